Background: an optimization exercise with open tools, aiming at small area. Do not read the settings as production practice.
In this exercise RTL edits were held to simulation tests only and were not proved equivalent to the original.
Runs are listed by start time; runs that overlapped did not see each other's results, and the first one shown may already differ from the original design.
The series may have gaps, and a smaller design here may also do less where the tests do not look.

File: design/flow/config.mk
export PLATFORM = sky130hd
export DESIGN_NAME = fdiv
export DESIGN_NICKNAME = fdiv
export VERILOG_FILES = /design/flow/design.v
export SDC_FILE = /design/flow/constraint.sdc
export NUM_CORES = 4
export LEC_CHECK = 0
export CAP_MARGIN = 20
export CORE_MARGIN = 2
export CORE_UTILIZATION = 40
export SLEW_MARGIN = 20
File: design/flow/constraint.sdc
create_clock -name core_clock -period 11.0 [get_ports {clk}]
set_input_delay 2.2000 -clock core_clock [delete_from_list [all_inputs] [get_ports {clk}]]
set_output_delay 2.2000 -clock core_clock [all_outputs]
set_load 0.01 [all_outputs]
File: design/flow/design.v
module flopren(input  logic       clk,
               input  logic       reset,
               input  logic       en, 
               input  logic [29:0] d, 
               output logic [29:0] q);
  always_ff @(posedge clk, posedge reset)
    if      (reset) q <= 4'b0;
    else if (en)    q <= d;
endmodule
module mux4(input  logic [29:0] d0, d1, d2, d3,
            input  logic [1:0] s,
            output logic [29:0] y);
   assign y = s[1] ? (s[0] ? d3 : d2) 
                   : (s[0] ? d1 : d0); 
endmodule
module mux2a(input  logic [7:0] d0, d1, 
            input  logic       s,
            output logic [7:0] y);
   assign y = s ? d1 : d0; 
endmodule
module fdiv (input  logic [31:0] N, D,
			input  logic [1:0] c1,
			input  logic [5:0] op,
			input  logic rm,
			input  logic reset,
			input  logic clk ,
            output logic [31:0] Q);
logic [29:0] ia;
logic [29:0] ina ;
logic [29:0] inb ;
logic [29:0] regc;
logic [29:0] rega;
logic [29:0] regb;
logic [29:0] regd;
logic [59:0] mult_output;
logic [59:0] comp_output;
logic [29:0] Nf;
logic [29:0] Df;
logic [29:0] rem;
logic [29:0] prem;
logic [29:0] rn;
logic [29:0] rz;
logic [29:0] mat;
logic [29:0] trunc;
logic [29:0] inc;
logic [29:0] dec;
logic [29:0] rne;
logic [1:0] rzd;
logic [7:0] ne;
logic sl1;
logic [7:0] nd;
logic [7:0] ned;
logic [7:0] ndd;
assign Nf = 30'b100000000000000000000000000000 | {N[22:0], 6'b0};
assign Df = 30'b100000000000000000000000000000 | {D[22:0], 6'b0};
assign ia = 30'b011000000000000000000000000000;
assign ne = N[30:23] - D[30:23] ;
assign nd = D[30:23] - N[30:23];
assign sl1 = D[30:23] > N[30:23];
assign ned = ne + 8'b01111111;
assign ndd = 8'b01111111 - nd;
mux2a mux2a ((ned), (ndd), sl1, Q [30:23]);
mux4 muxA (ia, regc, rega, prem, op[1:0], ina);
mux4 muxB (Nf, Df, rega, regb, c1, inb);
mux4 muxRN (trunc, dec, inc, rne, rzd, rn);
flopren RA (clk, reset, op [4], mult_output [58:29], rega);
flopren RC (clk, reset, op [2], comp_output [58:29], regc);
flopren RB (clk, reset, op [3], mult_output [58:29], regb);
flopren RD (clk, reset, op [5], mult_output [59:30], regd);
assign mult_output = ina * inb;
assign comp_output  = ~mult_output;
assign rem = regd - Nf;
assign prem = 30'b0;
assign rne = 30'b0;
assign trunc = rega + 30'b000000000000000000000000010000;
assign inc = rega + 30'b000000000000000000000001010000;
assign dec = rega + 30'b111111111111111111111111001111;
assign Q [31] = N[31] ^ D[31];
assign Q [22:0] = rn [28:5];
always @(*)
  begin
    case ({rega[6], rem[29:28], rm})
      4'b0000  : rzd <= 0;	
      4'b0001  : rzd <= 0;
      4'b0010  : rzd <= 0;
      4'b0011  : rzd <= 0;
	  4'b0100  : rzd <= 0;
	  4'b0101  : rzd <= 0;
      4'b0110  : rzd <= 0;
      4'b0111  : rzd <= 1;
	  4'b1000  : rzd <= 3;	
      4'b1001  : rzd <= 0;
      4'b1010  : rzd <= 2;
      4'b1011  : rzd <= 0;
	  4'b1100  : rzd <= 0;
	  4'b1101  : rzd <= 0;
      4'b1110  : rzd <= 0;
      4'b1111  : rzd <= 0;
      default : rzd <= 0; 
    endcase
  end
endmodule
File: design/flow/run.sh
#!/bin/bash
# synth_recipe.tcl (not shown) runs the flow's synth.tcl, then flattens the netlist and writes it again
# the make line also repeats each setting of config.mk as NAME=value (left out here)
make -C /OpenROAD-flow-scripts/flow DESIGN_CONFIG=/design/flow/config.mk WORK_HOME=/design/flow/orfs CLKGATE_MAP_FILE= SYNTH_SCRIPT=/design/flow/synth_recipe.tcl finish
==> run summary, run 1 <==
* Status: no timing/DRC/antenna violations
* Met1 Use GR at 0.366
* Worst EP required at 11.31 ns
* Final hold violation count at 0
* Die area at 93,000 um^2
* Slew Viols, Final at 0
* Met2 Use GR at 0.481
* Ports at 107
* Total wire length at 130 mm
* Layout net count at 5,456
* Clock sinks at 114
* Mapped Area at 36,200 um^2
* Std cell rows at 110
* CTS Buf Count at 17
* RSZ-0062 raised after global routing: false
* Placement Setup Slack at -0.296 ns
* Post-layout util at 0.456
* Vias per Instance at 5.46
* Crit path max-delay cell type: o21ai_2
* Setup crit end kind: flop
* Number of synthesized flops with an enable pin at 0
* Most frequent cells in the layout: inv_1, fa_1, nor2_1, nand2_1, ha_1
* WL/cell at 23.6 um
* Final min period at 10.76 ns
* DR vias at 30.1k
* Clk slew on worst S/H paths at 0.06 ns
* Share of post-route cells with drive strength above 1 at 0.0933
* Detail Route Antenna Nets at 0
* Crit path max fanout at 10
* Synth Area in Compound Gates at 0.0824
* Vias in the first global route at 31.9k
* Tot GR Track Use at 0.287
* Max cap viols at 0
* CP top delay family: adder cells
* GR peak layer: met2
* Met3 Usage GRT at 0.0469
* Tcrit/Tclk final at 0.978
* # H-tree levels at 4
* Largest family of logic cells by synthesized area: adder cells
* GP Congestion at 0.988
* Die X at 305 um
* Remaining global-route overflow at 0
* Initial drt markers at 2,524
* Post-synthesis xor/xnor area fraction at 0.0102
* Slowest stage delay, CP at 0.74 ns
* Chip height at 305 um
* Clock skew at 0.0120 ns
* Synthesis-to-layout area growth at 13.1%
* CP Class: input pin to flop
* Initial core utilization at 0.403
* Most used cell, CP: fa_1
* Clock latency (worst-skew pair) at 0.43 ns
* Detailed placement HPWL at 107 mm
* Post-route DRC at 0
* Mean Syn Cell Area at 8.63 um^2
* Final setup fails at 0
* Syn Inst Count at 4,197
* Clock Path Buffers at 2
* Register area share after synthesis at 0.0788
* Buffers & Inverters on Critical Path at 8
* DR pass1 iterations at 6
* First-pass GRT wire length at 199 mm
* Yosys warns at 2
* Hold crit path type: flop to flop
* Post-synthesis mux area share at 0.0346
* Commonest non-fill, non-tap cell in the layout: inv_1
* CP Launch Type: input pin
* Synth Flop Type: dfrtp_1
* Synth Area in Adders at 0.529
* Worst setup margin at 0.237 ns
* CTS tree: built
* Relative slew slack at 0.291
* Clk root buf: clkbuf_16
* WP data arrival at 11.07 ns
* Max frequency at 0.0929 GHz
* Initial antenna violation count at 2
* Worst Tran Pin Value at 1.06 ns
* Flops & latches, synth at 114
* Netlist cell types at 72
* Core Box Area at 89,900 um^2
* Port bufs at 106
* Largest net degree at the start of global routing at 67
* Ys async rst share at 1.00
* Post-CTS Repair Setup Buffers at 0
* Post-synthesis simple-gate area fraction at 0.151
-- logic make-up (layout without fill, tap and decap cells) --
logic type | count (synthesis) | in the layout
AND/OR/NAND/NOR | 1325 | 1325
buffers and inverters | 1090 | 1224
adder cells (fa/ha/maj) | 1063 | 1063
AO/OA/AOI/OAI | 453 | 453
flip-flops | 114 | 114
multiplexers | 110 | 110
XOR/XNOR | 42 | 42
other | 0 | 1
-- Yosys cell counts (5+ instances only) --
master / count / area [um^2]
a211o_1: 8 / 70.1
a211oi_1: 9 / 67.6
a21o_1: 32 / 240
a21oi_1: 129 / 646
a221oi_1: 5 / 43.8
a22o_1: 27 / 236
a22oi_1: 35 / 263
a31o_2: 5 / 43.8
a31oi_1: 18 / 113
and2_1: 20 / 125
and3_1: 17 / 106
and4_1: 5 / 43.8
buf_1: 7 / 26.3
clkbuf_1: 228 / 856
dfrtp_1: 114 / 2850
fa_1: 781 / 15600
ha_1: 282 / 3530
inv_1: 847 / 3180
mux2_2: 82 / 923
mux2i_1: 24 / 240
nand2_1: 495 / 1860
nand2b_1: 20 / 125
nand3_1: 42 / 210
nand4_1: 28 / 175
nor2_1: 616 / 2310
nor2b_1: 8 / 50.1
nor3_1: 24 / 120
nor4_1: 13 / 81.3
o211ai_1: 9 / 67.6
o21a_1: 24 / 180
o21ai_0: 77 / 385
o21ai_1: 8 / 40.0
o21bai_1: 15 / 113
o31ai_1: 7 / 52.6
o32a_1: 5 / 50.1
or3_1: 13 / 81.3
or4_1: 8 / 60.1
xnor2_1: 29 / 254
xor2_1: 13 / 114
-- per-layer routing --
| metal | share of wire | vias to the layer above |
|---|---|---|
| met5 | 0 | - |
| met3 | 0.077 | 308 |
| li1 | - | 13100 |
| met4 | 0.053 | 0 |
| met2 | 0.48 | 1279 |
| met1 | 0.39 | 15400 |
-- sequential cells by signal, summed over array words and instances, names as in the netlist --
name	count
RA.q	30
RD.q	24
RB.q	30
RC.q	30
-- worst reg2reg max path: cells and delay by family (launching register included) --
kind / cells / cell delay, ns
AOI/OAI and AO/OA: 9 / 2.52
xor gates and xnor gates: 1 / 0.15
adders and majority gates: 9 / 4.26
buffers and inverters: 7 / 0.95
DFF: 1 / 0.75
muxes: 1 / 0.30
and+or+nand+nor: 1 / 0.16
-- through the flow --
| step | setup TNS, ns | std cells | area [um^2] | hold WS [ns] |
|---|---|---|---|---|
| floorplan | 0 | 4197 | 36200 | 0.471 |
| detailed placement | -3.30 | 5475 | 40300 | 0.491 |
| global placement | -0.715 | 5475 | 40300 | 0.484 |
| finish | 0 | 5508 | 40900 | 0.502 |
| global route | 0 | 5507 | 40900 | 0.519 |
| CTS | 0 | 5507 | 40900 | 0.502 |
-- final timing paths --
kind	startpoint	to	slack (ns)	depth (start not counted)
min in group asynchronous	reset	RB.q[21]$_DFFE_PP0P_	2.22	2
worst min register to register	RB.q[3]$_DFFE_PP0P_	RB.q[3]$_DFFE_PP0P_	0.50	1
max in group asynchronous	reset	RA.q[7]$_DFFE_PP0P_	7.44	3
worst min-delay path	RB.q[3]$_DFFE_PP0P_	RB.q[3]$_DFFE_PP0P_	0.50	1
worst max register to register	RA.q[10]$_DFFE_PP0P_	RA.q[27]$_DFFE_PP0P_	1.81	28
worst max-delay path	N[4]	RA.q[27]$_DFFE_PP0P_	0.24	29
-- area by class of cell --
| class | count | area [um^2] |
|---|---|---|
| Inverter | 848 | 3190 |
| Multi-Input combinational cell | 2993 | 29400 |
| Tap cell | 1176 | 1470 |
| Fill cell | 8808 | 48900 |
| Antenna cell | 1 | 2.50 |
| Timing Repair Buffer | 344 | 3470 |
| Clock buffer | 20 | 457 |
| Clock inverter | 12 | 156 |
| Sequential cell | 114 | 2850 |
-- what timing repair did --
item | in CTS | in global routing
hold buffers | 0 | 0
endpoints found under the setup margin | 0 | 15
resized for setup | 0 | 8
Power of run 1 is left out: the tool's default activity adds up to more than one toggle a clock period on the data nets, which glitch-free logic cannot reach.
==> run 2: changes to the inputs <==
==> design/flow/design.v (replaced) <==
module flopren(input  logic       clk,
               input  logic       reset,
               input  logic       en, 
               input  logic [29:0] d, 
               output logic [29:0] q);
  always_ff @(posedge clk, posedge reset)
    if      (reset) q <= 4'b0;
    else if (en)    q <= d;
endmodule
module mux4(input  logic [29:0] d0, d1, d2, d3,
            input  logic [1:0] s,
            output logic [29:0] y);
   assign y = s[1] ? (s[0] ? d3 : d2) 
                   : (s[0] ? d1 : d0); 
endmodule
module mux2a(input  logic [7:0] d0, d1, 
            input  logic       s,
            output logic [7:0] y);
   assign y = s ? d1 : d0; 
endmodule
module fdiv (input  logic [31:0] N, D,
             input  logic [1:0] c1,
             input  logic [5:0] op,
             input  logic rm,
             input  logic reset,
             input  logic clk,
             output logic [31:0] Q);
  logic [29:0] rega, regb, regc;
  logic [29:6] regd;           
  logic [29:0] ina, inb;
  logic [30:0] prod;           
  assign ina = (op[1:0] == 2'd1) ? regc :
               (op[1:0] == 2'd2) ? rega :
               (op[1:0] == 2'd0) ? 30'h18000000 : 30'd0;
  assign inb = (c1 == 2'd0) ? {1'b1, N[22:0], 6'b0} :
               (c1 == 2'd1) ? {1'b1, D[22:0], 6'b0} :
               (c1 == 2'd2) ? rega : regb;
  logic b_one0, b_two0, b_neg0;
  logic [29:0] bz0;
  logic [30:0] bp0;
  assign b_one0 = ina[0] ^ 1'b0;
  assign b_two0 = (ina[1] & ~ina[0] & ~1'b0) | (~ina[1] & ina[0] & 1'b0);
  assign b_neg0 = ina[1] & ~(ina[0] & 1'b0);
  assign bz0 = inb ^ {30{b_neg0}};
  assign bp0 = ({31{b_one0}} & {b_neg0, bz0}) | ({31{b_two0}} & {bz0, b_neg0});
  logic b_one1, b_two1, b_neg1;
  logic [29:0] bz1;
  logic [30:0] bp1;
  assign b_one1 = ina[2] ^ ina[1];
  assign b_two1 = (ina[3] & ~ina[2] & ~ina[1]) | (~ina[3] & ina[2] & ina[1]);
  assign b_neg1 = ina[3] & ~(ina[2] & ina[1]);
  assign bz1 = inb ^ {30{b_neg1}};
  assign bp1 = ({31{b_one1}} & {b_neg1, bz1}) | ({31{b_two1}} & {bz1, b_neg1});
  logic b_one2, b_two2, b_neg2;
  logic [29:0] bz2;
  logic [30:0] bp2;
  assign b_one2 = ina[4] ^ ina[3];
  assign b_two2 = (ina[5] & ~ina[4] & ~ina[3]) | (~ina[5] & ina[4] & ina[3]);
  assign b_neg2 = ina[5] & ~(ina[4] & ina[3]);
  assign bz2 = inb ^ {30{b_neg2}};
  assign bp2 = ({31{b_one2}} & {b_neg2, bz2}) | ({31{b_two2}} & {bz2, b_neg2});
  logic b_one3, b_two3, b_neg3;
  logic [29:0] bz3;
  logic [30:0] bp3;
  assign b_one3 = ina[6] ^ ina[5];
  assign b_two3 = (ina[7] & ~ina[6] & ~ina[5]) | (~ina[7] & ina[6] & ina[5]);
  assign b_neg3 = ina[7] & ~(ina[6] & ina[5]);
  assign bz3 = inb ^ {30{b_neg3}};
  assign bp3 = ({31{b_one3}} & {b_neg3, bz3}) | ({31{b_two3}} & {bz3, b_neg3});
  logic b_one4, b_two4, b_neg4;
  logic [29:0] bz4;
  logic [30:0] bp4;
  assign b_one4 = ina[8] ^ ina[7];
  assign b_two4 = (ina[9] & ~ina[8] & ~ina[7]) | (~ina[9] & ina[8] & ina[7]);
  assign b_neg4 = ina[9] & ~(ina[8] & ina[7]);
  assign bz4 = inb ^ {30{b_neg4}};
  assign bp4 = ({31{b_one4}} & {b_neg4, bz4}) | ({31{b_two4}} & {bz4, b_neg4});
  logic b_one5, b_two5, b_neg5;
  logic [29:0] bz5;
  logic [30:0] bp5;
  assign b_one5 = ina[10] ^ ina[9];
  assign b_two5 = (ina[11] & ~ina[10] & ~ina[9]) | (~ina[11] & ina[10] & ina[9]);
  assign b_neg5 = ina[11] & ~(ina[10] & ina[9]);
  assign bz5 = inb ^ {30{b_neg5}};
  assign bp5 = ({31{b_one5}} & {b_neg5, bz5}) | ({31{b_two5}} & {bz5, b_neg5});
  logic b_one6, b_two6, b_neg6;
  logic [29:0] bz6;
  logic [30:0] bp6;
  assign b_one6 = ina[12] ^ ina[11];
  assign b_two6 = (ina[13] & ~ina[12] & ~ina[11]) | (~ina[13] & ina[12] & ina[11]);
  assign b_neg6 = ina[13] & ~(ina[12] & ina[11]);
  assign bz6 = inb ^ {30{b_neg6}};
  assign bp6 = ({31{b_one6}} & {b_neg6, bz6}) | ({31{b_two6}} & {bz6, b_neg6});
  logic b_one7, b_two7, b_neg7;
  logic [29:0] bz7;
  logic [30:0] bp7;
  assign b_one7 = ina[14] ^ ina[13];
  assign b_two7 = (ina[15] & ~ina[14] & ~ina[13]) | (~ina[15] & ina[14] & ina[13]);
  assign b_neg7 = ina[15] & ~(ina[14] & ina[13]);
  assign bz7 = inb ^ {30{b_neg7}};
  assign bp7 = ({31{b_one7}} & {b_neg7, bz7}) | ({31{b_two7}} & {bz7, b_neg7});
  logic b_one8, b_two8, b_neg8;
  logic [29:0] bz8;
  logic [30:0] bp8;
  assign b_one8 = ina[16] ^ ina[15];
  assign b_two8 = (ina[17] & ~ina[16] & ~ina[15]) | (~ina[17] & ina[16] & ina[15]);
  assign b_neg8 = ina[17] & ~(ina[16] & ina[15]);
  assign bz8 = inb ^ {30{b_neg8}};
  assign bp8 = ({31{b_one8}} & {b_neg8, bz8}) | ({31{b_two8}} & {bz8, b_neg8});
  logic b_one9, b_two9, b_neg9;
  logic [29:0] bz9;
  logic [30:0] bp9;
  assign b_one9 = ina[18] ^ ina[17];
  assign b_two9 = (ina[19] & ~ina[18] & ~ina[17]) | (~ina[19] & ina[18] & ina[17]);
  assign b_neg9 = ina[19] & ~(ina[18] & ina[17]);
  assign bz9 = inb ^ {30{b_neg9}};
  assign bp9 = ({31{b_one9}} & {b_neg9, bz9}) | ({31{b_two9}} & {bz9, b_neg9});
  logic b_one10, b_two10, b_neg10;
  logic [29:0] bz10;
  logic [30:0] bp10;
  assign b_one10 = ina[20] ^ ina[19];
  assign b_two10 = (ina[21] & ~ina[20] & ~ina[19]) | (~ina[21] & ina[20] & ina[19]);
  assign b_neg10 = ina[21] & ~(ina[20] & ina[19]);
  assign bz10 = inb ^ {30{b_neg10}};
  assign bp10 = ({31{b_one10}} & {b_neg10, bz10}) | ({31{b_two10}} & {bz10, b_neg10});
  logic b_one11, b_two11, b_neg11;
  logic [29:0] bz11;
  logic [30:0] bp11;
  assign b_one11 = ina[22] ^ ina[21];
  assign b_two11 = (ina[23] & ~ina[22] & ~ina[21]) | (~ina[23] & ina[22] & ina[21]);
  assign b_neg11 = ina[23] & ~(ina[22] & ina[21]);
  assign bz11 = inb ^ {30{b_neg11}};
  assign bp11 = ({31{b_one11}} & {b_neg11, bz11}) | ({31{b_two11}} & {bz11, b_neg11});
  logic b_one12, b_two12, b_neg12;
  logic [29:0] bz12;
  logic [30:0] bp12;
  assign b_one12 = ina[24] ^ ina[23];
  assign b_two12 = (ina[25] & ~ina[24] & ~ina[23]) | (~ina[25] & ina[24] & ina[23]);
  assign b_neg12 = ina[25] & ~(ina[24] & ina[23]);
  assign bz12 = inb ^ {30{b_neg12}};
  assign bp12 = ({31{b_one12}} & {b_neg12, bz12}) | ({31{b_two12}} & {bz12, b_neg12});
  logic b_one13, b_two13, b_neg13;
  logic [29:0] bz13;
  logic [30:0] bp13;
  assign b_one13 = ina[26] ^ ina[25];
  assign b_two13 = (ina[27] & ~ina[26] & ~ina[25]) | (~ina[27] & ina[26] & ina[25]);
  assign b_neg13 = ina[27] & ~(ina[26] & ina[25]);
  assign bz13 = inb ^ {30{b_neg13}};
  assign bp13 = ({31{b_one13}} & {b_neg13, bz13}) | ({31{b_two13}} & {bz13, b_neg13});
  logic b_one14, b_two14, b_neg14;
  logic [29:0] bz14;
  logic [30:0] bp14;
  assign b_one14 = ina[28] ^ ina[27];
  assign b_two14 = (ina[29] & ~ina[28] & ~ina[27]) | (~ina[29] & ina[28] & ina[27]);
  assign b_neg14 = ina[29] & ~(ina[28] & ina[27]);
  assign bz14 = inb ^ {30{b_neg14}};
  assign bp14 = ({31{b_one14}} & {b_neg14, bz14}) | ({31{b_two14}} & {bz14, b_neg14});
  logic s1;
  logic c2;
  fdiv_ha ha1 (.a(b_neg12), .b(bp0[24]), .s(s1), .co(c2));
  logic s3;
  logic c4;
  fdiv_ha ha2 (.a(bp0[25]), .b(bp1[23]), .s(s3), .co(c4));
  logic s5;
  logic c6;
  fdiv_fa fa1 (.a(b_neg13), .b(bp0[26]), .ci(bp1[24]), .s(s5), .co(c6));
  logic s7;
  logic c8;
  fdiv_ha ha3 (.a(bp2[22]), .b(bp3[20]), .s(s7), .co(c8));
  logic s9;
  logic c10;
  fdiv_fa fa2 (.a(bp0[27]), .b(bp1[25]), .ci(bp2[23]), .s(s9), .co(c10));
  logic s11;
  logic c12;
  fdiv_ha ha4 (.a(bp3[21]), .b(bp4[19]), .s(s11), .co(c12));
  logic s13;
  logic c14;
  fdiv_fa fa3 (.a(b_neg14), .b(bp0[28]), .ci(bp1[26]), .s(s13), .co(c14));
  logic s15;
  logic c16;
  fdiv_fa fa4 (.a(bp2[24]), .b(bp3[22]), .ci(bp4[20]), .s(s15), .co(c16));
  logic s17;
  logic c18;
  fdiv_ha ha5 (.a(bp5[18]), .b(bp6[16]), .s(s17), .co(c18));
  logic s19;
  logic c20;
  fdiv_fa fa5 (.a(bp0[29]), .b(bp1[27]), .ci(bp2[25]), .s(s19), .co(c20));
  logic s21;
  logic c22;
  fdiv_fa fa6 (.a(bp3[23]), .b(bp4[21]), .ci(bp5[19]), .s(s21), .co(c22));
  logic s23;
  logic c24;
  fdiv_ha ha6 (.a(bp6[17]), .b(bp7[15]), .s(s23), .co(c24));
  logic s25;
  logic c26;
  fdiv_fa fa7 (.a((ina[29] & inb[0])), .b(bp0[30]), .ci(bp1[28]), .s(s25), .co(c26));
  logic s27;
  logic c28;
  fdiv_fa fa8 (.a(bp2[26]), .b(bp3[24]), .ci(bp4[22]), .s(s27), .co(c28));
  logic s29;
  logic c30;
  fdiv_fa fa9 (.a(bp5[20]), .b(bp6[18]), .ci(bp7[16]), .s(s29), .co(c30));
  logic s31;
  logic c32;
  fdiv_fa fa10 (.a(1'b1), .b((ina[29] & inb[1])), .ci(~b_neg0), .s(s31), .co(c32));
  logic s33;
  logic c34;
  fdiv_fa fa11 (.a(bp1[29]), .b(bp2[27]), .ci(bp3[25]), .s(s33), .co(c34));
  logic s35;
  logic c36;
  fdiv_fa fa12 (.a(bp4[23]), .b(bp5[21]), .ci(bp6[19]), .s(s35), .co(c36));
  logic s37;
  logic c38;
  fdiv_ha ha7 (.a(bp7[17]), .b(bp8[15]), .s(s37), .co(c38));
  logic s39;
  logic c40;
  fdiv_fa fa13 (.a(1'b1), .b((ina[29] & inb[2])), .ci(bp1[30]), .s(s39), .co(c40));
  logic s41;
  logic c42;
  fdiv_fa fa14 (.a(bp2[28]), .b(bp3[26]), .ci(bp4[24]), .s(s41), .co(c42));
  logic s43;
  logic c44;
  fdiv_fa fa15 (.a(bp5[22]), .b(bp6[20]), .ci(bp7[18]), .s(s43), .co(c44));
  logic s45;
  logic c46;
  fdiv_ha ha8 (.a(bp8[16]), .b(bp9[14]), .s(s45), .co(c46));
  logic s47;
  logic c48;
  fdiv_fa fa16 (.a((ina[29] & inb[3])), .b(~b_neg1), .ci(bp2[29]), .s(s47), .co(c48));
  logic s49;
  logic c50;
  fdiv_fa fa17 (.a(bp3[27]), .b(bp4[25]), .ci(bp5[23]), .s(s49), .co(c50));
  logic s51;
  logic c52;
  fdiv_fa fa18 (.a(bp6[21]), .b(bp7[19]), .ci(bp8[17]), .s(s51), .co(c52));
  logic s53;
  logic c54;
  fdiv_fa fa19 (.a(1'b1), .b((ina[29] & inb[4])), .ci(bp2[30]), .s(s53), .co(c54));
  logic s55;
  logic c56;
  fdiv_fa fa20 (.a(bp3[28]), .b(bp4[26]), .ci(bp5[24]), .s(s55), .co(c56));
  logic s57;
  logic c58;
  fdiv_ha ha9 (.a(bp6[22]), .b(bp7[20]), .s(s57), .co(c58));
  logic s59;
  logic c60;
  fdiv_fa fa21 (.a((ina[29] & inb[5])), .b(~b_neg2), .ci(bp3[29]), .s(s59), .co(c60));
  logic s61;
  logic c62;
  fdiv_fa fa22 (.a(bp4[27]), .b(bp5[25]), .ci(bp6[23]), .s(s61), .co(c62));
  logic s63;
  logic c64;
  fdiv_fa fa23 (.a(1'b1), .b((ina[29] & inb[6])), .ci(bp3[30]), .s(s63), .co(c64));
  logic s65;
  logic c66;
  fdiv_ha ha10 (.a(bp4[28]), .b(bp5[26]), .s(s65), .co(c66));
  logic s67;
  logic c68;
  fdiv_fa fa24 (.a((ina[29] & inb[7])), .b(~b_neg3), .ci(bp4[29]), .s(s67), .co(c68));
  logic s69;
  logic c70;
  fdiv_ha ha11 (.a(1'b1), .b((ina[29] & inb[8])), .s(s69), .co(c70));
  logic s71;
  logic c72;
  fdiv_ha ha12 (.a(b_neg8), .b(bp0[16]), .s(s71), .co(c72));
  logic s73;
  logic c74;
  fdiv_ha ha13 (.a(bp0[17]), .b(bp1[15]), .s(s73), .co(c74));
  logic s75;
  logic c76;
  fdiv_fa fa25 (.a(b_neg9), .b(bp0[18]), .ci(bp1[16]), .s(s75), .co(c76));
  logic s77;
  logic c78;
  fdiv_ha ha14 (.a(bp2[14]), .b(bp3[12]), .s(s77), .co(c78));
  logic s79;
  logic c80;
  fdiv_fa fa26 (.a(bp0[19]), .b(bp1[17]), .ci(bp2[15]), .s(s79), .co(c80));
  logic s81;
  logic c82;
  fdiv_ha ha15 (.a(bp3[13]), .b(bp4[11]), .s(s81), .co(c82));
  logic s83;
  logic c84;
  fdiv_fa fa27 (.a(b_neg10), .b(bp0[20]), .ci(bp1[18]), .s(s83), .co(c84));
  logic s85;
  logic c86;
  fdiv_fa fa28 (.a(bp2[16]), .b(bp3[14]), .ci(bp4[12]), .s(s85), .co(c86));
  logic s87;
  logic c88;
  fdiv_ha ha16 (.a(bp5[10]), .b(bp6[8]), .s(s87), .co(c88));
  logic s89;
  logic c90;
  fdiv_fa fa29 (.a(bp0[21]), .b(bp1[19]), .ci(bp2[17]), .s(s89), .co(c90));
  logic s91;
  logic c92;
  fdiv_fa fa30 (.a(bp3[15]), .b(bp4[13]), .ci(bp5[11]), .s(s91), .co(c92));
  logic s93;
  logic c94;
  fdiv_ha ha17 (.a(bp6[9]), .b(bp7[7]), .s(s93), .co(c94));
  logic s95;
  logic c96;
  fdiv_fa fa31 (.a(b_neg11), .b(bp0[22]), .ci(bp1[20]), .s(s95), .co(c96));
  logic s97;
  logic c98;
  fdiv_fa fa32 (.a(bp2[18]), .b(bp3[16]), .ci(bp4[14]), .s(s97), .co(c98));
  logic s99;
  logic c100;
  fdiv_fa fa33 (.a(bp5[12]), .b(bp6[10]), .ci(bp7[8]), .s(s99), .co(c100));
  logic s101;
  logic c102;
  fdiv_ha ha18 (.a(bp8[6]), .b(bp9[4]), .s(s101), .co(c102));
  logic s103;
  logic c104;
  fdiv_fa fa34 (.a(bp0[23]), .b(bp1[21]), .ci(bp2[19]), .s(s103), .co(c104));
  logic s105;
  logic c106;
  fdiv_fa fa35 (.a(bp3[17]), .b(bp4[15]), .ci(bp5[13]), .s(s105), .co(c106));
  logic s107;
  logic c108;
  fdiv_fa fa36 (.a(bp6[11]), .b(bp7[9]), .ci(bp8[7]), .s(s107), .co(c108));
  logic s109;
  logic c110;
  fdiv_ha ha19 (.a(bp9[5]), .b(bp10[3]), .s(s109), .co(c110));
  logic s111;
  logic c112;
  fdiv_fa fa37 (.a(bp1[22]), .b(bp2[20]), .ci(bp3[18]), .s(s111), .co(c112));
  logic s113;
  logic c114;
  fdiv_fa fa38 (.a(bp4[16]), .b(bp5[14]), .ci(bp6[12]), .s(s113), .co(c114));
  logic s115;
  logic c116;
  fdiv_fa fa39 (.a(bp7[10]), .b(bp8[8]), .ci(bp9[6]), .s(s115), .co(c116));
  logic s117;
  logic c118;
  fdiv_fa fa40 (.a(bp10[4]), .b(bp11[2]), .ci(bp12[0]), .s(s117), .co(c118));
  logic s119;
  logic c120;
  fdiv_fa fa41 (.a(bp2[21]), .b(bp3[19]), .ci(bp4[17]), .s(s119), .co(c120));
  logic s121;
  logic c122;
  fdiv_fa fa42 (.a(bp5[15]), .b(bp6[13]), .ci(bp7[11]), .s(s121), .co(c122));
  logic s123;
  logic c124;
  fdiv_fa fa43 (.a(bp8[9]), .b(bp9[7]), .ci(bp10[5]), .s(s123), .co(c124));
  logic s125;
  logic c126;
  fdiv_fa fa44 (.a(bp11[3]), .b(bp12[1]), .ci(c2), .s(s125), .co(c126));
  logic s127;
  logic c128;
  fdiv_fa fa45 (.a(bp4[18]), .b(bp5[16]), .ci(bp6[14]), .s(s127), .co(c128));
  logic s129;
  logic c130;
  fdiv_fa fa46 (.a(bp7[12]), .b(bp8[10]), .ci(bp9[8]), .s(s129), .co(c130));
  logic s131;
  logic c132;
  fdiv_fa fa47 (.a(bp10[6]), .b(bp11[4]), .ci(bp12[2]), .s(s131), .co(c132));
  logic s133;
  logic c134;
  fdiv_fa fa48 (.a(bp13[0]), .b(c4), .ci(s7), .s(s133), .co(c134));
  logic s135;
  logic c136;
  fdiv_fa fa49 (.a(bp5[17]), .b(bp6[15]), .ci(bp7[13]), .s(s135), .co(c136));
  logic s137;
  logic c138;
  fdiv_fa fa50 (.a(bp8[11]), .b(bp9[9]), .ci(bp10[7]), .s(s137), .co(c138));
  logic s139;
  logic c140;
  fdiv_fa fa51 (.a(bp11[5]), .b(bp12[3]), .ci(bp13[1]), .s(s139), .co(c140));
  logic s141;
  logic c142;
  fdiv_fa fa52 (.a(c8), .b(s11), .ci(c6), .s(s141), .co(c142));
  logic s143;
  logic c144;
  fdiv_fa fa53 (.a(bp7[14]), .b(bp8[12]), .ci(bp9[10]), .s(s143), .co(c144));
  logic s145;
  logic c146;
  fdiv_fa fa54 (.a(bp10[8]), .b(bp11[6]), .ci(bp12[4]), .s(s145), .co(c146));
  logic s147;
  logic c148;
  fdiv_fa fa55 (.a(bp13[2]), .b(bp14[0]), .ci(c12), .s(s147), .co(c148));
  logic s149;
  logic c150;
  fdiv_fa fa56 (.a(s17), .b(c10), .ci(s13), .s(s149), .co(c150));
  logic s151;
  logic c152;
  fdiv_fa fa57 (.a(bp8[13]), .b(bp9[11]), .ci(bp10[9]), .s(s151), .co(c152));
  logic s153;
  logic c154;
  fdiv_fa fa58 (.a(bp11[7]), .b(bp12[5]), .ci(bp13[3]), .s(s153), .co(c154));
  logic s155;
  logic c156;
  fdiv_fa fa59 (.a(bp14[1]), .b(c18), .ci(s23), .s(s155), .co(c156));
  logic s157;
  logic c158;
  fdiv_fa fa60 (.a(c14), .b(c16), .ci(s19), .s(s157), .co(c158));
  logic s159;
  logic c160;
  fdiv_fa fa61 (.a(bp8[14]), .b(bp9[12]), .ci(bp10[10]), .s(s159), .co(c160));
  logic s161;
  logic c162;
  fdiv_fa fa62 (.a(bp11[8]), .b(bp12[6]), .ci(bp13[4]), .s(s161), .co(c162));
  logic s163;
  logic c164;
  fdiv_fa fa63 (.a(bp14[2]), .b(c24), .ci(c20), .s(s163), .co(c164));
  logic s165;
  logic c166;
  fdiv_fa fa64 (.a(c22), .b(s25), .ci(s27), .s(s165), .co(c166));
  logic s167;
  logic c168;
  fdiv_fa fa65 (.a(bp9[13]), .b(bp10[11]), .ci(bp11[9]), .s(s167), .co(c168));
  logic s169;
  logic c170;
  fdiv_fa fa66 (.a(bp12[7]), .b(bp13[5]), .ci(bp14[3]), .s(s169), .co(c170));
  logic s171;
  logic c172;
  fdiv_fa fa67 (.a(s31), .b(s37), .ci(c26), .s(s171), .co(c172));
  logic s173;
  logic c174;
  fdiv_fa fa68 (.a(c28), .b(c30), .ci(s33), .s(s173), .co(c174));
  logic s175;
  logic c176;
  fdiv_fa fa69 (.a(bp10[12]), .b(bp11[10]), .ci(bp12[8]), .s(s175), .co(c176));
  logic s177;
  logic c178;
  fdiv_fa fa70 (.a(bp13[6]), .b(bp14[4]), .ci(c32), .s(s177), .co(c178));
  logic s179;
  logic c180;
  fdiv_fa fa71 (.a(c38), .b(s45), .ci(c34), .s(s179), .co(c180));
  logic s181;
  logic c182;
  fdiv_fa fa72 (.a(c36), .b(s39), .ci(s41), .s(s181), .co(c182));
  logic s183;
  logic c184;
  fdiv_fa fa73 (.a(bp9[15]), .b(bp10[13]), .ci(bp11[11]), .s(s183), .co(c184));
  logic s185;
  logic c186;
  fdiv_fa fa74 (.a(bp12[9]), .b(bp13[7]), .ci(bp14[5]), .s(s185), .co(c186));
  logic s187;
  logic c188;
  fdiv_fa fa75 (.a(c46), .b(c40), .ci(c42), .s(s187), .co(c188));
  logic s189;
  logic c190;
  fdiv_fa fa76 (.a(c44), .b(s47), .ci(s49), .s(s189), .co(c190));
  logic s191;
  logic c192;
  fdiv_fa fa77 (.a(bp8[18]), .b(bp9[16]), .ci(bp10[14]), .s(s191), .co(c192));
  logic s193;
  logic c194;
  fdiv_fa fa78 (.a(bp11[12]), .b(bp12[10]), .ci(bp13[8]), .s(s193), .co(c194));
  logic s195;
  logic c196;
  fdiv_fa fa79 (.a(bp14[6]), .b(s57), .ci(c48), .s(s195), .co(c196));
  logic s197;
  logic c198;
  fdiv_fa fa80 (.a(c50), .b(c52), .ci(s53), .s(s197), .co(c198));
  logic s199;
  logic c200;
  fdiv_fa fa81 (.a(bp7[21]), .b(bp8[19]), .ci(bp9[17]), .s(s199), .co(c200));
  logic s201;
  logic c202;
  fdiv_fa fa82 (.a(bp10[15]), .b(bp11[13]), .ci(bp12[11]), .s(s201), .co(c202));
  logic s203;
  logic c204;
  fdiv_fa fa83 (.a(bp13[9]), .b(bp14[7]), .ci(c58), .s(s203), .co(c204));
  logic s205;
  logic c206;
  fdiv_fa fa84 (.a(c54), .b(c56), .ci(s59), .s(s205), .co(c206));
  logic s207;
  logic c208;
  fdiv_fa fa85 (.a(bp6[24]), .b(bp7[22]), .ci(bp8[20]), .s(s207), .co(c208));
  logic s209;
  logic c210;
  fdiv_fa fa86 (.a(bp9[18]), .b(bp10[16]), .ci(bp11[14]), .s(s209), .co(c210));
  logic s211;
  logic c212;
  fdiv_fa fa87 (.a(bp12[12]), .b(bp13[10]), .ci(bp14[8]), .s(s211), .co(c212));
  logic s213;
  logic c214;
  fdiv_fa fa88 (.a(s65), .b(c60), .ci(c62), .s(s213), .co(c214));
  logic s215;
  logic c216;
  fdiv_fa fa89 (.a(bp5[27]), .b(bp6[25]), .ci(bp7[23]), .s(s215), .co(c216));
  logic s217;
  logic c218;
  fdiv_fa fa90 (.a(bp8[21]), .b(bp9[19]), .ci(bp10[17]), .s(s217), .co(c218));
  logic s219;
  logic c220;
  fdiv_fa fa91 (.a(bp11[15]), .b(bp12[13]), .ci(bp13[11]), .s(s219), .co(c220));
  logic s221;
  logic c222;
  fdiv_fa fa92 (.a(bp14[9]), .b(c66), .ci(c64), .s(s221), .co(c222));
  logic s223;
  logic c224;
  fdiv_fa fa93 (.a(s69), .b(bp4[30]), .ci(bp5[28]), .s(s223), .co(c224));
  logic s225;
  logic c226;
  fdiv_fa fa94 (.a(bp6[26]), .b(bp7[24]), .ci(bp8[22]), .s(s225), .co(c226));
  logic s227;
  logic c228;
  fdiv_fa fa95 (.a(bp9[20]), .b(bp10[18]), .ci(bp11[16]), .s(s227), .co(c228));
  logic s229;
  logic c230;
  fdiv_fa fa96 (.a(bp12[14]), .b(bp13[12]), .ci(bp14[10]), .s(s229), .co(c230));
  logic s231;
  logic c232;
  fdiv_fa fa97 (.a((ina[29] & inb[9])), .b(~b_neg4), .ci(c70), .s(s231), .co(c232));
  logic s233;
  logic c234;
  fdiv_fa fa98 (.a(bp5[29]), .b(bp6[27]), .ci(bp7[25]), .s(s233), .co(c234));
  logic s235;
  logic c236;
  fdiv_fa fa99 (.a(bp8[23]), .b(bp9[21]), .ci(bp10[19]), .s(s235), .co(c236));
  logic s237;
  logic c238;
  fdiv_fa fa100 (.a(bp11[17]), .b(bp12[15]), .ci(bp13[13]), .s(s237), .co(c238));
  logic s239;
  logic c240;
  fdiv_fa fa101 (.a(1'b1), .b((ina[29] & inb[10])), .ci(bp5[30]), .s(s239), .co(c240));
  logic s241;
  logic c242;
  fdiv_fa fa102 (.a(bp6[28]), .b(bp7[26]), .ci(bp8[24]), .s(s241), .co(c242));
  logic s243;
  logic c244;
  fdiv_fa fa103 (.a(bp9[22]), .b(bp10[20]), .ci(bp11[18]), .s(s243), .co(c244));
  logic s245;
  logic c246;
  fdiv_ha ha20 (.a(bp12[16]), .b(bp13[14]), .s(s245), .co(c246));
  logic s247;
  logic c248;
  fdiv_fa fa104 (.a((ina[29] & inb[11])), .b(~b_neg5), .ci(bp6[29]), .s(s247), .co(c248));
  logic s249;
  logic c250;
  fdiv_fa fa105 (.a(bp7[27]), .b(bp8[25]), .ci(bp9[23]), .s(s249), .co(c250));
  logic s251;
  logic c252;
  fdiv_fa fa106 (.a(bp10[21]), .b(bp11[19]), .ci(bp12[17]), .s(s251), .co(c252));
  logic s253;
  logic c254;
  fdiv_fa fa107 (.a(1'b1), .b((ina[29] & inb[12])), .ci(bp6[30]), .s(s253), .co(c254));
  logic s255;
  logic c256;
  fdiv_fa fa108 (.a(bp7[28]), .b(bp8[26]), .ci(bp9[24]), .s(s255), .co(c256));
  logic s257;
  logic c258;
  fdiv_ha ha21 (.a(bp10[22]), .b(bp11[20]), .s(s257), .co(c258));
  logic s259;
  logic c260;
  fdiv_fa fa109 (.a((ina[29] & inb[13])), .b(~b_neg6), .ci(bp7[29]), .s(s259), .co(c260));
  logic s261;
  logic c262;
  fdiv_fa fa110 (.a(bp8[27]), .b(bp9[25]), .ci(bp10[23]), .s(s261), .co(c262));
  logic s263;
  logic c264;
  fdiv_fa fa111 (.a(1'b1), .b((ina[29] & inb[14])), .ci(bp7[30]), .s(s263), .co(c264));
  logic s265;
  logic c266;
  fdiv_ha ha22 (.a(bp8[28]), .b(bp9[26]), .s(s265), .co(c266));
  logic s267;
  logic c268;
  fdiv_fa fa112 (.a((ina[29] & inb[15])), .b(~b_neg7), .ci(bp8[29]), .s(s267), .co(c268));
  logic s269;
  logic c270;
  fdiv_ha ha23 (.a(1'b1), .b((ina[29] & inb[16])), .s(s269), .co(c270));
  logic s271;
  logic c272;
  fdiv_ha ha24 (.a(b_neg5), .b(bp0[10]), .s(s271), .co(c272));
  logic s273;
  logic c274;
  fdiv_ha ha25 (.a(bp0[11]), .b(bp1[9]), .s(s273), .co(c274));
  logic s275;
  logic c276;
  fdiv_fa fa113 (.a(b_neg6), .b(bp0[12]), .ci(bp1[10]), .s(s275), .co(c276));
  logic s277;
  logic c278;
  fdiv_ha ha26 (.a(bp2[8]), .b(bp3[6]), .s(s277), .co(c278));
  logic s279;
  logic c280;
  fdiv_fa fa114 (.a(bp0[13]), .b(bp1[11]), .ci(bp2[9]), .s(s279), .co(c280));
  logic s281;
  logic c282;
  fdiv_ha ha27 (.a(bp3[7]), .b(bp4[5]), .s(s281), .co(c282));
  logic s283;
  logic c284;
  fdiv_fa fa115 (.a(b_neg7), .b(bp0[14]), .ci(bp1[12]), .s(s283), .co(c284));
  logic s285;
  logic c286;
  fdiv_fa fa116 (.a(bp2[10]), .b(bp3[8]), .ci(bp4[6]), .s(s285), .co(c286));
  logic s287;
  logic c288;
  fdiv_ha ha28 (.a(bp5[4]), .b(bp6[2]), .s(s287), .co(c288));
  logic s289;
  logic c290;
  fdiv_fa fa117 (.a(bp0[15]), .b(bp1[13]), .ci(bp2[11]), .s(s289), .co(c290));
  logic s291;
  logic c292;
  fdiv_fa fa118 (.a(bp3[9]), .b(bp4[7]), .ci(bp5[5]), .s(s291), .co(c292));
  logic s293;
  logic c294;
  fdiv_ha ha29 (.a(bp6[3]), .b(bp7[1]), .s(s293), .co(c294));
  logic s295;
  logic c296;
  fdiv_fa fa119 (.a(bp1[14]), .b(bp2[12]), .ci(bp3[10]), .s(s295), .co(c296));
  logic s297;
  logic c298;
  fdiv_fa fa120 (.a(bp4[8]), .b(bp5[6]), .ci(bp6[4]), .s(s297), .co(c298));
  logic s299;
  logic c300;
  fdiv_fa fa121 (.a(bp7[2]), .b(bp8[0]), .ci(s71), .s(s299), .co(c300));
  logic s301;
  logic c302;
  fdiv_fa fa122 (.a(bp2[13]), .b(bp3[11]), .ci(bp4[9]), .s(s301), .co(c302));
  logic s303;
  logic c304;
  fdiv_fa fa123 (.a(bp5[7]), .b(bp6[5]), .ci(bp7[3]), .s(s303), .co(c304));
  logic s305;
  logic c306;
  fdiv_fa fa124 (.a(bp8[1]), .b(c72), .ci(s73), .s(s305), .co(c306));
  logic s307;
  logic c308;
  fdiv_fa fa125 (.a(bp4[10]), .b(bp5[8]), .ci(bp6[6]), .s(s307), .co(c308));
  logic s309;
  logic c310;
  fdiv_fa fa126 (.a(bp7[4]), .b(bp8[2]), .ci(bp9[0]), .s(s309), .co(c310));
  logic s311;
  logic c312;
  fdiv_fa fa127 (.a(c74), .b(s77), .ci(s75), .s(s311), .co(c312));
  logic s313;
  logic c314;
  fdiv_fa fa128 (.a(bp5[9]), .b(bp6[7]), .ci(bp7[5]), .s(s313), .co(c314));
  logic s315;
  logic c316;
  fdiv_fa fa129 (.a(bp8[3]), .b(bp9[1]), .ci(c78), .s(s315), .co(c316));
  logic s317;
  logic c318;
  fdiv_fa fa130 (.a(s81), .b(c76), .ci(s79), .s(s317), .co(c318));
  logic s319;
  logic c320;
  fdiv_fa fa131 (.a(bp7[6]), .b(bp8[4]), .ci(bp9[2]), .s(s319), .co(c320));
  logic s321;
  logic c322;
  fdiv_fa fa132 (.a(bp10[0]), .b(c82), .ci(s87), .s(s321), .co(c322));
  logic s323;
  logic c324;
  fdiv_fa fa133 (.a(c80), .b(s83), .ci(s85), .s(s323), .co(c324));
  logic s325;
  logic c326;
  fdiv_fa fa134 (.a(bp8[5]), .b(bp9[3]), .ci(bp10[1]), .s(s325), .co(c326));
  logic s327;
  logic c328;
  fdiv_fa fa135 (.a(c88), .b(s93), .ci(c84), .s(s327), .co(c328));
  logic s329;
  logic c330;
  fdiv_fa fa136 (.a(c86), .b(s89), .ci(s91), .s(s329), .co(c330));
  logic s331;
  logic c332;
  fdiv_fa fa137 (.a(bp10[2]), .b(bp11[0]), .ci(c94), .s(s331), .co(c332));
  logic s333;
  logic c334;
  fdiv_fa fa138 (.a(s101), .b(c90), .ci(c92), .s(s333), .co(c334));
  logic s335;
  logic c336;
  fdiv_fa fa139 (.a(s95), .b(s97), .ci(s99), .s(s335), .co(c336));
  logic s337;
  logic c338;
  fdiv_fa fa140 (.a(bp11[1]), .b(c102), .ci(s109), .s(s337), .co(c338));
  logic s339;
  logic c340;
  fdiv_fa fa141 (.a(c96), .b(c98), .ci(c100), .s(s339), .co(c340));
  logic s341;
  logic c342;
  fdiv_fa fa142 (.a(s103), .b(s105), .ci(s107), .s(s341), .co(c342));
  logic s343;
  logic c344;
  fdiv_fa fa143 (.a(c110), .b(s1), .ci(c104), .s(s343), .co(c344));
  logic s345;
  logic c346;
  fdiv_fa fa144 (.a(c106), .b(c108), .ci(s111), .s(s345), .co(c346));
  logic s347;
  logic c348;
  fdiv_fa fa145 (.a(s113), .b(s115), .ci(s117), .s(s347), .co(c348));
  logic s349;
  logic c350;
  fdiv_fa fa146 (.a(s3), .b(c112), .ci(c114), .s(s349), .co(c350));
  logic s351;
  logic c352;
  fdiv_fa fa147 (.a(c116), .b(c118), .ci(s119), .s(s351), .co(c352));
  logic s353;
  logic c354;
  fdiv_fa fa148 (.a(s121), .b(s123), .ci(s125), .s(s353), .co(c354));
  logic s355;
  logic c356;
  fdiv_fa fa149 (.a(c120), .b(c122), .ci(c124), .s(s355), .co(c356));
  logic s357;
  logic c358;
  fdiv_fa fa150 (.a(s127), .b(s129), .ci(s131), .s(s357), .co(c358));
  logic s359;
  logic c360;
  fdiv_fa fa151 (.a(s5), .b(c126), .ci(s133), .s(s359), .co(c360));
  logic s361;
  logic c362;
  fdiv_fa fa152 (.a(c128), .b(c130), .ci(c132), .s(s361), .co(c362));
  logic s363;
  logic c364;
  fdiv_fa fa153 (.a(s135), .b(s137), .ci(s139), .s(s363), .co(c364));
  logic s365;
  logic c366;
  fdiv_fa fa154 (.a(s9), .b(c134), .ci(s141), .s(s365), .co(c366));
  logic s367;
  logic c368;
  fdiv_fa fa155 (.a(c136), .b(c138), .ci(c140), .s(s367), .co(c368));
  logic s369;
  logic c370;
  fdiv_fa fa156 (.a(s143), .b(s145), .ci(s15), .s(s369), .co(c370));
  logic s371;
  logic c372;
  fdiv_fa fa157 (.a(s147), .b(c142), .ci(s149), .s(s371), .co(c372));
  logic s373;
  logic c374;
  fdiv_fa fa158 (.a(c144), .b(c146), .ci(s151), .s(s373), .co(c374));
  logic s375;
  logic c376;
  fdiv_fa fa159 (.a(s153), .b(s21), .ci(c148), .s(s375), .co(c376));
  logic s377;
  logic c378;
  fdiv_fa fa160 (.a(s155), .b(c150), .ci(s157), .s(s377), .co(c378));
  logic s379;
  logic c380;
  fdiv_fa fa161 (.a(c152), .b(c154), .ci(s159), .s(s379), .co(c380));
  logic s381;
  logic c382;
  fdiv_fa fa162 (.a(s161), .b(s29), .ci(c156), .s(s381), .co(c382));
  logic s383;
  logic c384;
  fdiv_fa fa163 (.a(s163), .b(c158), .ci(s165), .s(s383), .co(c384));
  logic s385;
  logic c386;
  fdiv_fa fa164 (.a(c160), .b(c162), .ci(s167), .s(s385), .co(c386));
  logic s387;
  logic c388;
  fdiv_fa fa165 (.a(s169), .b(s35), .ci(c164), .s(s387), .co(c388));
  logic s389;
  logic c390;
  fdiv_fa fa166 (.a(s171), .b(c166), .ci(s173), .s(s389), .co(c390));
  logic s391;
  logic c392;
  fdiv_fa fa167 (.a(c168), .b(c170), .ci(s175), .s(s391), .co(c392));
  logic s393;
  logic c394;
  fdiv_fa fa168 (.a(s43), .b(s177), .ci(c172), .s(s393), .co(c394));
  logic s395;
  logic c396;
  fdiv_fa fa169 (.a(s179), .b(c174), .ci(s181), .s(s395), .co(c396));
  logic s397;
  logic c398;
  fdiv_fa fa170 (.a(c176), .b(s183), .ci(s185), .s(s397), .co(c398));
  logic s399;
  logic c400;
  fdiv_fa fa171 (.a(s51), .b(c178), .ci(c180), .s(s399), .co(c400));
  logic s401;
  logic c402;
  fdiv_fa fa172 (.a(c182), .b(s187), .ci(s189), .s(s401), .co(c402));
  logic s403;
  logic c404;
  fdiv_fa fa173 (.a(c184), .b(c186), .ci(s191), .s(s403), .co(c404));
  logic s405;
  logic c406;
  fdiv_fa fa174 (.a(s193), .b(s55), .ci(c188), .s(s405), .co(c406));
  logic s407;
  logic c408;
  fdiv_fa fa175 (.a(s195), .b(c190), .ci(s197), .s(s407), .co(c408));
  logic s409;
  logic c410;
  fdiv_fa fa176 (.a(c192), .b(c194), .ci(s199), .s(s409), .co(c410));
  logic s411;
  logic c412;
  fdiv_fa fa177 (.a(s201), .b(s61), .ci(s203), .s(s411), .co(c412));
  logic s413;
  logic c414;
  fdiv_fa fa178 (.a(c196), .b(c198), .ci(s205), .s(s413), .co(c414));
  logic s415;
  logic c416;
  fdiv_fa fa179 (.a(c200), .b(c202), .ci(s63), .s(s415), .co(c416));
  logic s417;
  logic c418;
  fdiv_fa fa180 (.a(s207), .b(s209), .ci(s211), .s(s417), .co(c418));
  logic s419;
  logic c420;
  fdiv_fa fa181 (.a(c204), .b(c206), .ci(s213), .s(s419), .co(c420));
  logic s421;
  logic c422;
  fdiv_fa fa182 (.a(c208), .b(c210), .ci(c212), .s(s421), .co(c422));
  logic s423;
  logic c424;
  fdiv_fa fa183 (.a(s67), .b(s215), .ci(s217), .s(s423), .co(c424));
  logic s425;
  logic c426;
  fdiv_fa fa184 (.a(s219), .b(c214), .ci(s221), .s(s425), .co(c426));
  logic s427;
  logic c428;
  fdiv_fa fa185 (.a(c216), .b(c218), .ci(c220), .s(s427), .co(c428));
  logic s429;
  logic c430;
  fdiv_fa fa186 (.a(c68), .b(s223), .ci(s225), .s(s429), .co(c430));
  logic s431;
  logic c432;
  fdiv_fa fa187 (.a(s227), .b(s229), .ci(c222), .s(s431), .co(c432));
  logic s433;
  logic c434;
  fdiv_fa fa188 (.a(bp14[11]), .b(s231), .ci(c224), .s(s433), .co(c434));
  logic s435;
  logic c436;
  fdiv_fa fa189 (.a(c226), .b(c228), .ci(c230), .s(s435), .co(c436));
  logic s437;
  logic c438;
  fdiv_fa fa190 (.a(s233), .b(s235), .ci(s237), .s(s437), .co(c438));
  logic s439;
  logic c440;
  fdiv_fa fa191 (.a(bp14[12]), .b(c232), .ci(s245), .s(s439), .co(c440));
  logic s441;
  logic c442;
  fdiv_fa fa192 (.a(c234), .b(c236), .ci(c238), .s(s441), .co(c442));
  logic s443;
  logic c444;
  fdiv_fa fa193 (.a(s239), .b(s241), .ci(s243), .s(s443), .co(c444));
  logic s445;
  logic c446;
  fdiv_fa fa194 (.a(bp13[15]), .b(bp14[13]), .ci(c246), .s(s445), .co(c446));
  logic s447;
  logic c448;
  fdiv_fa fa195 (.a(c240), .b(c242), .ci(c244), .s(s447), .co(c448));
  logic s449;
  logic c450;
  fdiv_fa fa196 (.a(s247), .b(s249), .ci(s251), .s(s449), .co(c450));
  logic s451;
  logic c452;
  fdiv_fa fa197 (.a(bp12[18]), .b(bp13[16]), .ci(bp14[14]), .s(s451), .co(c452));
  logic s453;
  logic c454;
  fdiv_fa fa198 (.a(s257), .b(c248), .ci(c250), .s(s453), .co(c454));
  logic s455;
  logic c456;
  fdiv_fa fa199 (.a(c252), .b(s253), .ci(s255), .s(s455), .co(c456));
  logic s457;
  logic c458;
  fdiv_fa fa200 (.a(bp11[21]), .b(bp12[19]), .ci(bp13[17]), .s(s457), .co(c458));
  logic s459;
  logic c460;
  fdiv_fa fa201 (.a(bp14[15]), .b(c258), .ci(c254), .s(s459), .co(c460));
  logic s461;
  logic c462;
  fdiv_fa fa202 (.a(c256), .b(s259), .ci(s261), .s(s461), .co(c462));
  logic s463;
  logic c464;
  fdiv_fa fa203 (.a(bp10[24]), .b(bp11[22]), .ci(bp12[20]), .s(s463), .co(c464));
  logic s465;
  logic c466;
  fdiv_fa fa204 (.a(bp13[18]), .b(bp14[16]), .ci(s265), .s(s465), .co(c466));
  logic s467;
  logic c468;
  fdiv_fa fa205 (.a(c260), .b(c262), .ci(s263), .s(s467), .co(c468));
  logic s469;
  logic c470;
  fdiv_fa fa206 (.a(bp9[27]), .b(bp10[25]), .ci(bp11[23]), .s(s469), .co(c470));
  logic s471;
  logic c472;
  fdiv_fa fa207 (.a(bp12[21]), .b(bp13[19]), .ci(bp14[17]), .s(s471), .co(c472));
  logic s473;
  logic c474;
  fdiv_fa fa208 (.a(c266), .b(c264), .ci(s267), .s(s473), .co(c474));
  logic s475;
  logic c476;
  fdiv_fa fa209 (.a(s269), .b(bp8[30]), .ci(bp9[28]), .s(s475), .co(c476));
  logic s477;
  logic c478;
  fdiv_fa fa210 (.a(bp10[26]), .b(bp11[24]), .ci(bp12[22]), .s(s477), .co(c478));
  logic s479;
  logic c480;
  fdiv_fa fa211 (.a(bp13[20]), .b(bp14[18]), .ci(c268), .s(s479), .co(c480));
  logic s481;
  logic c482;
  fdiv_fa fa212 (.a((ina[29] & inb[17])), .b(~b_neg8), .ci(c270), .s(s481), .co(c482));
  logic s483;
  logic c484;
  fdiv_fa fa213 (.a(bp9[29]), .b(bp10[27]), .ci(bp11[25]), .s(s483), .co(c484));
  logic s485;
  logic c486;
  fdiv_fa fa214 (.a(bp12[23]), .b(bp13[21]), .ci(bp14[19]), .s(s485), .co(c486));
  logic s487;
  logic c488;
  fdiv_fa fa215 (.a(1'b1), .b((ina[29] & inb[18])), .ci(bp9[30]), .s(s487), .co(c488));
  logic s489;
  logic c490;
  fdiv_fa fa216 (.a(bp10[28]), .b(bp11[26]), .ci(bp12[24]), .s(s489), .co(c490));
  logic s491;
  logic c492;
  fdiv_ha ha30 (.a(bp13[22]), .b(bp14[20]), .s(s491), .co(c492));
  logic s493;
  logic c494;
  fdiv_fa fa217 (.a((ina[29] & inb[19])), .b(~b_neg9), .ci(bp10[29]), .s(s493), .co(c494));
  logic s495;
  logic c496;
  fdiv_fa fa218 (.a(bp11[27]), .b(bp12[25]), .ci(bp13[23]), .s(s495), .co(c496));
  logic s497;
  logic c498;
  fdiv_fa fa219 (.a(1'b1), .b((ina[29] & inb[20])), .ci(bp10[30]), .s(s497), .co(c498));
  logic s499;
  logic c500;
  fdiv_ha ha31 (.a(bp11[28]), .b(bp12[26]), .s(s499), .co(c500));
  logic s501;
  logic c502;
  fdiv_fa fa220 (.a((ina[29] & inb[21])), .b(~b_neg10), .ci(bp11[29]), .s(s501), .co(c502));
  logic s503;
  logic c504;
  fdiv_ha ha32 (.a(1'b1), .b((ina[29] & inb[22])), .s(s503), .co(c504));
  logic s505;
  logic c506;
  fdiv_ha ha33 (.a(b_neg3), .b(bp0[6]), .s(s505), .co(c506));
  logic s507;
  logic c508;
  fdiv_ha ha34 (.a(bp0[7]), .b(bp1[5]), .s(s507), .co(c508));
  logic s509;
  logic c510;
  fdiv_fa fa221 (.a(b_neg4), .b(bp0[8]), .ci(bp1[6]), .s(s509), .co(c510));
  logic s511;
  logic c512;
  fdiv_ha ha35 (.a(bp2[4]), .b(bp3[2]), .s(s511), .co(c512));
  logic s513;
  logic c514;
  fdiv_fa fa222 (.a(bp0[9]), .b(bp1[7]), .ci(bp2[5]), .s(s513), .co(c514));
  logic s515;
  logic c516;
  fdiv_ha ha36 (.a(bp3[3]), .b(bp4[1]), .s(s515), .co(c516));
  logic s517;
  logic c518;
  fdiv_fa fa223 (.a(bp1[8]), .b(bp2[6]), .ci(bp3[4]), .s(s517), .co(c518));
  logic s519;
  logic c520;
  fdiv_fa fa224 (.a(bp4[2]), .b(bp5[0]), .ci(s271), .s(s519), .co(c520));
  logic s521;
  logic c522;
  fdiv_fa fa225 (.a(bp2[7]), .b(bp3[5]), .ci(bp4[3]), .s(s521), .co(c522));
  logic s523;
  logic c524;
  fdiv_fa fa226 (.a(bp5[1]), .b(c272), .ci(s273), .s(s523), .co(c524));
  logic s525;
  logic c526;
  fdiv_fa fa227 (.a(bp4[4]), .b(bp5[2]), .ci(bp6[0]), .s(s525), .co(c526));
  logic s527;
  logic c528;
  fdiv_fa fa228 (.a(c274), .b(s277), .ci(s275), .s(s527), .co(c528));
  logic s529;
  logic c530;
  fdiv_fa fa229 (.a(bp5[3]), .b(bp6[1]), .ci(c278), .s(s529), .co(c530));
  logic s531;
  logic c532;
  fdiv_fa fa230 (.a(s281), .b(c276), .ci(s279), .s(s531), .co(c532));
  logic s533;
  logic c534;
  fdiv_fa fa231 (.a(bp7[0]), .b(c282), .ci(s287), .s(s533), .co(c534));
  logic s535;
  logic c536;
  fdiv_fa fa232 (.a(c280), .b(s283), .ci(s285), .s(s535), .co(c536));
  logic s537;
  logic c538;
  fdiv_fa fa233 (.a(c288), .b(s293), .ci(c284), .s(s537), .co(c538));
  logic s539;
  logic c540;
  fdiv_fa fa234 (.a(c286), .b(s289), .ci(s291), .s(s539), .co(c540));
  logic s541;
  logic c542;
  fdiv_fa fa235 (.a(c294), .b(c290), .ci(c292), .s(s541), .co(c542));
  logic s543;
  logic c544;
  fdiv_fa fa236 (.a(s295), .b(s297), .ci(s299), .s(s543), .co(c544));
  logic s545;
  logic c546;
  fdiv_fa fa237 (.a(c296), .b(c298), .ci(s301), .s(s545), .co(c546));
  logic s547;
  logic c548;
  fdiv_fa fa238 (.a(s303), .b(c300), .ci(s305), .s(s547), .co(c548));
  logic s549;
  logic c550;
  fdiv_fa fa239 (.a(c302), .b(c304), .ci(s307), .s(s549), .co(c550));
  logic s551;
  logic c552;
  fdiv_fa fa240 (.a(s309), .b(c306), .ci(s311), .s(s551), .co(c552));
  logic s553;
  logic c554;
  fdiv_fa fa241 (.a(c308), .b(c310), .ci(s313), .s(s553), .co(c554));
  logic s555;
  logic c556;
  fdiv_fa fa242 (.a(s315), .b(c312), .ci(s317), .s(s555), .co(c556));
  logic s557;
  logic c558;
  fdiv_fa fa243 (.a(c314), .b(s319), .ci(c316), .s(s557), .co(c558));
  logic s559;
  logic c560;
  fdiv_fa fa244 (.a(s321), .b(c318), .ci(s323), .s(s559), .co(c560));
  logic s561;
  logic c562;
  fdiv_fa fa245 (.a(c320), .b(s325), .ci(c322), .s(s561), .co(c562));
  logic s563;
  logic c564;
  fdiv_fa fa246 (.a(s327), .b(c324), .ci(s329), .s(s563), .co(c564));
  logic s565;
  logic c566;
  fdiv_fa fa247 (.a(c326), .b(s331), .ci(c328), .s(s565), .co(c566));
  logic s567;
  logic c568;
  fdiv_fa fa248 (.a(c330), .b(s333), .ci(s335), .s(s567), .co(c568));
  logic s569;
  logic c570;
  fdiv_fa fa249 (.a(c332), .b(s337), .ci(c334), .s(s569), .co(c570));
  logic s571;
  logic c572;
  fdiv_fa fa250 (.a(c336), .b(s339), .ci(s341), .s(s571), .co(c572));
  logic s573;
  logic c574;
  fdiv_fa fa251 (.a(c338), .b(c340), .ci(s343), .s(s573), .co(c574));
  logic s575;
  logic c576;
  fdiv_fa fa252 (.a(c342), .b(s345), .ci(s347), .s(s575), .co(c576));
  logic s577;
  logic c578;
  fdiv_fa fa253 (.a(c344), .b(c346), .ci(c348), .s(s577), .co(c578));
  logic s579;
  logic c580;
  fdiv_fa fa254 (.a(s349), .b(s351), .ci(s353), .s(s579), .co(c580));
  logic s581;
  logic c582;
  fdiv_fa fa255 (.a(c350), .b(c352), .ci(s355), .s(s581), .co(c582));
  logic s583;
  logic c584;
  fdiv_fa fa256 (.a(s357), .b(c354), .ci(s359), .s(s583), .co(c584));
  logic s585;
  logic c586;
  fdiv_fa fa257 (.a(c356), .b(c358), .ci(s361), .s(s585), .co(c586));
  logic s587;
  logic c588;
  fdiv_fa fa258 (.a(s363), .b(c360), .ci(s365), .s(s587), .co(c588));
  logic s589;
  logic c590;
  fdiv_fa fa259 (.a(c362), .b(c364), .ci(s367), .s(s589), .co(c590));
  logic s591;
  logic c592;
  fdiv_fa fa260 (.a(s369), .b(c366), .ci(s371), .s(s591), .co(c592));
  logic s593;
  logic c594;
  fdiv_fa fa261 (.a(c368), .b(c370), .ci(s373), .s(s593), .co(c594));
  logic s595;
  logic c596;
  fdiv_fa fa262 (.a(s375), .b(c372), .ci(s377), .s(s595), .co(c596));
  logic s597;
  logic c598;
  fdiv_fa fa263 (.a(c374), .b(s379), .ci(c376), .s(s597), .co(c598));
  logic s599;
  logic c600;
  fdiv_fa fa264 (.a(s381), .b(c378), .ci(s383), .s(s599), .co(c600));
  logic s601;
  logic c602;
  fdiv_fa fa265 (.a(c380), .b(s385), .ci(c382), .s(s601), .co(c602));
  logic s603;
  logic c604;
  fdiv_fa fa266 (.a(s387), .b(c384), .ci(s389), .s(s603), .co(c604));
  logic s605;
  logic c606;
  fdiv_fa fa267 (.a(c386), .b(s391), .ci(c388), .s(s605), .co(c606));
  logic s607;
  logic c608;
  fdiv_fa fa268 (.a(s393), .b(c390), .ci(s395), .s(s607), .co(c608));
  logic s609;
  logic c610;
  fdiv_fa fa269 (.a(c392), .b(s397), .ci(c394), .s(s609), .co(c610));
  logic s611;
  logic c612;
  fdiv_fa fa270 (.a(s399), .b(c396), .ci(s401), .s(s611), .co(c612));
  logic s613;
  logic c614;
  fdiv_fa fa271 (.a(c398), .b(s403), .ci(c400), .s(s613), .co(c614));
  logic s615;
  logic c616;
  fdiv_fa fa272 (.a(s405), .b(c402), .ci(s407), .s(s615), .co(c616));
  logic s617;
  logic c618;
  fdiv_fa fa273 (.a(c404), .b(s409), .ci(s411), .s(s617), .co(c618));
  logic s619;
  logic c620;
  fdiv_fa fa274 (.a(c406), .b(c408), .ci(s413), .s(s619), .co(c620));
  logic s621;
  logic c622;
  fdiv_fa fa275 (.a(c410), .b(s415), .ci(s417), .s(s621), .co(c622));
  logic s623;
  logic c624;
  fdiv_fa fa276 (.a(c412), .b(c414), .ci(s419), .s(s623), .co(c624));
  logic s625;
  logic c626;
  fdiv_fa fa277 (.a(c416), .b(c418), .ci(s421), .s(s625), .co(c626));
  logic s627;
  logic c628;
  fdiv_fa fa278 (.a(s423), .b(c420), .ci(s425), .s(s627), .co(c628));
  logic s629;
  logic c630;
  fdiv_fa fa279 (.a(c422), .b(c424), .ci(s427), .s(s629), .co(c630));
  logic s631;
  logic c632;
  fdiv_fa fa280 (.a(s429), .b(c426), .ci(s431), .s(s631), .co(c632));
  logic s633;
  logic c634;
  fdiv_fa fa281 (.a(c428), .b(s433), .ci(c430), .s(s633), .co(c634));
  logic s635;
  logic c636;
  fdiv_fa fa282 (.a(s435), .b(s437), .ci(c432), .s(s635), .co(c636));
  logic s637;
  logic c638;
  fdiv_fa fa283 (.a(s439), .b(c434), .ci(c436), .s(s637), .co(c638));
  logic s639;
  logic c640;
  fdiv_fa fa284 (.a(c438), .b(s441), .ci(s443), .s(s639), .co(c640));
  logic s641;
  logic c642;
  fdiv_fa fa285 (.a(s445), .b(c440), .ci(c442), .s(s641), .co(c642));
  logic s643;
  logic c644;
  fdiv_fa fa286 (.a(c444), .b(s447), .ci(s449), .s(s643), .co(c644));
  logic s645;
  logic c646;
  fdiv_fa fa287 (.a(s451), .b(c446), .ci(c448), .s(s645), .co(c646));
  logic s647;
  logic c648;
  fdiv_fa fa288 (.a(c450), .b(s453), .ci(s455), .s(s647), .co(c648));
  logic s649;
  logic c650;
  fdiv_fa fa289 (.a(c452), .b(s457), .ci(c454), .s(s649), .co(c650));
  logic s651;
  logic c652;
  fdiv_fa fa290 (.a(s459), .b(c456), .ci(s461), .s(s651), .co(c652));
  logic s653;
  logic c654;
  fdiv_fa fa291 (.a(c458), .b(s463), .ci(s465), .s(s653), .co(c654));
  logic s655;
  logic c656;
  fdiv_fa fa292 (.a(c460), .b(c462), .ci(s467), .s(s655), .co(c656));
  logic s657;
  logic c658;
  fdiv_fa fa293 (.a(c464), .b(s469), .ci(s471), .s(s657), .co(c658));
  logic s659;
  logic c660;
  fdiv_fa fa294 (.a(c466), .b(c468), .ci(s473), .s(s659), .co(c660));
  logic s661;
  logic c662;
  fdiv_fa fa295 (.a(c470), .b(c472), .ci(s475), .s(s661), .co(c662));
  logic s663;
  logic c664;
  fdiv_fa fa296 (.a(s477), .b(c474), .ci(s479), .s(s663), .co(c664));
  logic s665;
  logic c666;
  fdiv_fa fa297 (.a(s481), .b(c476), .ci(c478), .s(s665), .co(c666));
  logic s667;
  logic c668;
  fdiv_fa fa298 (.a(s483), .b(s485), .ci(c480), .s(s667), .co(c668));
  logic s669;
  logic c670;
  fdiv_fa fa299 (.a(c482), .b(s491), .ci(c484), .s(s669), .co(c670));
  logic s671;
  logic c672;
  fdiv_fa fa300 (.a(c486), .b(s487), .ci(s489), .s(s671), .co(c672));
  logic s673;
  logic c674;
  fdiv_fa fa301 (.a(bp14[21]), .b(c492), .ci(c488), .s(s673), .co(c674));
  logic s675;
  logic c676;
  fdiv_fa fa302 (.a(c490), .b(s493), .ci(s495), .s(s675), .co(c676));
  logic s677;
  logic c678;
  fdiv_fa fa303 (.a(bp13[24]), .b(bp14[22]), .ci(s499), .s(s677), .co(c678));
  logic s679;
  logic c680;
  fdiv_fa fa304 (.a(c494), .b(c496), .ci(s497), .s(s679), .co(c680));
  logic s681;
  logic c682;
  fdiv_fa fa305 (.a(bp12[27]), .b(bp13[25]), .ci(bp14[23]), .s(s681), .co(c682));
  logic s683;
  logic c684;
  fdiv_fa fa306 (.a(c500), .b(c498), .ci(s501), .s(s683), .co(c684));
  logic s685;
  logic c686;
  fdiv_fa fa307 (.a(s503), .b(bp11[30]), .ci(bp12[28]), .s(s685), .co(c686));
  logic s687;
  logic c688;
  fdiv_fa fa308 (.a(bp13[26]), .b(bp14[24]), .ci(c502), .s(s687), .co(c688));
  logic s689;
  logic c690;
  fdiv_fa fa309 (.a((ina[29] & inb[23])), .b(~b_neg11), .ci(c504), .s(s689), .co(c690));
  logic s691;
  logic c692;
  fdiv_fa fa310 (.a(bp12[29]), .b(bp13[27]), .ci(bp14[25]), .s(s691), .co(c692));
  logic s693;
  logic c694;
  fdiv_fa fa311 (.a(1'b1), .b((ina[29] & inb[24])), .ci(bp12[30]), .s(s693), .co(c694));
  logic s695;
  logic c696;
  fdiv_ha ha37 (.a(bp13[28]), .b(bp14[26]), .s(s695), .co(c696));
  logic s697;
  logic c698;
  fdiv_fa fa312 (.a((ina[29] & inb[25])), .b(~b_neg12), .ci(bp13[29]), .s(s697), .co(c698));
  logic s699;
  logic c700;
  fdiv_ha ha38 (.a(1'b1), .b((ina[29] & inb[26])), .s(s699), .co(c700));
  logic s701;
  logic c702;
  fdiv_ha ha39 (.a(b_neg2), .b(bp0[4]), .s(s701), .co(c702));
  logic s703;
  logic c704;
  fdiv_ha ha40 (.a(bp0[5]), .b(bp1[3]), .s(s703), .co(c704));
  logic s705;
  logic c706;
  fdiv_fa fa313 (.a(bp1[4]), .b(bp2[2]), .ci(bp3[0]), .s(s705), .co(c706));
  logic s707;
  logic c708;
  fdiv_fa fa314 (.a(bp2[3]), .b(bp3[1]), .ci(c506), .s(s707), .co(c708));
  logic s709;
  logic c710;
  fdiv_fa fa315 (.a(bp4[0]), .b(c508), .ci(s511), .s(s709), .co(c710));
  logic s711;
  logic c712;
  fdiv_fa fa316 (.a(c512), .b(s515), .ci(c510), .s(s711), .co(c712));
  logic s713;
  logic c714;
  fdiv_fa fa317 (.a(c516), .b(c514), .ci(s517), .s(s713), .co(c714));
  logic s715;
  logic c716;
  fdiv_fa fa318 (.a(c518), .b(s521), .ci(c520), .s(s715), .co(c716));
  logic s717;
  logic c718;
  fdiv_fa fa319 (.a(c522), .b(s525), .ci(c524), .s(s717), .co(c718));
  logic s719;
  logic c720;
  fdiv_fa fa320 (.a(c526), .b(s529), .ci(c528), .s(s719), .co(c720));
  logic s721;
  logic c722;
  fdiv_fa fa321 (.a(c530), .b(s533), .ci(c532), .s(s721), .co(c722));
  logic s723;
  logic c724;
  fdiv_fa fa322 (.a(c534), .b(s537), .ci(c536), .s(s723), .co(c724));
  logic s725;
  logic c726;
  fdiv_fa fa323 (.a(c538), .b(c540), .ci(s541), .s(s725), .co(c726));
  logic s727;
  logic c728;
  fdiv_fa fa324 (.a(c542), .b(s545), .ci(c544), .s(s727), .co(c728));
  logic s729;
  logic c730;
  fdiv_fa fa325 (.a(c546), .b(s549), .ci(c548), .s(s729), .co(c730));
  logic s731;
  logic c732;
  fdiv_fa fa326 (.a(c550), .b(s553), .ci(c552), .s(s731), .co(c732));
  logic s733;
  logic c734;
  fdiv_fa fa327 (.a(c554), .b(s557), .ci(c556), .s(s733), .co(c734));
  logic s735;
  logic c736;
  fdiv_fa fa328 (.a(c558), .b(s561), .ci(c560), .s(s735), .co(c736));
  logic s737;
  logic c738;
  fdiv_fa fa329 (.a(c562), .b(s565), .ci(c564), .s(s737), .co(c738));
  logic s739;
  logic c740;
  fdiv_fa fa330 (.a(c566), .b(s569), .ci(c568), .s(s739), .co(c740));
  logic s741;
  logic c742;
  fdiv_fa fa331 (.a(c570), .b(s573), .ci(c572), .s(s741), .co(c742));
  logic s743;
  logic c744;
  fdiv_fa fa332 (.a(c574), .b(c576), .ci(s577), .s(s743), .co(c744));
  logic s745;
  logic c746;
  fdiv_fa fa333 (.a(c578), .b(s581), .ci(c580), .s(s745), .co(c746));
  logic s747;
  logic c748;
  fdiv_fa fa334 (.a(c582), .b(s585), .ci(c584), .s(s747), .co(c748));
  logic s749;
  logic c750;
  fdiv_fa fa335 (.a(c586), .b(s589), .ci(c588), .s(s749), .co(c750));
  logic s751;
  logic c752;
  fdiv_fa fa336 (.a(c590), .b(s593), .ci(c592), .s(s751), .co(c752));
  logic s753;
  logic c754;
  fdiv_fa fa337 (.a(c594), .b(s597), .ci(c596), .s(s753), .co(c754));
  logic s755;
  logic c756;
  fdiv_fa fa338 (.a(c598), .b(s601), .ci(c600), .s(s755), .co(c756));
  logic s757;
  logic c758;
  fdiv_fa fa339 (.a(c602), .b(s605), .ci(c604), .s(s757), .co(c758));
  logic s759;
  logic c760;
  fdiv_fa fa340 (.a(c606), .b(s609), .ci(c608), .s(s759), .co(c760));
  logic s761;
  logic c762;
  fdiv_fa fa341 (.a(c610), .b(s613), .ci(c612), .s(s761), .co(c762));
  logic s763;
  logic c764;
  fdiv_fa fa342 (.a(s617), .b(c614), .ci(c616), .s(s763), .co(c764));
  logic s765;
  logic c766;
  fdiv_fa fa343 (.a(s621), .b(c618), .ci(c620), .s(s765), .co(c766));
  logic s767;
  logic c768;
  fdiv_fa fa344 (.a(c622), .b(s625), .ci(c624), .s(s767), .co(c768));
  logic s769;
  logic c770;
  fdiv_fa fa345 (.a(c626), .b(s629), .ci(c628), .s(s769), .co(c770));
  logic s771;
  logic c772;
  fdiv_fa fa346 (.a(c630), .b(s633), .ci(c632), .s(s771), .co(c772));
  logic s773;
  logic c774;
  fdiv_fa fa347 (.a(c634), .b(s637), .ci(s639), .s(s773), .co(c774));
  logic s775;
  logic c776;
  fdiv_fa fa348 (.a(c638), .b(s641), .ci(c640), .s(s775), .co(c776));
  logic s777;
  logic c778;
  fdiv_fa fa349 (.a(c642), .b(s645), .ci(c644), .s(s777), .co(c778));
  logic s779;
  logic c780;
  fdiv_fa fa350 (.a(c646), .b(s649), .ci(c648), .s(s779), .co(c780));
  logic s781;
  logic c782;
  fdiv_fa fa351 (.a(s653), .b(c650), .ci(c652), .s(s781), .co(c782));
  logic s783;
  logic c784;
  fdiv_fa fa352 (.a(s657), .b(c654), .ci(c656), .s(s783), .co(c784));
  logic s785;
  logic c786;
  fdiv_fa fa353 (.a(c658), .b(s661), .ci(c660), .s(s785), .co(c786));
  logic s787;
  logic c788;
  fdiv_fa fa354 (.a(c662), .b(s665), .ci(c664), .s(s787), .co(c788));
  logic s789;
  logic c790;
  fdiv_fa fa355 (.a(c666), .b(s669), .ci(s671), .s(s789), .co(c790));
  logic s791;
  logic c792;
  fdiv_fa fa356 (.a(c670), .b(s673), .ci(c672), .s(s791), .co(c792));
  logic s793;
  logic c794;
  fdiv_fa fa357 (.a(s677), .b(c674), .ci(c676), .s(s793), .co(c794));
  logic s795;
  logic c796;
  fdiv_fa fa358 (.a(s681), .b(c678), .ci(c680), .s(s795), .co(c796));
  logic s797;
  logic c798;
  fdiv_fa fa359 (.a(c682), .b(s685), .ci(c684), .s(s797), .co(c798));
  logic s799;
  logic c800;
  fdiv_fa fa360 (.a(s689), .b(c686), .ci(s691), .s(s799), .co(c800));
  logic s801;
  logic c802;
  fdiv_fa fa361 (.a(c690), .b(s695), .ci(c692), .s(s801), .co(c802));
  logic s803;
  logic c804;
  fdiv_fa fa362 (.a(bp14[27]), .b(c696), .ci(c694), .s(s803), .co(c804));
  logic s805;
  logic c806;
  fdiv_fa fa363 (.a(s699), .b(bp13[30]), .ci(bp14[28]), .s(s805), .co(c806));
  logic s807;
  logic c808;
  fdiv_fa fa364 (.a((ina[29] & inb[27])), .b(~b_neg13), .ci(c700), .s(s807), .co(c808));
  logic s809;
  logic c810;
  fdiv_ha ha41 (.a(1'b1), .b((ina[29] & inb[28])), .s(s809), .co(c810));
  logic s811;
  logic c812;
  fdiv_ha ha42 (.a(b_neg1), .b(bp0[2]), .s(s811), .co(c812));
  logic s813;
  logic c814;
  fdiv_ha ha43 (.a(bp0[3]), .b(bp1[1]), .s(s813), .co(c814));
  logic s815;
  logic c816;
  fdiv_fa fa365 (.a(bp1[2]), .b(bp2[0]), .ci(s701), .s(s815), .co(c816));
  logic s817;
  logic c818;
  fdiv_fa fa366 (.a(bp2[1]), .b(c702), .ci(s703), .s(s817), .co(c818));
  logic s819;
  logic c820;
  fdiv_fa fa367 (.a(c704), .b(s505), .ci(s705), .s(s819), .co(c820));
  logic s821;
  logic c822;
  fdiv_fa fa368 (.a(s507), .b(c706), .ci(s707), .s(s821), .co(c822));
  logic s823;
  logic c824;
  fdiv_fa fa369 (.a(s509), .b(c708), .ci(s709), .s(s823), .co(c824));
  logic s825;
  logic c826;
  fdiv_fa fa370 (.a(s513), .b(c710), .ci(s711), .s(s825), .co(c826));
  logic s827;
  logic c828;
  fdiv_fa fa371 (.a(s519), .b(c712), .ci(s713), .s(s827), .co(c828));
  logic s829;
  logic c830;
  fdiv_fa fa372 (.a(s523), .b(c714), .ci(s715), .s(s829), .co(c830));
  logic s831;
  logic c832;
  fdiv_fa fa373 (.a(s527), .b(c716), .ci(s717), .s(s831), .co(c832));
  logic s833;
  logic c834;
  fdiv_fa fa374 (.a(s531), .b(c718), .ci(s719), .s(s833), .co(c834));
  logic s835;
  logic c836;
  fdiv_fa fa375 (.a(s535), .b(c720), .ci(s721), .s(s835), .co(c836));
  logic s837;
  logic c838;
  fdiv_fa fa376 (.a(s539), .b(c722), .ci(s723), .s(s837), .co(c838));
  logic s839;
  logic c840;
  fdiv_fa fa377 (.a(s543), .b(c724), .ci(s725), .s(s839), .co(c840));
  logic s841;
  logic c842;
  fdiv_fa fa378 (.a(s547), .b(c726), .ci(s727), .s(s841), .co(c842));
  logic s843;
  logic c844;
  fdiv_fa fa379 (.a(s551), .b(c728), .ci(s729), .s(s843), .co(c844));
  logic s845;
  logic c846;
  fdiv_fa fa380 (.a(s555), .b(c730), .ci(s731), .s(s845), .co(c846));
  logic s847;
  logic c848;
  fdiv_fa fa381 (.a(s559), .b(c732), .ci(s733), .s(s847), .co(c848));
  logic s849;
  logic c850;
  fdiv_fa fa382 (.a(s563), .b(c734), .ci(s735), .s(s849), .co(c850));
  logic s851;
  logic c852;
  fdiv_fa fa383 (.a(s567), .b(c736), .ci(s737), .s(s851), .co(c852));
  logic s853;
  logic c854;
  fdiv_fa fa384 (.a(s571), .b(c738), .ci(s739), .s(s853), .co(c854));
  logic s855;
  logic c856;
  fdiv_fa fa385 (.a(s575), .b(c740), .ci(s741), .s(s855), .co(c856));
  logic s857;
  logic c858;
  fdiv_fa fa386 (.a(s579), .b(c742), .ci(s743), .s(s857), .co(c858));
  logic s859;
  logic c860;
  fdiv_fa fa387 (.a(s583), .b(c744), .ci(s745), .s(s859), .co(c860));
  logic s861;
  logic c862;
  fdiv_fa fa388 (.a(s587), .b(c746), .ci(s747), .s(s861), .co(c862));
  logic s863;
  logic c864;
  fdiv_fa fa389 (.a(s591), .b(c748), .ci(s749), .s(s863), .co(c864));
  logic s865;
  logic c866;
  fdiv_fa fa390 (.a(s595), .b(c750), .ci(s751), .s(s865), .co(c866));
  logic s867;
  logic c868;
  fdiv_fa fa391 (.a(s599), .b(c752), .ci(s753), .s(s867), .co(c868));
  logic s869;
  logic c870;
  fdiv_fa fa392 (.a(s603), .b(c754), .ci(s755), .s(s869), .co(c870));
  logic s871;
  logic c872;
  fdiv_fa fa393 (.a(s607), .b(c756), .ci(s757), .s(s871), .co(c872));
  logic s873;
  logic c874;
  fdiv_fa fa394 (.a(s611), .b(c758), .ci(s759), .s(s873), .co(c874));
  logic s875;
  logic c876;
  fdiv_fa fa395 (.a(s615), .b(c760), .ci(s761), .s(s875), .co(c876));
  logic s877;
  logic c878;
  fdiv_fa fa396 (.a(s619), .b(c762), .ci(s763), .s(s877), .co(c878));
  logic s879;
  logic c880;
  fdiv_fa fa397 (.a(s623), .b(s765), .ci(c764), .s(s879), .co(c880));
  logic s881;
  logic c882;
  fdiv_fa fa398 (.a(s627), .b(c766), .ci(s767), .s(s881), .co(c882));
  logic s883;
  logic c884;
  fdiv_fa fa399 (.a(s631), .b(c768), .ci(s769), .s(s883), .co(c884));
  logic s885;
  logic c886;
  fdiv_fa fa400 (.a(s635), .b(s771), .ci(c770), .s(s885), .co(c886));
  logic s887;
  logic c888;
  fdiv_fa fa401 (.a(c636), .b(s773), .ci(c772), .s(s887), .co(c888));
  logic s889;
  logic c890;
  fdiv_fa fa402 (.a(s643), .b(c774), .ci(s775), .s(s889), .co(c890));
  logic s891;
  logic c892;
  fdiv_fa fa403 (.a(s647), .b(c776), .ci(s777), .s(s891), .co(c892));
  logic s893;
  logic c894;
  fdiv_fa fa404 (.a(s651), .b(s779), .ci(c778), .s(s893), .co(c894));
  logic s895;
  logic c896;
  fdiv_fa fa405 (.a(s655), .b(c780), .ci(s781), .s(s895), .co(c896));
  logic s897;
  logic c898;
  fdiv_fa fa406 (.a(s659), .b(c782), .ci(s783), .s(s897), .co(c898));
  logic s899;
  logic c900;
  fdiv_fa fa407 (.a(s663), .b(c784), .ci(s785), .s(s899), .co(c900));
  logic s901;
  logic c902;
  fdiv_fa fa408 (.a(s667), .b(s787), .ci(c786), .s(s901), .co(c902));
  logic s903;
  logic c904;
  fdiv_fa fa409 (.a(c668), .b(s789), .ci(c788), .s(s903), .co(c904));
  logic s905;
  logic c906;
  fdiv_fa fa410 (.a(s675), .b(c790), .ci(s791), .s(s905), .co(c906));
  logic s907;
  logic c908;
  fdiv_fa fa411 (.a(s679), .b(c792), .ci(s793), .s(s907), .co(c908));
  logic s909;
  logic c910;
  fdiv_fa fa412 (.a(s683), .b(s795), .ci(c794), .s(s909), .co(c910));
  logic s911;
  logic c912;
  fdiv_fa fa413 (.a(s687), .b(c796), .ci(s797), .s(s911), .co(c912));
  logic s913;
  logic c914;
  fdiv_fa fa414 (.a(c688), .b(s799), .ci(c798), .s(s913), .co(c914));
  logic s915;
  logic c916;
  fdiv_fa fa415 (.a(s693), .b(s801), .ci(c800), .s(s915), .co(c916));
  logic s917;
  logic c918;
  fdiv_fa fa416 (.a(s697), .b(c802), .ci(s803), .s(s917), .co(c918));
  logic s919;
  logic c920;
  fdiv_fa fa417 (.a(c698), .b(s805), .ci(c804), .s(s919), .co(c920));
  logic s921;
  logic c922;
  fdiv_fa fa418 (.a(bp14[29]), .b(s807), .ci(c806), .s(s921), .co(c922));
  logic s923;
  logic c924;
  fdiv_fa fa419 (.a(s809), .b(bp14[30]), .ci(c808), .s(s923), .co(c924));
  logic s925;
  logic c926;
  fdiv_fa fa420 (.a((ina[29] & inb[29])), .b(~b_neg14), .ci(c810), .s(s925), .co(c926));
  logic [59:0] fa_a, fa_b;
  assign fa_a[0] = b_neg0;  assign fa_b[0] = bp0[0];
  assign fa_a[1] = bp0[1];  assign fa_b[1] = 1'b0;
  assign fa_a[2] = s811;  assign fa_b[2] = bp1[0];
  assign fa_a[3] = c812;  assign fa_b[3] = s813;
  assign fa_a[4] = c814;  assign fa_b[4] = s815;
  assign fa_a[5] = c816;  assign fa_b[5] = s817;
  assign fa_a[6] = c818;  assign fa_b[6] = s819;
  assign fa_a[7] = c820;  assign fa_b[7] = s821;
  assign fa_a[8] = c822;  assign fa_b[8] = s823;
  assign fa_a[9] = c824;  assign fa_b[9] = s825;
  assign fa_a[10] = c826;  assign fa_b[10] = s827;
  assign fa_a[11] = c828;  assign fa_b[11] = s829;
  assign fa_a[12] = c830;  assign fa_b[12] = s831;
  assign fa_a[13] = c832;  assign fa_b[13] = s833;
  assign fa_a[14] = c834;  assign fa_b[14] = s835;
  assign fa_a[15] = c836;  assign fa_b[15] = s837;
  assign fa_a[16] = c838;  assign fa_b[16] = s839;
  assign fa_a[17] = c840;  assign fa_b[17] = s841;
  assign fa_a[18] = c842;  assign fa_b[18] = s843;
  assign fa_a[19] = c844;  assign fa_b[19] = s845;
  assign fa_a[20] = c846;  assign fa_b[20] = s847;
  assign fa_a[21] = c848;  assign fa_b[21] = s849;
  assign fa_a[22] = c850;  assign fa_b[22] = s851;
  assign fa_a[23] = c852;  assign fa_b[23] = s853;
  assign fa_a[24] = c854;  assign fa_b[24] = s855;
  assign fa_a[25] = c856;  assign fa_b[25] = s857;
  assign fa_a[26] = c858;  assign fa_b[26] = s859;
  assign fa_a[27] = c860;  assign fa_b[27] = s861;
  assign fa_a[28] = c862;  assign fa_b[28] = s863;
  assign fa_a[29] = c864;  assign fa_b[29] = s865;
  assign fa_a[30] = c866;  assign fa_b[30] = s867;
  assign fa_a[31] = c868;  assign fa_b[31] = s869;
  assign fa_a[32] = c870;  assign fa_b[32] = s871;
  assign fa_a[33] = c872;  assign fa_b[33] = s873;
  assign fa_a[34] = c874;  assign fa_b[34] = s875;
  assign fa_a[35] = c876;  assign fa_b[35] = s877;
  assign fa_a[36] = c878;  assign fa_b[36] = s879;
  assign fa_a[37] = c880;  assign fa_b[37] = s881;
  assign fa_a[38] = c882;  assign fa_b[38] = s883;
  assign fa_a[39] = c884;  assign fa_b[39] = s885;
  assign fa_a[40] = c886;  assign fa_b[40] = s887;
  assign fa_a[41] = c888;  assign fa_b[41] = s889;
  assign fa_a[42] = c890;  assign fa_b[42] = s891;
  assign fa_a[43] = c892;  assign fa_b[43] = s893;
  assign fa_a[44] = c894;  assign fa_b[44] = s895;
  assign fa_a[45] = c896;  assign fa_b[45] = s897;
  assign fa_a[46] = c898;  assign fa_b[46] = s899;
  assign fa_a[47] = c900;  assign fa_b[47] = s901;
  assign fa_a[48] = c902;  assign fa_b[48] = s903;
  assign fa_a[49] = c904;  assign fa_b[49] = s905;
  assign fa_a[50] = c906;  assign fa_b[50] = s907;
  assign fa_a[51] = c908;  assign fa_b[51] = s909;
  assign fa_a[52] = c910;  assign fa_b[52] = s911;
  assign fa_a[53] = c912;  assign fa_b[53] = s913;
  assign fa_a[54] = c914;  assign fa_b[54] = s915;
  assign fa_a[55] = c916;  assign fa_b[55] = s917;
  assign fa_a[56] = c918;  assign fa_b[56] = s919;
  assign fa_a[57] = c920;  assign fa_b[57] = s921;
  assign fa_a[58] = c922;  assign fa_b[58] = s923;
  assign fa_a[59] = c924;  assign fa_b[59] = s925;
  logic [59:0] fg, fp, fx;
  assign fg = fa_a & fa_b;
  assign fp = fa_a | fa_b;
  assign fx = fa_a ^ fa_b;
  logic gg1, pp1;
  assign gg1 = fg[1] | (fp[1] & fg[0]);
  logic gg2, pp2;
  assign gg2 = fg[2] | (fp[2] & gg1);
  logic gg3, pp3;
  assign gg3 = fg[3] | (fp[3] & gg2);
  logic gg4, pp4;
  assign gg4 = fg[5] | (fp[5] & fg[4]);
  assign pp4 = fp[5] & fp[4];
  logic gg5, pp5;
  assign gg5 = gg4 | (pp4 & gg3);
  logic gg6, pp6;
  assign gg6 = fg[7] | (fp[7] & fg[6]);
  assign pp6 = fp[7] & fp[6];
  logic gg7, pp7;
  assign gg7 = fg[9] | (fp[9] & fg[8]);
  assign pp7 = fp[9] & fp[8];
  logic gg8, pp8;
  assign gg8 = gg6 | (pp6 & gg5);
  logic gg9, pp9;
  assign gg9 = fg[10] | (fp[10] & gg7);
  assign pp9 = fp[10] & pp7;
  logic gg10, pp10;
  assign gg10 = fg[12] | (fp[12] & fg[11]);
  assign pp10 = fp[12] & fp[11];
  logic gg11, pp11;
  assign gg11 = gg9 | (pp9 & gg8);
  logic gg12, pp12;
  assign gg12 = fg[14] | (fp[14] & fg[13]);
  assign pp12 = fp[14] & fp[13];
  logic gg13, pp13;
  assign gg13 = fg[16] | (fp[16] & fg[15]);
  assign pp13 = fp[16] & fp[15];
  logic gg14, pp14;
  assign gg14 = gg10 | (pp10 & gg11);
  logic gg15, pp15;
  assign gg15 = gg13 | (pp13 & gg12);
  assign pp15 = pp13 & pp12;
  logic gg16, pp16;
  assign gg16 = fg[18] | (fp[18] & fg[17]);
  assign pp16 = fp[18] & fp[17];
  logic gg17, pp17;
  assign gg17 = fg[20] | (fp[20] & fg[19]);
  assign pp17 = fp[20] & fp[19];
  logic gg18, pp18;
  assign gg18 = fg[22] | (fp[22] & fg[21]);
  assign pp18 = fp[22] & fp[21];
  logic gg19, pp19;
  assign gg19 = fg[24] | (fp[24] & fg[23]);
  assign pp19 = fp[24] & fp[23];
  logic gg20, pp20;
  assign gg20 = gg15 | (pp15 & gg14);
  logic gg21, pp21;
  assign gg21 = fg[26] | (fp[26] & fg[25]);
  assign pp21 = fp[26] & fp[25];
  logic gg22, pp22;
  assign gg22 = gg17 | (pp17 & gg16);
  assign pp22 = pp17 & pp16;
  logic gg23, pp23;
  assign gg23 = gg19 | (pp19 & gg18);
  assign pp23 = pp19 & pp18;
  logic gg24, pp24;
  assign gg24 = fg[28] | (fp[28] & fg[27]);
  assign pp24 = fp[28] & fp[27];
  logic gg25, pp25;
  assign gg25 = gg22 | (pp22 & gg20);
  logic gg26, pp26;
  assign gg26 = gg21 | (pp21 & gg23);
  assign pp26 = pp21 & pp23;
  logic gg27, pp27;
  assign gg27 = gg26 | (pp26 & gg25);
  logic gg28, pp28;
  assign gg28 = gg24 | (pp24 & gg27);
  logic gg29, pp29;
  assign gg29 = fg[30] | (fx[30] & fg[29]);
  assign pp29 = fx[30] & fx[29];
  logic gg30, pp30;
  assign gg30 = fg[32] | (fx[32] & fg[31]);
  assign pp30 = fx[32] & fx[31];
  logic gg31, pp31;
  assign gg31 = fg[34] | (fx[34] & fg[33]);
  assign pp31 = fx[34] & fx[33];
  logic gg32, pp32;
  assign gg32 = fg[36] | (fx[36] & fg[35]);
  assign pp32 = fx[36] & fx[35];
  logic gg33, pp33;
  assign gg33 = fg[38] | (fx[38] & fg[37]);
  assign pp33 = fx[38] & fx[37];
  logic gg34, pp34;
  assign gg34 = fg[40] | (fx[40] & fg[39]);
  assign pp34 = fx[40] & fx[39];
  logic gg35, pp35;
  assign gg35 = fg[42] | (fx[42] & fg[41]);
  assign pp35 = fx[42] & fx[41];
  logic gg36, pp36;
  assign gg36 = fg[44] | (fx[44] & fg[43]);
  assign pp36 = fx[44] & fx[43];
  logic gg37, pp37;
  assign gg37 = fg[46] | (fx[46] & fg[45]);
  assign pp37 = fx[46] & fx[45];
  logic gg38, pp38;
  assign gg38 = fg[48] | (fx[48] & fg[47]);
  assign pp38 = fx[48] & fx[47];
  logic gg39, pp39;
  assign gg39 = fg[50] | (fx[50] & fg[49]);
  assign pp39 = fx[50] & fx[49];
  logic gg40, pp40;
  assign gg40 = fg[52] | (fx[52] & fg[51]);
  assign pp40 = fx[52] & fx[51];
  logic gg41, pp41;
  assign gg41 = fg[54] | (fx[54] & fg[53]);
  assign pp41 = fx[54] & fx[53];
  logic gg42, pp42;
  assign gg42 = fg[56] | (fx[56] & fg[55]);
  assign pp42 = fx[56] & fx[55];
  logic gg43, pp43;
  assign gg43 = fg[58] | (fx[58] & fg[57]);
  assign pp43 = fx[58] & fx[57];
  logic gg44, pp44;
  assign gg44 = gg30 | (pp30 & gg29);
  assign pp44 = pp30 & pp29;
  logic gg45, pp45;
  assign gg45 = gg32 | (pp32 & gg31);
  assign pp45 = pp32 & pp31;
  logic gg46, pp46;
  assign gg46 = gg34 | (pp34 & gg33);
  assign pp46 = pp34 & pp33;
  logic gg47, pp47;
  assign gg47 = gg36 | (pp36 & gg35);
  assign pp47 = pp36 & pp35;
  logic gg48, pp48;
  assign gg48 = gg38 | (pp38 & gg37);
  assign pp48 = pp38 & pp37;
  logic gg49, pp49;
  assign gg49 = gg40 | (pp40 & gg39);
  assign pp49 = pp40 & pp39;
  logic gg50, pp50;
  assign gg50 = gg42 | (pp42 & gg41);
  assign pp50 = pp42 & pp41;
  logic gg51, pp51;
  assign gg51 = gg45 | (pp45 & gg44);
  assign pp51 = pp45 & pp44;
  logic gg52, pp52;
  assign gg52 = gg47 | (pp47 & gg46);
  assign pp52 = pp47 & pp46;
  logic gg53, pp53;
  assign gg53 = gg49 | (pp49 & gg48);
  assign pp53 = pp49 & pp48;
  logic gg54, pp54;
  assign gg54 = gg52 | (pp52 & gg51);
  assign pp54 = pp52 & pp51;
  logic gg55, pp55;
  assign gg55 = gg53 | (pp53 & gg54);
  assign pp55 = pp53 & pp54;
  logic gg56, pp56;
  assign gg56 = gg46 | (pp46 & gg51);
  assign pp56 = pp46 & pp51;
  logic gg57, pp57;
  assign gg57 = gg48 | (pp48 & gg54);
  assign pp57 = pp48 & pp54;
  logic gg58, pp58;
  assign gg58 = gg50 | (pp50 & gg55);
  assign pp58 = pp50 & pp55;
  logic gg59, pp59;
  assign gg59 = gg31 | (pp31 & gg44);
  assign pp59 = pp31 & pp44;
  logic gg60, pp60;
  assign gg60 = gg33 | (pp33 & gg51);
  assign pp60 = pp33 & pp51;
  logic gg61, pp61;
  assign gg61 = gg35 | (pp35 & gg56);
  assign pp61 = pp35 & pp56;
  logic gg62, pp62;
  assign gg62 = gg37 | (pp37 & gg54);
  assign pp62 = pp37 & pp54;
  logic gg63, pp63;
  assign gg63 = gg39 | (pp39 & gg57);
  assign pp63 = pp39 & pp57;
  logic gg64, pp64;
  assign gg64 = gg41 | (pp41 & gg55);
  assign pp64 = pp41 & pp55;
  logic gg65, pp65;
  assign gg65 = gg43 | (pp43 & gg58);
  assign pp65 = pp43 & pp58;
  logic gg66, pp66;
  assign gg66 = fg[31] | (fx[31] & gg29);
  assign pp66 = fx[31] & pp29;
  logic gg67, pp67;
  assign gg67 = fg[33] | (fx[33] & gg44);
  assign pp67 = fx[33] & pp44;
  logic gg68, pp68;
  assign gg68 = fg[35] | (fx[35] & gg59);
  assign pp68 = fx[35] & pp59;
  logic gg69, pp69;
  assign gg69 = fg[37] | (fx[37] & gg51);
  assign pp69 = fx[37] & pp51;
  logic gg70, pp70;
  assign gg70 = fg[39] | (fx[39] & gg60);
  assign pp70 = fx[39] & pp60;
  logic gg71, pp71;
  assign gg71 = fg[41] | (fx[41] & gg56);
  assign pp71 = fx[41] & pp56;
  logic gg72, pp72;
  assign gg72 = fg[43] | (fx[43] & gg61);
  assign pp72 = fx[43] & pp61;
  logic gg73, pp73;
  assign gg73 = fg[45] | (fx[45] & gg54);
  assign pp73 = fx[45] & pp54;
  logic gg74, pp74;
  assign gg74 = fg[47] | (fx[47] & gg62);
  assign pp74 = fx[47] & pp62;
  logic gg75, pp75;
  assign gg75 = fg[49] | (fx[49] & gg57);
  assign pp75 = fx[49] & pp57;
  logic gg76, pp76;
  assign gg76 = fg[51] | (fx[51] & gg63);
  assign pp76 = fx[51] & pp63;
  logic gg77, pp77;
  assign gg77 = fg[53] | (fx[53] & gg55);
  assign pp77 = fx[53] & pp55;
  logic gg78, pp78;
  assign gg78 = fg[55] | (fx[55] & gg64);
  assign pp78 = fx[55] & pp64;
  logic gg79, pp79;
  assign gg79 = fg[57] | (fx[57] & gg58);
  assign pp79 = fx[57] & pp58;
  logic gg80, pp80;
  assign gg80 = fg[59] | (fx[59] & gg65);
  assign pp80 = fx[59] & pp65;
  logic [30:0] fc;
  assign fc[0] = gg28;
  assign fc[1] = fg[29] | (fx[29] & gg28);
  assign fc[2] = gg29 | (pp29 & gg28);
  assign fc[3] = gg66 | (pp66 & gg28);
  assign fc[4] = gg44 | (pp44 & gg28);
  assign fc[5] = gg67 | (pp67 & gg28);
  assign fc[6] = gg59 | (pp59 & gg28);
  assign fc[7] = gg68 | (pp68 & gg28);
  assign fc[8] = gg51 | (pp51 & gg28);
  assign fc[9] = gg69 | (pp69 & gg28);
  assign fc[10] = gg60 | (pp60 & gg28);
  assign fc[11] = gg70 | (pp70 & gg28);
  assign fc[12] = gg56 | (pp56 & gg28);
  assign fc[13] = gg71 | (pp71 & gg28);
  assign fc[14] = gg61 | (pp61 & gg28);
  assign fc[15] = gg72 | (pp72 & gg28);
  assign fc[16] = gg54 | (pp54 & gg28);
  assign fc[17] = gg73 | (pp73 & gg28);
  assign fc[18] = gg62 | (pp62 & gg28);
  assign fc[19] = gg74 | (pp74 & gg28);
  assign fc[20] = gg57 | (pp57 & gg28);
  assign fc[21] = gg75 | (pp75 & gg28);
  assign fc[22] = gg63 | (pp63 & gg28);
  assign fc[23] = gg76 | (pp76 & gg28);
  assign fc[24] = gg55 | (pp55 & gg28);
  assign fc[25] = gg77 | (pp77 & gg28);
  assign fc[26] = gg64 | (pp64 & gg28);
  assign fc[27] = gg78 | (pp78 & gg28);
  assign fc[28] = gg58 | (pp58 & gg28);
  assign fc[29] = gg79 | (pp79 & gg28);
  assign fc[30] = gg65 | (pp65 & gg28);
  assign prod = fx[59:29] ^ fc;
  always_ff @(posedge clk, posedge reset)
    if (reset) begin
      rega <= 30'd0; regb <= 30'd0; regc <= 30'd0; regd <= 24'd0;
    end else begin
      if (op[4]) rega <= prod[29:0];
      if (op[3]) regb <= prod[29:0];
      if (op[2]) regc <= ~prod[29:0];
      if (op[5]) regd <= prod[30:7];
    end
  logic [23:0] rem;            
  logic [2:0] delta;
  logic zero;
  assign rem = regd - {1'b1, N[22:0]};
  assign zero = rega[6] & ~rem[23] & ~rm & ~rem[22];
  always_comb
    case ({rega[6], rem[23:22], rm})
      4'b0111: delta = rega[4] & (rega[3:0] != 4'd0) ? 3'b111 : 3'b110;    
      4'b1010: delta = rega[4] ? 3'd3 : 3'd2;                               
      default: delta = {2'b00, rega[4]};                                    
    endcase
  assign Q[31] = N[31] ^ D[31];
  assign Q[30:23] = N[30:23] - D[30:23] + 8'd127;
  assign Q[22:0] = zero ? 23'd0 : rega[27:5] + {{20{delta[2]}}, delta};
endmodule
module fdiv_fa (input logic a, b, ci, output logic s, co);
  assign s = a ^ b ^ ci;
  assign co = (a & b) | (ci & (a ^ b));
endmodule
module fdiv_ha (input logic a, b, output logic s, co);
  assign s = a ^ b;
  assign co = a & b;
endmodule
--- a/design/flow/config.mk
+++ b/design/flow/config.mk
@@ -9,3 +9,5 @@
 export CORE_MARGIN = 2
 export CORE_UTILIZATION = 40
 export SLEW_MARGIN = 20
+export SYNTH_HIERARCHICAL = 1
+export SYNTH_MINIMUM_KEEP_SIZE = 0
==> run summary, run 2 <==
* Status: no timing/DRC/antenna violations
* # H-tree levels at 4 (unchanged)
* Top cell type's share of synthesized area at 0.305 (-0.126)
* Final min period at 10.66 ns (-0.104 ns)
* Final setup fails at 0 (unchanged)
* DR pass1 iterations at 8 (+2)
* CP Class: input pin to flop
* Max frequency at 0.0938 GHz (+0.98%)
* Most frequent cells in the layout: xnor2_1, fa_1, o22ai_1, buf_4, nand2_1
* Std cell rows at 96 (-13%)
* Die X at 267 um (-12%)
* Hold Buf Count CTS at 0 (unchanged)
* Setup crit end kind: flop
* Clock skew at 0.0145 ns (+0.00244 ns)
* RSZ-0062 raised after global routing: false
* Flops & latches, synth at 114 (unchanged)
* Mapped Area at 27,700 um^2 (-23%)
* Slew Viols, Final at 0 (unchanged)
* Initial core utilization at 0.404 (+0.00122)
* Initial drt markers at 2,720 (+7.8%)
* Top cells by area, synth: fa_1, xnor2_1, dfrtp_1
* Synthesis-to-layout area growth at 12.6%
* Largest registers: rega x30, regb x30, regc x30
* Vias per Instance at 6.26 (+15%)
* Share of post-route cells with drive strength above 1 at 0.126 (+0.0327)
* Synth top cells by count: xnor2_1, fa_1, o22ai_1, clkbuf_1, nand2_1
* Commonest non-fill, non-tap cell in the layout: xnor2_1
* Yosys warns at 7 (+5)
* Initial antenna violation count at 4 (+2)
* Final hold violation count at 0 (unchanged)
* Largest net degree at the start of global routing at 74 (+10%)
* CTS Buf Count at 17 (unchanged)
* Core Box Area at 68,600 um^2 (-24%)
* Register area share after synthesis at 0.103 (+0.0241)
* Total wire length at 105 mm (-19%)
* Port bufs at 106 (unchanged)
* CTS tree: built
* Clk slew on worst S/H paths at 0.06 ns (about the same)
* WL/cell at 26.9 um (+14%)
* Detailed placement HPWL at 84.9 mm (-21%)
* Remaining global-route overflow at 0 (unchanged)
* Cell area after layout at 31,200 um^2 (-24%)
* Synth area leader: fa_1
* Clock sinks at 114 (unchanged)
* Clock Path Buffers at 2 (unchanged)
* Post-CTS Repair Setup Buffers at 0 (unchanged)
* CP Launch Type: input pin
* Flop2flop setup slack at 2.73 ns (+0.92 ns)
* Clk root buf: clkbuf_16
* Worst Tran Pin Value at 1.14 ns (+0.0720 ns)
* Worst EP required at 11.30 ns (about the same)
* Mean Syn Cell Area at 9.56 um^2 (+11%)
* Max cap viols at 0 (unchanged)
* Number of synthesized flops with an enable pin at 0 (unchanged)
* Die area at 71,400 um^2 (-23%)
* Detail Route Antenna Nets at 0 (unchanged)
* Syn Inst Count at 2,899 (-31%)
* Hold crit path type: flop to flop
* Post-DP Area at 30,600 um^2 (-24%)
* Tcrit/Tclk final at 0.969 (-0.00948)
* Tot GR Track Use at 0.297 (+0.00982)
* Vias in the first global route at 25.5k (-20%)
* DR vias at 24.6k (-18%)
* Crit path max fanout at 26 (+16)
* Layout net count at 3,620 (-34%)
* Netlist cell types at 80 (+11%)
* Synth Flop Type: dfrtp_1
* Relative slew slack at 0.243 (-0.0480)
* Top-count cell post-synth: xnor2_1
* GP Congestion at 1.03 (+4.1%)
* Post-route DRC at 0 (unchanged)
* Ys async rst share at 1.00 (unchanged)
* Ports at 107 (unchanged)
* First-pass GRT wire length at 159 mm (-20%)
* WP data arrival at 10.95 ns (-0.12 ns)
* Clock latency (worst-skew pair) at 0.42 ns (about the same)
* Chip height at 267 um (-12%)
## run 2: cell types whose count changed after synthesis, moves of 19 or more
cell and change:
nor2_1 -499, ha_1 -140, nor2b_1 +37, fa_1 -358, a22o_1 +40, buf_1 +38
inv_1 -769, o22ai_1 +300, nand2_1 -324, clkbuf_1 -45, xnor2_1 +419, mux4_2 +19
o221ai_1 +53
## run 2: final cells by class
type,instances,area [um^2]
Clock inverter,15,185
Tap cell,931,1160
Clock buffer,17,425
Inverter,91,345
Fill cell,6533,37400
Multi-Input combinational cell,2457,23700
Sequential cell,114,2850
Timing Repair Buffer,299,2540
Antenna cell,2,5.00
## run 2: per-stage QoR
| stage | instances | TNS, ns | worst slack, ns | hold slack [ns] | utilization |
|---|---|---|---|---|---|
| after floorplan | 2913 | 0 | 0.131 | 0.453 | - |
| after global placement | 3892 | -0.0606 | -0.0606 | 0.480 | 0.446 |
| after detailed placement | 3892 | -0.171 | -0.120 | 0.479 | 0.446 |
| after CTS | 3924 | 0 | 0.0323 | 0.503 | 0.454 |
| after global routing | 3925 | 0 | 0.000571 | 0.515 | 0.455 |
| final | 3926 | 0 | 0.341 | 0.503 | 0.455 |
## run 2: timing repair
item,4_1_cts,5_1_grt
endpoints found under the setup margin,1,2
gates resized for setup,1,6
pin swaps,0,2
## run 2: path summary, 6_finish.rpt
check / from / endpoint / depth (start not counted)
min in group asynchronous: reset / rega[22]$_DFFE_PP0P_ / 2
min reg2reg: regb[23]$_DFFE_PP0P_ / regb[23]$_DFFE_PP0P_ / 1
max in group asynchronous: reset / rega[5]$_DFFE_PP0P_ / 3
max: op[0] / rega[0]$_DFFE_PP0P_ / 26
min: regb[23]$_DFFE_PP0P_ / regb[23]$_DFFE_PP0P_ / 1
max reg2reg: rega[7]$_DFFE_PP0P_ / rega[0]$_DFFE_PP0P_ / 23
## run 2: cells by family (layout without fill, tap and decap cells)
logic type | after synthesis | in the layout | share of synthesized area
AO/OA/AOI/OAI | 788 | 788 | 0.190
multiplexers | 98 | 98 | 0.0488
adder cells (fa/ha/maj) | 565 | 565 | 0.370
other | 1 | 17 | 0.000135
AND/OR/NAND/NOR | 518 | 518 | 0.0912
flip-flops | 114 | 114 | 0.103
buffers and inverters | 342 | 422 | 0.0475
XOR/XNOR | 473 | 473 | 0.150
## run 2: modules after synthesis (local to each module, per instance)
module | area [um^2] | cells inside | times used
fdiv | 18800 | 2436 | 1
fdiv_fa | 20.0 | 1 | 420
fdiv_ha | 12.5 | 1 | 43
## run 2: routing by layer
| layer | track usage | vias up | wire length, um |
|---|---|---|---|
| li1 | - | 10500 | - |
| met1 | 0.372 | 12400 | 39900 |
| met2 | 0.483 | 1431 | 49000 |
| met3 | 0.0542 | 302 | 9590 |
| met4 | 0.167 | 2 | 6930 |
| met5 | 0 | - | 12 |
## run 2: worst max-delay path: stages
cell	delay, ns
clkdlybuf4s50_1	0.62
nor2b_2	0.28
buf_12	0.18
a22oi_1	0.28
inv_1	0.16
ha_1	0.23
or2_2	0.36
inv_2	0.31
buf_4	0.40
xnor2_1	0.20
o22ai_1	0.17
fa_1	0.42
fa_1	0.47
fa_1	0.45
fa_1	0.47
fa_1	0.56
o22ai_1	0.12
nor4_1	0.51
o21ai_0	0.36
a311oi_1	0.43
nor3_1	0.15
a21oi_2	0.42
buf_4	0.24
and2_1	0.15
fa_1	0.48
mux2_2	0.30
Power of run 2 is left out for the same reason.
==> run 3: too many edits to list; what changed since run 2 <==
design/flow/design.v: 1905 -> 2570 lines; modules unchanged: 5
  fdiv: edited, 1877 -> 2529 lines, shown in part
  fdiv_hai: new, 4 lines
  fdiv_xnor2: new, 3 lines
  fdiv_or2: new, 3 lines
  fdiv_aoi222: new, 3 lines
==> module fdiv as of run 3, first 45 of 2529 lines <==
module fdiv (input  logic [31:0] N, D,
             input  logic [1:0] c1,
             input  logic [5:0] op,
             input  logic rm,
             input  logic reset,
             input  logic clk,
             output logic [31:0] Q);
  logic [29:0] rega, regb, regc;
  logic [29:6] regd;           
  logic [29:0] ina, inb;
  logic [30:0] prod;           
  assign ina = (op[1:0] == 2'd1) ? regc :
               (op[1:0] == 2'd2) ? rega :
               (op[1:0] == 2'd0) ? 30'h18000000 : 30'd0;
  assign inb = (c1 == 2'd0) ? {1'b1, N[22:0], 6'b0} :
               (c1 == 2'd1) ? {1'b1, D[22:0], 6'b0} :
               (c1 == 2'd2) ? rega : regb;
  logic [31:0] ty;
  assign ty = {2'b00, ina};
  logic [31:0] t3c;
  logic gg1;
  assign gg1 = (regc[1] & regc[0]) | ((regc[1] ^ regc[0]) & 1'b0);
  logic gg2;
  assign gg2 = (regc[3] & regc[2]) | ((regc[3] ^ regc[2]) & (regc[2] & regc[1]));
  logic pp2;
  assign pp2 = (regc[3] ^ regc[2]) & (regc[2] ^ regc[1]);
  logic gg3;
  assign gg3 = (regc[5] & regc[4]) | ((regc[5] ^ regc[4]) & (regc[4] & regc[3]));
  logic pp3;
  assign pp3 = (regc[5] ^ regc[4]) & (regc[4] ^ regc[3]);
  logic gg4;
  assign gg4 = (regc[7] & regc[6]) | ((regc[7] ^ regc[6]) & (regc[6] & regc[5]));
  logic pp4;
  assign pp4 = (regc[7] ^ regc[6]) & (regc[6] ^ regc[5]);
  logic gg5;
  assign gg5 = (regc[9] & regc[8]) | ((regc[9] ^ regc[8]) & (regc[8] & regc[7]));
  logic pp5;
  assign pp5 = (regc[9] ^ regc[8]) & (regc[8] ^ regc[7]);
  logic gg6;
  assign gg6 = (regc[11] & regc[10]) | ((regc[11] ^ regc[10]) & (regc[10] & regc[9]));
  logic pp6;
  assign pp6 = (regc[11] ^ regc[10]) & (regc[10] ^ regc[9]);
  logic gg7;
  assign gg7 = (regc[13] & regc[12]) | ((regc[13] ^ regc[12]) & (regc[12] & regc[11]));
  logic pp7;
==> module fdiv_hai as of run 3 <==
module fdiv_hai (input logic a, b, output logic s, co);
  fdiv_xnor2 x (.a(a), .b(b), .y(s));
  fdiv_or2 o (.a(a), .b(b), .y(co));
endmodule
==> module fdiv_xnor2 as of run 3 <==
module fdiv_xnor2 (input logic a, b, output logic y);
  assign y = ~(a ^ b);
endmodule
==> module fdiv_or2 as of run 3 <==
module fdiv_or2 (input logic a, b, output logic y);
  assign y = a | b;
endmodule
==> module fdiv_aoi222 as of run 3 <==
module fdiv_aoi222 (input logic a1, a2, b1, b2, c1, c2, output logic y);
  assign y = ~((a1 & a2) | (b1 & b2) | (c1 & c2));
endmodule
==> run summary, run 3 <==
* Hold Buf Count CTS at 0 (unchanged)
* Synth area leader: fa_1
* Status: no timing/DRC/antenna violations
* Total wire length at 114 mm (+8.0%)
* CTS Buf Count at 17 (unchanged)
* Crit path max-delay cell type: clkdlybuf4s50_1
* Tot GR Track Use at 0.356 (+0.0589)
* Number of synthesized flops with an enable pin at 0 (unchanged)
* # H-tree levels at 4 (unchanged)
* Most frequent cells in the layout: a222oi_1, fa_1, buf_4, ha_1, inv_1
* CTS tree: built
* Synthesis-to-layout area growth at 18.2%
* Multi-input gate area at 21,300 um^2 (-10%)
* Largest net degree at the start of global routing at 67 (-9.5%)
* Initial core utilization at 0.402 (-0.00180)
* Top cell type's share of synthesized area at 0.319 (+0.0139)
* Register area share after synthesis at 0.116 (+0.0126)
* Detail Route Antenna Nets at 0 (unchanged)
* Critical path, cell by cell: clkdlybuf4s50_1 -> inv_1 -> ha_1 -> a21o_1 -> a21o_1 -> a21oi_1 -> and3_1 -> o21ai_0 -> a21o_1 -> xnor2_1 -> nor2_1 -> a31oi_1 -> ha_1 -> fa_1 -> a21o_1 -> a21oi_1 -> o21bai_1 -> a21oi_1 -> o211ai_1 -> o211ai_1 -> a21oi_1 -> a211o_1 -> mux2i_1 -> clkdlybuf4s50_1
* Clock sinks at 114 (unchanged)
* Commonest non-fill, non-tap cell in the layout: a222oi_1
* Detailed placement HPWL at 83.9 mm (-1.2%)
* Post_cts resized at 0 (-1)
* Clk root buf: clkbuf_16
* Initial antenna violation count at 1 (-3)
* Layout net count at 3,194 (-12%)
* Chip height at 252 um (-5.5%)
* Hold crit path type: flop to flop
* Ys async rst share at 1.00 (unchanged)
* RSZ-0062 raised after global routing: false
* Vias per Instance at 7.57 (+21%)
* Slowest stage delay, CP at 0.55 ns (-0.07 ns)
* Remaining global-route overflow at 0 (unchanged)
* Flops & latches, synth at 114 (unchanged)
* CP top delay family: compound AO/OA/AOI/OAI gates
* Initial drt markers at 7,078 (+160%)
* Mean Syn Cell Area at 10.8 um^2 (+13%)
* Core Box Area at 61,400 um^2 (-11%)
* Synth top cells by count: a222oi_1, fa_1, ha_1, inv_1, nand2_1
* Final hold violation count at 0 (unchanged)
* Die X at 252 um (-5.5%)
* Final min period at 10.55 ns (-0.108 ns)
* Die area at 63,700 um^2 (-11%)
* DR pass1 iterations at 17 (+9)
* Post-route DRC at 0 (unchanged)
* Relative slew slack at 0.165 (-0.0787)
* Setup TNS at 0 ns (unchanged)
* Syn Inst Count at 2,283 (-21%)
* Ports at 107 (unchanged)
* Crit path max fanout at 7 (-73%)
* Worst EP required at 8.80 ns (-2.50 ns)
* WL/cell at 33.7 um (+25%)
* Post-CTS Repair Setup Buffers at 0 (unchanged)
* Clock Path Buffers at 2 (unchanged)
* Tcrit/Tclk final at 0.959 (-0.00979)
* CP Class: input pin to output port
* Vias in the first global route at 26.2k (+2.9%)
* Std cell rows at 91 (-5.2%)
* GP Congestion at 1.07 (+4.2%)
* Largest registers: rega x30, regb x30, regc x30
* First-pass GRT wire length at 168 mm (+6.2%)
* Netlist cell types at 76 (-5.0%)
* Clock skew at 0.0132 ns (-0.00128 ns)
* Top-count cell post-synth: a222oi_1
* Top cells by area, synth: fa_1, a222oi_1, dfrtp_1
* Yosys warns at 7 (unchanged)
* Setup crit end kind: output port
* Synth Flop Type: dfrtp_1
* Buffers & Inverters on Critical Path at 3 (-3)
* FILL cells at 5,623 (-14%)
* Final setup fails at 0 (unchanged)
* Share of post-route cells with drive strength above 1 at 0.163 (+0.0374)
* Register area at 2850 um^2 (unchanged)
* Worst Tran Pin Value at 1.25 ns (+0.118 ns)
* CP Launch Type: input pin
* Clock latency (worst-skew pair) at 0.45 ns (+0.03 ns)
* Clk slew on worst S/H paths at 0.06 ns (about the same)
* DR vias at 25.6k (+4.1%)
* Mapped Area at 24,700 um^2 (-11%)
* Max cap viols at 0 (unchanged)
* WP data arrival at 8.35 ns (-2.60 ns)
* Slew Viols, Final at 0 (unchanged)
* Port bufs at 106 (unchanged)
* Max frequency at 0.0948 GHz (+1.0%)
==> run 3: cell count changes after synthesis, moves of 32 or more <==
cell	previous run	this run
nand3_1	48	16
nand2_1	171	120
buf_1	45	5
a22o_1	67	24
inv_1	78	134
o221ai_1	54	2
o22ai_1	301	19
xnor2_1	448	82
a222oi_1	0	439
o21ai_0	94	59
clkbuf_1	183	45
==> run 3: worst paths after layout <==
check                                     from                   end  slack, ns  cells after the start
max in group asynchronous                reset   rega[2]$_DFFE_PP0P_       7.46                      3
max                                      N[11]                 Q[22]       0.45                     24
max reg2reg                rega[7]$_DFFE_PP0P_  regb[28]$_DFFE_PP0P_       0.78                     31
min                        regd[6]$_DFFE_PP0P_   regd[6]$_DFFE_PP0P_       0.50                      1
min reg2reg                regd[6]$_DFFE_PP0P_   regd[6]$_DFFE_PP0P_       0.50                      1
min in group asynchronous                reset  rega[25]$_DFFE_PP0P_       2.18                      2
==> run 3: area by class of cell <==
type                            count  area share
Clock inverter                     15     0.00622
Antenna cell                        1   0.0000858
Tap cell                          790      0.0339
Timing Repair Buffer              328      0.0996
Sequential cell                   114      0.0978
Multi-Input combinational cell   1981       0.731
Inverter                          134      0.0173
Clock buffer                       17      0.0146
==> run 3: cells by family after synthesis <==
kind of cell    count (synthesis)  share of synthesized area
fa+ha+maj                     544                      0.395
flops                         114                      0.116
buf+inv                       188                     0.0293
xor+xnor                      107                     0.0380
compound gates                832                      0.286
mux                           101                     0.0561
simple gates                  397                     0.0797
==> run 3: per-stage QoR <==
step           worst slack, ns  utilization  std cells  area, um^2  hold slack (ns)
3_5_place_dp             0.506        0.466       3347       28600            0.492
4_1_cts                  0.467        0.475       3379       29200            0.504
2_1_floorplan            0.578            -       2283       24700            0.472
3_3_place_gp             0.713        0.466       3347       28600            0.483
6_report                 0.449        0.476       3380       29200            0.502
5_1_grt                 0.0744        0.475       3379       29200            0.516
==> run 3: modules after synthesis (local to each module, per instance), a selection <==
module / flip-flops and latches / area, um^2
fdiv_xnor2: 0 / 8.76
fdiv_aoi222: 0 / 10.0
fdiv: 114 / 12700
fdiv_fa: 0 / 20.0
fdiv_or2: 0 / 6.26
==> run 3: layer usage <==
metal	routed length [um]	GRT usage	share of wire	vias up
li1	-	-	-	10100
met1	39300	0.436	0.34	12500
met2	48300	0.530	0.42	2407
met3	16900	0.127	0.15	580
met4	9440	0.228	0.083	0
met5	0	0	0	-
Power of run 3 is left out for the same reason.
==> run 4: changes to the inputs <==
--- a/design/flow/design.v
+++ b/design/flow/design.v
@@ -37,370 +37,393 @@
                (c1 == 2'd2) ? rega : regb;
   logic [31:0] ty;
   assign ty = {2'b00, ina};
-  logic [31:0] t3c;
-  logic gg1;
-  assign gg1 = (regc[1] & regc[0]) | ((regc[1] ^ regc[0]) & 1'b0);
-  logic gg2;
-  assign gg2 = (regc[3] & regc[2]) | ((regc[3] ^ regc[2]) & (regc[2] & regc[1]));
-  logic pp2;
-  assign pp2 = (regc[3] ^ regc[2]) & (regc[2] ^ regc[1]);
-  logic gg3;
-  assign gg3 = (regc[5] & regc[4]) | ((regc[5] ^ regc[4]) & (regc[4] & regc[3]));
-  logic pp3;
-  assign pp3 = (regc[5] ^ regc[4]) & (regc[4] ^ regc[3]);
-  logic gg4;
-  assign gg4 = (regc[7] & regc[6]) | ((regc[7] ^ regc[6]) & (regc[6] & regc[5]));
-  logic pp4;
-  assign pp4 = (regc[7] ^ regc[6]) & (regc[6] ^ regc[5]);
-  logic gg5;
-  assign gg5 = (regc[9] & regc[8]) | ((regc[9] ^ regc[8]) & (regc[8] & regc[7]));
-  logic pp5;
-  assign pp5 = (regc[9] ^ regc[8]) & (regc[8] ^ regc[7]);
-  logic gg6;
-  assign gg6 = (regc[11] & regc[10]) | ((regc[11] ^ regc[10]) & (regc[10] & regc[9]));
-  logic pp6;
-  assign pp6 = (regc[11] ^ regc[10]) & (regc[10] ^ regc[9]);
-  logic gg7;
-  assign gg7 = (regc[13] & regc[12]) | ((regc[13] ^ regc[12]) & (regc[12] & regc[11]));
-  logic pp7;
-  assign pp7 = (regc[13] ^ regc[12]) & (regc[12] ^ regc[11]);
-  logic gg8;
-  assign gg8 = (regc[15] & regc[14]) | ((regc[15] ^ regc[14]) & (regc[14] & regc[13]));
-  logic pp8;
-  assign pp8 = (regc[15] ^ regc[14]) & (regc[14] ^ regc[13]);
-  logic gg9;
-  assign gg9 = (regc[17] & regc[16]) | ((regc[17] ^ regc[16]) & (regc[16] & regc[15]));
-  logic pp9;
-  assign pp9 = (regc[17] ^ regc[16]) & (regc[16] ^ regc[15]);
-  logic gg10;
-  assign gg10 = (regc[19] & regc[18]) | ((regc[19] ^ regc[18]) & (regc[18] & regc[17]));
-  logic pp10;
-  assign pp10 = (regc[19] ^ regc[18]) & (regc[18] ^ regc[17]);
-  logic gg11;
-  assign gg11 = (regc[21] & regc[20]) | ((regc[21] ^ regc[20]) & (regc[20] & regc[19]));
-  logic pp11;
-  assign pp11 = (regc[21] ^ regc[20]) & (regc[20] ^ regc[19]);
-  logic gg12;
-  assign gg12 = (regc[23] & regc[22]) | ((regc[23] ^ regc[22]) & (regc[22] & regc[21]));
-  logic pp12;
-  assign pp12 = (regc[23] ^ regc[22]) & (regc[22] ^ regc[21]);
-  logic gg13;
-  assign gg13 = (regc[25] & regc[24]) | ((regc[25] ^ regc[24]) & (regc[24] & regc[23]));
-  logic pp13;
-  assign pp13 = (regc[25] ^ regc[24]) & (regc[24] ^ regc[23]);
-  logic gg14;
-  assign gg14 = (regc[27] & regc[26]) | ((regc[27] ^ regc[26]) & (regc[26] & regc[25]));
-  logic pp14;
-  assign pp14 = (regc[27] ^ regc[26]) & (regc[26] ^ regc[25]);
-  logic gg15;
-  assign gg15 = (regc[29] & regc[28]) | ((regc[29] ^ regc[28]) & (regc[28] & regc[27]));
-  logic pp15;
-  assign pp15 = (regc[29] ^ regc[28]) & (regc[28] ^ regc[27]);
-  logic gg16;
-  assign gg16 = gg2 | (pp2 & gg1);
-  logic gg17;
-  assign gg17 = gg4 | (pp4 & gg3);
-  logic pp17;
-  assign pp17 = pp4 & pp3;
-  logic gg18;
-  assign gg18 = gg6 | (pp6 & gg5);
-  logic pp18;
-  assign pp18 = pp6 & pp5;
-  logic gg19;
-  assign gg19 = gg8 | (pp8 & gg7);
-  logic pp19;
-  assign pp19 = pp8 & pp7;
-  logic gg20;
-  assign gg20 = gg10 | (pp10 & gg9);
-  logic pp20;
-  assign pp20 = pp10 & pp9;
-  logic gg21;
-  assign gg21 = gg12 | (pp12 & gg11);
-  logic pp21;
-  assign pp21 = pp12 & pp11;
-  logic gg22;
-  assign gg22 = gg14 | (pp14 & gg13);
-  logic pp22;
-  assign pp22 = pp14 & pp13;
-  logic gg23;
-  assign gg23 = gg17 | (pp17 & gg16);
-  logic gg24;
-  assign gg24 = gg19 | (pp19 & gg18);
-  logic pp24;
-  assign pp24 = pp19 & pp18;
-  logic gg25;
-  assign gg25 = gg21 | (pp21 & gg20);
-  logic pp25;
-  assign pp25 = pp21 & pp20;
-  logic gg26;
-  assign gg26 = gg24 | (pp24 & gg23);
-  logic gg27;
-  assign gg27 = gg25 | (pp25 & gg26);
-  logic gg28;
-  assign gg28 = gg18 | (pp18 & gg23);
-  logic gg29;
-  assign gg29 = gg20 | (pp20 & gg26);
-  logic gg30;
-  assign gg30 = gg22 | (pp22 & gg27);
-  logic gg31;
-  assign gg31 = gg3 | (pp3 & gg16);
-  logic gg32;
-  assign gg32 = gg5 | (pp5 & gg23);
-  logic gg33;
-  assign gg33 = gg7 | (pp7 & gg28);
-  logic gg34;
-  assign gg34 = gg9 | (pp9 & gg26);
-  logic gg35;
-  assign gg35 = gg11 | (pp11 & gg29);
-  logic gg36;
-  assign gg36 = gg13 | (pp13 & gg27);
-  logic gg37;
-  assign gg37 = gg15 | (pp15 & gg30);
-  logic gg38;
-  assign gg38 = (regc[2] & regc[1]) | ((regc[2] ^ regc[1]) & gg1);
-  logic gg39;
-  assign gg39 = (regc[4] & regc[3]) | ((regc[4] ^ regc[3]) & gg16);
-  logic gg40;
-  assign gg40 = (regc[6] & regc[5]) | ((regc[6] ^ regc[5]) & gg31);
-  logic gg41;
-  assign gg41 = (regc[8] & regc[7]) | ((regc[8] ^ regc[7]) & gg23);
-  logic gg42;
-  assign gg42 = (regc[10] & regc[9]) | ((regc[10] ^ regc[9]) & gg32);
-  logic gg43;
-  assign gg43 = (regc[12] & regc[11]) | ((regc[12] ^ regc[11]) & gg28);
-  logic gg44;
-  assign gg44 = (regc[14] & regc[13]) | ((regc[14] ^ regc[13]) & gg33);
-  logic gg45;
-  assign gg45 = (regc[16] & regc[15]) | ((regc[16] ^ regc[15]) & gg26);
-  logic gg46;
-  assign gg46 = (regc[18] & regc[17]) | ((regc[18] ^ regc[17]) & gg34);
-  logic gg47;
-  assign gg47 = (regc[20] & regc[19]) | ((regc[20] ^ regc[19]) & gg29);
-  logic gg48;
-  assign gg48 = (regc[22] & regc[21]) | ((regc[22] ^ regc[21]) & gg35);
-  logic gg49;
-  assign gg49 = (regc[24] & regc[23]) | ((regc[24] ^ regc[23]) & gg27);
-  logic gg50;
-  assign gg50 = (regc[26] & regc[25]) | ((regc[26] ^ regc[25]) & gg36);
-  logic gg51;
-  assign gg51 = (regc[28] & regc[27]) | ((regc[28] ^ regc[27]) & gg30);
-  logic gg52;
-  assign gg52 = (1'b0 & regc[29]) | ((1'b0 ^ regc[29]) & gg37);
-  assign t3c[0] = regc[0];
-  assign t3c[1] = regc[1] ^ regc[0] ^ 1'b0;
-  assign t3c[2] = regc[2] ^ regc[1] ^ gg1;
-  assign t3c[3] = regc[3] ^ regc[2] ^ gg38;
-  assign t3c[4] = regc[4] ^ regc[3] ^ gg16;
-  assign t3c[5] = regc[5] ^ regc[4] ^ gg39;
-  assign t3c[6] = regc[6] ^ regc[5] ^ gg31;
-  assign t3c[7] = regc[7] ^ regc[6] ^ gg40;
-  assign t3c[8] = regc[8] ^ regc[7] ^ gg23;
-  assign t3c[9] = regc[9] ^ regc[8] ^ gg41;
-  assign t3c[10] = regc[10] ^ regc[9] ^ gg32;
-  assign t3c[11] = regc[11] ^ regc[10] ^ gg42;
-  assign t3c[12] = regc[12] ^ regc[11] ^ gg28;
-  assign t3c[13] = regc[13] ^ regc[12] ^ gg43;
-  assign t3c[14] = regc[14] ^ regc[13] ^ gg33;
-  assign t3c[15] = regc[15] ^ regc[14] ^ gg44;
-  assign t3c[16] = regc[16] ^ regc[15] ^ gg26;
-  assign t3c[17] = regc[17] ^ regc[16] ^ gg45;
-  assign t3c[18] = regc[18] ^ regc[17] ^ gg34;
-  assign t3c[19] = regc[19] ^ regc[18] ^ gg46;
-  assign t3c[20] = regc[20] ^ regc[19] ^ gg29;
-  assign t3c[21] = regc[21] ^ regc[20] ^ gg47;
-  assign t3c[22] = regc[22] ^ regc[21] ^ gg35;
-  assign t3c[23] = regc[23] ^ regc[22] ^ gg48;
-  assign t3c[24] = regc[24] ^ regc[23] ^ gg27;
-  assign t3c[25] = regc[25] ^ regc[24] ^ gg49;
-  assign t3c[26] = regc[26] ^ regc[25] ^ gg36;
-  assign t3c[27] = regc[27] ^ regc[26] ^ gg50;
-  assign t3c[28] = regc[28] ^ regc[27] ^ gg30;
-  assign t3c[29] = regc[29] ^ regc[28] ^ gg51;
-  assign t3c[30] = regc[29] ^ gg37;
-  assign t3c[31] = gg52;
-  logic [31:0] t3a;
-  logic gg53;
-  assign gg53 = (rega[1] & rega[0]) | ((rega[1] ^ rega[0]) & 1'b0);
-  logic gg54;
-  assign gg54 = (rega[3] & rega[2]) | ((rega[3] ^ rega[2]) & (rega[2] & rega[1]));
-  logic pp54;
-  assign pp54 = (rega[3] ^ rega[2]) & (rega[2] ^ rega[1]);
-  logic gg55;
-  assign gg55 = (rega[5] & rega[4]) | ((rega[5] ^ rega[4]) & (rega[4] & rega[3]));
-  logic pp55;
-  assign pp55 = (rega[5] ^ rega[4]) & (rega[4] ^ rega[3]);
-  logic gg56;
-  assign gg56 = (rega[7] & rega[6]) | ((rega[7] ^ rega[6]) & (rega[6] & rega[5]));
-  logic pp56;
-  assign pp56 = (rega[7] ^ rega[6]) & (rega[6] ^ rega[5]);
-  logic gg57;
-  assign gg57 = (rega[9] & rega[8]) | ((rega[9] ^ rega[8]) & (rega[8] & rega[7]));
-  logic pp57;
-  assign pp57 = (rega[9] ^ rega[8]) & (rega[8] ^ rega[7]);
-  logic gg58;
-  assign gg58 = (rega[11] & rega[10]) | ((rega[11] ^ rega[10]) & (rega[10] & rega[9]));
-  logic pp58;
-  assign pp58 = (rega[11] ^ rega[10]) & (rega[10] ^ rega[9]);
-  logic gg59;
-  assign gg59 = (rega[13] & rega[12]) | ((rega[13] ^ rega[12]) & (rega[12] & rega[11]));
-  logic pp59;
-  assign pp59 = (rega[13] ^ rega[12]) & (rega[12] ^ rega[11]);
-  logic gg60;
-  assign gg60 = (rega[15] & rega[14]) | ((rega[15] ^ rega[14]) & (rega[14] & rega[13]));
-  logic pp60;
-  assign pp60 = (rega[15] ^ rega[14]) & (rega[14] ^ rega[13]);
-  logic gg61;
-  assign gg61 = (rega[17] & rega[16]) | ((rega[17] ^ rega[16]) & (rega[16] & rega[15]));
-  logic pp61;
-  assign pp61 = (rega[17] ^ rega[16]) & (rega[16] ^ rega[15]);
-  logic gg62;
-  assign gg62 = (rega[19] & rega[18]) | ((rega[19] ^ rega[18]) & (rega[18] & rega[17]));
-  logic pp62;
-  assign pp62 = (rega[19] ^ rega[18]) & (rega[18] ^ rega[17]);
-  logic gg63;
-  assign gg63 = (rega[21] & rega[20]) | ((rega[21] ^ rega[20]) & (rega[20] & rega[19]));
-  logic pp63;
-  assign pp63 = (rega[21] ^ rega[20]) & (rega[20] ^ rega[19]);
-  logic gg64;
-  assign gg64 = (rega[23] & rega[22]) | ((rega[23] ^ rega[22]) & (rega[22] & rega[21]));
-  logic pp64;
-  assign pp64 = (rega[23] ^ rega[22]) & (rega[22] ^ rega[21]);
-  logic gg65;
-  assign gg65 = (rega[25] & rega[24]) | ((rega[25] ^ rega[24]) & (rega[24] & rega[23]));
-  logic pp65;
-  assign pp65 = (rega[25] ^ rega[24]) & (rega[24] ^ rega[23]);
-  logic gg66;
-  assign gg66 = (rega[27] & rega[26]) | ((rega[27] ^ rega[26]) & (rega[26] & rega[25]));
-  logic pp66;
-  assign pp66 = (rega[27] ^ rega[26]) & (rega[26] ^ rega[25]);
-  logic gg67;
-  assign gg67 = (rega[29] & rega[28]) | ((rega[29] ^ rega[28]) & (rega[28] & rega[27]));
-  logic pp67;
-  assign pp67 = (rega[29] ^ rega[28]) & (rega[28] ^ rega[27]);
-  logic gg68;
-  assign gg68 = gg54 | (pp54 & gg53);
-  logic gg69;
-  assign gg69 = gg56 | (pp56 & gg55);
-  logic pp69;
-  assign pp69 = pp56 & pp55;
-  logic gg70;
-  assign gg70 = gg58 | (pp58 & gg57);
-  logic pp70;
-  assign pp70 = pp58 & pp57;
-  logic gg71;
-  assign gg71 = gg60 | (pp60 & gg59);
-  logic pp71;
-  assign pp71 = pp60 & pp59;
-  logic gg72;
-  assign gg72 = gg62 | (pp62 & gg61);
-  logic pp72;
-  assign pp72 = pp62 & pp61;
-  logic gg73;
-  assign gg73 = gg64 | (pp64 & gg63);
-  logic pp73;
-  assign pp73 = pp64 & pp63;
-  logic gg74;
-  assign gg74 = gg66 | (pp66 & gg65);
-  logic pp74;
-  assign pp74 = pp66 & pp65;
-  logic gg75;
-  assign gg75 = gg69 | (pp69 & gg68);
-  logic gg76;
-  assign gg76 = gg71 | (pp71 & gg70);
-  logic pp76;
-  assign pp76 = pp71 & pp70;
-  logic gg77;
-  assign gg77 = gg73 | (pp73 & gg72);
-  logic pp77;
-  assign pp77 = pp73 & pp72;
-  logic gg78;
-  assign gg78 = gg76 | (pp76 & gg75);
-  logic gg79;
-  assign gg79 = gg77 | (pp77 & gg78);
-  logic gg80;
-  assign gg80 = gg70 | (pp70 & gg75);
-  logic gg81;
-  assign gg81 = gg72 | (pp72 & gg78);
-  logic gg82;
-  assign gg82 = gg74 | (pp74 & gg79);
-  logic gg83;
-  assign gg83 = gg55 | (pp55 & gg68);
-  logic gg84;
-  assign gg84 = gg57 | (pp57 & gg75);
-  logic gg85;
-  assign gg85 = gg59 | (pp59 & gg80);
-  logic gg86;
-  assign gg86 = gg61 | (pp61 & gg78);
-  logic gg87;
-  assign gg87 = gg63 | (pp63 & gg81);
-  logic gg88;
-  assign gg88 = gg65 | (pp65 & gg79);
-  logic gg89;
-  assign gg89 = gg67 | (pp67 & gg82);
-  logic gg90;
-  assign gg90 = (rega[2] & rega[1]) | ((rega[2] ^ rega[1]) & gg53);
-  logic gg91;
-  assign gg91 = (rega[4] & rega[3]) | ((rega[4] ^ rega[3]) & gg68);
-  logic gg92;
-  assign gg92 = (rega[6] & rega[5]) | ((rega[6] ^ rega[5]) & gg83);
-  logic gg93;
-  assign gg93 = (rega[8] & rega[7]) | ((rega[8] ^ rega[7]) & gg75);
-  logic gg94;
-  assign gg94 = (rega[10] & rega[9]) | ((rega[10] ^ rega[9]) & gg84);
-  logic gg95;
-  assign gg95 = (rega[12] & rega[11]) | ((rega[12] ^ rega[11]) & gg80);
-  logic gg96;
-  assign gg96 = (rega[14] & rega[13]) | ((rega[14] ^ rega[13]) & gg85);
-  logic gg97;
-  assign gg97 = (rega[16] & rega[15]) | ((rega[16] ^ rega[15]) & gg78);
-  logic gg98;
-  assign gg98 = (rega[18] & rega[17]) | ((rega[18] ^ rega[17]) & gg86);
-  logic gg99;
-  assign gg99 = (rega[20] & rega[19]) | ((rega[20] ^ rega[19]) & gg81);
-  logic gg100;
-  assign gg100 = (rega[22] & rega[21]) | ((rega[22] ^ rega[21]) & gg87);
-  logic gg101;
-  assign gg101 = (rega[24] & rega[23]) | ((rega[24] ^ rega[23]) & gg79);
-  logic gg102;
-  assign gg102 = (rega[26] & rega[25]) | ((rega[26] ^ rega[25]) & gg88);
-  logic gg103;
-  assign gg103 = (rega[28] & rega[27]) | ((rega[28] ^ rega[27]) & gg82);
-  logic gg104;
-  assign gg104 = (1'b0 & rega[29]) | ((1'b0 ^ rega[29]) & gg89);
-  assign t3a[0] = rega[0];
-  assign t3a[1] = rega[1] ^ rega[0] ^ 1'b0;
-  assign t3a[2] = rega[2] ^ rega[1] ^ gg53;
-  assign t3a[3] = rega[3] ^ rega[2] ^ gg90;
-  assign t3a[4] = rega[4] ^ rega[3] ^ gg68;
-  assign t3a[5] = rega[5] ^ rega[4] ^ gg91;
-  assign t3a[6] = rega[6] ^ rega[5] ^ gg83;
-  assign t3a[7] = rega[7] ^ rega[6] ^ gg92;
-  assign t3a[8] = rega[8] ^ rega[7] ^ gg75;
-  assign t3a[9] = rega[9] ^ rega[8] ^ gg93;
-  assign t3a[10] = rega[10] ^ rega[9] ^ gg84;
-  assign t3a[11] = rega[11] ^ rega[10] ^ gg94;
-  assign t3a[12] = rega[12] ^ rega[11] ^ gg80;
-  assign t3a[13] = rega[13] ^ rega[12] ^ gg95;
-  assign t3a[14] = rega[14] ^ rega[13] ^ gg85;
-  assign t3a[15] = rega[15] ^ rega[14] ^ gg96;
-  assign t3a[16] = rega[16] ^ rega[15] ^ gg78;
-  assign t3a[17] = rega[17] ^ rega[16] ^ gg97;
-  assign t3a[18] = rega[18] ^ rega[17] ^ gg86;
-  assign t3a[19] = rega[19] ^ rega[18] ^ gg98;
-  assign t3a[20] = rega[20] ^ rega[19] ^ gg81;
-  assign t3a[21] = rega[21] ^ rega[20] ^ gg99;
-  assign t3a[22] = rega[22] ^ rega[21] ^ gg87;
-  assign t3a[23] = rega[23] ^ rega[22] ^ gg100;
-  assign t3a[24] = rega[24] ^ rega[23] ^ gg79;
-  assign t3a[25] = rega[25] ^ rega[24] ^ gg101;
-  assign t3a[26] = rega[26] ^ rega[25] ^ gg88;
-  assign t3a[27] = rega[27] ^ rega[26] ^ gg102;
-  assign t3a[28] = rega[28] ^ rega[27] ^ gg82;
-  assign t3a[29] = rega[29] ^ rega[28] ^ gg103;
-  assign t3a[30] = rega[29] ^ gg89;
-  assign t3a[31] = gg104;
   logic [31:0] t3;
-  assign t3 = (op[1:0] == 2'd1) ? t3c : (op[1:0] == 2'd2) ? t3a : (op[1:0] == 2'd0) ? 32'h48000000 : 32'd0;
+  logic gp1;
+  fdiv_nand2 u_gp1 (.a(ina[1]), .b(ina[0]), .y(gp1));
+  logic gp2;
+  fdiv_xnor2 u_gp2 (.a(ina[1]), .b(ina[0]), .y(gp2));
+  logic gp3;
+  fdiv_nand2 u_gp3 (.a(ina[2]), .b(ina[1]), .y(gp3));
+  logic gp4;
+  fdiv_xnor2 u_gp4 (.a(ina[2]), .b(ina[1]), .y(gp4));
+  logic gp5;
+  fdiv_nand2 u_gp5 (.a(ina[3]), .b(ina[2]), .y(gp5));
+  logic gp6;
+  fdiv_xnor2 u_gp6 (.a(ina[3]), .b(ina[2]), .y(gp6));
+  logic gp7;
+  fdiv_nand2 u_gp7 (.a(ina[4]), .b(ina[3]), .y(gp7));
+  logic gp8;
+  fdiv_xnor2 u_gp8 (.a(ina[4]), .b(ina[3]), .y(gp8));
+  logic gp9;
+  fdiv_nand2 u_gp9 (.a(ina[5]), .b(ina[4]), .y(gp9));
+  logic gp10;
+  fdiv_xnor2 u_gp10 (.a(ina[5]), .b(ina[4]), .y(gp10));
+  logic gp11;
+  fdiv_nand2 u_gp11 (.a(ina[6]), .b(ina[5]), .y(gp11));
+  logic gp12;
+  fdiv_xnor2 u_gp12 (.a(ina[6]), .b(ina[5]), .y(gp12));
+  logic gp13;
+  fdiv_nand2 u_gp13 (.a(ina[7]), .b(ina[6]), .y(gp13));
+  logic gp14;
+  fdiv_xnor2 u_gp14 (.a(ina[7]), .b(ina[6]), .y(gp14));
+  logic gp15;
+  fdiv_nand2 u_gp15 (.a(ina[8]), .b(ina[7]), .y(gp15));
+  logic gp16;
+  fdiv_xnor2 u_gp16 (.a(ina[8]), .b(ina[7]), .y(gp16));
+  logic gp17;
+  fdiv_nand2 u_gp17 (.a(ina[9]), .b(ina[8]), .y(gp17));
+  logic gp18;
+  fdiv_xnor2 u_gp18 (.a(ina[9]), .b(ina[8]), .y(gp18));
+  logic gp19;
+  fdiv_nand2 u_gp19 (.a(ina[10]), .b(ina[9]), .y(gp19));
+  logic gp20;
+  fdiv_xnor2 u_gp20 (.a(ina[10]), .b(ina[9]), .y(gp20));
+  logic gp21;
+  fdiv_nand2 u_gp21 (.a(ina[11]), .b(ina[10]), .y(gp21));
+  logic gp22;
+  fdiv_xnor2 u_gp22 (.a(ina[11]), .b(ina[10]), .y(gp22));
+  logic gp23;
+  fdiv_nand2 u_gp23 (.a(ina[12]), .b(ina[11]), .y(gp23));
+  logic gp24;
+  fdiv_xnor2 u_gp24 (.a(ina[12]), .b(ina[11]), .y(gp24));
+  logic gp25;
+  fdiv_nand2 u_gp25 (.a(ina[13]), .b(ina[12]), .y(gp25));
+  logic gp26;
+  fdiv_xnor2 u_gp26 (.a(ina[13]), .b(ina[12]), .y(gp26));
+  logic gp27;
+  fdiv_nand2 u_gp27 (.a(ina[14]), .b(ina[13]), .y(gp27));
+  logic gp28;
+  fdiv_xnor2 u_gp28 (.a(ina[14]), .b(ina[13]), .y(gp28));
+  logic gp29;
+  fdiv_nand2 u_gp29 (.a(ina[15]), .b(ina[14]), .y(gp29));
+  logic gp30;
+  fdiv_xnor2 u_gp30 (.a(ina[15]), .b(ina[14]), .y(gp30));
+  logic gp31;
+  fdiv_nand2 u_gp31 (.a(ina[16]), .b(ina[15]), .y(gp31));
+  logic gp32;
+  fdiv_xnor2 u_gp32 (.a(ina[16]), .b(ina[15]), .y(gp32));
+  logic gp33;
+  fdiv_nand2 u_gp33 (.a(ina[17]), .b(ina[16]), .y(gp33));
+  logic gp34;
+  fdiv_xnor2 u_gp34 (.a(ina[17]), .b(ina[16]), .y(gp34));
+  logic gp35;
+  fdiv_nand2 u_gp35 (.a(ina[18]), .b(ina[17]), .y(gp35));
+  logic gp36;
+  fdiv_xnor2 u_gp36 (.a(ina[18]), .b(ina[17]), .y(gp36));
+  logic gp37;
+  fdiv_nand2 u_gp37 (.a(ina[19]), .b(ina[18]), .y(gp37));
+  logic gp38;
+  fdiv_xnor2 u_gp38 (.a(ina[19]), .b(ina[18]), .y(gp38));
+  logic gp39;
+  fdiv_nand2 u_gp39 (.a(ina[20]), .b(ina[19]), .y(gp39));
+  logic gp40;
+  fdiv_xnor2 u_gp40 (.a(ina[20]), .b(ina[19]), .y(gp40));
+  logic gp41;
+  fdiv_nand2 u_gp41 (.a(ina[21]), .b(ina[20]), .y(gp41));
+  logic gp42;
+  fdiv_xnor2 u_gp42 (.a(ina[21]), .b(ina[20]), .y(gp42));
+  logic gp43;
+  fdiv_nand2 u_gp43 (.a(ina[22]), .b(ina[21]), .y(gp43));
+  logic gp44;
+  fdiv_xnor2 u_gp44 (.a(ina[22]), .b(ina[21]), .y(gp44));
+  logic gp45;
+  fdiv_nand2 u_gp45 (.a(ina[23]), .b(ina[22]), .y(gp45));
+  logic gp46;
+  fdiv_xnor2 u_gp46 (.a(ina[23]), .b(ina[22]), .y(gp46));
+  logic gp47;
+  fdiv_nand2 u_gp47 (.a(ina[24]), .b(ina[23]), .y(gp47));
+  logic gp48;
+  fdiv_xnor2 u_gp48 (.a(ina[24]), .b(ina[23]), .y(gp48));
+  logic gp49;
+  fdiv_nand2 u_gp49 (.a(ina[25]), .b(ina[24]), .y(gp49));
+  logic gp50;
+  fdiv_xnor2 u_gp50 (.a(ina[25]), .b(ina[24]), .y(gp50));
+  logic gp51;
+  fdiv_nand2 u_gp51 (.a(ina[26]), .b(ina[25]), .y(gp51));
+  logic gp52;
+  fdiv_xnor2 u_gp52 (.a(ina[26]), .b(ina[25]), .y(gp52));
+  logic gp53;
+  fdiv_nand2 u_gp53 (.a(ina[27]), .b(ina[26]), .y(gp53));
+  logic gp54;
+  fdiv_xnor2 u_gp54 (.a(ina[27]), .b(ina[26]), .y(gp54));
+  logic gp55;
+  fdiv_nand2 u_gp55 (.a(ina[28]), .b(ina[27]), .y(gp55));
+  logic gp56;
+  fdiv_xnor2 u_gp56 (.a(ina[28]), .b(ina[27]), .y(gp56));
+  logic gp57;
+  fdiv_nand2 u_gp57 (.a(ina[29]), .b(ina[28]), .y(gp57));
+  logic gp58;
+  fdiv_xnor2 u_gp58 (.a(ina[29]), .b(ina[28]), .y(gp58));
+  logic gp59;
+  fdiv_oai21 u_gp59 (.a1(gp6), .a2(gp3), .b1(gp5), .y(gp59));
+  logic gp60;
+  fdiv_nor2 u_gp60 (.a(gp6), .b(gp4), .y(gp60));
+  logic gp61;
+  fdiv_oai21 u_gp61 (.a1(gp10), .a2(gp7), .b1(gp9), .y(gp61));
+  logic gp62;
+  fdiv_nor2 u_gp62 (.a(gp10), .b(gp8), .y(gp62));
+  logic gp63;
+  fdiv_oai21 u_gp63 (.a1(gp14), .a2(gp11), .b1(gp13), .y(gp63));
+  logic gp64;
+  fdiv_nor2 u_gp64 (.a(gp14), .b(gp12), .y(gp64));
+  logic gp65;
+  fdiv_oai21 u_gp65 (.a1(gp18), .a2(gp15), .b1(gp17), .y(gp65));
+  logic gp66;
+  fdiv_nor2 u_gp66 (.a(gp18), .b(gp16), .y(gp66));
+  logic gp67;
+  fdiv_oai21 u_gp67 (.a1(gp22), .a2(gp19), .b1(gp21), .y(gp67));
+  logic gp68;
+  fdiv_nor2 u_gp68 (.a(gp22), .b(gp20), .y(gp68));
+  logic gp69;
+  fdiv_oai21 u_gp69 (.a1(gp26), .a2(gp23), .b1(gp25), .y(gp69));
+  logic gp70;
+  fdiv_nor2 u_gp70 (.a(gp26), .b(gp24), .y(gp70));
+  logic gp71;
+  fdiv_oai21 u_gp71 (.a1(gp30), .a2(gp27), .b1(gp29), .y(gp71));
+  logic gp72;
+  fdiv_nor2 u_gp72 (.a(gp30), .b(gp28), .y(gp72));
+  logic gp73;
+  fdiv_oai21 u_gp73 (.a1(gp34), .a2(gp31), .b1(gp33), .y(gp73));
+  logic gp74;
+  fdiv_nor2 u_gp74 (.a(gp34), .b(gp32), .y(gp74));
+  logic gp75;
+  fdiv_oai21 u_gp75 (.a1(gp38), .a2(gp35), .b1(gp37), .y(gp75));
+  logic gp76;
+  fdiv_nor2 u_gp76 (.a(gp38), .b(gp36), .y(gp76));
+  logic gp77;
+  fdiv_oai21 u_gp77 (.a1(gp42), .a2(gp39), .b1(gp41), .y(gp77));
+  logic gp78;
+  fdiv_nor2 u_gp78 (.a(gp42), .b(gp40), .y(gp78));
+  logic gp79;
+  fdiv_oai21 u_gp79 (.a1(gp46), .a2(gp43), .b1(gp45), .y(gp79));
+  logic gp80;
+  fdiv_nor2 u_gp80 (.a(gp46), .b(gp44), .y(gp80));
+  logic gp81;
+  fdiv_oai21 u_gp81 (.a1(gp50), .a2(gp47), .b1(gp49), .y(gp81));
+  logic gp82;
+  fdiv_nor2 u_gp82 (.a(gp50), .b(gp48), .y(gp82));
+  logic gp83;
+  fdiv_oai21 u_gp83 (.a1(gp54), .a2(gp51), .b1(gp53), .y(gp83));
+  logic gp84;
+  fdiv_nor2 u_gp84 (.a(gp54), .b(gp52), .y(gp84));
+  logic gp85;
+  fdiv_oai21 u_gp85 (.a1(gp58), .a2(gp55), .b1(gp57), .y(gp85));
+  logic gp86;
+  fdiv_nor2 u_gp86 (.a(gp58), .b(gp56), .y(gp86));
+  logic gp87;
+  fdiv_oai21 u_gp87 (.a1(gp4), .a2(gp1), .b1(gp3), .y(gp87));
+  logic gp88;
+  assign gp88 = gp59 | (gp60 & ~gp1);
+  logic gp89;
+  assign gp89 = ~gp11 | (~gp12 & gp61);
+  logic gp90;
+  assign gp90 = ~gp12 & gp62;
+  logic gp91;
+  fdiv_aoi21 u_gp91 (.a1(gp64), .a2(gp61), .b1(gp63), .y(gp91));
+  logic gp92;
+  fdiv_nand2 u_gp92 (.a(gp64), .b(gp62), .y(gp92));
+  logic gp93;
+  assign gp93 = ~gp19 | (~gp20 & gp65);
+  logic gp94;
+  assign gp94 = ~gp20 & gp66;
+  logic gp95;
+  fdiv_aoi21 u_gp95 (.a1(gp68), .a2(gp65), .b1(gp67), .y(gp95));
+  logic gp96;
+  fdiv_nand2 u_gp96 (.a(gp68), .b(gp66), .y(gp96));
+  logic gp97;
+  assign gp97 = ~gp27 | (~gp28 & gp69);
+  logic gp98;
+  assign gp98 = ~gp28 & gp70;
+  logic gp99;
+  fdiv_aoi21 u_gp99 (.a1(gp72), .a2(gp69), .b1(gp71), .y(gp99));
+  logic gp100;
+  fdiv_nand2 u_gp100 (.a(gp72), .b(gp70), .y(gp100));
+  logic gp101;
+  assign gp101 = ~gp35 | (~gp36 & gp73);
+  logic gp102;
+  assign gp102 = ~gp36 & gp74;
+  logic gp103;
+  fdiv_aoi21 u_gp103 (.a1(gp76), .a2(gp73), .b1(gp75), .y(gp103));
+  logic gp104;
+  fdiv_nand2 u_gp104 (.a(gp76), .b(gp74), .y(gp104));
+  logic gp105;
+  assign gp105 = ~gp43 | (~gp44 & gp77);
+  logic gp106;
+  assign gp106 = ~gp44 & gp78;
+  logic gp107;
+  fdiv_aoi21 u_gp107 (.a1(gp80), .a2(gp77), .b1(gp79), .y(gp107));
+  logic gp108;
+  fdiv_nand2 u_gp108 (.a(gp80), .b(gp78), .y(gp108));
+  logic gp109;
+  assign gp109 = ~gp51 | (~gp52 & gp81);
+  logic gp110;
+  assign gp110 = ~gp52 & gp82;
+  logic gp111;
+  fdiv_aoi21 u_gp111 (.a1(gp84), .a2(gp81), .b1(gp83), .y(gp111));
+  logic gp112;
+  fdiv_nand2 u_gp112 (.a(gp84), .b(gp82), .y(gp112));
+  logic gp113;
+  fdiv_nand2 u_gp113 (.a(ina[29]), .b(gp85), .y(gp113));
+  logic gp114;
+  fdiv_nand2 u_gp114 (.a(ina[29]), .b(gp86), .y(gp114));
+  logic gp115;
+  assign gp115 = ~gp7 | (~gp8 & gp88);
+  logic gp116;
+  fdiv_aoi21 u_gp116 (.a1(gp62), .a2(gp88), .b1(gp61), .y(gp116));
+  logic gp117;
+  fdiv_aoi21 u_gp117 (.a1(gp90), .a2(gp88), .b1(gp89), .y(gp117));
+  logic gp118;
+  assign gp118 = ~gp91 | (~gp92 & gp88);
+  logic gp119;
+  fdiv_oai21 u_gp119 (.a1(gp24), .a2(gp95), .b1(gp23), .y(gp119));
+  logic gp120;
+  fdiv_nor2 u_gp120 (.a(gp24), .b(gp96), .y(gp120));
+  logic gp121;
+  assign gp121 = gp69 | (gp70 & ~gp95);
+  logic gp122;
+  assign gp122 = gp70 & ~gp96;
+  logic gp123;
+  assign gp123 = gp97 | (gp98 & ~gp95);
+  logic gp124;
+  assign gp124 = gp98 & ~gp96;
+  logic gp125;
+  fdiv_oai21 u_gp125 (.a1(gp100), .a2(gp95), .b1(gp99), .y(gp125));
+  logic gp126;
+  fdiv_nor2 u_gp126 (.a(gp100), .b(gp96), .y(gp126));
+  logic gp127;
+  fdiv_oai21 u_gp127 (.a1(gp40), .a2(gp103), .b1(gp39), .y(gp127));
+  logic gp128;
+  fdiv_nor2 u_gp128 (.a(gp40), .b(gp104), .y(gp128));
+  logic gp129;
+  assign gp129 = gp77 | (gp78 & ~gp103);
+  logic gp130;
+  assign gp130 = gp78 & ~gp104;
+  logic gp131;
+  assign gp131 = gp105 | (gp106 & ~gp103);
+  logic gp132;
+  assign gp132 = gp106 & ~gp104;
+  logic gp133;
+  fdiv_oai21 u_gp133 (.a1(gp108), .a2(gp103), .b1(gp107), .y(gp133));
+  logic gp134;
+  fdiv_nor2 u_gp134 (.a(gp108), .b(gp104), .y(gp134));
+  logic gp135;
+  fdiv_oai21 u_gp135 (.a1(gp56), .a2(gp111), .b1(gp55), .y(gp135));
+  logic gp136;
+  fdiv_nor2 u_gp136 (.a(gp56), .b(gp112), .y(gp136));
+  logic gp137;
+  assign gp137 = gp85 | (gp86 & ~gp111);
+  logic gp138;
+  assign gp138 = gp86 & ~gp112;
+  logic gp139;
+  fdiv_oai21 u_gp139 (.a1(gp114), .a2(gp111), .b1(gp113), .y(gp139));
+  logic gp140;
+  fdiv_nor2 u_gp140 (.a(gp114), .b(gp112), .y(gp140));
+  logic gp141;
+  assign gp141 = ~gp15 | (~gp16 & gp118);
+  logic gp142;
+  fdiv_aoi21 u_gp142 (.a1(gp66), .a2(gp118), .b1(gp65), .y(gp142));
+  logic gp143;
+  fdiv_aoi21 u_gp143 (.a1(gp94), .a2(gp118), .b1(gp93), .y(gp143));
+  logic gp144;
+  assign gp144 = ~gp95 | (~gp96 & gp118);
+  logic gp145;
+  fdiv_aoi21 u_gp145 (.a1(gp120), .a2(gp118), .b1(gp119), .y(gp145));
+  logic gp146;
+  fdiv_aoi21 u_gp146 (.a1(gp122), .a2(gp118), .b1(gp121), .y(gp146));
+  logic gp147;
+  fdiv_aoi21 u_gp147 (.a1(gp124), .a2(gp118), .b1(gp123), .y(gp147));
+  logic gp148;
+  fdiv_aoi21 u_gp148 (.a1(gp126), .a2(gp118), .b1(gp125), .y(gp148));
+  logic gp149;
+  assign gp149 = ~gp47 | (~gp48 & gp133);
+  logic gp150;
+  assign gp150 = ~gp48 & gp134;
+  logic gp151;
+  fdiv_aoi21 u_gp151 (.a1(gp82), .a2(gp133), .b1(gp81), .y(gp151));
+  logic gp152;
+  fdiv_nand2 u_gp152 (.a(gp82), .b(gp134), .y(gp152));
+  logic gp153;
+  fdiv_aoi21 u_gp153 (.a1(gp110), .a2(gp133), .b1(gp109), .y(gp153));
+  logic gp154;
+  fdiv_nand2 u_gp154 (.a(gp110), .b(gp134), .y(gp154));
+  logic gp155;
+  assign gp155 = ~gp111 | (~gp112 & gp133);
+  logic gp156;
+  assign gp156 = ~gp112 & gp134;
+  logic gp157;
+  fdiv_aoi21 u_gp157 (.a1(gp136), .a2(gp133), .b1(gp135), .y(gp157));
+  logic gp158;
+  fdiv_nand2 u_gp158 (.a(gp136), .b(gp134), .y(gp158));
+  logic gp159;
+  fdiv_aoi21 u_gp159 (.a1(gp138), .a2(gp133), .b1(gp137), .y(gp159));
+  logic gp160;
+  fdiv_nand2 u_gp160 (.a(gp138), .b(gp134), .y(gp160));
+  logic gp161;
+  fdiv_aoi21 u_gp161 (.a1(gp140), .a2(gp133), .b1(gp139), .y(gp161));
+  logic gp162;
+  fdiv_nand2 u_gp162 (.a(gp140), .b(gp134), .y(gp162));
+  logic gp163;
+  fdiv_oai21 u_gp163 (.a1(gp32), .a2(gp148), .b1(gp31), .y(gp163));
+  logic gp164;
+  assign gp164 = gp73 | (gp74 & ~gp148);
+  logic gp165;
+  assign gp165 = gp101 | (gp102 & ~gp148);
+  logic gp166;
+  fdiv_oai21 u_gp166 (.a1(gp104), .a2(gp148), .b1(gp103), .y(gp166));
+  logic gp167;
+  assign gp167 = gp127 | (gp128 & ~gp148);
+  logic gp168;
+  assign gp168 = gp129 | (gp130 & ~gp148);
+  logic gp169;
+  assign gp169 = gp131 | (gp132 & ~gp148);
+  logic gp170;
+  assign gp170 = gp133 | (gp134 & ~gp148);
+  logic gp171;
+  assign gp171 = gp149 | (gp150 & ~gp148);
+  logic gp172;
+  fdiv_oai21 u_gp172 (.a1(gp152), .a2(gp148), .b1(gp151), .y(gp172));
+  logic gp173;
+  fdiv_oai21 u_gp173 (.a1(gp154), .a2(gp148), .b1(gp153), .y(gp173));
+  logic gp174;
+  assign gp174 = gp155 | (gp156 & ~gp148);
+  logic gp175;
+  fdiv_oai21 u_gp175 (.a1(gp158), .a2(gp148), .b1(gp157), .y(gp175));
+  logic gp176;
+  fdiv_oai21 u_gp176 (.a1(gp160), .a2(gp148), .b1(gp159), .y(gp176));
+  logic gp177;
+  fdiv_oai21 u_gp177 (.a1(gp162), .a2(gp148), .b1(gp161), .y(gp177));
+  assign t3[0] = ina[0];
+  assign t3[1] = ~gp2;
+  assign t3[2] = ~gp4 ^ ~gp1;
+  assign t3[3] = ~gp6 ^ gp87;
+  assign t3[4] = ~gp8 ^ gp88;
+  assign t3[5] = ~gp10 ^ gp115;
+  assign t3[6] = ~gp12 ^ ~gp116;
+  assign t3[7] = ~gp14 ^ ~gp117;
+  assign t3[8] = ~gp16 ^ gp118;
+  assign t3[9] = ~gp18 ^ gp141;
+  assign t3[10] = ~gp20 ^ ~gp142;
+  assign t3[11] = ~gp22 ^ ~gp143;
+  assign t3[12] = ~gp24 ^ gp144;
+  assign t3[13] = ~gp26 ^ ~gp145;
+  assign t3[14] = ~gp28 ^ ~gp146;
+  assign t3[15] = ~gp30 ^ ~gp147;
+  assign t3[16] = ~gp32 ^ ~gp148;
+  assign t3[17] = ~gp34 ^ gp163;
+  assign t3[18] = ~gp36 ^ gp164;
+  assign t3[19] = ~gp38 ^ gp165;
+  assign t3[20] = ~gp40 ^ gp166;
+  assign t3[21] = ~gp42 ^ gp167;
+  assign t3[22] = ~gp44 ^ gp168;
+  assign t3[23] = ~gp46 ^ gp169;
+  assign t3[24] = ~gp48 ^ gp170;
+  assign t3[25] = ~gp50 ^ gp171;
+  assign t3[26] = ~gp52 ^ gp172;
+  assign t3[27] = ~gp54 ^ gp173;
+  assign t3[28] = ~gp56 ^ gp174;
+  assign t3[29] = ~gp58 ^ gp175;
+  assign t3[30] = ina[29] ^ gp176;
+  assign t3[31] = gp177;
   logic s1_0, s2_0, s3_0;
   assign s1_0 = inb[0] & ~inb[1];
   assign s2_0 = inb[1] & ~inb[0];
@@ -2191,337 +2214,542 @@
   logic [59:0] fg;
   logic [59:0] fp;
   logic [59:0] fx;
-  assign fg = fa_a & fa_b;
-  assign fp = fa_a | fa_b;
-  assign fx = fa_a ^ fa_b;
-  logic gg105;
-  assign gg105 = fg[1] | (fp[1] & fg[0]);
-  logic gg106;
-  assign gg106 = fg[3] | (fp[3] & fg[2]);
-  logic pp106;
-  assign pp106 = fp[3] & fp[2];
-  logic gg107;
-  assign gg107 = gg106 | (pp106 & gg105);
-  logic gg108;
-  assign gg108 = fg[4] | (fp[4] & gg107);
-  logic gg109;
-  assign gg109 = fg[5] | (fp[5] & gg108);
-  logic gg110;
-  assign gg110 = fg[6] | (fp[6] & gg109);
-  logic gg111;
-  assign gg111 = fg[8] | (fp[8] & fg[7]);
-  logic pp111;
-  assign pp111 = fp[8] & fp[7];
-  logic gg112;
-  assign gg112 = gg111 | (pp111 & gg110);
-  logic gg113;
-  assign gg113 = fg[10] | (fp[10] & fg[9]);
-  logic pp113;
-  assign pp113 = fp[10] & fp[9];
-  logic gg114;
-  assign gg114 = fg[12] | (fp[12] & fg[11]);
-  logic pp114;
-  assign pp114 = fp[12] & fp[11];
-  logic gg115;
-  assign gg115 = gg113 | (pp113 & gg112);
-  logic gg116;
-  assign gg116 = fg[13] | (fp[13] & gg114);
-  logic pp116;
-  assign pp116 = fp[13] & pp114;
-  logic gg117;
-  assign gg117 = fg[15] | (fp[15] & fg[14]);
-  logic pp117;
-  assign pp117 = fp[15] & fp[14];
-  logic gg118;
-  assign gg118 = fg[17] | (fp[17] & fg[16]);
-  logic pp118;
-  assign pp118 = fp[17] & fp[16];
-  logic gg119;
-  assign gg119 = gg116 | (pp116 & gg115);
-  logic gg120;
-  assign gg120 = gg118 | (pp118 & gg117);
-  logic pp120;
-  assign pp120 = pp118 & pp117;
-  logic gg121;
-  assign gg121 = fg[19] | (fp[19] & fg[18]);
-  logic pp121;
-  assign pp121 = fp[19] & fp[18];
-  logic gg122;
-  assign gg122 = gg120 | (pp120 & gg119);
-  logic gg123;
-  assign gg123 = fg[21] | (fp[21] & fg[20]);
-  logic pp123;
-  assign pp123 = fp[21] & fp[20];
-  logic gg124;
-  assign gg124 = fg[23] | (fp[23] & fg[22]);
-  logic pp124;
-  assign pp124 = fp[23] & fp[22];
-  logic gg125;
-  assign gg125 = fg[25] | (fp[25] & fg[24]);
-  logic pp125;
-  assign pp125 = fp[25] & fp[24];
-  logic gg126;
-  assign gg126 = fg[27] | (fp[27] & fg[26]);
-  logic pp126;
-  assign pp126 = fp[27] & fp[26];
-  logic gg127;
-  assign gg127 = gg121 | (pp121 & gg122);
-  logic gg128;
-  assign gg128 = gg124 | (pp124 & gg123);
-  logic pp128;
-  assign pp128 = pp124 & pp123;
-  logic gg129;
-  assign gg129 = gg126 | (pp126 & gg125);
-  logic pp129;
-  assign pp129 = pp126 & pp125;
-  logic gg130;
-  assign gg130 = gg128 | (pp128 & gg127);
-  logic gg131;
-  assign gg131 = fg[28] | (fp[28] & gg129);
-  logic pp131;
-  assign pp131 = fp[28] & pp129;
-  logic gg132;
-  assign gg132 = gg131 | (pp131 & gg130);
-  logic gg133;
-  assign gg133 = fg[30] | (fx[30] & fg[29]);
-  logic pp133;
-  assign pp133 = fx[30] & fx[29];
-  logic gg134;
-  assign gg134 = fg[32] | (fx[32] & fg[31]);
-  logic pp134;
-  assign pp134 = fx[32] & fx[31];
-  logic gg135;
-  assign gg135 = fg[34] | (fx[34] & fg[33]);
-  logic pp135;
-  assign pp135 = fx[34] & fx[33];
-  logic gg136;
-  assign gg136 = fg[36] | (fx[36] & fg[35]);
-  logic pp136;
-  assign pp136 = fx[36] & fx[35];
-  logic gg137;
-  assign gg137 = fg[38] | (fx[38] & fg[37]);
-  logic pp137;
-  assign pp137 = fx[38] & fx[37];
-  logic gg138;
-  assign gg138 = fg[40] | (fx[40] & fg[39]);
-  logic pp138;
-  assign pp138 = fx[40] & fx[39];
-  logic gg139;
-  assign gg139 = fg[42] | (fx[42] & fg[41]);
-  logic pp139;
-  assign pp139 = fx[42] & fx[41];
-  logic gg140;
-  assign gg140 = fg[44] | (fx[44] & fg[43]);
-  logic pp140;
-  assign pp140 = fx[44] & fx[43];
-  logic gg141;
-  assign gg141 = fg[46] | (fx[46] & fg[45]);
-  logic pp141;
-  assign pp141 = fx[46] & fx[45];
-  logic gg142;
-  assign gg142 = fg[48] | (fx[48] & fg[47]);
-  logic pp142;
-  assign pp142 = fx[48] & fx[47];
-  logic gg143;
-  assign gg143 = fg[50] | (fx[50] & fg[49]);
-  logic pp143;
-  assign pp143 = fx[50] & fx[49];
-  logic gg144;
-  assign gg144 = fg[52] | (fx[52] & fg[51]);
-  logic pp144;
-  assign pp144 = fx[52] & fx[51];
-  logic gg145;
-  assign gg145 = fg[54] | (fx[54] & fg[53]);
-  logic pp145;
-  assign pp145 = fx[54] & fx[53];
-  logic gg146;
-  assign gg146 = fg[56] | (fx[56] & fg[55]);
-  logic pp146;
-  assign pp146 = fx[56] & fx[55];
-  logic gg147;
-  assign gg147 = fg[58] | (fx[58] & fg[57]);
-  logic pp147;
-  assign pp147 = fx[58] & fx[57];
-  logic gg148;
-  assign gg148 = gg134 | (pp134 & gg133);
-  logic pp148;
-  assign pp148 = pp134 & pp133;
-  logic gg149;
-  assign gg149 = gg136 | (pp136 & gg135);
-  logic pp149;
-  assign pp149 = pp136 & pp135;
-  logic gg150;
-  assign gg150 = gg138 | (pp138 & gg137);
-  logic pp150;
-  assign pp150 = pp138 & pp137;
-  logic gg151;
-  assign gg151 = gg140 | (pp140 & gg139);
-  logic pp151;
-  assign pp151 = pp140 & pp139;
-  logic gg152;
-  assign gg152 = gg142 | (pp142 & gg141);
-  logic pp152;
-  assign pp152 = pp142 & pp141;
-  logic gg153;
-  assign gg153 = gg144 | (pp144 & gg143);
-  logic pp153;
-  assign pp153 = pp144 & pp143;
-  logic gg154;
-  assign gg154 = gg146 | (pp146 & gg145);
-  logic pp154;
-  assign pp154 = pp146 & pp145;
-  logic gg155;
-  assign gg155 = gg149 | (pp149 & gg148);
-  logic pp155;
-  assign pp155 = pp149 & pp148;
-  logic gg156;
-  assign gg156 = gg151 | (pp151 & gg150);
-  logic pp156;
-  assign pp156 = pp151 & pp150;
-  logic gg157;
-  assign gg157 = gg153 | (pp153 & gg152);
-  logic pp157;
-  assign pp157 = pp153 & pp152;
-  logic gg158;
-  assign gg158 = gg156 | (pp156 & gg155);
-  logic pp158;
-  assign pp158 = pp156 & pp155;
-  logic gg159;
-  assign gg159 = gg157 | (pp157 & gg158);
-  logic pp159;
-  assign pp159 = pp157 & pp158;
-  logic gg160;
-  assign gg160 = gg150 | (pp150 & gg155);
-  logic pp160;
-  assign pp160 = pp150 & pp155;
-  logic gg161;
-  assign gg161 = gg152 | (pp152 & gg158);
-  logic pp161;
-  assign pp161 = pp152 & pp158;
-  logic gg162;
-  assign gg162 = gg154 | (pp154 & gg159);
-  logic pp162;
-  assign pp162 = pp154 & pp159;
-  logic gg163;
-  assign gg163 = gg135 | (pp135 & gg148);
-  logic pp163;
-  assign pp163 = pp135 & pp148;
-  logic gg164;
-  assign gg164 = gg137 | (pp137 & gg155);
-  logic pp164;
-  assign pp164 = pp137 & pp155;
-  logic gg165;
-  assign gg165 = gg139 | (pp139 & gg160);
-  logic pp165;
-  assign pp165 = pp139 & pp160;
-  logic gg166;
-  assign gg166 = gg141 | (pp141 & gg158);
-  logic pp166;
-  assign pp166 = pp141 & pp158;
-  logic gg167;
-  assign gg167 = gg143 | (pp143 & gg161);
-  logic pp167;
-  assign pp167 = pp143 & pp161;
-  logic gg168;
-  assign gg168 = gg145 | (pp145 & gg159);
-  logic pp168;
-  assign pp168 = pp145 & pp159;
-  logic gg169;
-  assign gg169 = gg147 | (pp147 & gg162);
-  logic pp169;
-  assign pp169 = pp147 & pp162;
-  logic gg170;
-  assign gg170 = fg[31] | (fx[31] & gg133);
-  logic pp170;
-  assign pp170 = fx[31] & pp133;
-  logic gg171;
-  assign gg171 = fg[33] | (fx[33] & gg148);
-  logic pp171;
-  assign pp171 = fx[33] & pp148;
-  logic gg172;
-  assign gg172 = fg[35] | (fx[35] & gg163);
-  logic pp172;
-  assign pp172 = fx[35] & pp163;
-  logic gg173;
-  assign gg173 = fg[37] | (fx[37] & gg155);
-  logic pp173;
-  assign pp173 = fx[37] & pp155;
-  logic gg174;
-  assign gg174 = fg[39] | (fx[39] & gg164);
-  logic pp174;
-  assign pp174 = fx[39] & pp164;
-  logic gg175;
-  assign gg175 = fg[41] | (fx[41] & gg160);
-  logic pp175;
-  assign pp175 = fx[41] & pp160;
-  logic gg176;
-  assign gg176 = fg[43] | (fx[43] & gg165);
-  logic pp176;
-  assign pp176 = fx[43] & pp165;
-  logic gg177;
-  assign gg177 = fg[45] | (fx[45] & gg158);
-  logic pp177;
-  assign pp177 = fx[45] & pp158;
-  logic gg178;
-  assign gg178 = fg[47] | (fx[47] & gg166);
-  logic pp178;
-  assign pp178 = fx[47] & pp166;
-  logic gg179;
-  assign gg179 = fg[49] | (fx[49] & gg161);
-  logic pp179;
-  assign pp179 = fx[49] & pp161;
-  logic gg180;
-  assign gg180 = fg[51] | (fx[51] & gg167);
-  logic pp180;
-  assign pp180 = fx[51] & pp167;
-  logic gg181;
-  assign gg181 = fg[53] | (fx[53] & gg159);
-  logic pp181;
-  assign pp181 = fx[53] & pp159;
-  logic gg182;
-  assign gg182 = fg[55] | (fx[55] & gg168);
-  logic pp182;
-  assign pp182 = fx[55] & pp168;
-  logic gg183;
-  assign gg183 = fg[57] | (fx[57] & gg162);
-  logic pp183;
-  assign pp183 = fx[57] & pp162;
-  logic gg184;
-  assign gg184 = fg[59] | (fx[59] & gg169);
-  logic pp184;
-  assign pp184 = fx[59] & pp169;
+  assign fg[0] = fa_a[0] & fa_b[0];
+  assign fp[0] = fa_a[0] | fa_b[0];
+  assign fx[0] = fa_a[0] ^ fa_b[0];
+  assign fg[1] = fa_a[1] & fa_b[1];
+  assign fp[1] = fa_a[1] | fa_b[1];
+  assign fx[1] = fa_a[1] ^ fa_b[1];
+  fdiv_nor2 fgn2 (.a(ppn0[2]), .b(ppn1[0]), .y(fg[2]));
+  fdiv_nand2 fpn2 (.a(ppn0[2]), .b(ppn1[0]), .y(fp[2]));
+  assign fx[2] = 1'b0;
+  fdiv_nor2 fgn3 (.a(ppn0[3]), .b(ppn1[1]), .y(fg[3]));
+  fdiv_nand2 fpn3 (.a(ppn0[3]), .b(ppn1[1]), .y(fp[3]));
+  assign fx[3] = 1'b0;
+  fdiv_nor2 fgn4 (.a(s673), .b(ppn2[0]), .y(fg[4]));
+  fdiv_nand2 fpn4 (.a(s673), .b(ppn2[0]), .y(fp[4]));
+  assign fx[4] = 1'b0;
+  fdiv_nor2 fgn5 (.a(c674), .b(s675), .y(fg[5]));
+  fdiv_nand2 fpn5 (.a(c674), .b(s675), .y(fp[5]));
+  assign fx[5] = 1'b0;
+  fdiv_nor2 fgn6 (.a(c676), .b(s677), .y(fg[6]));
+  fdiv_nand2 fpn6 (.a(c676), .b(s677), .y(fp[6]));
+  assign fx[6] = 1'b0;
+  fdiv_nor2 fgn7 (.a(c678), .b(s679), .y(fg[7]));
+  fdiv_nand2 fpn7 (.a(c678), .b(s679), .y(fp[7]));
+  assign fx[7] = 1'b0;
+  fdiv_nor2 fgn8 (.a(c680), .b(s681), .y(fg[8]));
+  fdiv_nand2 fpn8 (.a(c680), .b(s681), .y(fp[8]));
+  assign fx[8] = 1'b0;
+  fdiv_nor2 fgn9 (.a(c682), .b(s683), .y(fg[9]));
+  fdiv_nand2 fpn9 (.a(c682), .b(s683), .y(fp[9]));
+  assign fx[9] = 1'b0;
+  fdiv_nor2 fgn10 (.a(c684), .b(s685), .y(fg[10]));
+  fdiv_nand2 fpn10 (.a(c684), .b(s685), .y(fp[10]));
+  assign fx[10] = 1'b0;
+  fdiv_nor2 fgn11 (.a(c686), .b(s687), .y(fg[11]));
+  fdiv_nand2 fpn11 (.a(c686), .b(s687), .y(fp[11]));
+  assign fx[11] = 1'b0;
+  fdiv_nor2 fgn12 (.a(c688), .b(s689), .y(fg[12]));
+  fdiv_nand2 fpn12 (.a(c688), .b(s689), .y(fp[12]));
+  assign fx[12] = 1'b0;
+  fdiv_nor2 fgn13 (.a(c690), .b(s691), .y(fg[13]));
+  fdiv_nand2 fpn13 (.a(c690), .b(s691), .y(fp[13]));
+  assign fx[13] = 1'b0;
+  fdiv_nor2 fgn14 (.a(c692), .b(s693), .y(fg[14]));
+  fdiv_nand2 fpn14 (.a(c692), .b(s693), .y(fp[14]));
+  assign fx[14] = 1'b0;
+  fdiv_nor2 fgn15 (.a(c694), .b(s695), .y(fg[15]));
+  fdiv_nand2 fpn15 (.a(c694), .b(s695), .y(fp[15]));
+  assign fx[15] = 1'b0;
+  fdiv_nor2 fgn16 (.a(c696), .b(s697), .y(fg[16]));
+  fdiv_nand2 fpn16 (.a(c696), .b(s697), .y(fp[16]));
+  assign fx[16] = 1'b0;
+  fdiv_nor2 fgn17 (.a(c698), .b(s699), .y(fg[17]));
+  fdiv_nand2 fpn17 (.a(c698), .b(s699), .y(fp[17]));
+  assign fx[17] = 1'b0;
+  fdiv_nor2 fgn18 (.a(c700), .b(s701), .y(fg[18]));
+  fdiv_nand2 fpn18 (.a(c700), .b(s701), .y(fp[18]));
+  assign fx[18] = 1'b0;
+  fdiv_nor2 fgn19 (.a(c702), .b(s703), .y(fg[19]));
+  fdiv_nand2 fpn19 (.a(c702), .b(s703), .y(fp[19]));
+  assign fx[19] = 1'b0;
+  fdiv_nor2 fgn20 (.a(c704), .b(s705), .y(fg[20]));
+  fdiv_nand2 fpn20 (.a(c704), .b(s705), .y(fp[20]));
+  assign fx[20] = 1'b0;
+  fdiv_nor2 fgn21 (.a(c706), .b(s707), .y(fg[21]));
+  fdiv_nand2 fpn21 (.a(c706), .b(s707), .y(fp[21]));
+  assign fx[21] = 1'b0;
+  fdiv_nor2 fgn22 (.a(c708), .b(s709), .y(fg[22]));
+  fdiv_nand2 fpn22 (.a(c708), .b(s709), .y(fp[22]));
+  assign fx[22] = 1'b0;
+  fdiv_nor2 fgn23 (.a(c710), .b(s711), .y(fg[23]));
+  fdiv_nand2 fpn23 (.a(c710), .b(s711), .y(fp[23]));
+  assign fx[23] = 1'b0;
+  fdiv_nor2 fgn24 (.a(c712), .b(s713), .y(fg[24]));
+  fdiv_nand2 fpn24 (.a(c712), .b(s713), .y(fp[24]));
+  assign fx[24] = 1'b0;
+  fdiv_nor2 fgn25 (.a(c714), .b(s715), .y(fg[25]));
+  fdiv_nand2 fpn25 (.a(c714), .b(s715), .y(fp[25]));
+  assign fx[25] = 1'b0;
+  fdiv_nor2 fgn26 (.a(c716), .b(s717), .y(fg[26]));
+  fdiv_nand2 fpn26 (.a(c716), .b(s717), .y(fp[26]));
+  assign fx[26] = 1'b0;
+  fdiv_nor2 fgn27 (.a(c718), .b(s719), .y(fg[27]));
+  fdiv_nand2 fpn27 (.a(c718), .b(s719), .y(fp[27]));
+  assign fx[27] = 1'b0;
+  fdiv_nor2 fgn28 (.a(c720), .b(s721), .y(fg[28]));
+  fdiv_nand2 fpn28 (.a(c720), .b(s721), .y(fp[28]));
+  assign fx[28] = 1'b0;
+  fdiv_nor2 fgn29 (.a(c722), .b(s723), .y(fg[29]));
+  fdiv_xor2 fxn29 (.a(c722), .b(s723), .y(fx[29]));
+  assign fp[29] = 1'b0;
+  fdiv_nor2 fgn30 (.a(c724), .b(s725), .y(fg[30]));
+  fdiv_xor2 fxn30 (.a(c724), .b(s725), .y(fx[30]));
+  assign fp[30] = 1'b0;
+  fdiv_nor2 fgn31 (.a(c726), .b(s727), .y(fg[31]));
+  fdiv_xor2 fxn31 (.a(c726), .b(s727), .y(fx[31]));
+  assign fp[31] = 1'b0;
+  fdiv_nor2 fgn32 (.a(c728), .b(s729), .y(fg[32]));
+  fdiv_xor2 fxn32 (.a(c728), .b(s729), .y(fx[32]));
+  assign fp[32] = 1'b0;
+  fdiv_nor2 fgn33 (.a(c730), .b(s731), .y(fg[33]));
+  fdiv_xor2 fxn33 (.a(c730), .b(s731), .y(fx[33]));
+  assign fp[33] = 1'b0;
+  fdiv_nor2 fgn34 (.a(c732), .b(s733), .y(fg[34]));
+  fdiv_xor2 fxn34 (.a(c732), .b(s733), .y(fx[34]));
+  assign fp[34] = 1'b0;
+  fdiv_nor2 fgn35 (.a(c734), .b(s735), .y(fg[35]));
+  fdiv_xor2 fxn35 (.a(c734), .b(s735), .y(fx[35]));
+  assign fp[35] = 1'b0;
+  fdiv_nor2 fgn36 (.a(c736), .b(s737), .y(fg[36]));
+  fdiv_xor2 fxn36 (.a(c736), .b(s737), .y(fx[36]));
+  assign fp[36] = 1'b0;
+  fdiv_nor2 fgn37 (.a(c738), .b(s739), .y(fg[37]));
+  fdiv_xor2 fxn37 (.a(c738), .b(s739), .y(fx[37]));
+  assign fp[37] = 1'b0;
+  fdiv_nor2 fgn38 (.a(c740), .b(s741), .y(fg[38]));
+  fdiv_xor2 fxn38 (.a(c740), .b(s741), .y(fx[38]));
+  assign fp[38] = 1'b0;
+  fdiv_nor2 fgn39 (.a(c742), .b(s743), .y(fg[39]));
+  fdiv_xor2 fxn39 (.a(c742), .b(s743), .y(fx[39]));
+  assign fp[39] = 1'b0;
+  fdiv_nor2 fgn40 (.a(c744), .b(s745), .y(fg[40]));
+  fdiv_xor2 fxn40 (.a(c744), .b(s745), .y(fx[40]));
+  assign fp[40] = 1'b0;
+  fdiv_nor2 fgn41 (.a(c746), .b(s747), .y(fg[41]));
+  fdiv_xor2 fxn41 (.a(c746), .b(s747), .y(fx[41]));
+  assign fp[41] = 1'b0;
+  fdiv_nor2 fgn42 (.a(c748), .b(s749), .y(fg[42]));
+  fdiv_xor2 fxn42 (.a(c748), .b(s749), .y(fx[42]));
+  assign fp[42] = 1'b0;
+  fdiv_nor2 fgn43 (.a(c750), .b(s751), .y(fg[43]));
+  fdiv_xor2 fxn43 (.a(c750), .b(s751), .y(fx[43]));
+  assign fp[43] = 1'b0;
+  fdiv_nor2 fgn44 (.a(c752), .b(s753), .y(fg[44]));
+  fdiv_xor2 fxn44 (.a(c752), .b(s753), .y(fx[44]));
+  assign fp[44] = 1'b0;
+  fdiv_nor2 fgn45 (.a(c754), .b(s755), .y(fg[45]));
+  fdiv_xor2 fxn45 (.a(c754), .b(s755), .y(fx[45]));
+  assign fp[45] = 1'b0;
+  fdiv_nor2 fgn46 (.a(c756), .b(s757), .y(fg[46]));
+  fdiv_xor2 fxn46 (.a(c756), .b(s757), .y(fx[46]));
+  assign fp[46] = 1'b0;
+  fdiv_nor2 fgn47 (.a(c758), .b(s759), .y(fg[47]));
+  fdiv_xor2 fxn47 (.a(c758), .b(s759), .y(fx[47]));
+  assign fp[47] = 1'b0;
+  fdiv_nor2 fgn48 (.a(c760), .b(s761), .y(fg[48]));
+  fdiv_xor2 fxn48 (.a(c760), .b(s761), .y(fx[48]));
+  assign fp[48] = 1'b0;
+  fdiv_nor2 fgn49 (.a(c762), .b(s763), .y(fg[49]));
+  fdiv_xor2 fxn49 (.a(c762), .b(s763), .y(fx[49]));
+  assign fp[49] = 1'b0;
+  fdiv_nor2 fgn50 (.a(c764), .b(s765), .y(fg[50]));
+  fdiv_xor2 fxn50 (.a(c764), .b(s765), .y(fx[50]));
+  assign fp[50] = 1'b0;
+  fdiv_nor2 fgn51 (.a(c766), .b(s767), .y(fg[51]));
+  fdiv_xor2 fxn51 (.a(c766), .b(s767), .y(fx[51]));
+  assign fp[51] = 1'b0;
+  fdiv_nor2 fgn52 (.a(c768), .b(s769), .y(fg[52]));
+  fdiv_xor2 fxn52 (.a(c768), .b(s769), .y(fx[52]));
+  assign fp[52] = 1'b0;
+  fdiv_nor2 fgn53 (.a(c770), .b(s771), .y(fg[53]));
+  fdiv_xor2 fxn53 (.a(c770), .b(s771), .y(fx[53]));
+  assign fp[53] = 1'b0;
+  fdiv_nor2 fgn54 (.a(c772), .b(s773), .y(fg[54]));
+  fdiv_xor2 fxn54 (.a(c772), .b(s773), .y(fx[54]));
+  assign fp[54] = 1'b0;
+  fdiv_nor2 fgn55 (.a(c774), .b(s775), .y(fg[55]));
+  fdiv_xor2 fxn55 (.a(c774), .b(s775), .y(fx[55]));
+  assign fp[55] = 1'b0;
+  fdiv_nor2 fgn56 (.a(c776), .b(s777), .y(fg[56]));
+  fdiv_xor2 fxn56 (.a(c776), .b(s777), .y(fx[56]));
+  assign fp[56] = 1'b0;
+  fdiv_nor2 fgn57 (.a(c778), .b(s779), .y(fg[57]));
+  fdiv_xor2 fxn57 (.a(c778), .b(s779), .y(fx[57]));
+  assign fp[57] = 1'b0;
+  fdiv_nor2 fgn58 (.a(c780), .b(ppn14[30]), .y(fg[58]));
+  fdiv_xor2 fxn58 (.a(c780), .b(ppn14[30]), .y(fx[58]));
+  assign fp[58] = 1'b0;
+  assign fg[59] = fa_a[59] & fa_b[59];
+  assign fp[59] = fa_a[59] | fa_b[59];
+  assign fx[59] = fa_a[59] ^ fa_b[59];
+  logic gp178;
+  fdiv_aoi21 u_gp178 (.a1(fp[3]), .a2(fg[2]), .b1(fg[3]), .y(gp178));
+  logic gp179;
+  fdiv_nand2 u_gp179 (.a(fp[3]), .b(fp[2]), .y(gp179));
+  logic gp180;
+  assign gp180 = fg[4] | (fp[4] & ~gp178);
+  logic gp181;
+  fdiv_aoi21 u_gp181 (.a1(fp[5]), .a2(gp180), .b1(fg[5]), .y(gp181));
+  logic gp182;
+  assign gp182 = fg[6] | (fp[6] & ~gp181);
+  logic gp183;
+  fdiv_aoi21 u_gp183 (.a1(fp[8]), .a2(fg[7]), .b1(fg[8]), .y(gp183));
+  logic gp184;
+  fdiv_nand2 u_gp184 (.a(fp[8]), .b(fp[7]), .y(gp184));
+  logic gp185;
+  assign gp185 = ~gp183 | (~gp184 & gp182);
+  logic gp186;
+  fdiv_aoi21 u_gp186 (.a1(fp[10]), .a2(fg[9]), .b1(fg[10]), .y(gp186));
+  logic gp187;
+  fdiv_nand2 u_gp187 (.a(fp[10]), .b(fp[9]), .y(gp187));
+  logic gp188;
+  fdiv_aoi21 u_gp188 (.a1(fp[12]), .a2(fg[11]), .b1(fg[12]), .y(gp188));
+  logic gp189;
+  fdiv_nand2 u_gp189 (.a(fp[12]), .b(fp[11]), .y(gp189));
+  logic gp190;
+  assign gp190 = ~gp186 | (~gp187 & gp185);
+  logic gp191;
+  assign gp191 = fg[13] | (fp[13] & ~gp188);
+  logic gp192;
+  assign gp192 = fp[13] & ~gp189;
+  logic gp193;
+  fdiv_aoi21 u_gp193 (.a1(fp[15]), .a2(fg[14]), .b1(fg[15]), .y(gp193));
+  logic gp194;
+  fdiv_nand2 u_gp194 (.a(fp[15]), .b(fp[14]), .y(gp194));
+  logic gp195;
+  fdiv_aoi21 u_gp195 (.a1(fp[17]), .a2(fg[16]), .b1(fg[17]), .y(gp195));
+  logic gp196;
+  fdiv_nand2 u_gp196 (.a(fp[17]), .b(fp[16]), .y(gp196));
+  logic gp197;
+  fdiv_aoi21 u_gp197 (.a1(gp192), .a2(gp190), .b1(gp191), .y(gp197));
+  logic gp198;
+  fdiv_oai21 u_gp198 (.a1(gp196), .a2(gp193), .b1(gp195), .y(gp198));
+  logic gp199;
+  fdiv_nor2 u_gp199 (.a(gp196), .b(gp194), .y(gp199));
+  logic gp200;
+  fdiv_aoi21 u_gp200 (.a1(fp[19]), .a2(fg[18]), .b1(fg[19]), .y(gp200));
+  logic gp201;
+  fdiv_nand2 u_gp201 (.a(fp[19]), .b(fp[18]), .y(gp201));
+  logic gp202;
+  assign gp202 = gp198 | (gp199 & ~gp197);
+  logic gp203;
+  fdiv_aoi21 u_gp203 (.a1(fp[21]), .a2(fg[20]), .b1(fg[21]), .y(gp203));
+  logic gp204;
+  fdiv_nand2 u_gp204 (.a(fp[21]), .b(fp[20]), .y(gp204));
+  logic gp205;
+  fdiv_aoi21 u_gp205 (.a1(fp[23]), .a2(fg[22]), .b1(fg[23]), .y(gp205));
+  logic gp206;
+  fdiv_nand2 u_gp206 (.a(fp[23]), .b(fp[22]), .y(gp206));
+  logic gp207;
+  fdiv_aoi21 u_gp207 (.a1(fp[25]), .a2(fg[24]), .b1(fg[25]), .y(gp207));
+  logic gp208;
+  fdiv_nand2 u_gp208 (.a(fp[25]), .b(fp[24]), .y(gp208));
+  logic gp209;
+  fdiv_aoi21 u_gp209 (.a1(fp[27]), .a2(fg[26]), .b1(fg[27]), .y(gp209));
+  logic gp210;
+  fdiv_nand2 u_gp210 (.a(fp[27]), .b(fp[26]), .y(gp210));
+  logic gp211;
+  assign gp211 = ~gp200 | (~gp201 & gp202);
+  logic gp212;
+  fdiv_oai21 u_gp212 (.a1(gp206), .a2(gp203), .b1(gp205), .y(gp212));
+  logic gp213;
+  fdiv_nor2 u_gp213 (.a(gp206), .b(gp204), .y(gp213));
+  logic gp214;
+  fdiv_oai21 u_gp214 (.a1(gp210), .a2(gp207), .b1(gp209), .y(gp214));
+  logic gp215;
+  fdiv_nor2 u_gp215 (.a(gp210), .b(gp208), .y(gp215));
+  logic gp216;
+  fdiv_aoi21 u_gp216 (.a1(gp213), .a2(gp211), .b1(gp212), .y(gp216));
+  logic gp217;
+  fdiv_aoi21 u_gp217 (.a1(fp[28]), .a2(gp214), .b1(fg[28]), .y(gp217));
+  logic gp218;
+  fdiv_nand2 u_gp218 (.a(fp[28]), .b(gp215), .y(gp218));
+  logic gp219;
+  fdiv_oai21 u_gp219 (.a1(gp218), .a2(gp216), .b1(gp217), .y(gp219));
   logic [30:0] fc;
-  assign fc[0] = gg132;
-  assign fc[1] = fg[29] | (fx[29] & gg132);
-  assign fc[2] = gg133 | (pp133 & gg132);
-  assign fc[3] = gg170 | (pp170 & gg132);
-  assign fc[4] = gg148 | (pp148 & gg132);
-  assign fc[5] = gg171 | (pp171 & gg132);
-  assign fc[6] = gg163 | (pp163 & gg132);
-  assign fc[7] = gg172 | (pp172 & gg132);
-  assign fc[8] = gg155 | (pp155 & gg132);
-  assign fc[9] = gg173 | (pp173 & gg132);
-  assign fc[10] = gg164 | (pp164 & gg132);
-  assign fc[11] = gg174 | (pp174 & gg132);
-  assign fc[12] = gg160 | (pp160 & gg132);
-  assign fc[13] = gg175 | (pp175 & gg132);
-  assign fc[14] = gg165 | (pp165 & gg132);
-  assign fc[15] = gg176 | (pp176 & gg132);
-  assign fc[16] = gg158 | (pp158 & gg132);
-  assign fc[17] = gg177 | (pp177 & gg132);
-  assign fc[18] = gg166 | (pp166 & gg132);
-  assign fc[19] = gg178 | (pp178 & gg132);
-  assign fc[20] = gg161 | (pp161 & gg132);
-  assign fc[21] = gg179 | (pp179 & gg132);
-  assign fc[22] = gg167 | (pp167 & gg132);
-  assign fc[23] = gg180 | (pp180 & gg132);
-  assign fc[24] = gg159 | (pp159 & gg132);
-  assign fc[25] = gg181 | (pp181 & gg132);
-  assign fc[26] = gg168 | (pp168 & gg132);
-  assign fc[27] = gg182 | (pp182 & gg132);
-  assign fc[28] = gg162 | (pp162 & gg132);
-  assign fc[29] = gg183 | (pp183 & gg132);
-  assign fc[30] = gg169 | (pp169 & gg132);
+  assign fc[0] = gp219;
+  logic gp220;
+  fdiv_aoi21 u_gp220 (.a1(fx[29]), .a2(gp219), .b1(fg[29]), .y(gp220));
+  logic gp221;
+  fdiv_aoi21 u_gp221 (.a1(fx[31]), .a2(fg[30]), .b1(fg[31]), .y(gp221));
+  logic gp222;
+  fdiv_nand2 u_gp222 (.a(fx[31]), .b(fx[30]), .y(gp222));
+  logic gp223;
+  fdiv_aoi21 u_gp223 (.a1(fx[33]), .a2(fg[32]), .b1(fg[33]), .y(gp223));
+  logic gp224;
+  fdiv_nand2 u_gp224 (.a(fx[33]), .b(fx[32]), .y(gp224));
+  logic gp225;
+  fdiv_aoi21 u_gp225 (.a1(fx[35]), .a2(fg[34]), .b1(fg[35]), .y(gp225));
+  logic gp226;
+  fdiv_nand2 u_gp226 (.a(fx[35]), .b(fx[34]), .y(gp226));
+  logic gp227;
+  fdiv_aoi21 u_gp227 (.a1(fx[37]), .a2(fg[36]), .b1(fg[37]), .y(gp227));
+  logic gp228;
+  fdiv_nand2 u_gp228 (.a(fx[37]), .b(fx[36]), .y(gp228));
+  logic gp229;
+  fdiv_aoi21 u_gp229 (.a1(fx[39]), .a2(fg[38]), .b1(fg[39]), .y(gp229));
+  logic gp230;
+  fdiv_nand2 u_gp230 (.a(fx[39]), .b(fx[38]), .y(gp230));
+  logic gp231;
+  fdiv_aoi21 u_gp231 (.a1(fx[41]), .a2(fg[40]), .b1(fg[41]), .y(gp231));
+  logic gp232;
+  fdiv_nand2 u_gp232 (.a(fx[41]), .b(fx[40]), .y(gp232));
+  logic gp233;
+  fdiv_aoi21 u_gp233 (.a1(fx[43]), .a2(fg[42]), .b1(fg[43]), .y(gp233));
+  logic gp234;
+  fdiv_nand2 u_gp234 (.a(fx[43]), .b(fx[42]), .y(gp234));
+  logic gp235;
+  fdiv_aoi21 u_gp235 (.a1(fx[45]), .a2(fg[44]), .b1(fg[45]), .y(gp235));
+  logic gp236;
+  fdiv_nand2 u_gp236 (.a(fx[45]), .b(fx[44]), .y(gp236));
+  logic gp237;
+  fdiv_aoi21 u_gp237 (.a1(fx[47]), .a2(fg[46]), .b1(fg[47]), .y(gp237));
+  logic gp238;
+  fdiv_nand2 u_gp238 (.a(fx[47]), .b(fx[46]), .y(gp238));
+  logic gp239;
+  fdiv_aoi21 u_gp239 (.a1(fx[49]), .a2(fg[48]), .b1(fg[49]), .y(gp239));
+  logic gp240;
+  fdiv_nand2 u_gp240 (.a(fx[49]), .b(fx[48]), .y(gp240));
+  logic gp241;
+  fdiv_aoi21 u_gp241 (.a1(fx[51]), .a2(fg[50]), .b1(fg[51]), .y(gp241));
+  logic gp242;
+  fdiv_nand2 u_gp242 (.a(fx[51]), .b(fx[50]), .y(gp242));
+  logic gp243;
+  fdiv_aoi21 u_gp243 (.a1(fx[53]), .a2(fg[52]), .b1(fg[53]), .y(gp243));
+  logic gp244;
+  fdiv_nand2 u_gp244 (.a(fx[53]), .b(fx[52]), .y(gp244));
+  logic gp245;
+  fdiv_aoi21 u_gp245 (.a1(fx[55]), .a2(fg[54]), .b1(fg[55]), .y(gp245));
+  logic gp246;
+  fdiv_nand2 u_gp246 (.a(fx[55]), .b(fx[54]), .y(gp246));
+  logic gp247;
+  fdiv_aoi21 u_gp247 (.a1(fx[57]), .a2(fg[56]), .b1(fg[57]), .y(gp247));
+  logic gp248;
+  fdiv_nand2 u_gp248 (.a(fx[57]), .b(fx[56]), .y(gp248));
+  logic gp249;
+  assign gp249 = fg[30] | (fx[30] & ~gp220);
+  logic gp250;
+  fdiv_oai21 u_gp250 (.a1(gp222), .a2(gp220), .b1(gp221), .y(gp250));
+  logic gp251;
+  assign gp251 = fg[34] | (fx[34] & ~gp223);
+  logic gp252;
+  assign gp252 = fx[34] & ~gp224;
+  logic gp253;
+  fdiv_oai21 u_gp253 (.a1(gp226), .a2(gp223), .b1(gp225), .y(gp253));
+  logic gp254;
+  fdiv_nor2 u_gp254 (.a(gp226), .b(gp224), .y(gp254));
+  logic gp255;
+  assign gp255 = fg[38] | (fx[38] & ~gp227);
+  logic gp256;
+  assign gp256 = fx[38] & ~gp228;
+  logic gp257;
+  fdiv_oai21 u_gp257 (.a1(gp230), .a2(gp227), .b1(gp229), .y(gp257));
+  logic gp258;
+  fdiv_nor2 u_gp258 (.a(gp230), .b(gp228), .y(gp258));
+  logic gp259;
+  assign gp259 = fg[42] | (fx[42] & ~gp231);
+  logic gp260;
+  assign gp260 = fx[42] & ~gp232;
+  logic gp261;
+  fdiv_oai21 u_gp261 (.a1(gp234), .a2(gp231), .b1(gp233), .y(gp261));
+  logic gp262;
+  fdiv_nor2 u_gp262 (.a(gp234), .b(gp232), .y(gp262));
+  logic gp263;
+  assign gp263 = fg[46] | (fx[46] & ~gp235);
+  logic gp264;
+  assign gp264 = fx[46] & ~gp236;
+  logic gp265;
+  fdiv_oai21 u_gp265 (.a1(gp238), .a2(gp235), .b1(gp237), .y(gp265));
+  logic gp266;
+  fdiv_nor2 u_gp266 (.a(gp238), .b(gp236), .y(gp266));
+  logic gp267;
+  assign gp267 = fg[50] | (fx[50] & ~gp239);
+  logic gp268;
+  assign gp268 = fx[50] & ~gp240;
+  logic gp269;
+  fdiv_oai21 u_gp269 (.a1(gp242), .a2(gp239), .b1(gp241), .y(gp269));
+  logic gp270;
+  fdiv_nor2 u_gp270 (.a(gp242), .b(gp240), .y(gp270));
+  logic gp271;
+  assign gp271 = fg[54] | (fx[54] & ~gp243);
+  logic gp272;
+  assign gp272 = fx[54] & ~gp244;
+  logic gp273;
+  fdiv_oai21 u_gp273 (.a1(gp246), .a2(gp243), .b1(gp245), .y(gp273));
+  logic gp274;
+  fdiv_nor2 u_gp274 (.a(gp246), .b(gp244), .y(gp274));
+  logic gp275;
+  assign gp275 = fg[58] | (fx[58] & ~gp247);
+  logic gp276;
+  assign gp276 = fx[58] & ~gp248;
+  logic gp277;
+  fdiv_aoi21 u_gp277 (.a1(fx[32]), .a2(gp250), .b1(fg[32]), .y(gp277));
+  logic gp278;
+  assign gp278 = ~gp223 | (~gp224 & gp250);
+  logic gp279;
+  fdiv_aoi21 u_gp279 (.a1(gp252), .a2(gp250), .b1(gp251), .y(gp279));
+  logic gp280;
+  fdiv_aoi21 u_gp280 (.a1(gp254), .a2(gp250), .b1(gp253), .y(gp280));
+  logic gp281;
+  fdiv_aoi21 u_gp281 (.a1(fx[40]), .a2(gp257), .b1(fg[40]), .y(gp281));
+  logic gp282;
+  fdiv_nand2 u_gp282 (.a(fx[40]), .b(gp258), .y(gp282));
+  logic gp283;
+  assign gp283 = ~gp231 | (~gp232 & gp257);
+  logic gp284;
+  assign gp284 = ~gp232 & gp258;
+  logic gp285;
+  fdiv_aoi21 u_gp285 (.a1(gp260), .a2(gp257), .b1(gp259), .y(gp285));
+  logic gp286;
+  fdiv_nand2 u_gp286 (.a(gp260), .b(gp258), .y(gp286));
+  logic gp287;
+  fdiv_aoi21 u_gp287 (.a1(gp262), .a2(gp257), .b1(gp261), .y(gp287));
+  logic gp288;
+  fdiv_nand2 u_gp288 (.a(gp262), .b(gp258), .y(gp288));
+  logic gp289;
+  fdiv_aoi21 u_gp289 (.a1(fx[48]), .a2(gp265), .b1(fg[48]), .y(gp289));
+  logic gp290;
+  fdiv_nand2 u_gp290 (.a(fx[48]), .b(gp266), .y(gp290));
+  logic gp291;
+  assign gp291 = ~gp239 | (~gp240 & gp265);
+  logic gp292;
+  assign gp292 = ~gp240 & gp266;
+  logic gp293;
+  fdiv_aoi21 u_gp293 (.a1(gp268), .a2(gp265), .b1(gp267), .y(gp293));
+  logic gp294;
+  fdiv_nand2 u_gp294 (.a(gp268), .b(gp266), .y(gp294));
+  logic gp295;
+  fdiv_aoi21 u_gp295 (.a1(gp270), .a2(gp265), .b1(gp269), .y(gp295));
+  logic gp296;
+  fdiv_nand2 u_gp296 (.a(gp270), .b(gp266), .y(gp296));
+  logic gp297;
+  fdiv_aoi21 u_gp297 (.a1(fx[56]), .a2(gp273), .b1(fg[56]), .y(gp297));
+  logic gp298;
+  fdiv_nand2 u_gp298 (.a(fx[56]), .b(gp274), .y(gp298));
+  logic gp299;
+  assign gp299 = ~gp247 | (~gp248 & gp273);
+  logic gp300;
+  assign gp300 = ~gp248 & gp274;
+  logic gp301;
+  fdiv_aoi21 u_gp301 (.a1(gp276), .a2(gp273), .b1(gp275), .y(gp301));
+  logic gp302;
+  fdiv_nand2 u_gp302 (.a(gp276), .b(gp274), .y(gp302));
+  logic gp303;
+  assign gp303 = fg[36] | (fx[36] & ~gp280);
+  logic gp304;
+  fdiv_oai21 u_gp304 (.a1(gp228), .a2(gp280), .b1(gp227), .y(gp304));
+  logic gp305;
+  assign gp305 = gp255 | (gp256 & ~gp280);
+  logic gp306;
+  assign gp306 = gp257 | (gp258 & ~gp280);
+  logic gp307;
+  fdiv_oai21 u_gp307 (.a1(gp282), .a2(gp280), .b1(gp281), .y(gp307));
+  logic gp308;
+  assign gp308 = gp283 | (gp284 & ~gp280);
+  logic gp309;
+  fdiv_oai21 u_gp309 (.a1(gp286), .a2(gp280), .b1(gp285), .y(gp309));
+  logic gp310;
+  fdiv_oai21 u_gp310 (.a1(gp288), .a2(gp280), .b1(gp287), .y(gp310));
+  logic gp311;
+  assign gp311 = fg[52] | (fx[52] & ~gp295);
+  logic gp312;
+  assign gp312 = fx[52] & ~gp296;
+  logic gp313;
+  fdiv_oai21 u_gp313 (.a1(gp244), .a2(gp295), .b1(gp243), .y(gp313));
+  logic gp314;
+  fdiv_nor2 u_gp314 (.a(gp244), .b(gp296), .y(gp314));
+  logic gp315;
+  assign gp315 = gp271 | (gp272 & ~gp295);
+  logic gp316;
+  assign gp316 = gp272 & ~gp296;
+  logic gp317;
+  assign gp317 = gp273 | (gp274 & ~gp295);
+  logic gp318;
+  assign gp318 = gp274 & ~gp296;
+  logic gp319;
+  fdiv_oai21 u_gp319 (.a1(gp298), .a2(gp295), .b1(gp297), .y(gp319));
+  logic gp320;
+  fdiv_nor2 u_gp320 (.a(gp298), .b(gp296), .y(gp320));
+  logic gp321;
+  assign gp321 = gp299 | (gp300 & ~gp295);
+  logic gp322;
+  assign gp322 = gp300 & ~gp296;
+  logic gp323;
+  fdiv_oai21 u_gp323 (.a1(gp302), .a2(gp295), .b1(gp301), .y(gp323));
+  logic gp324;
+  fdiv_nor2 u_gp324 (.a(gp302), .b(gp296), .y(gp324));
+  logic gp325;
+  fdiv_aoi21 u_gp325 (.a1(fx[44]), .a2(gp310), .b1(fg[44]), .y(gp325));
+  logic gp326;
+  assign gp326 = ~gp235 | (~gp236 & gp310);
+  logic gp327;
+  fdiv_aoi21 u_gp327 (.a1(gp264), .a2(gp310), .b1(gp263), .y(gp327));
+  logic gp328;
+  fdiv_aoi21 u_gp328 (.a1(gp266), .a2(gp310), .b1(gp265), .y(gp328));
+  logic gp329;
+  assign gp329 = ~gp289 | (~gp290 & gp310);
+  logic gp330;
+  fdiv_aoi21 u_gp330 (.a1(gp292), .a2(gp310), .b1(gp291), .y(gp330));
+  logic gp331;
+  assign gp331 = ~gp293 | (~gp294 & gp310);
+  logic gp332;
+  assign gp332 = ~gp295 | (~gp296 & gp310);
+  logic gp333;
+  fdiv_aoi21 u_gp333 (.a1(gp312), .a2(gp310), .b1(gp311), .y(gp333));
+  logic gp334;
+  fdiv_aoi21 u_gp334 (.a1(gp314), .a2(gp310), .b1(gp313), .y(gp334));
+  logic gp335;
+  fdiv_aoi21 u_gp335 (.a1(gp316), .a2(gp310), .b1(gp315), .y(gp335));
+  logic gp336;
+  fdiv_aoi21 u_gp336 (.a1(gp318), .a2(gp310), .b1(gp317), .y(gp336));
+  logic gp337;
+  fdiv_aoi21 u_gp337 (.a1(gp320), .a2(gp310), .b1(gp319), .y(gp337));
+  logic gp338;
+  fdiv_aoi21 u_gp338 (.a1(gp322), .a2(gp310), .b1(gp321), .y(gp338));
+  logic gp339;
+  fdiv_aoi21 u_gp339 (.a1(gp324), .a2(gp310), .b1(gp323), .y(gp339));
+  assign fc[1] = ~gp220;
+  assign fc[2] = gp249;
+  assign fc[3] = gp250;
+  assign fc[4] = ~gp277;
+  assign fc[5] = gp278;
+  assign fc[6] = ~gp279;
+  assign fc[7] = ~gp280;
+  assign fc[8] = gp303;
+  assign fc[9] = gp304;
+  assign fc[10] = gp305;
+  assign fc[11] = gp306;
+  assign fc[12] = gp307;
+  assign fc[13] = gp308;
+  assign fc[14] = gp309;
+  assign fc[15] = gp310;
+  assign fc[16] = ~gp325;
+  assign fc[17] = gp326;
+  assign fc[18] = ~gp327;
+  assign fc[19] = ~gp328;
+  assign fc[20] = gp329;
+  assign fc[21] = ~gp330;
+  assign fc[22] = gp331;
+  assign fc[23] = gp332;
+  assign fc[24] = ~gp333;
+  assign fc[25] = ~gp334;
+  assign fc[26] = ~gp335;
+  assign fc[27] = ~gp336;
+  assign fc[28] = ~gp337;
+  assign fc[29] = ~gp338;
+  assign fc[30] = ~gp339;
   assign prod = fx[59:29] ^ fc;
   always_ff @(posedge clk, posedge reset)
     if (reset) begin
@@ -2532,20 +2760,50 @@
       if (op[2]) regc <= ~prod[29:0];
       if (op[5]) regd <= prod[30:7];
     end
-  logic [23:0] rem;
-  logic [2:0] delta;
-  logic zero;
-  assign rem = regd - {1'b1, N[22:0]};
-  assign zero = rega[6] & ~rem[23] & ~rem[22] & ~rm;
+  genvar k;
+  logic ge;         
+  logic [21:0] cg, cp_;
+  assign cg = regd[27:6] & ~N[21:0];
+  assign cp_ = regd[27:6] | ~N[21:0];
+  logic [22:0] cc;
+  assign cc[0] = 1'b1;
+  for (k = 0; k < 22; k++) begin : cmp
+    assign cc[k+1] = cg[k] | (cp_[k] & cc[k]);
+  end
+  assign ge = cc[22];
+  logic r22, r23;
+  assign r22 = regd[28] ^ ~N[22] ^ ge;
+  assign r23 = regd[29] ^ ((regd[28] & ~N[22]) | (ge & (regd[28] | ~N[22])));
+  logic sinc, sdec, zero;
+  assign sinc = rega[6] & ~r23 & r22 & ~rm;
+  assign sdec = ~rega[6] & r23 & r22 & rm;
+  assign zero = rega[6] & ~r23 & ~r22 & ~rm;
+  logic [22:0] x;
+  assign x = rega[27:5];
+  logic c17;
+  assign c17 = rega[4] & (rega[3:0] != 4'd0);
+  logic [2:0] lo;    
   always_comb
-    case ({rega[6], rem[23:22], rm})
-      4'b0111: delta = (rega[4] & (rega[3:0] != 4'd0)) ? 3'b111 : 3'b110;    
-      4'b1010: delta = rega[4] ? 3'd3 : 3'd2;                                 
-      default: delta = {2'b00, rega[4]};                                      
-    endcase
+    if (sinc) lo = {1'b0, x[1:0]} + 3'd2 + rega[4];
+    else if (sdec) lo = {1'b0, x[1:0]} - 3'd2 + c17;
+    else lo = {1'b0, x[1:0]} + rega[4];
+  logic cp, cm;
+  assign cm = sdec & (({1'b0, x[1:0]} + c17) < 3'd2);
+  assign cp = ~cm & lo[2];
+  logic [21:0] t;
+  assign t[0] = (cp | cm) & ~zero;
+  for (k = 0; k < 21; k++) begin : incdec
+    assign t[k+1] = t[k] & ~(x[k+2] ^ rega[6]);
+  end
   assign Q[31] = N[31] ^ D[31];
-  assign Q[30:23] = N[30:23] - D[30:23] + 8'd127;
-  assign Q[22:0] = zero ? 23'd0 : rega[27:5] + {{20{delta[2]}}, delta};
+  logic [8:0] ec;
+  assign ec[0] = 1'b0;
+  for (k = 0; k < 8; k++) begin : ex
+    assign Q[23+k] = N[23+k] ^ ~D[23+k] ^ ec[k] ^ (k == 7);
+    assign ec[k+1] = (N[23+k] & ~D[23+k]) | (ec[k] & (N[23+k] ^ ~D[23+k]));
+  end
+  assign Q[1:0] = zero ? 2'b00 : lo[1:0];
+  assign Q[22:2] = (x[22:2] & ~{21{zero}}) ^ t[20:0];
 endmodule
 module fdiv_fa (input logic a, b, ci, output logic s, co);
   assign s = a ^ b ^ ci;
@@ -2562,6 +2820,21 @@
 module fdiv_xnor2 (input logic a, b, output logic y);
   assign y = ~(a ^ b);
 endmodule
+module fdiv_aoi21 (input logic a1, a2, b1, output logic y);
+  assign y = ~((a1 & a2) | b1);
+endmodule
+module fdiv_oai21 (input logic a1, a2, b1, output logic y);
+  assign y = ~((a1 | a2) & b1);
+endmodule
+module fdiv_nor2 (input logic a, b, output logic y);
+  assign y = ~(a | b);
+endmodule
+module fdiv_nand2 (input logic a, b, output logic y);
+  assign y = ~(a & b);
+endmodule
+module fdiv_xor2 (input logic a, b, output logic y);
+  assign y = a ^ b;
+endmodule
 module fdiv_or2 (input logic a, b, output logic y);
   assign y = a | b;
 endmodule
==> design/flow/flow/run.sh (new file) <==
#!/bin/bash
# The standard layout (standard.sh), with three changes to how it is made:
#  - the buffers put on the input and output ports are the smallest buffer cell (buf_1);
#  - global routing leaves more of met1 free (flow/fastroute.tcl), which eases pin access;
#  - after global routing, gates off the critical paths are downsized (ORFS RECOVER_POWER).
# make's full output goes to flow_make.log in the work folder; ORFS keeps each step's log
# under orfs/logs/.
set -euo pipefail
cd "$(dirname "$0")/.."
W=$(pwd)
export BUFFER_PORTS_ARGS="-buffer_cell sky130_fd_sc_hd__buf_1"
export FASTROUTE_TCL="$W/flow/fastroute.tcl"
export RECOVER_POWER=100
bash standard.sh "BUFFER_PORTS_ARGS=-buffer_cell sky130_fd_sc_hd__buf_1" \
  "FASTROUTE_TCL=$W/flow/fastroute.tcl" "RECOVER_POWER=100" finish > flow_make.log 2>&1
==> design/flow/flow/fastroute.tcl (new file) <==
# The platform's global-routing capacity adjustment, with more of met1 left free, so that the
# detailed router has room to reach the pins of the dense AOI cells.
set_global_routing_layer_adjustment $::env(MIN_ROUTING_LAYER)-$::env(MAX_ROUTING_LAYER) 0.2
set_global_routing_layer_adjustment met1 0.6
==> design/flow/standard.sh (new file) <==
#!/bin/bash
# synth_recipe.tcl (not shown) runs the flow's synth.tcl, then flattens the netlist and writes it again
# the make line also repeats each setting of config.mk as NAME=value (left out here)
make -C /OpenROAD-flow-scripts/flow DESIGN_CONFIG=/design/flow/config.mk WORK_HOME=/design/flow/orfs CLKGATE_MAP_FILE= SYNTH_SCRIPT=/design/flow/synth_recipe.tcl "${@:-finish}"
--- a/design/flow/config.mk
+++ b/design/flow/config.mk
@@ -7,7 +7,7 @@
 export LEC_CHECK = 0
 export CAP_MARGIN = 20
 export CORE_MARGIN = 2
-export CORE_UTILIZATION = 40
+export CORE_UTILIZATION = 55
 export SLEW_MARGIN = 20
 export SYNTH_HIERARCHICAL = 1
 export SYNTH_MINIMUM_KEEP_SIZE = 0
removed: design/flow/run.sh
==> run summary, run 4 <==
* Clock latency (worst-skew pair) at 0.44 ns (about the same)
* CTS tree: built
* CP Class: input pin to flop
* Register area share after synthesis at 0.127 (+0.0114)
* Post-route DRC at 0 (unchanged)
* RSZ-0062 raised after global routing: false
* Hold Buf Count CTS at 0 (unchanged)
* Worst EP required at 11.31 ns (+2.51 ns)
* # H-tree levels at 4 (unchanged)
* WL/cell at 34.4 um (+2.2%)
* Clock sinks at 114 (unchanged)
* Inserted Diodes at 0 (-1)
* Mapped Area at 22,500 um^2 (-9.0%)
* Detailed placement HPWL at 68.5 mm (-18%)
* CP Launch Type: input pin
* Post-CTS Repair Setup Buffers at 0 (unchanged)
* Largest net degree at the start of global routing at 80 (+19%)
* Setup crit end kind: flop
* Final hold violation count at 0 (unchanged)
* Share of post-route cells with drive strength above 1 at 0.157 (-0.00591)
* Synth top cells by count: a222oi_1, fa_1, nand2_1, nor2_1, dfrtp_1
* Status: complete, but fails checks
* Initial antenna violation count at 1 (unchanged)
* Die X at 206 um (-18%)
* CTS Buf Count at 17 (unchanged)
* Initial core utilization at 0.554 (+0.152)
* Top cells by area, synth: fa_1, a222oi_1, dfrtp_1
* DR pass1 iterations at 19 (+2)
* SO Viols: capacitance limit, slew limit
* GP Congestion at 1.13 (+5.5%)
* Crit path max-delay cell type: xnor2_1
* Port bufs at 106 (unchanged)
* Synth Flop Type: dfrtp_1
* Detail Route Antenna Nets at 0 (unchanged)
* Number of synthesized flops with an enable pin at 0 (unchanged)
* Post_cts resized at 0 (unchanged)
* Yosys warns at 7 (unchanged)
* Final min period at 10.60 ns (+0.0466 ns)
* First-pass GRT wire length at 151 mm (-10%)
* WP data arrival at 10.91 ns (+2.56 ns)
* Ports at 107 (unchanged)
* Clk slew on worst S/H paths at 0.06 ns (about the same)
* Clk root buf: clkbuf_16
* Max frequency at 0.0944 GHz (-0.44%)
* Setup TNS at 0 ns (unchanged)
* Chip height at 206 um (-18%)
* Mean Syn Cell Area at 10.6 um^2 (-2.2%)
* Vias in the first global route at 26.6k (+1.4%)
* Initial drt markers at 4,119 (-42%)
* Largest registers: rega x30, regb x30, regc x30
* Worst Tran Pin Value at 3.11 ns (+1.86 ns)
* Synthesis-to-layout area growth at 11.3%
* Tot GR Track Use at 0.583 (+0.227)
* Commonest non-fill, non-tap cell in the layout: a222oi_1
* Clock skew at 0.0225 ns (+0.00933 ns)
* Layout net count at 2,800 (-12%)
* Clock Path Buffers at 2 (unchanged)
* Most frequent cells in the layout: a222oi_1, fa_1, nand2_1, nor2_1, buf_4
* Vias per Instance at 8.10 (+7.0%)
* Std cell rows at 74 (-19%)
* Synth area leader: fa_1
* Flops & latches, synth at 114 (unchanged)
* Ys async rst share at 1.00 (unchanged)
* Die area at 42,500 um^2 (-33%)
* Slew Viols, Final at 96 (+96)
* Slowest stage delay, CP at 0.98 ns (+0.43 ns)
* Top-count cell post-synth: a222oi_1
* Core Box Area at 40,600 um^2 (-34%)
* Relative slew slack at -1.07 (-1.24)
* Hold crit path type: flop to flop
* Top cell type's share of synthesized area at 0.329 (+0.0101)
* Netlist cell types at 58 (-24%)
* DR vias at 23.4k (-8.6%)
* Crit path max fanout at 28 (+21)
* Syn Inst Count at 2,125 (-6.9%)
* Total wire length at 99.4 mm (-13%)
* Tcrit/Tclk final at 0.963 (+0.00424)
* Max cap viols at 2 (+2)
* Remaining global-route overflow at 0 (unchanged)
* Final setup fails at 0 (unchanged)
==> run 4: cell count changes in the layout (fill, tap and decap cells not counted), sizes merged, moves of 25 or more <==
| cell | previous run | this run |
|---|---|---|
| nor2 | 87 | 141 |
| inv | 137 | 66 |
| clkdlybuf4s50 | 101 | 0 |
| a21oi | 96 | 138 |
| xnor2 | 82 | 107 |
| xor2 | 25 | 82 |
| ha | 149 | 11 |
| nand2 | 120 | 198 |
| a21o | 52 | 11 |
==> run 4: per-stage QoR <==
stage	instances	setup slack, ns	cell area, um^2	utilization	hold slack [ns]
global route	2888	0.0183	25000	0.617	0.518
finish	2888	0.402	25000	0.617	0.506
floorplan	2125	0.0334	22500	-	0.475
CTS	2887	0.674	25100	0.619	0.506
global placement	2856	0.414	24500	0.604	0.485
detailed placement	2856	0.311	24500	0.604	0.494
==> run 4: Yosys stat by module, one instance, submodules excluded, a selection <==
module / area, um^2 / copies in the design
fdiv_nor2: 3.75 / 89
fdiv_fa: 20.0 / 363
fdiv_nand2: 3.75 / 101
fdiv_aoi222: 10.0 / 434
fdiv_xor2: 8.76 / 30
fdiv_aoi21: 8.76 / 71
fdiv: 8380 / 1
==> run 4: worst max-delay path, delay by kind of cell <==
| kind | cells | cell delay [ns] |
|---|---|---|
| compound gates | 15 | 3.10 |
| xor+xnor | 3 | 1.42 |
| fa+ha+maj | 5 | 2.51 |
| buf+inv | 4 | 0.92 |
| mux | 1 | 0.30 |
| simple gates | 3 | 0.43 |
==> run 4: path summary, 6_finish.rpt <==
path,from,to,slack [ns],depth (start not counted)
max in group asynchronous,reset,regd[20]$_DFFE_PP0P_,4.38,4
setup reg to reg,rega[5]$_DFFE_PP0P_,rega[24]$_DFFE_PP0P_,2.30,28
min in group asynchronous,reset,regb[6]$_DFFE_PP0P_,2.13,2
setup / recovery,op[0],rega[24]$_DFFE_PP0P_,0.40,31
hold reg to reg,regb[8]$_DFFE_PP0P_,regb[8]$_DFFE_PP0P_,0.51,1
hold / removal,regb[8]$_DFFE_PP0P_,regb[8]$_DFFE_PP0P_,0.51,1
==> run 4: metal layers <==
metal  track usage  vias up  part of all wire
li1              -     9068                 -
met1         0.802    11100              0.30
met2         0.711     2485              0.42
met3         0.464      674              0.19
met4         0.345       26             0.089
met5         0.163        -            0.0050
==> run 4: layout make-up <==
| class | instances | area [um^2] |
|---|---|---|
| multi-input cells | 1900 | 19200 |
| fillers | 3479 | 15500 |
| flip-flops and latches | 114 | 2850 |
| repair buffers | 246 | 1450 |
| well taps | 532 | 666 |
| clock buffers | 20 | 457 |
| inverters | 65 | 245 |
| clock inverters | 11 | 130 |
==> run 4: cell families (layout without fill, tap and decap cells) <==
logic type                 after synthesis  after routing  synth area share
DFF                                    114            114             0.127
adders and majority gates              387            387             0.338
xor gates and xnor gates               189            189            0.0736
muxes                                   97             97            0.0599
and+or+nand+nor                        509            509             0.103
buffers and inverters                  111            342            0.0198
AOI/OAI and AO/OA                      718            718             0.278
Power of run 4 is left out for the same reason.
==> run 5: changes to the inputs <==
--- a/design/flow/config.mk
+++ b/design/flow/config.mk
@@ -8,6 +8,7 @@
 export CAP_MARGIN = 20
 export CORE_MARGIN = 2
 export CORE_UTILIZATION = 55
+export CTS_BUF_LIST = sky130_fd_sc_hd__clkbuf_8
 export SLEW_MARGIN = 20
 export SYNTH_HIERARCHICAL = 1
 export SYNTH_MINIMUM_KEEP_SIZE = 0
==> run summary, run 5 <==
* Largest net degree at the start of global routing at 80 (unchanged)
* Max cap viols at 2 (unchanged)
* Buffers & Inverters on Critical Path at 4 (unchanged)
* Detailed placement HPWL at 68.5 mm (unchanged)
* CP Launch Type: input pin
* WL met1 at 29.8 mm (-0.61%)
* Ys async rst share at 1.00 (unchanged)
* Hold crit path type: flop to flop
* Hold Worst Slack at 0.508 ns (+0.00265 ns)
* Top cells by area, synth: fa_1, a222oi_1, dfrtp_1
* SO Viols: capacitance limit, slew limit
* CTS Buf Count at 17 (unchanged)
* Worst setup margin at 0.366 ns (-0.0360 ns)
* WL/cell at 34.1 um (-1.1%)
* Std cell rows at 74 (unchanged)
* Ports at 107 (unchanged)
* Worst EP required at 11.32 ns (about the same)
* Mean Syn Cell Area at 10.6 um^2 (unchanged)
* Hold Crit Depth at 1 (unchanged)
* Synthesis-to-layout area growth at 10.5%
* Crit path max-delay cell type: xnor2_1
* Crit path max fanout at 28 (unchanged)
* Relative slew slack at -1.06 (+0.0128)
* Chip height at 206 um (unchanged)
* Initial drt markers at 4,044 (-1.8%)
* Slew Viols, Final at 96 (unchanged)
* Placement Setup Slack at 0.311 ns (unchanged)
* First-pass GRT wire length at 150 mm (-0.58%)
* CP top delay family: compound AO/OA/AOI/OAI gates
* WP data arrival at 10.96 ns (+0.05 ns)
* Commonest non-fill, non-tap cell in the layout: a222oi_1
* Synth top cells by count: a222oi_1, fa_1, nand2_1, nor2_1, dfrtp_1
* Final min period at 10.63 ns (+0.0360 ns)
* Largest registers: rega x30, regb x30, regc x30
* Total wire length at 98.5 mm (-0.98%)
* DR pass1 iterations at 23 (+4)
* Setup crit end kind: flop
* Synth area leader: fa_1
* Setup TNS at 0 ns (unchanged)
* Port bufs at 106 (unchanged)
* WL met2 at 41.2 mm (-0.75%)
* Clk root buf: clkbuf_8
* Synth Flop Type: dfrtp_1
* Vias in the first global route at 26.5k (-0.31%)
* Hold Buf Count CTS at 0 (unchanged)
* Final hold violation count at 0 (unchanged)
* Layout net count at 2,800 (unchanged)
* Top-count cell post-synth: a222oi_1
* Clock skew at 0.0202 ns (-0.00234 ns)
* Yosys warns at 7 (unchanged)
* Clock Path Buffers at 2 (unchanged)
* Flops & latches, synth at 114 (unchanged)
* Netlist cell types at 58 (unchanged)
* Initial core utilization at 0.554 (unchanged)
* Post-CTS Repair Setup Buffers at 0 (unchanged)
* # H-tree levels at 4 (unchanged)
* RSZ-0062 raised after global routing: false
* Max frequency at 0.0940 GHz (-0.34%)
* Most used cell, CP: o21ai_1
* Initial antenna violation count at 1 (unchanged)
* Die X at 206 um (unchanged)
* Worst r2r src: rega[9]$_DFFE_PP0P_
* CTS tree: built
* Met3 wire length at 18.3 mm (-1.3%)
* Top layer reached by signal wires: met5
* Top cell type's share of synthesized area at 0.329 (unchanged)
* Tcrit/Tclk final at 0.967 (+0.00327)
* FF-to-FF path depth at 28 (unchanged)
* Final setup fails at 0 (unchanged)
* Clock latency (worst-skew pair) at 0.45 ns (about the same)
* Mapped Area at 22,500 um^2 (unchanged)
* Share of post-route cells with drive strength above 1 at 0.156 (-0.00127)
* Remaining global-route overflow at 0 (unchanged)
* Slowest stage delay, CP at 0.99 ns (about the same)
* Register area share after synthesis at 0.127 (unchanged)
* Clk slew on worst S/H paths at 0.07 ns (about the same)
* Post-route DRC at 0 (unchanged)
* Core Box Area at 40,600 um^2 (unchanged)
* Number of synthesized flops with an enable pin at 0 (unchanged)
* Syn Inst Count at 2,125 (unchanged)
* Die area at 42,500 um^2 (unchanged)
* Detail Route Antenna Nets at 0 (unchanged)
* WHS Endpoint: regb[27]$_DFFE_PP0P_
* Most frequent cells in the layout: a222oi_1, fa_1, nand2_1, nor2_1, buf_4
* Crit Reg-Reg Endpoint: regb[18]$_DFFE_PP0P_
* Flop2flop setup slack at 2.26 ns (-0.04 ns)
* Vias per Instance at 8.02 (-1.0%)
* Worst Tran Pin Value at 3.09 ns (-0.0192 ns)
* DR vias at 23.2k (-0.93%)
* CP Class: input pin to flop
* Hold_sp: regb[27]$_DFFE_PP0P_
* Clock sinks at 114 (unchanged)
* Tot GR Track Use at 0.579 (-0.00387)
* Post_cts resized at 0 (unchanged)
* Status: complete, but fails checks
* FILL cells at 3,512 (+0.95%)
* GP Congestion at 1.13 (unchanged)
run 5: cell count changes in the layout (fill, tap and decap cells not counted), sizes merged:
| cell | delta |
|---|---|
| clkbuf | -1 |
| inv | +1 |
| diode | +2 |
run 5: layout make-up:
type,instances,area (um^2),area share
Sequential cell,114,2850,0.115
Antenna cell,2,5.00,0.000201
Inverter,65,245,0.00987
Clock inverter,12,134,0.00539
Clock buffer,19,262,0.0105
Tap cell,532,666,0.0268
Timing Repair Buffer,246,1450,0.0583
Multi-Input combinational cell,1900,19200,0.774
run 5: through the flow:
stage | cell area (um^2) | util | instances
final | 24800 | 0.612 | 2890
after detailed placement | 24500 | 0.604 | 2856
after global routing | 24800 | 0.612 | 2889
after global placement | 24500 | 0.604 | 2856
after floorplan | 22500 | - | 2125
after CTS | 24900 | 0.614 | 2887
run 5: how the worst max path moves through the flow:
| stage | cells after the start | slack [ns] | end | startpoint |
|---|---|---|---|---|
| final | 31 | 0.37 | regb[18]$_DFFE_PP0P_ | op[0] |
| after global routing | 34 | 0.05 | regd[16]$_DFFE_PP0P_ | op[1] |
| after CTS | 31 | 0.73 | regd[22]$_DFFE_PP0P_ | op[0] |
| after detailed placement | 31 | 0.31 | regd[22]$_DFFE_PP0P_ | op[0] |
| after global placement | 31 | 0.41 | regb[23]$_DFFE_PP0P_ | op[0] |
| after floorplan | 29 | 0.03 | rega[20]$_DFFE_PP0P_ | op[1] |
run 5: Yosys stat by module (local to each module, per instance), excerpt:
module | area, um^2 | cells inside | flip-flops and latches
fdiv | 8380 | 908 | 114
fdiv_aoi21 | 8.76 | 1 | 0
fdiv_fa | 20.0 | 1 | 0
fdiv_nor2 | 3.75 | 1 | 0
fdiv_oai21 | 5.00 | 1 | 0
fdiv_or2 | 6.26 | 1 | 0
fdiv_xor2 | 8.76 | 1 | 0
run 5: logic make-up (layout without fill, tap and decap cells):
logic type	Yosys count	after routing	synth area share
buffers and inverters	111	342	0.0198
AO/OA/AOI/OAI	718	718	0.278
adder cells (fa/ha/maj)	387	387	0.338
multiplexers	97	97	0.0599
XOR/XNOR	189	189	0.0736
flip-flops	114	114	0.127
other	0	2	0
AND/OR/NAND/NOR	509	509	0.103
run 5: worst reg2reg max path, delay by kind of cell (launching register included):
family                   cells  cell delay (ns)
AO/OA/AOI/OAI               15             3.16
adder cells (fa/ha/maj)      5             2.51
XOR/XNOR                     3             1.51
flip-flops                   1             0.51
buffers and inverters        2             0.39
multiplexers                 1             0.30
AND/OR/NAND/NOR              2             0.23
run 5: per-layer routing:
layer,up-vias,global-route usage
met5,-,0.175
met3,678,0.454
met4,10,0.332
met2,2450,0.711
li1,9067,-
met1,11000,0.805
Power of run 5 is left out for the same reason.

-- re-timing with driven ports --
No port has a modelled driver above. Below, the same layouts with a new extraction and two added sets of constraints.
Step 1: set_driving_cell puts a clkbuf_16 on clk and a buf_2 on each other input, an assumption about the parent block.
Step 2 moves the port delays by t, midway between the first and last clock arrival at a register: inputs arrive t later, outputs are due t later. That takes back most of the time a late clock gives input paths.
Three values: no drivers, after step 1, after step 2; two values: the first two.
run | shift t [ns] | slack for setup (ns) | worst hold slack (ns) | latest minus earliest clock arrival (ns) | slew at the worst register clock pin (ns)
run 1 | 0.474 | 0.237 / 0.260 / -0.214 | 0.502 / 0.502 / 0.502 | 0.012 / 0.012 | 0.06 / 0.06
run 2 | 0.464 | 0.341 / 0.288 / -0.176 | 0.503 / 0.503 / 0.503 | 0.014 / 0.014 | 0.07 / 0.07
run 3 | 0.493 | 0.449 / 0.421 / 0.325 | 0.502 / 0.502 / 0.502 | 0.013 / 0.013 | 0.06 / 0.06
run 4 | 0.476 | 0.402 / 0.416 / -0.059 | 0.506 / 0.506 / 0.506 | 0.023 / 0.023 | 0.06 / 0.06
run 5 | 0.479 | 0.366 / 0.368 / -0.112 | 0.508 / 0.508 / 0.508 | 0.020 / 0.021 | 0.09 / 0.09
The setup slack of run 2, which loses most, moves by -0.053 ns with the drivers and by -0.517 ns with both steps.
